This is an optimization exercise on Yosys and OpenROAD, whose aim is small area, not a production implementation. In this exercise RTL edits were held to simulation tests only and were not proved equivalent to the original. Order is by start time. A run may have started before the one above it ended, and the first run may already hold edits. Some runs may be left out. An edit can pass the tests and still lose a function that they never use.

<file path="design/flow/design.v">
module uart_rx #(
  parameter NUM_SYNC_STAGE = 5,     
  parameter BAUDGEN_PERIOD = 1600   
)(
  input  logic       clk,       
  input  logic       reset_n,   
  input  logic       rx_in,     
  output logic       valid,     
  output logic [7:0] d_out,     
  output logic       f_error    
);
  localparam BAUDGEN_PERIOD_HALF = BAUDGEN_PERIOD / 2;
  logic [NUM_SYNC_STAGE-1:0] rx_buf;
  always_ff @(posedge clk)
    rx_buf <= {rx_buf[NUM_SYNC_STAGE-2:0], rx_in};
  logic rx_sync;
  assign rx_sync = rx_buf[NUM_SYNC_STAGE-1];
  logic baudgen_valid;
  logic [15:0] baudgen_t_count;
  logic [ 4:0] baudgen_b_count;
  logic baudgen_t_match, endofrx;
  assign baudgen_t_match = baudgen_t_count == BAUDGEN_PERIOD_HALF-1;
  assign endofrx = baudgen_valid & baudgen_b_count == 5'd19;
  always_ff @(posedge clk) begin
    if (~reset_n)
      baudgen_valid <= 1'b0;
    else if (endofrx)
      baudgen_valid <= 1'b0;
    else if (~baudgen_valid & ~rx_sync)
      baudgen_valid <= 1'b1;
    else
      baudgen_valid <= baudgen_valid;
  end
  always_ff @(posedge clk) begin
    if (baudgen_valid) begin
      if (baudgen_t_match)
        baudgen_t_count <= 16'd0;
      else
        baudgen_t_count <= baudgen_t_count + 16'd1;
    end
    else
      baudgen_t_count <= 16'd0;
  end
  always_ff @(posedge clk) begin
    if (baudgen_valid) begin
      if (baudgen_t_match)
        baudgen_b_count <= baudgen_b_count + 5'd1;
      else
        baudgen_b_count <= baudgen_b_count;
    end
    else
      baudgen_b_count <= 5'd0;
  end
  logic sample_tmg;
  assign sample_tmg = baudgen_t_match & ~baudgen_b_count[0];
  logic [8:0] d_shiftreg;   
  always_ff @(posedge clk) begin
    if (sample_tmg)
      d_shiftreg <= {rx_sync, d_shiftreg[8:1]};
    else
      d_shiftreg <= d_shiftreg;
  end
  always_ff @(posedge clk) begin
    if (~reset_n)
      d_out <= 8'd0;
    else if (endofrx)
      d_out <= d_shiftreg[7:0];
    else
      d_out <= d_out;
  end
  always_ff @(posedge clk) begin
    if (~reset_n)
      f_error <= 1'd0;
    else if (endofrx)
      f_error <= ~d_shiftreg[8];
    else
      f_error <= f_error;
  end
  always_ff @(posedge clk)
    valid <= endofrx;
endmodule
module midi_perser (
  input  logic        clk,
  input  logic        reset_n,
  input  logic [ 7:0] d_in,
  input  logic        d_valid,
  input  logic        f_error,
  output logic        v_valid,
  output logic [ 3:0] v_channel,
  output logic        v_note_off,
  output logic        v_note_on,
  output logic [ 6:0] v_note_num,
  output logic [ 6:0] v_note_velocity 
);
  typedef enum logic [2:0] {
    V_NOTE_OFF,
    V_NOTE_ON,
    V_KEY_PRESSURE,
    V_PARAMETER,
    V_PROGRAM,
    V_AFTER_TOUCH,
    V_PITCH_WHEEL
  } t_voice;
  t_voice voice_state;
  logic [1:0] voice_len, voice_len_max;
  logic [7:0] d_in_str;
  logic data_valid, is_data_byte, is_status_byte;
  assign data_valid = ~f_error & d_valid;
  assign is_data_byte = ~d_in_str[7];
  assign is_status_byte = d_in_str[7] & ~&d_in_str[6:4];   
  always_ff @(posedge clk) begin
    if (~reset_n)
      d_in_str <= 8'b0;
    else if (data_valid)
      d_in_str <= d_in;
  end
  logic [2:0] data_valid_p;
  always_ff @(posedge clk) begin
    if (~reset_n)
      data_valid_p <= 3'b0;
    else
      data_valid_p <= {data_valid_p[1:0], data_valid};
  end
  always_ff @(posedge clk) begin
    if (~reset_n)
      voice_state <= V_NOTE_OFF;
    else if (data_valid_p[0] & is_status_byte) begin
      voice_state <= t_voice'(d_in_str[6:4]);
    end
  end
  always_ff @(posedge clk) begin
    case (voice_state)
      V_NOTE_OFF     : voice_len_max <= 2'd2;
      V_NOTE_ON      : voice_len_max <= 2'd2;
      V_KEY_PRESSURE : voice_len_max <= 2'd2;
      V_PARAMETER    : voice_len_max <= 2'd2;
      V_PROGRAM      : voice_len_max <= 2'd1;
      V_AFTER_TOUCH  : voice_len_max <= 2'd1;
      V_PITCH_WHEEL  : voice_len_max <= 2'd2;
      default : voice_len_max <= 2'd1;
    endcase
  end
  always_ff @(posedge clk) begin
    if (~reset_n)
      voice_len <= 2'd0;
    else if (data_valid_p[0]) begin
      if (is_status_byte)
        voice_len <= 2'd0;
      else if (is_data_byte)
        voice_len <= (voice_len == voice_len_max) ? 2'd1 : voice_len + 2'd1;
    end
  end
  always_ff @(posedge clk) begin
    if (~reset_n)
      v_valid <= 1'b0;
    else if (data_valid_p[2]) begin
      if (voice_len == voice_len_max)
        v_valid <= 1'b1;
    end
    else
      v_valid <= 1'b0;
  end
  always_ff @(posedge clk) begin
    if (~reset_n)
      v_channel <= 4'd0;
    else if (data_valid_p[2] & is_status_byte)
      v_channel <= d_in_str[3:0];
  end
  always_ff @(posedge clk) begin
    if (~reset_n)
      v_note_off <= 1'b0;
    else if (data_valid_p[2] & is_status_byte)
      v_note_off <= voice_state == V_NOTE_OFF;
  end
  always_ff @(posedge clk) begin
    if (~reset_n)
      v_note_on <= 1'b0;
    else if (data_valid_p[2] & is_status_byte)
      v_note_on <= voice_state == V_NOTE_ON;
  end
  always_ff @(posedge clk) begin
    if (~reset_n)
      v_note_num <= 7'd0;
    else if (data_valid_p[2] & voice_len == 2'd1) begin
      if (voice_state == V_NOTE_OFF | voice_state == V_NOTE_ON)
        v_note_num <= d_in_str[6:0];
    end
  end
  always_ff @(posedge clk) begin
    if (~reset_n)
      v_note_velocity <= 7'd0;
    else if (data_valid_p[2] & voice_len == 2'd2) begin
      if (voice_state == V_NOTE_OFF | voice_state == V_NOTE_ON)
        v_note_velocity <= d_in_str[6:0];
    end
  end
endmodule
module ptcam #(
  parameter DWIDTH = 19,
  parameter MEMSIZE = 16
)(
  input  logic              clk,
  input  logic              reset_n,
  input  logic [AWIDTH-1:0] w_addr,
  input  logic [DWIDTH-1:0] w_din,
  input  logic [DWIDTH-1:0] w_mask,
  input  logic              w_en,
  input  logic [AWIDTH-1:0] r_addr,
  output logic [DWIDTH-1:0] r_dout,
  input  logic [DWIDTH-1:0] search_din,
  input  logic [DWIDTH-1:0] search_mask,
  input  logic              search_en,
  output logic              search_valid,
  output logic [DWIDTH-1:0] search_dout,
  output logic [AWIDTH-1:0] search_addr_out,
  output logic              search_notfound
);
  localparam AWIDTH = $clog2(MEMSIZE);
  integer i;
  logic [MEMSIZE-1:0][DWIDTH-1:0] mem;
  always_ff @(posedge clk) begin
    if (~reset_n) begin
      for (i=0; i<MEMSIZE; i=i+1)
        mem[i] <= 0;
    end
    else if (w_en)
      mem[w_addr] <= (w_din & w_mask) | (mem[w_addr] & ~w_mask);
  end
  always_ff @(posedge clk)
    r_dout <= mem[r_addr];
  logic [DWIDTH-1:0] search_din_str;
  logic [DWIDTH-1:0] search_mask_str;
  logic [AWIDTH-1:0] search_addr;
  logic search_busy;
  logic search_match, end_of_search;
  assign search_match = (mem[search_addr] & search_mask_str) == (search_din_str & search_mask_str);
  assign end_of_search = search_addr == MEMSIZE-1;
  always_ff @(posedge clk) begin
    if (~search_busy & search_en) begin
      search_din_str <= search_din;
      search_mask_str <= search_mask;
    end
  end
  always_ff @(posedge clk) begin
    if (~reset_n)
      search_busy <= 1'b0;
    else if (search_busy & (search_match | end_of_search))
      search_busy <= 1'b0;
    else if (~search_busy & search_en)
      search_busy <= 1'b1;
  end
  always_ff @(posedge clk) begin
    if (~reset_n)
      search_addr <= 0;
    else if (search_busy) begin
      if (search_match | end_of_search)
        search_addr <= 0;
      else
        search_addr <= search_addr + 1;
    end
  end
  always_ff @(posedge clk) begin
    if (~reset_n)
      search_dout <= 0;
    else if (search_match)
      search_dout <= mem[search_addr];
  end
  always_ff @(posedge clk) begin
    if (~reset_n)
      search_addr_out <= 0;
    else if (search_match)
      search_addr_out <= search_addr;
  end
  always_ff @(posedge clk) begin
    if (~reset_n)
      search_notfound <= 1'b0;
    else if (search_match)
      search_notfound <= 1'b0;
    else if (end_of_search)
      search_notfound <= 1'b1;
  end
  always_ff @(posedge clk)
    search_valid <= search_busy & (end_of_search | search_match);
endmodule
module poly2mono #(
  parameter MAX_VOICE = 16
)(
  input  logic       clk,
  input  logic       reset_n,
  output logic       ready,
  input  logic       valid_in,
  input  logic       note_on_in,
  input  logic [6:0] note_num_in,
  input  logic [6:0] velocity_in,
  output logic       note_on_out,
  output logic [6:0] note_num_out,
  output logic [6:0] velocity_out
);
  typedef enum logic [3:0] {
    S_IDLE,
    S_STORE_INPUT,
    S_SEARCH_SAME_NOTE,
    S_SEARCH_SAME_NOTE_WAIT,
    S_UPDATE_VELOCITY,
    S_SEARCH_NONACTIVE,
    S_SEARCH_NONACTIVE_WAIT,
    S_UPDATE_LIST,
    S_CLEAR_ACTIVE,
    S_CHECK_VOICES,
    S_SEARCH_LAST_VOICED,
    S_SEARCH_LAST_VOICED_WAIT,
    S_UPDATE_TO_LAST_VOICED,
    S_SEARCH_PRIORITY,
    S_SEARCH_PRIORITY_WAIT,
    S_UPDATE_PRIORITY
  } t_state;
  typedef enum logic [18:0] {
    M_ACTIVE = {1'b1, 18'b0},
    M_PRIORITY = {1'b0, ~4'b0, 14'b0},
    M_NOTENUM = {5'b0, ~7'b0, 7'b0},
    M_VELOCITY = {12'b0, ~7'b0}
  } t_mask;
  t_state state;
  logic note_on_str;
  logic [6:0] note_num_str, velocity_str;
  logic [3:0] w_addr, search_addr_out;
  logic [18:0] w_din, search_din, search_dout;
  logic [18:0] w_mask, search_mask;   
  logic w_en, search_en, search_valid, search_notfound;
  logic [3:0] search_addr_out_str;
  logic [18:0] search_dout_str;
  logic [4:0] voices;
  logic [3:0] pcount;
  ptcam ptcam_i (
    .r_addr (4'd0),
    .r_dout (),
    .*
  );
  always_ff @(posedge clk) begin
    if (~reset_n)
      state <= S_IDLE;
    else if (state == S_UPDATE_VELOCITY)
      state <= S_IDLE;
    else if (state == S_UPDATE_LIST)
      state <= S_IDLE;
    else if (state == S_UPDATE_TO_LAST_VOICED)
      state <= S_IDLE;
    else if (state == S_IDLE & valid_in)
      state <= S_STORE_INPUT;
    else if (state == S_STORE_INPUT)
      state <= S_SEARCH_SAME_NOTE;
    else if (state == S_SEARCH_SAME_NOTE)
      state <= S_SEARCH_SAME_NOTE_WAIT;
    else if (state == S_SEARCH_SAME_NOTE_WAIT & search_valid) begin
      if (note_on_str & |velocity_str)
        state <= search_notfound ? S_SEARCH_NONACTIVE : S_UPDATE_VELOCITY;
      else
        state <= search_notfound ? S_IDLE : S_CLEAR_ACTIVE;
    end
    else if (state == S_SEARCH_NONACTIVE)
      state <= S_SEARCH_NONACTIVE_WAIT;
    else if (state == S_SEARCH_NONACTIVE_WAIT & search_valid)
      state <= search_notfound ? S_IDLE : S_UPDATE_LIST;
    else if (state == S_CLEAR_ACTIVE)
      state <= S_CHECK_VOICES;
    else if (state == S_CHECK_VOICES) begin
      if (voices[3:0] == pcount)
        state <= S_SEARCH_LAST_VOICED;
      else if (|voices)
        state <= S_SEARCH_PRIORITY;
      else
        state <= S_IDLE;
    end
    else if (state == S_SEARCH_LAST_VOICED)
      state <= S_SEARCH_LAST_VOICED_WAIT;
    else if (state == S_SEARCH_LAST_VOICED_WAIT & search_valid)
      state <= S_UPDATE_TO_LAST_VOICED;
    else if (state == S_SEARCH_PRIORITY)
      state <= S_SEARCH_PRIORITY_WAIT;
    else if (state == S_SEARCH_PRIORITY_WAIT & search_valid)
      state <= S_UPDATE_PRIORITY;
    else if (state == S_UPDATE_PRIORITY)
      state <= (pcount == voices[3:0]) ? S_IDLE : S_SEARCH_PRIORITY;
  end
  always_ff @(posedge clk) begin
    if (state == S_IDLE & valid_in) begin
      note_on_str <= note_on_in;
      note_num_str <= note_num_in;
      velocity_str <= velocity_in;
    end
  end
  always_ff @(posedge clk) begin
    if (state == S_SEARCH_SAME_NOTE)
      search_din <= {1'b1, 4'b0, note_num_str, 7'b0};
    else if (state == S_SEARCH_NONACTIVE)
      search_din <= {1'b0, 4'b0, 7'b0, 7'b0};
    else if (state == S_SEARCH_LAST_VOICED)
      search_din <= {1'b1, pcount - 4'd1, 7'b0, 7'b0};
    else if (state == S_SEARCH_PRIORITY)
      search_din <= {1'b1, pcount, 7'b0, 7'b0};
  end
  always_ff @(posedge clk) begin
    if (state == S_SEARCH_SAME_NOTE)
      search_mask <= M_ACTIVE | M_NOTENUM;
    else if (state == S_SEARCH_NONACTIVE)
      search_mask <= M_ACTIVE;
    else if (state == S_SEARCH_LAST_VOICED)
      search_mask <= M_ACTIVE | M_PRIORITY;
    else if (state == S_SEARCH_PRIORITY)
      search_mask <= M_ACTIVE | M_PRIORITY;
  end
  always_ff @(posedge clk) begin
    if (state == S_SEARCH_SAME_NOTE)
      search_en <= 1'b1;
    else if (state == S_SEARCH_NONACTIVE)
      search_en <= 1'b1;
    else if (state == S_SEARCH_LAST_VOICED)
      search_en <= 1'b1;
    else if (state == S_SEARCH_PRIORITY)
      search_en <= 1'b1;
    else
      search_en <= 1'b0;
  end
  always_ff @(posedge clk) begin
    if (search_valid)
      search_addr_out_str <= search_addr_out;
  end
  always_ff @(posedge clk) begin
    if (search_valid)
      search_dout_str <= search_dout;
  end
  always_ff @(posedge clk) begin
    if (state == S_UPDATE_VELOCITY)
      w_addr <= search_addr_out_str;
    else if (state == S_UPDATE_LIST)
      w_addr <= search_addr_out_str;
    else if (state == S_CLEAR_ACTIVE)
      w_addr <= search_addr_out_str;
    else if (state == S_UPDATE_PRIORITY)
      w_addr <= search_addr_out_str;
  end
  always_ff @(posedge clk) begin
    if (state == S_UPDATE_VELOCITY)
      w_din <= {1'b0, 4'b0, 7'b0, velocity_str};
    else if (state == S_UPDATE_LIST)
      w_din <= {1'b1, voices[3:0], note_num_str, velocity_str};
    else if (state == S_CLEAR_ACTIVE)
      w_din <= {1'b0, 4'b0, 7'b0, 7'b0};
    else if (state == S_UPDATE_PRIORITY)
      w_din <= {1'b0, pcount - 4'd1, 7'b0, 7'b0};
  end
  always_ff @(posedge clk) begin
    if (state == S_UPDATE_VELOCITY)
      w_mask <= M_VELOCITY;
    else if (state == S_UPDATE_LIST)
      w_mask <= M_ACTIVE | M_PRIORITY | M_NOTENUM | M_VELOCITY;
    else if (state == S_CLEAR_ACTIVE)
      w_mask <= M_ACTIVE;
    else if (state == S_UPDATE_PRIORITY)
      w_mask <= M_PRIORITY;
  end
  always_ff @(posedge clk) begin
    if (state == S_UPDATE_VELOCITY)
      w_en <= 1'b1;
    else if (state == S_UPDATE_LIST)
      w_en <= 1'b1;
    else if (state == S_CLEAR_ACTIVE)
      w_en <= 1'b1;
    else if (state == S_UPDATE_PRIORITY)
      w_en <= 1'b1;
    else
      w_en <= 1'b0;
  end
  always @(posedge clk) begin
    if (~reset_n)
      voices <= 5'd0;
    else if (state == S_UPDATE_LIST)
      voices <= voices + 5'd1;
    else if (state == S_CLEAR_ACTIVE)
      voices <= voices - 5'd1;
  end
  always @(posedge clk) begin
    if (state == S_CLEAR_ACTIVE)
      pcount <= search_dout_str[17:14];
    else if (state == S_UPDATE_PRIORITY & pcount != voices[3:0])
      pcount <= pcount + 4'd1;
  end
  always @(posedge clk) begin
    if (~reset_n)
      note_on_out <= 1'b0;
    else if (state == S_STORE_INPUT & ~voices[4] & note_on_str & |velocity_str)
      note_on_out <= 1'b1;
    else if (state == S_CHECK_VOICES & ~|voices)
      note_on_out <= 1'b0;
  end
  always @(posedge clk) begin
    if (~reset_n)
      note_num_out <= 7'd0;
    else if (state == S_STORE_INPUT & ~voices[4] & note_on_str & |velocity_str)
      note_num_out <= note_num_str;
    else if (state == S_UPDATE_TO_LAST_VOICED)
      note_num_out <= search_dout_str[13:7];
  end
  always @(posedge clk) begin
    if (~reset_n)
      velocity_out <= 7'd0;
    else if (state == S_STORE_INPUT & ~voices[4] & note_on_str & |velocity_str)
      velocity_out <= velocity_str;
    else if (state == S_UPDATE_TO_LAST_VOICED)
      velocity_out <= search_dout_str[6:0];
  end
  assign ready = state == S_IDLE;
endmodule
module dsm #(
  parameter DEPTH = 8
)(
  input  logic             clk,
  input  logic             reset_n,
  input  logic             enable,
  input  logic [DEPTH-1:0] data_in,
  output logic             dsm_out_p,
  output logic             dsm_out_n
);
  logic [DEPTH-1:0] dse;
  logic [DEPTH  :0] add;
  assign add = data_in + dse;
  always_ff @(posedge clk) begin
    if (~reset_n)
      dse <= 0;
    else if (enable)
      dse <= add[DEPTH-1:0];
  end
  always_ff @(posedge clk) begin
    dsm_out_p <=  add[DEPTH];
    dsm_out_n <= ~add[DEPTH];
  end
endmodule
module top (
  input  logic clk,   
  input  logic reset_n_in,
  input  logic midi_in,
  output logic note_cv_p,
  output logic note_cv_n
);
  logic [9:0] reset_n_buf;
  always_ff @(posedge clk)
    reset_n_buf <= {reset_n_buf[8:0], reset_n_in};
  logic reset_n;
  always_ff @(posedge clk)
    reset_n <= &reset_n_buf;
  logic [5:0] dsm_enable_count;
  logic dsm_enable_count_match;
  assign dsm_enable_count_match = dsm_enable_count == 6'd49;   
  always_ff @(posedge clk) begin
    if (~reset_n)
      dsm_enable_count <= 6'd0;
    else if (dsm_enable_count_match)
      dsm_enable_count <= 6'd0;
    else
      dsm_enable_count <= dsm_enable_count + 6'd1;
  end
  logic dsm_enable;
  always_ff @(posedge clk)
    dsm_enable <= dsm_enable_count_match;
  logic rx_valid, rx_f_error;
  logic [7:0] rx_data;
  uart_rx uart_rx_i (
    .rx_in   (midi_in   ),
    .valid   (rx_valid  ),
    .d_out   (rx_data   ),
    .f_error (rx_f_error),
    .*
  );
  logic v_valid, v_note_off, v_note_on;
  logic [3:0] v_channel;
  logic [6:0] v_note_num;
  logic [6:0] v_note_velocity;
  midi_perser midi_perser_i (
    .d_in    (rx_data   ),
    .d_valid (rx_valid  ),
    .f_error (rx_f_error),
    .*
  );
  logic [6:0] note_num_out_mono;
  poly2mono poly2mono_i (
    .ready (),
    .valid_in (v_valid & (v_note_off | v_note_on)),
    .note_on_in (v_note_on),
    .note_num_in (v_note_num),
    .velocity_in (v_note_velocity),
    .note_on_out (),
    .note_num_out (note_num_out_mono),
    .velocity_out (),
    .*
  );
  logic [6:0] note_num_wrap;
  always_ff @(posedge clk) begin
    if (note_num_out_mono >= 7'd60)
      note_num_wrap <= 7'd59;
    else
      note_num_wrap <= note_num_out_mono;
  end
  dsm #(
    .DEPTH   (6)
  ) dsm_i (
    .enable   (dsm_enable          ),
    .data_in  (note_num_wrap[5:0]),
    .dsm_out_p(note_cv_p           ),
    .dsm_out_n(note_cv_n           ),
    .*
  );
endmodule
</file>
<file path="design/flow/run.sh">
#!/bin/bash
# synth_recipe.tcl (not shown) runs the flow's synth.tcl, then flattens the netlist and writes it again
# the make line also repeats each setting of config.mk as NAME=value (left out here)
make -C /OpenROAD-flow-scripts/flow DESIGN_CONFIG=/design/flow/config.mk WORK_HOME=/design/flow/orfs CLKGATE_MAP_FILE= SYNTH_SCRIPT=/design/flow/synth_recipe.tcl finish
</file>
<file path="design/flow/config.mk">
export PLATFORM = sky130hd
export DESIGN_NAME = top
export DESIGN_NICKNAME = top
export VERILOG_FILES = /design/flow/design.v
export SDC_FILE = /design/flow/constraint.sdc
export NUM_CORES = 4
export LEC_CHECK = 0
export CAP_MARGIN = 20
export CORE_MARGIN = 2
export CORE_UTILIZATION = 40
export SLEW_MARGIN = 20
</file>
<file path="design/flow/constraint.sdc">
create_clock -name core_clock -period 20.0 [get_ports {clk}]
set_input_delay 4.0000 -clock core_clock [delete_from_list [all_inputs] [get_ports {clk}]]
set_output_delay 4.0000 -clock core_clock [all_outputs]
set_load 0.01 [all_outputs]
</file>
==> results of run 1 <==
==> worst paths after layout <==
check | end | slack (ps) | depth (start not counted)
worst min-delay path | uart_rx_i.rx_buf[4]$_DFF_P_ | 320 | 0
worst min register to register | uart_rx_i.rx_buf[4]$_DFF_P_ | 320 | 0
worst max-delay path | note_cv_p | 14600 | 1
worst max register to register | poly2mono_i.ptcam_i.mem[242]$_SDFFE_PN0P_ | 15620 | 8
==> routing by layer <==
| metal | vias up | track usage | routed length (µm) |
|---|---|---|---|
| li1 | 6730 | - | - |
| met1 | 7053 | 0.269 | 21400 |
| met2 | 534 | 0.321 | 23100 |
| met3 | 129 | 0.0465 | 4230 |
| met4 | 0 | 0.0946 | 2130 |
| met5 | - | 0 | 0 |
==> Yosys cell counts (12+ instances only) <==
cell type and count:
dfxtp_1 357, ha_1 22, a2bb2oi_1 36, and3_1 23, buf_4 14, a21oi_1 179, nor2b_1 15, nand2_1 114
nand2b_1 26, buf_1 15, mux2_2 12, o21ai_0 50, xnor2_1 20, nor3_1 20, edfxtp_1 68, buf_2 18
clkbuf_1 98, a211oi_1 59, nor2_1 363, mux4_2 103, nand3_1 38, mux2i_1 54, and2_1 13, nor4_1 16
xor2_1 32, a21o_1 12, inv_1 23
==> state kept, by name, summed over array words and instances, names as in the netlist, 5 cells and up <==
signal / count
dsm_enable_count: 6
dsm_i.dse: 6
midi_perser_i.d_in_str: 8
midi_perser_i.v_note_num: 7
midi_perser_i.v_note_velocity: 7
note_num_wrap: 6
poly2mono_i.note_num_out: 7
poly2mono_i.note_num_str: 7
poly2mono_i.ptcam_i.mem: 192
poly2mono_i.ptcam_i.search_din_str: 12
poly2mono_i.ptcam_i.search_dout: 11
poly2mono_i.search_din: 12
poly2mono_i.search_dout_str: 11
poly2mono_i.velocity_str: 7
poly2mono_i.voices: 5
poly2mono_i.w_din: 11
reset_n_buf: 10
uart_rx_i.baudgen_b_count: 5
uart_rx_i.baudgen_t_count: 16
uart_rx_i.d_out: 8
uart_rx_i.d_shiftreg: 9
uart_rx_i.rx_buf: 5
==> per-stage QoR <==
stage,worst slack [ps],hold slack (ps)
2_1_floorplan,15670,310
3_3_place_gp,15160,315
3_5_place_dp,15170,321
4_1_cts,14560,329
5_1_grt,14550,336
6_report,14600,322
==> cell families after synthesis <==
| group | Yosys count | share of synthesized area |
|---|---|---|
| simple gates | 664 | 0.153 |
| flops | 425 | 0.478 |
| compound gates | 402 | 0.131 |
| mux | 169 | 0.156 |
| buf+inv | 180 | 0.0426 |
| xor+xnor | 53 | 0.0245 |
| fa+ha+maj | 24 | 0.0164 |
==> cell usage in the layout (no fill, tap or decap), types with 9 or more instances in the layout <==
cell type / n
o21ai_0: 50
inv_1: 23
dfxtp_1: 354
nor2b_1: 15
and2_1: 13
clkbuf_8: 9
a22o_1: 9
nand2b_1: 26
nand2_1: 114
xor2_1: 32
edfxtp_1: 68
a21o_1: 12
nand3_1: 38
nor3_1: 19
nand4_1: 10
clkbuf_16: 50
xnor2_1: 20
clkinv_2: 9
mux2_2: 12
o22ai_1: 11
ha_1: 22
mux2i_1: 50
nor4_1: 15
mux4_2: 103
a21oi_1: 179
nor2_1: 363
a2bb2oi_1: 36
buf_4: 29
a211oi_1: 59
and3_1: 22
==> layout make-up <==
class	count	area [µm²]
sequential	425	9200
tap	615	769
clock buffer	66	1400
timing repair buffer	33	258
inverter	27	109
fill	4463	26400
multi-input combinational	1312	9270
clock inverter	19	204
==> results.cfg, run 1 <==
[finish]
final_area_um2 = 21200
stdcell_count = 2497
syn2layout_area_growth_pct = 10.2
final_layout_size_suffix_gt1_frac = 0.129
num_antenna_cells = 0
final_nets = 1872
fin_util = 0.445

[timing]
timing.fmax_mhz = 185
setup_tns_ps = 0
post-route-period-util = 0.270
hold_violations = 0
setup_violations = 0
tightest_slew_ps = 1200
fin_crit_ps = 5400
drv_slew = 0
rsz0062_at_grt = false
clock_skew_ps = 24.5
slew_headroom = 0.200

[clock_network]
clock_latency_ps = 580
cts_tree = done
cts_buffers = 46
cts_sinks = 425
cts_resized = 0
clockBufferDepth = 3
clk_pin_slew_ps = 60
root_buffer = clkbuf_16
cts_setup_buffers = 0
cts_hold_buf = 0
cts_max_level = 2

[synthesis]
synth_flop_cell = dfxtp_1
syn-num-nets = 1944
synth.area.top_cells = dfxtp_1, mux4_2, edfxtp_1
synth_largest_area_cell = dfxtp_1
async_flop_share = 0
yosysSeqAreaShare = 0.478
syn_avg_cell_area_um2 = 10.0
netlist_instances = 1917
yosysUniqueCellTypes = 70
synth_seq_cells = 425
synth.cell_area_um2 = 19200
synth_edf_count = 68
synth_warnings = 6
synth_top_cell_area_share = 0.371

[global_routing]
overflow = 0
grt_pass1_vias = 13806
grt_first_pass_wirelength_mm = 79.5
antenna_found_initial = 1
grt_max_degree = 107
track_usage = 0.204

[route]
wl_per_cell_um = 20.3
vias = 14446
viasPerCell = 5.79
drc = 0
finalWirelength_mm = 50.8
postRouteAntennaNets = 0
firstDrtPassIters = 7
drt_iter0_drc = 1234

[place]
port_buffers = 4
dp.cells = 2412
dpl-instance-area_um2 = 19600
gp_congestion = 0.829
hpwlAfterDp_mm = 31.4

[floorplan]
die_area_um2 = 49900
die_w_um = 223
num_rows = 80
start_util = 0.404
die_h_um = 223
ios = 5
core_area_um2 = 47600

[run]
drv_cap = 0

[critical_path]
critPathLaunch = dsm_i.dsm_out_p$_DFF_P_
critPathArrivalTime_ps = 1400
path_cells = clkdlybuf4s50_1
required_ps = 16000
crit_family = buffers and inverters
cp_slowest_cell = clkdlybuf4s50_1
crit_type = register to primary output
reg2reg_from = poly2mono_i.w_addr[0]$_DFFE_PP_
crit_path_end_kind = primary output
cp_max_fo = 1
cpPeakStageDelay_ps = 530
worst-path-buf-inv = 1
start_kind = register

[hold_path]
hold_start = uart_rx_i.rx_buf[3]$_DFF_P_
hold_class = register to register

[outcome]
outcome = finished clean
Power of run 1 is not shown: the default activity estimate is doubtful for this run.
==> run 2: changes to the inputs <==
==> design/flow/design.v (replaced) <==
module top (
  input  logic clk,   
  input  logic reset_n_in,
  input  logic midi_in,
  output logic note_cv_p,
  output logic note_cv_n
);
  logic [3:0] rc;       
  logic       rn;       
  logic       rn_d;     
  wire        rc_full = rc[3] & rc[1];
  always_ff @(posedge clk) begin
    if (~reset_n_in)
      rc <= 4'd0;
    else if (~rc_full)
      rc <= rc + 4'd1;
    rn   <= rc_full;
    rn_d <= rn;
  end
  logic [4:0] rxb;
  always_ff @(posedge clk)
    rxb <= {rxb[3:0], midi_in};
  wire rxs = rxb[4];
  logic [9:0] t;        
  logic [4:0] b;        
  wire idle   = b[4] & b[2];
  wire tmatch = t[9] & t[8] & t[4] & t[3] & t[2] & t[1] & t[0];   
  wire eor    = b[4] & b[1] & b[0];                                
  wire b18    = b[4] & b[1] & ~b[0];                               
  always_ff @(posedge clk) begin
    if (idle | tmatch)
      t <= 10'd0;
    else
      t <= t + 10'd1;
  end
  always_ff @(posedge clk) begin
    if (~rn | eor)
      b <= 5'd20;
    else if (idle)
      b <= rxs ? 5'd20 : 5'd0;
    else if (tmatch)
      b <= b + 5'd1;
  end
  logic [7:0] sr;
  always_ff @(posedge clk)
    if (tmatch & ~b[0])
      sr <= {rxs, sr[7:1]};
  wire ok = rn & tmatch & b18 & rxs;    
  logic [1:0] kind, len;
  logic [6:0] n;
  wire is_data = ~sr[7];
  wire is_stat = sr[7] & ~&sr[6:4];
  wire [1:0] kind_new = {~|sr[6:5], ~|sr[6:5] ? sr[4] : (sr[6] & ~sr[5])};
  wire [1:0] maxl = (kind == 2'b01) ? 2'd1 : 2'd2;
  wire [1:0] nlen = is_stat ? 2'd0 : is_data ? ((len == maxl) ? 2'd1 : len + 2'd1) : len;
  wire ev    = kind[1] & (nlen == maxl);
  wire is_on = kind[0] & (|sr[6:0]);
  always_ff @(posedge clk) begin
    if (~rn) begin
      kind <= 2'b00;
      len  <= 2'd0;
    end
    else if (ok) begin
      if (is_stat)
        kind <= kind_new;
      len <= nlen;
    end
  end
  always_ff @(posedge clk)
    if (ok & kind[1] & (nlen == 2'd1))
      n <= sr[6:0];
  logic [3:0]  ph;                  
  logic [15:0][10:0] ring;          
  logic [4:0]  k;                   
  wire [6:0] hn = ring[15][10:4];
  wire [3:0] hd = ring[15][3:0];
  wire kz   = (k == 5'd0);
  wire k1   = (k == 5'd1);
  wire full = k[4];
  wire act  = (hd != 4'hf) | full;
  wire neq  = (hn == n);
  wire nmatch = act & neq;
  wire newest = act & (hd == 4'd0);
  wire second = act & (hd == 4'd1);
  localparam logic [2:0] S_IDLE = 3'd0, S_ARM = 3'd1, S_F = 3'd2, S_R1 = 3'd3,
                         S_R2 = 3'd4, S_WT = 3'd5, S_P1 = 3'd6, S_P2 = 3'd7;
  logic [2:0] st;
  logic [3:0] tm;
  logic       op;                   
  logic       hit;                  
  logic [3:0] a1, a2;               
  logic [6:0] o2;                   
  logic       held;
  logic [3:0] q;                    
  wire ph15 = &ph;
  wire teq  = (tm == ((st == S_R1) ? a1 : a2));
  wire go   = op ? (~held & ~full) : held;
  always_ff @(posedge clk) begin
    if (~rn)
      st <= S_IDLE;
    else begin
      case (st)
        S_IDLE: if (ok & ev) st <= S_ARM;
        S_ARM:  if (eor) st <= S_F;
        S_F:    if (&tm) st <= (~op & hit & ~kz) ? S_R1 : S_WT;
        S_R1:   if (teq) st <= S_R2;
        S_R2:   if (teq) st <= S_WT;
        S_WT:   if (ph15) st <= S_P1;
        S_P1:   if (ph15) st <= go ? S_P2 : S_IDLE;
        default: if (ph15) st <= S_IDLE;
      endcase
    end
  end
  always_ff @(posedge clk) begin
    if ((st == S_ARM) | ((st == S_R1) & teq))
      tm <= 4'd0;
    else
      tm <= tm + 4'd1;
  end
  always_ff @(posedge clk)
    if (st == S_IDLE)
      op <= is_on;
  always_ff @(posedge clk) begin
    if (newest) begin
      hit <= neq;
      a1  <= ph;
    end
    if (second | (newest & k1)) begin
      a2 <= ph | {4{~second}};
      o2 <= hn;
    end
  end
  wire p2     = (st == S_P2);
  wire ins_w  = p2 & op & ~act & ~held;
  wire del_c  = p2 & ~op & nmatch;
  wire del_d  = p2 & ~op & act & (hd > q);
  wire inc    = p2 & op & act;
  always_ff @(posedge clk) begin
    if (st == S_P1) begin
      if (nmatch)
        q <= hd;
      held <= nmatch | (held & (ph != 4'd0));
    end
    else if (ins_w)
      held <= 1'b1;
  end
  logic [3:0] nd;
  always_comb begin
    if (ins_w)
      nd = 4'd0;
    else if (kz | del_c)
      nd = 4'hf;
    else if (inc)
      nd = hd + 4'd1;
    else if (del_d)
      nd = hd - 4'd1;
    else
      nd = hd;
  end
  always_ff @(posedge clk) begin
    ph <= ph + 4'd1;
    ring <= {ring[14:0], {ins_w ? n : hn, nd}};
  end
  always_ff @(posedge clk) begin
    if (~rn)
      k <= 5'd0;
    else if (ins_w)
      k <= k + 5'd1;
    else if (p2 & ~op & ph15)
      k <= k - 5'd1;
  end
  wire fire = ((st == S_F) & (tm == 4'd6) & op & ~full) | ((st == S_R2) & teq);
  wire [6:0] src = (st == S_F) ? n : o2;
  wire ge60 = src[6] | (&src[5:2]);
  logic [5:0] w;
  always_ff @(posedge clk) begin
    if (~rn_d)
      w <= 6'd0;
    else if (fire)
      w <= {src[5:3] | {3{ge60}}, src[2] & ~ge60, src[1:0] | {2{ge60}}};
  end
  logic [5:0] dc;
  logic       den;
  wire        dm = dc[5] & dc[4] & dc[0];    
  always_ff @(posedge clk) begin
    if (~rn | dm)
      dc <= 6'd0;
    else
      dc <= dc + 6'd1;
    den <= dm;
  end
  logic [5:0] dse;
  wire  [6:0] add = {1'b0, w} + {1'b0, dse};
  always_ff @(posedge clk) begin
    if (~rn)
      dse <= 6'd0;
    else if (den)
      dse <= add[5:0];
    note_cv_p <= add[6];
  end
  assign note_cv_n = ~note_cv_p;
endmodule
==> run 2 against run 1 <==
Synthesized cell count is 65% lower. Via count is 68% lower. Core utilization is 1.9 points higher. Count of clock-buffer cells in the layout is 28 lower. Die area is 55% lower. Register-to-register slack better by 1900 ps. Global-route usage is 8.4 points lower. Final area is 54% lower.
==> results.cfg, run 2 <==
[outcome]
outcome = finished clean

[run]
drv_cap = 0

[floorplan]
core_area_um2 = 20900
die_area_um2 = 22300
start_util = 0.405
num_rows = 53
die_w_um = 149
ios = 5
die_h_um = 149

[clock_network]
clk_pin_slew_ps = 60
cts_hold_buf = 0
cts_setup_buffers = 0
cts_max_level = 1
cts_resized = 0
cts_tree = done
clock_latency_ps = 520
root_buffer = clkbuf_16
cts_sinks = 279
clockBufferDepth = 3
cts_buffers = 27

[hold_path]
hold_class = register to register
hold_start = ring[73]$_DFF_P_
hold_path_depth = 0
hold_end = ring[84]$_DFF_P_

[synthesis]
netlist_instances = 680
synth_flop_cell = dfxtp_1
synth.cell_area_um2 = 8460
yosys.cell_count.top_type = dfxtp_1
async_flop_share = 0
yosysSeqAreaShare = 0.704
synth_edf_count = 37
synth_seq_cells = 279
syn_avg_cell_area_um2 = 12.4
synth_warnings = 1
syn-num-nets = 709
synth_top_cell_area_share = 0.573
synth.area.top_cells = dfxtp_1, edfxtp_1, ha_1
synth_largest_area_cell = dfxtp_1
ys_top_cells_by_count = dfxtp_1, nand2_1, nor2_1, edfxtp_1, ha_1
yosysUniqueCellTypes = 59

[critical_path]
critPathArrivalTime_ps = 1380
worst-path-buf-inv = 2
cpPeakStageDelay_ps = 520
critPathLaunch = note_cv_p$_DFF_P_
start_kind = register
cp_max_fo = 2
crit_type = register to primary output
crit_path_end_kind = primary output
r2r_cells = 5
regToRegEndpoint = w[2]$_SDFFE_PN0P_
crit_family = buffers and inverters
regToRegSetupSlack_ps = 17520
required_ps = 16000
cp_slowest_cell = clkdlybuf4s50_1
path_cells = inv_1 -> clkdlybuf4s50_1
reg2reg_from = st[0]$_SDFFE_PN0P_

[route]
postRouteAntennaNets = 0
finalWirelength_mm = 12.9
viasPerCell = 4.69
firstDrtPassIters = 4
drc = 0
vias = 4651
drt_iter0_drc = 259
wl_per_cell_um = 13.0

[place]
gp_congestion = 0.778
port_buffers = 4
hpwlAfterDp_mm = 8.35

[global_routing]
overflow = 0
grt_max_degree = 23
track_usage = 0.120
antenna_found_initial = 0
grt_first_pass_wirelength_mm = 22.3
grt_pass1_vias = 4800

[finish]
regArea_um2 = 5960
fill_cells = 1887
syn2layout_area_growth_pct = 14.6
top_register = ring
most-common-layout-cells = dfxtp_1, nand2_1, nor2_1
top_regs = ring x176, t x10, sr x8
largest_reg_flops = 176
num_antenna_cells = 0
final_nets = 727
layout_commonest_cell = dfxtp_1
final_layout_size_suffix_gt1_frac = 0.0711
multi_input_area_um2 = 2340

[timing]
fin_crit_ps = 5380
setup_violations = 0
rsz0062_at_grt = false
holdWs_ps = 323
hold_violations = 0
timing.fmax_mhz = 186
post-route-period-util = 0.269
drv_slew = 0
clock_skew_ps = 13.1
setup_tns_ps = 0
tightest_slew_ps = 913
slew_headroom = 0.390
==> run 2: changes by cell type after synthesis, sizes merged, moves of 49 or more <==
cell / before / now
clkbuf: 98 / 10
buf: 55 / 6
dfxtp: 357 / 242
a21oi: 179 / 18
a211oi: 59 / 3
mux4: 103 / 0
nand2: 114 / 58
nor2: 363 / 50
==> run 2: kinds of logic (layout without fill, tap and decap cells) <==
group,count (synthesis),count (layout),share of synthesized area
mux,11,11,0.0132
fa+ha+maj,26,26,0.0393
simple gates,206,206,0.121
buf+inv,40,77,0.0191
xor+xnor,34,34,0.0352
compound gates,84,84,0.0686
flops,279,279,0.704
==> run 2: worst max path at each step <==
stage,end,slack [ps],depth (start not counted)
2_1_floorplan,note_cv_n,15560,1
3_3_place_gp,note_cv_n,15140,2
3_5_place_dp,note_cv_n,15140,2
4_1_cts,note_cv_n,14580,2
5_1_grt,note_cv_n,14560,2
6_report,note_cv_n,14620,2
==> run 2: per-layer routing <==
layer | share of wire | track usage | vias up
met5 | 0 | 0 | -
met4 | 0.023 | 0.0433 | 0
met3 | 0.034 | 0.0262 | 24
met2 | 0.45 | 0.194 | 69
met1 | 0.49 | 0.160 | 2194
li1 | - | - | 2364
==> run 2: final cells by class <==
| type | count | share of cell area |
|---|---|---|
| Sequential cell | 279 | 0.614 |
| Multi-Input combinational cell | 361 | 0.242 |
| Clock buffer | 38 | 0.0836 |
| Tap cell | 275 | 0.0355 |
| Clock inverter | 10 | 0.0111 |
| Inverter | 24 | 0.00929 |
| Timing Repair Buffer | 5 | 0.00490 |
==> run 2: metrics by stage <==
step	instance area (µm²)	setup WS (ps)	instances	util
6_report	9700	14620	992	0.464
5_1_grt	9700	14560	992	0.464
4_1_cts	9700	14580	992	0.464
3_5_place_dp	8780	15140	944	0.420
3_3_place_gp	8780	15140	944	0.420
2_1_floorplan	8460	15560	680	-
==> run 2: worst register-to-register path: stages, from the launching register on <==
cell      delay [ps]
dfxtp_1          770
nand3b_1         310
o31ai_1          460
a41o_1           480
o221ai_1         200
o211a_1          160
Power of run 2 is not shown: the default activity estimate is doubtful for this run.
==> run 3: changes to the inputs <==
--- a/design/flow/design.v
+++ b/design/flow/design.v
@@ -94,7 +94,8 @@
   logic [3:0] q;                    
   wire ph15 = &ph;
   wire teq  = (tm == ((st == S_R1) ? a1 : a2));
-  wire go   = op ? (~held & ~full) : held;
+  wire held_p1 = nmatch | (held & (ph != 4'd0));
+  wire go   = op ? (~held_p1 & ~full) : held_p1;
   always_ff @(posedge clk) begin
     if (~rn)
       st <= S_IDLE;
@@ -139,7 +140,7 @@
     if (st == S_P1) begin
       if (nmatch)
         q <= hd;
-      held <= nmatch | (held & (ph != 4'd0));
+      held <= held_p1;
     end
     else if (ins_w)
       held <= 1'b1;
==> run 3 against run 2 <==
Highest routed layer unchanged. Die area up 0.76%. Still clean on timing, DRC and antenna. Flip-flop and latch count unchanged. Register-to-register slack better by 50 ps. Critical endpoint unchanged. Core utilization up 0.62 points. Clock skew up 8.7 ps.
==> results.cfg, run 3 <==
[outcome]
outcome = finished clean

[hold_path]
hold_class = register to register

[floorplan]
ios = 5
die_area_um2 = 22500
die_w_um = 150
die_h_um = 150
core_area_um2 = 21000
start_util = 0.407
num_rows = 53

[clock_network]
clockBufferDepth = 3
cts_sinks = 279
cts_tree = done
cts_resized = 0
clk_pin_slew_ps = 60
cts_setup_buffers = 0
cts_buffers = 27
root_buffer = clkbuf_16
cts_max_level = 1
cts_hold_buf = 0
clock_latency_ps = 540

[global_routing]
track_usage = 0.122
grt_max_degree = 19
grt_first_pass_wirelength_mm = 22.5
overflow = 0
antenna_found_initial = 0
grt_pass1_vias = 4711

[synthesis]
synth_seq_cells = 279
synth_warnings = 1
yosys.cell_count.top_type = dfxtp_1
synth_largest_area_cell = dfxtp_1
yosysUniqueCellTypes = 60
netlist_instances = 664
syn-num-nets = 693
synth_flop_cell = dfxtp_1
syn_avg_cell_area_um2 = 12.8
synth.area.top_cells = dfxtp_1, edfxtp_1, ha_1
synth.cell_area_um2 = 8530
ys_top_cells_by_count = dfxtp_1, nor2_1, edfxtp_1, xnor2_1, inv_1
yosysSeqAreaShare = 0.699
synth_edf_count = 37
async_flop_share = 0
synth_top_cell_area_share = 0.568

[place]
hpwlAfterDp_mm = 8.65
port_buffers = 4
gp_congestion = 0.786

[finish]
final_layout_size_suffix_gt1_frac = 0.0948
top_register = ring
fill_cells = 1906
top_regs = ring x176, t x10, sr x8
final_nets = 715
largest_reg_flops = 176
most-common-layout-cells = dfxtp_1, nor2_1, edfxtp_1
layout_commonest_cell = dfxtp_1
num_antenna_cells = 0
syn2layout_area_growth_pct = 15.6

[critical_path]
crit_path_end_kind = primary output
crit_type = register to primary output
regToRegSetupSlack_ps = 17570
cp_max_fo = 2
critPathArrivalTime_ps = 1420
start_kind = register
required_ps = 16000

[run]
drv_cap = 0

[timing]
setup_tns_ps = 0
slew_headroom = 0.309
post-route-period-util = 0.271
setup_violations = 0
rsz0062_at_grt = false
clock_skew_ps = 21.8
timing.fmax_mhz = 185
hold_violations = 0
drv_slew = 0
tightest_slew_ps = 1030
fin_crit_ps = 5420

[route]
viasPerCell = 4.76
drc = 0
vias = 4675
drt_iter0_drc = 232
postRouteAntennaNets = 0
firstDrtPassIters = 4
wl_per_cell_um = 13.5
finalWirelength_mm = 13.3
-- run 3: worst max-delay path, stage by stage, from the launching register on --
cell,delay [ps]
dfxtp_1,310
inv_1,50
clkdlybuf4s50_1,520
-- run 3: worst paths after layout --
check	cells after the start	end	start
setup reg to reg	6	w[1]$_SDFFE_PN0P_	st[0]$_SDFFE_PN0P_
hold reg to reg	0	ring[129]$_DFF_P_	ring[118]$_DFF_P_
setup / recovery	2	note_cv_n	note_cv_p$_DFF_P_
hold / removal	0	ring[129]$_DFF_P_	ring[118]$_DFF_P_
-- run 3: layout make-up --
| cell class | count | area (µm²) | share of cell area |
|---|---|---|---|
| sequential | 279 | 5960 | 0.604 |
| tap | 275 | 344 | 0.0349 |
| timing repair buffer | 6 | 55.1 | 0.00558 |
| inverter | 26 | 97.6 | 0.00990 |
| multi-input combinational | 346 | 2430 | 0.246 |
| clock inverter | 15 | 189 | 0.0192 |
| clock buffer | 35 | 790 | 0.0801 |
-- run 3: logic make-up after synthesis --
group           after synthesis  share of synthesized area
flops                       279                      0.699
simple gates                179                      0.113
compound gates               86                     0.0710
buf+inv                      39                     0.0182
xor+xnor                     37                     0.0380
fa+ha+maj                    26                     0.0390
mux                          18                     0.0225
-- run 3: through the flow --
stage | instances | area (µm²) | hold WS, ps | setup slack, ps | util
2_1_floorplan | 664 | 8530 | 310 | 15560 | -
3_3_place_gp | 932 | 8870 | 310 | 15130 | 0.423
3_5_place_dp | 932 | 8870 | 312 | 15150 | 0.423
4_1_cts | 982 | 9850 | 320 | 14550 | 0.470
5_1_grt | 982 | 9860 | 324 | 14540 | 0.470
6_report | 982 | 9860 | 321 | 14580 | 0.470
-- run 3: routing by layer --
metal	vias up	track usage	routed length, µm
met5	-	0	0
met4	0	0.0420	314
met3	22	0.0256	398
met2	45	0.200	6160
met1	2254	0.159	6410
li1	2354	-	-
Power of run 3 is not shown: the default activity estimate is doubtful for this run.
==> run 4: changes to the inputs <==
--- a/design/flow/design.v
+++ b/design/flow/design.v
@@ -7,7 +7,6 @@
 );
   logic [3:0] rc;       
   logic       rn;       
-  logic       rn_d;     
   wire        rc_full = rc[3] & rc[1];
   always_ff @(posedge clk) begin
     if (~reset_n_in)
@@ -15,7 +14,6 @@
     else if (~rc_full)
       rc <= rc + 4'd1;
     rn   <= rc_full;
-    rn_d <= rn;
   end
   logic [4:0] rxb;
   always_ff @(posedge clk)
@@ -24,14 +22,14 @@
   logic [9:0] t;        
   logic [4:0] b;        
   wire idle   = b[4] & b[2];
-  wire tmatch = t[9] & t[8] & t[4] & t[3] & t[2] & t[1] & t[0];   
+  wire tmatch = (t == 10'b0100011001);
   wire eor    = b[4] & b[1] & b[0];                                
   wire b18    = b[4] & b[1] & ~b[0];                               
   always_ff @(posedge clk) begin
     if (idle | tmatch)
       t <= 10'd0;
     else
-      t <= t + 10'd1;
+      t <= {t[8:0], ~(t[9] ^ t[6])};
   end
   always_ff @(posedge clk) begin
     if (~rn | eor)
@@ -43,7 +41,7 @@
   end
   logic [7:0] sr;
   always_ff @(posedge clk)
-    if (tmatch & ~b[0])
+    if (tmatch & ~b[0] & ~b18)
       sr <= {rxs, sr[7:1]};
   wire ok = rn & tmatch & b18 & rxs;    
   logic [1:0] kind, len;
@@ -86,12 +84,12 @@
                          S_R2 = 3'd4, S_WT = 3'd5, S_P1 = 3'd6, S_P2 = 3'd7;
   logic [2:0] st;
   logic [3:0] tm;
-  logic       op;                   
+  wire        op = is_on;           
   logic       hit;                  
   logic [3:0] a1, a2;               
   logic [6:0] o2;                   
-  logic       held;
-  logic [3:0] q;                    
+  wire        held = hit;           
+  wire  [3:0] q = a2;
   wire ph15 = &ph;
   wire teq  = (tm == ((st == S_R1) ? a1 : a2));
   wire held_p1 = nmatch | (held & (ph != 4'd0));
@@ -118,32 +116,31 @@
     else
       tm <= tm + 4'd1;
   end
-  always_ff @(posedge clk)
-    if (st == S_IDLE)
-      op <= is_on;
-  always_ff @(posedge clk) begin
-    if (newest) begin
-      hit <= neq;
-      a1  <= ph;
-    end
-    if (second | (newest & k1)) begin
-      a2 <= ph | {4{~second}};
-      o2 <= hn;
-    end
-  end
   wire p2     = (st == S_P2);
   wire ins_w  = p2 & op & ~act & ~held;
   wire del_c  = p2 & ~op & nmatch;
   wire del_d  = p2 & ~op & act & (hd > q);
   wire inc    = p2 & op & act;
   always_ff @(posedge clk) begin
+    if (newest)
+      a1 <= ph;
+    if (second | (newest & k1))
+      o2 <= hn;
     if (st == S_P1) begin
+      hit <= held_p1;
       if (nmatch)
-        q <= hd;
-      held <= held_p1;
+        a2 <= hd;
     end
-    else if (ins_w)
-      held <= 1'b1;
+    else if (st == S_P2) begin
+      if (ins_w)
+        hit <= 1'b1;
+    end
+    else begin
+      if (newest)
+        hit <= neq;
+      if (second | (newest & k1))
+        a2 <= ph | {4{~second}};
+    end
   end
   logic [3:0] nd;
   always_comb begin
@@ -175,20 +172,19 @@
   wire ge60 = src[6] | (&src[5:2]);
   logic [5:0] w;
   always_ff @(posedge clk) begin
-    if (~rn_d)
+    if (~rn)
       w <= 6'd0;
     else if (fire)
       w <= {src[5:3] | {3{ge60}}, src[2] & ~ge60, src[1:0] | {2{ge60}}};
   end
   logic [5:0] dc;
-  logic       den;
-  wire        dm = dc[5] & dc[4] & dc[0];    
+  wire        dm  = (dc == 6'b001001);
+  wire        den = (dc == 6'd0);
   always_ff @(posedge clk) begin
     if (~rn | dm)
       dc <= 6'd0;
     else
-      dc <= dc + 6'd1;
-    den <= dm;
+      dc <= {dc[4:0], ~(dc[5] ^ dc[4])};
   end
   logic [5:0] dse;
   wire  [6:0] add = {1'b0, w} + {1'b0, dse};
--- a/design/flow/config.mk
+++ b/design/flow/config.mk
@@ -8,4 +8,7 @@
 export CAP_MARGIN = 20
 export CORE_MARGIN = 2
 export CORE_UTILIZATION = 40
+export CTS_BUF_LIST = sky130_fd_sc_hd__clkbuf_8
+export CTS_CLUSTER_DIAMETER = 60
+export CTS_CLUSTER_SIZE = 20
 export SLEW_MARGIN = 20
==> run 4 against run 3 <==
Still clean. Global-route usage is 0.24 points higher. Worst hold slack better by 10 ps. Count of clock-buffer cells in the layout is 16 lower. Maximum frequency hardly changed. Final area is 9.1% lower. First-iteration DRC count is 3.0% higher. Cell count is 1.9% lower. Synthesized cell count is 1.7% higher. Register-to-register slack worse by 400 ps. Wire length is 0.20% higher. Sequential share of layout area is 3.6 points higher. Non-clock buffer count stayed put. Critical path type unchanged. Critical endpoint unchanged.
==> results.cfg, run 4 <==
[synthesis]
yosys.cell_count.top_type = dfxtp_1
synth_edf_count = 31
syn_avg_cell_area_um2 = 12.3
ys_top_cells_by_count = dfxtp_1, nand2_1, nor2_1, edfxtp_1, inv_1
yosysSeqAreaShare = 0.692
synth.cell_area_um2 = 8280
synth_warnings = 1
synth.area.top_cells = dfxtp_1, edfxtp_1, ha_1
synth_seq_cells = 271
synth_top_cell_area_share = 0.580
synth_flop_cell = dfxtp_1
async_flop_share = 0
synth_largest_area_cell = dfxtp_1
syn-num-nets = 703
yosysUniqueCellTypes = 68
netlist_instances = 675

[timing]
setup_tns_ps = 0
hold_violations = 0
slew_headroom = 0.423
rsz0062_at_grt = false
post-route-period-util = 0.271
clock_skew_ps = 14.4
timing.fmax_mhz = 185
fin_crit_ps = 5420
holdWs_ps = 331
tightest_slew_ps = 859
setup_violations = 0
drv_slew = 0

[place]
gp_congestion = 0.882
dp.cells = 935
dpl-instance-area_um2 = 8630
hpwlAfterDp_mm = 9.08
port_buffers = 4

[finish]
stdcell_count = 963
layout_commonest_cell = dfxtp_1
multi_input_area_um2 = 2400
regArea_um2 = 5740
top_register = ring
most-common-layout-cells = dfxtp_1, nand2_1, nor2_1
fill_cells = 1859
num_antenna_cells = 0
syn2layout_area_growth_pct = 8.22
largest_reg_flops = 176
final_nets = 713
final_area_um2 = 8960
top_regs = ring x176, t x10, sr x8
final_layout_size_suffix_gt1_frac = 0.0592

[critical_path]
cp_slowest_cell = clkdlybuf4s50_1
path_cells = inv_1 -> clkdlybuf4s50_1
required_ps = 16000
start_kind = register
crit_path_end_kind = primary output
worst-path-buf-inv = 2
cpPeakStageDelay_ps = 520
critPathArrivalTime_ps = 1420
crit_family = buffers and inverters
cp_max_fo = 2
crit_type = register to primary output

[global_routing]
grtUsageMet2 = 0.207
grt-busiest-layer = met2
overflow = 0
grt_pass1_vias = 4646
grt_first_pass_wirelength_mm = 22.3
grt_max_degree = 38
track_usage = 0.124
use_met1 = 0.162
antenna_found_initial = 0
met3_usage = 0.0272

[floorplan]
num_rows = 52
die_area_um2 = 21900
die_w_um = 148
ios = 5
start_util = 0.408
die_h_um = 148
core_area_um2 = 20300

[clock_network]
cts_buffers = 18
cts_hold_buf = 0
cts_max_level = 1
clockBufferDepth = 3
cts_tree = done
clk_pin_slew_ps = 110
cts_sinks = 271
cts_resized = 0
cts_setup_buffers = 0
clock_latency_ps = 520
root_buffer = clkbuf_8

[outcome]
outcome = finished clean

[route]
firstDrtPassIters = 4
drt_iter0_drc = 239
postRouteAntennaNets = 0
viasPerCell = 4.75
vias = 4574
drc = 0
wl_per_cell_um = 13.8
finalWirelength_mm = 13.3

[hold_path]
hold_class = register to register

[run]
drv_cap = 0
==> run 4: cell types whose count changed after synthesis, sizes merged, moves of 4 or more <==
cell | before | now
o41ai | 1 | 5
edfxtp | 37 | 31
nor2 | 46 | 32
xnor2 | 28 | 17
and2 | 6 | 19
mux2 | 9 | 1
a211oi | 5 | 1
nand2 | 25 | 74
clkbuf | 8 | 15
buf | 5 | 1
and3 | 7 | 12
nand3 | 21 | 16
nand2b | 19 | 9
==> run 4: logic make-up after synthesis <==
| group | after synthesis | share of synthesized area |
|---|---|---|
| buf+inv | 43 | 0.0196 |
| compound gates | 84 | 0.0731 |
| simple gates | 216 | 0.136 |
| flops | 271 | 0.692 |
| xor+xnor | 26 | 0.0275 |
| mux | 10 | 0.0122 |
| fa+ha+maj | 25 | 0.0387 |
==> run 4: cell type report <==
cell class,instances,area share
Sequential cell,271,0.640
Multi-Input combinational cell,361,0.267
Clock buffer,19,0.0292
Inverter,27,0.0113
Tap cell,270,0.0377
Timing Repair Buffer,6,0.00614
Clock inverter,9,0.00851
==> run 4: path summary, 6_finish.rpt <==
| kind | start | end | slack (ps) | cells past startpoint |
|---|---|---|---|---|
| worst max-delay path | note_cv_p$_DFF_P_ | note_cv_n | 14580 | 2 |
| worst min register to register | ring[124]$_DFF_P_ | ring[135]$_DFF_P_ | 330 | 0 |
| worst min-delay path | ring[124]$_DFF_P_ | ring[135]$_DFF_P_ | 330 | 0 |
| worst max register to register | st[0]$_SDFFE_PN0P_ | st[0]$_SDFFE_PN0P_ | 17170 | 7 |
==> run 4: worst reg2reg max path, delay by kind of cell, from the launching register on <==
family,cells,cell delay [ps]
flip-flops,1,630
AND/OR/NAND/NOR,4,1310
AO/OA/AOI/OAI,2,650
multiplexers,1,140
==> run 4: routing by layer <==
layer	wire length [µm]	share of wire
met5	0	0
met4	308	0.023
met3	448	0.034
met2	6170	0.46
met1	6390	0.48
==> run 4: through the flow <==
stage          setup WS, ps  utilization
6_report              14580        0.442
3_3_place_gp          15140        0.425
4_1_cts               14540        0.442
3_5_place_dp          15120        0.425
2_1_floorplan         15560            -
5_1_grt               14500        0.442
Power of run 4 is not shown: the default activity estimate is doubtful for this run.
==> run 5: changes to the inputs <==
--- a/design/flow/config.mk
+++ b/design/flow/config.mk
@@ -7,8 +7,8 @@
 export LEC_CHECK = 0
 export CAP_MARGIN = 20
 export CORE_MARGIN = 2
-export CORE_UTILIZATION = 40
+export CORE_UTILIZATION = 65
 export CTS_BUF_LIST = sky130_fd_sc_hd__clkbuf_8
-export CTS_CLUSTER_DIAMETER = 60
-export CTS_CLUSTER_SIZE = 20
+export CTS_CLUSTER_DIAMETER = 50
+export CTS_CLUSTER_SIZE = 22
 export SLEW_MARGIN = 20
==> run 5 against run 4 <==
Still clean. Final area fell by 0.96%. Worst hold slack better by 4.7 ps. Synthesized area is the same. Clock skew is 2.2 ps higher. First-iteration DRC count grew 0.84%. Count of clock-buffer cells in the layout is the same. Synthesized cell count is the same. Critical path type unchanged.
==> results.cfg, run 5 <==
[outcome]
outcome = finished clean

[finish]
top_register = ring
syn2layout_area_growth_pct = 7.18
top_regs = ring x176, t x10, sr x8
num_antenna_cells = 0
final_nets = 714
multi_input_area_um2 = 2400
most-common-layout-cells = dfxtp_1, nand2_1, nor2_1
fill_cells = 916
regArea_um2 = 5740
final_layout_size_suffix_gt1_frac = 0.0661
layout_commonest_cell = dfxtp_1
largest_reg_flops = 176
final_area_um2 = 8880

[global_routing]
grt_first_pass_wirelength_mm = 20.2
grt_pass1_vias = 4359
grt_max_degree = 38
track_usage = 0.184
overflow = 0
antenna_found_initial = 0

[floorplan]
num_rows = 41
die_h_um = 117
ios = 5
core_area_um2 = 12500
start_util = 0.662
die_w_um = 117
die_area_um2 = 13700

[route]
postRouteAntennaNets = 0
routed-wl-met2_mm = 5.49
drc = 0
route.top_layer_used = met4
wl_met3_um = 462
wl_per_cell_um = 14.0
drt_iter0_drc = 241
firstDrtPassIters = 4
drt-met1-wl_mm = 5.95
finalWirelength_mm = 12.2
viasPerCell = 5.29
vias = 4589

[synthesis]
synth_edf_count = 31
yosys.cell_count.top_type = dfxtp_1
syn_avg_cell_area_um2 = 12.3
synth.cell_area_um2 = 8280
syn-num-nets = 703
synth_largest_area_cell = dfxtp_1
synthSimpleGateAreaFrac = 0.136
synth.area.top_cells = dfxtp_1, edfxtp_1, ha_1
netlist_instances = 675
ys_top_cells_by_count = dfxtp_1, nand2_1, nor2_1, edfxtp_1, inv_1
synth_top_cell_area_share = 0.580
yosys.area_share.xor_xnor = 0.0275
synth_adder_area_share = 0.0387
synth_compound_area_frac = 0.0731
yosysSeqAreaShare = 0.692
synth_warnings = 1
synth_flop_cell = dfxtp_1
synthMuxAreaShare = 0.0122
async_flop_share = 0
synth_seq_cells = 271
yosysUniqueCellTypes = 68
synth_top_family_by_area = simple AND/OR/NAND/NOR gates

[clock_network]
cts_buffers = 19
cts_tree = done
clockBufferDepth = 3
cts_sinks = 271
clock_latency_ps = 510
root_buffer = clkbuf_8
clk_pin_slew_ps = 110
cts_max_level = 1
cts_hold_buf = 0
cts_setup_buffers = 0
cts_resized = 0

[timing]
slew_headroom = 0.520
clock_skew_ps = 16.6
post-route-period-util = 0.270
setup_tns_ps = 0
setup_ws_ps = 14590
timing.fmax_mhz = 185
fin_crit_ps = 5410
tightest_slew_ps = 715
hold_violations = 0
holdWs_ps = 335
drv_slew = 0
rsz0062_at_grt = false
setup_violations = 0

[hold_path]
hold_class = register to register

[place]
port_buffers = 4
pre_cts_slack_ps = 15130
hpwlAfterDp_mm = 8.16
gp_congestion = 0.786
dpl-instance-area_um2 = 8500

[critical_path]
required_ps = 16000
cpPeakStageDelay_ps = 520
path_cells = inv_1 -> clkdlybuf4s50_1
cp_slowest_cell = clkdlybuf4s50_1
crit_path_end_kind = primary output
cp_max_fo = 2
crit_type = register to primary output
start_kind = register
critPathArrivalTime_ps = 1410

[run]
drv_cap = 0
[run 5: cell counts after synthesis]
No cell type changed its count.
[run 5: routing by layer]
| metal | vias up | GRT usage |
|---|---|---|
| met5 | - | 0 |
| met4 | 0 | 0.0510 |
| met3 | 20 | 0.0350 |
| met2 | 96 | 0.292 |
| met1 | 2151 | 0.261 |
| li1 | 2322 | - |
[run 5: critical path, delay by kind of cell, from the launching register on]
kind,cells,cell delay [ps]
flops,1,330
buf+inv,2,570
[run 5: layout make-up]
class | count | area share
Multi-Input combinational cell | 361 | 0.270
Clock inverter | 12 | 0.0127
Inverter | 27 | 0.0114
Sequential cell | 271 | 0.646
Tap cell | 172 | 0.0242
Clock buffer | 19 | 0.0295
Timing Repair Buffer | 6 | 0.00620
[run 5: final timing paths]
path              slack, ps         startpoint                 to  cells past startpoint
setup / recovery      14590  note_cv_p$_DFF_P_          note_cv_n                      2
hold / removal          340   ring[55]$_DFF_P_   ring[66]$_DFF_P_                      0
setup reg to reg      17300    sr[5]$_DFFE_PP_  k[4]$_SDFFE_PN0P_                      7
hold reg to reg         340   ring[55]$_DFF_P_   ring[66]$_DFF_P_                      0
[run 5: cell families (layout without fill, tap and decap cells)]
group           after synthesis  count (layout)
fa+ha+maj                    25              25
mux                          10              10
simple gates                216             216
compound gates               84              84
flops                       271             271
buf+inv                      43              64
xor+xnor                     26              26
[run 5: stage by stage]
stage                util  std cells
finish              0.709        868
global route        0.709        868
CTS                 0.709        868
detailed placement  0.679        837
global placement    0.679        837
floorplan               -        675
Power of run 5 is not shown: the default activity estimate is doubtful for this run.
==> run 6: changes to the inputs <==
--- a/design/flow/design.v
+++ b/design/flow/design.v
@@ -91,7 +91,7 @@
   wire        held = hit;           
   wire  [3:0] q = a2;
   wire ph15 = &ph;
-  wire teq  = (tm == ((st == S_R1) ? a1 : a2));
+  wire tend = &tm;
   wire held_p1 = nmatch | (held & (ph != 4'd0));
   wire go   = op ? (~held_p1 & ~full) : held_p1;
   always_ff @(posedge clk) begin
@@ -101,9 +101,9 @@
       case (st)
         S_IDLE: if (ok & ev) st <= S_ARM;
         S_ARM:  if (eor) st <= S_F;
-        S_F:    if (&tm) st <= (~op & hit & ~kz) ? S_R1 : S_WT;
-        S_R1:   if (teq) st <= S_R2;
-        S_R2:   if (teq) st <= S_WT;
+        S_F:    if (tend) st <= (~op & hit & ~kz) ? S_R1 : S_WT;
+        S_R1:   if (tend) st <= S_R2;
+        S_R2:   if (tend) st <= S_WT;
         S_WT:   if (ph15) st <= S_P1;
         S_P1:   if (ph15) st <= go ? S_P2 : S_IDLE;
         default: if (ph15) st <= S_IDLE;
@@ -111,8 +111,10 @@
     end
   end
   always_ff @(posedge clk) begin
-    if ((st == S_ARM) | ((st == S_R1) & teq))
+    if (st == S_ARM)
       tm <= 4'd0;
+    else if (tend & ((st == S_F) | (st == S_R1)))
+      tm <= ~((st == S_F) ? a1 : a2);
     else
       tm <= tm + 4'd1;
   end
@@ -167,7 +169,7 @@
     else if (p2 & ~op & ph15)
       k <= k - 5'd1;
   end
-  wire fire = ((st == S_F) & (tm == 4'd6) & op & ~full) | ((st == S_R2) & teq);
+  wire fire = ((st == S_F) & (tm == 4'd6) & op & ~full) | ((st == S_R2) & tend);
   wire [6:0] src = (st == S_F) ? n : o2;
   wire ge60 = src[6] | (&src[5:2]);
   logic [5:0] w;
--- a/design/flow/config.mk
+++ b/design/flow/config.mk
@@ -7,8 +7,8 @@
 export LEC_CHECK = 0
 export CAP_MARGIN = 20
 export CORE_MARGIN = 2
-export CORE_UTILIZATION = 65
+export CORE_UTILIZATION = 40
 export CTS_BUF_LIST = sky130_fd_sc_hd__clkbuf_8
-export CTS_CLUSTER_DIAMETER = 50
-export CTS_CLUSTER_SIZE = 22
+export CTS_CLUSTER_DIAMETER = 60
+export CTS_CLUSTER_SIZE = 20
 export SLEW_MARGIN = 20
==> run 6 against run 5 <==
Still clean on timing, DRC and antenna. Setup slack worse by 10 ps. Wire length up 5.3%. Cell count up 9.7%. Critical path type unchanged. Largest cell class unchanged.
==> results.cfg, run 6 <==
[timing]
setup_violations = 0
post-route-period-util = 0.271
fin_crit_ps = 5420
rsz0062_at_grt = false
drv_slew = 0
setup_tns_ps = 0
clock_skew_ps = 37.2
holdWs_ps = 311
hold_violations = 0
timing.fmax_mhz = 185
tightest_slew_ps = 1050
slew_headroom = 0.301
setup_ws_ps = 14580

[synthesis]
yosys.cell_count.top_type = dfxtp_1
syn_avg_cell_area_um2 = 12.4
synth.area.top_cells = dfxtp_1, edfxtp_1, ha_1
synth_flop_cell = dfxtp_1
ys_top_cells_by_count = dfxtp_1, nand2_1, edfxtp_1, nor2_1, ha_1
yosysSeqAreaShare = 0.698
yosysUniqueCellTypes = 62
async_flop_share = 0
synth_warnings = 1
synth.cell_area_um2 = 8220
synth_edf_count = 31
synth_top_cell_area_share = 0.585
synthMuxAreaShare = 0.0101
yosys.area_share.xor_xnor = 0.0256
synth_adder_area_share = 0.0390
syn-num-nets = 688
netlist_instances = 660
synth_top_family_by_area = simple AND/OR/NAND/NOR gates
synth_largest_area_cell = dfxtp_1
synth_seq_cells = 271
synthSimpleGateAreaFrac = 0.124
synth_compound_area_frac = 0.0841

[place]
pre_cts_slack_ps = 15140
hpwlAfterDp_mm = 8.55
port_buffers = 4
gp_congestion = 0.803

[route]
postRouteAntennaNets = 0
vias = 4611
route.top_layer_used = met4
finalWirelength_mm = 12.8
drt-met1-wl_mm = 6.17
drt_iter0_drc = 272
firstDrtPassIters = 4
wl_per_cell_um = 13.4
routed-wl-met2_mm = 5.90
viasPerCell = 4.84
drc = 0
wl_met3_um = 363

[finish]
top_regs = ring x176, t x10, sr x8
most-common-layout-cells = dfxtp_1, nand2_1, nor2_1, edfxtp_1, inv_1
num_antenna_cells = 0
layout_commonest_cell = dfxtp_1
final_layout_size_suffix_gt1_frac = 0.0616
final_nets = 698
fill_cells = 1878
top_register = ring
largest_reg_flops = 176
syn2layout_area_growth_pct = 8.54

[global_routing]
overflow = 0
grt_first_pass_wirelength_mm = 22.0
grt_pass1_vias = 4648
track_usage = 0.123
antenna_found_initial = 0
grt_max_degree = 34

[clock_network]
cts_sinks = 271
cts_max_level = 1
cts_buffers = 20
cts_tree = done
cts_setup_buffers = 0
cts_hold_buf = 0
clockBufferDepth = 3
root_buffer = clkbuf_8
clock_latency_ps = 540
clk_pin_slew_ps = 110
cts_resized = 0

[floorplan]
core_area_um2 = 20200
ios = 5
num_rows = 52
die_h_um = 147
die_area_um2 = 21700
die_w_um = 147
start_util = 0.407

[critical_path]
critPathArrivalTime_ps = 1420
cp_max_fo = 2
worst-path-buf-inv = 2
cp_slowest_cell = clkdlybuf4s50_1
path_cells = inv_1 -> clkdlybuf4s50_1
cpPeakStageDelay_ps = 520
required_ps = 16000
crit_type = register to primary output
crit_path_end_kind = primary output
start_kind = register
crit_family = buffers and inverters

[run]
drv_cap = 0

[outcome]
outcome = finished clean

[hold_path]
hold_class = register to register
## run 6: cell types whose count changed in the layout (fill, tap and decap cells not counted), moves of 4 or more
cell / delta
a21boi_1: +4
o21ai_0: +10
nand2_1: -22
a21oi_1: -4
nand3_1: +4
and3_1: +5
## run 6: logic make-up (layout without fill, tap and decap cells)
kind of cell / after synthesis / count (layout)
XOR/XNOR: 24 / 24
AO/OA/AOI/OAI: 99 / 99
adder cells (fa/ha/maj): 25 / 25
AND/OR/NAND/NOR: 194 / 194
buffers and inverters: 39 / 61
multiplexers: 8 / 8
flip-flops: 271 / 271
## run 6: worst paths after layout
kind / endpoint / slack, ps / cells after the start / from
worst max-delay path: note_cv_n / 14580 / 2 / note_cv_p$_DFF_P_
worst min register to register: ring[59]$_DFF_P_ / 310 / 0 / ring[48]$_DFF_P_
worst max register to register: a2[0]$_DFFE_PP_ / 17370 / 6 / ring[166]$_DFF_P_
worst min-delay path: ring[59]$_DFF_P_ / 310 / 0 / ring[48]$_DFF_P_
## run 6: area by class of cell
class	instances	area [µm²]	area share
sequential	271	5740	0.643
inverter	23	86.3	0.00968
timing repair buffer	4	40.0	0.00449
multi-input combinational	350	2320	0.261
clock buffer	21	289	0.0324
tap	270	338	0.0379
clock inverter	13	104	0.0116
## run 6: through the flow
| stage | utilization | cell area, µm² | std cells |
|---|---|---|---|
| floorplan | - | 8220 | 660 |
| global placement | 0.422 | 8520 | 918 |
| detailed placement | 0.422 | 8520 | 918 |
| CTS | 0.442 | 8910 | 952 |
| global route | 0.442 | 8920 | 952 |
| finish | 0.442 | 8920 | 952 |
## run 6: metal layers
metal  global-route usage  vias to the layer above
li1                     -                     2306
met1                0.162                     2234
met2                0.200                       50
met3               0.0261                       21
met4               0.0438                        0
met5                    0                        -
Power of run 6 is not shown: the default activity estimate is doubtful for this run.
==> run 7: changes to the inputs <==
==> design/flow/flow/run.sh (new file) <==
#!/bin/bash
set -euo pipefail
export CTS_ARGS="-sink_clustering_enable -repair_clock_nets -dont_use_dummy_load -buf_list sky130_fd_sc_hd__clkbuf_8 -sink_clustering_size 20 -sink_clustering_max_diameter 60"
bash standard.sh > standard.log 2>&1
==> design/flow/standard.sh (new file) <==
#!/bin/bash
# synth_recipe.tcl (not shown) runs the flow's synth.tcl, then flattens the netlist and writes it again
# the make line also repeats each setting of config.mk as NAME=value (left out here)
make -C /OpenROAD-flow-scripts/flow DESIGN_CONFIG=/design/flow/config.mk WORK_HOME=/design/flow/orfs CLKGATE_MAP_FILE= SYNTH_SCRIPT=/design/flow/synth_recipe.tcl "${@:-finish}"
removed: design/flow/run.sh
==> run 7 against run 6 <==
Cell count shrank 1.5%. Setup slack gained 1.4 ps. Global-route usage shrank 0.080 points. Register-to-register slack is essentially flat. Maximum frequency is essentially flat. Critical endpoint unchanged. First-iteration DRC count shrank 12%. Count of clock-buffer cells in the layout shrank 1. Still clean on timing, DRC and antenna. Worst hold slack lost 20 ps. Largest cell class unchanged. Via count shrank 0.93%. Highest routed layer unchanged. Clock skew grew 32 ps.
==> results.cfg, run 7 <==
[timing]
post-route-period-util = 0.271
setup_violations = 0
slew_headroom = 0.320
drv_slew = 0
hold_violations = 0
timing.fmax_mhz = 185
rsz0062_at_grt = false
fin_crit_ps = 5420
clock_skew_ps = 69.3
tightest_slew_ps = 1020
setup_tns_ps = 0

[clock_network]
clk_pin_slew_ps = 110
root_buffer = clkbuf_8
cts_hold_buf = 0
clock_latency_ps = 530
cts_sinks = 271
cts_buffers = 20
cts_tree = done
clockBufferDepth = 3
cts_max_level = 1
cts_setup_buffers = 0
cts_resized = 0

[route]
firstDrtPassIters = 4
wl_per_cell_um = 13.6
postRouteAntennaNets = 0
vias = 4568
finalWirelength_mm = 12.7
drt_iter0_drc = 239
drc = 0
viasPerCell = 4.87

[finish]
top_regs = ring x176, t x10, sr x8
num_antenna_cells = 0
largest_reg_flops = 176
final_layout_size_suffix_gt1_frac = 0.0479
syn2layout_area_growth_pct = 7.11
top_register = ring
final_nets = 698
most-common-layout-cells = dfxtp_1, nand2_1, nor2_1, edfxtp_1, ha_1
layout_commonest_cell = dfxtp_1

[critical_path]
cp_max_fo = 2
regToRegSetupSlack_ps = 17370
critPathArrivalTime_ps = 1420
regToRegEndpoint = ring[3]$_SDFF_PP0_
crit_path_end_kind = primary output
crit_type = register to primary output
required_ps = 16000
r2r_cells = 6
start_kind = register
critPathLaunch = note_cv_p$_DFF_P_
reg2reg_from = sr[4]$_DFFE_PP_

[synthesis]
synth_edf_count = 31
synth_seq_cells = 271
netlist_instances = 660
synth_largest_area_cell = dfxtp_1
syn_avg_cell_area_um2 = 12.4
yosys.cell_count.top_type = dfxtp_1
syn-num-nets = 688
synth.cell_area_um2 = 8220
synth_warnings = 1
yosysUniqueCellTypes = 62
yosysSeqAreaShare = 0.698
synth.area.top_cells = dfxtp_1, edfxtp_1, ha_1
synth_flop_cell = dfxtp_1
ys_top_cells_by_count = dfxtp_1, nand2_1, edfxtp_1, nor2_1, ha_1
synth_top_cell_area_share = 0.585
async_flop_share = 0

[floorplan]
num_rows = 52
die_w_um = 147
die_area_um2 = 21700
die_h_um = 147
ios = 5
start_util = 0.407
core_area_um2 = 20200

[global_routing]
antenna_found_initial = 0
grt_first_pass_wirelength_mm = 21.9
overflow = 0
grt_pass1_vias = 4624
grt_max_degree = 34
track_usage = 0.122

[hold_path]
hold_start = ring[156]$_DFF_P_
hold_class = register to register
hold_path_depth = 0
hold_end = ring[167]$_DFF_P_

[outcome]
outcome = finished clean

[place]
hpwlAfterDp_mm = 8.55
gp_congestion = 0.803
port_buffers = 4

[run]
drv_cap = 0
run 7: how the worst max path moves through the flow:
stage / to / slack [ps] / cells past startpoint
final: note_cv_n / 14580 / 2
after global routing: note_cv_n / 14530 / 2
after CTS: note_cv_n / 14550 / 2
after detailed placement: note_cv_n / 15140 / 2
after global placement: note_cv_n / 15130 / 2
after floorplan: note_cv_n / 15560 / 1
run 7: cell families (layout without fill, tap and decap cells):
kind of cell,count (synthesis),count (layout),synth area share
fa+ha+maj,25,25,0.0390
compound gates,99,99,0.0841
xor+xnor,24,24,0.0256
flops,271,271,0.698
mux,8,8,0.0101
buf+inv,39,47,0.0196
simple gates,194,194,0.124
run 7: worst max-delay path: stages (launching register included):
cell and delay, ps:
dfxtp_1 320, inv_1 40, clkdlybuf4s50_1 520
run 7: stage by stage:
| step | worst slack [ps] | area, µm² | hold slack (ps) | std cells | util |
|---|---|---|---|---|---|
| final | 14580 | 8800 | 291 | 938 | 0.436 |
| after global placement | 15130 | 8520 | 310 | 918 | 0.422 |
| after floorplan | 15560 | 8220 | 310 | 660 | - |
| after detailed placement | 15140 | 8520 | 312 | 918 | 0.422 |
| after CTS | 14550 | 8790 | 292 | 938 | 0.436 |
| after global routing | 14530 | 8800 | 289 | 938 | 0.436 |
run 7: layout make-up:
type / instances / area, µm²
Timing Repair Buffer: 4 / 40.0
Clock buffer: 20 / 275
Sequential cell: 271 / 5740
Inverter: 23 / 86.3
Multi-Input combinational cell: 350 / 2320
Fill cell: 1882 / 11400
Tap cell: 270 / 338
run 7: layer usage:
metal	part of all wire	global-route usage	wire length, µm	up-vias
met5	0	0	0	-
met4	0.026	0.0442	326	0
met3	0.030	0.0261	386	21
met2	0.47	0.199	5920	53
met1	0.48	0.160	6080	2204
li1	-	-	-	2290
Power of run 7 is not shown: the default activity estimate is doubtful for this run.
==> run 8: changes to the inputs <==
--- a/design/flow/design.v
+++ b/design/flow/design.v
@@ -40,9 +40,7 @@
       b <= b + 5'd1;
   end
   logic [7:0] sr;
-  always_ff @(posedge clk)
-    if (tmatch & ~b[0] & ~b18)
-      sr <= {rxs, sr[7:1]};
+  wire shift = tmatch & ~b[0] & ~b18;
   wire ok = rn & tmatch & b18 & rxs;    
   logic [1:0] kind, len;
   logic [6:0] n;
@@ -84,9 +82,10 @@
                          S_R2 = 3'd4, S_WT = 3'd5, S_P1 = 3'd6, S_P2 = 3'd7;
   logic [2:0] st;
   logic [3:0] tm;
-  wire        op = is_on;           
+  logic       op;                   
   logic       hit;                  
-  logic [3:0] a1, a2;               
+  wire  [3:0] a1 = sr[3:0];         
+  wire  [3:0] a2 = sr[7:4];
   logic [6:0] o2;                   
   wire        held = hit;           
   wire  [3:0] q = a2;
@@ -94,21 +93,14 @@
   wire tend = &tm;
   wire held_p1 = nmatch | (held & (ph != 4'd0));
   wire go   = op ? (~held_p1 & ~full) : held_p1;
-  always_ff @(posedge clk) begin
-    if (~rn)
+  wire adv = (st == S_IDLE) ? (ok & ev) :
+             (st == S_ARM)  ? eor :
+             ((st == S_F) | (st == S_R1) | (st == S_R2)) ? tend : ph15;
+  always_ff @(posedge clk) begin
+    if (~rn | (adv & (st == S_P1) & ~go))
       st <= S_IDLE;
-    else begin
-      case (st)
-        S_IDLE: if (ok & ev) st <= S_ARM;
-        S_ARM:  if (eor) st <= S_F;
-        S_F:    if (tend) st <= (~op & hit & ~kz) ? S_R1 : S_WT;
-        S_R1:   if (tend) st <= S_R2;
-        S_R2:   if (tend) st <= S_WT;
-        S_WT:   if (ph15) st <= S_P1;
-        S_P1:   if (ph15) st <= go ? S_P2 : S_IDLE;
-        default: if (ph15) st <= S_IDLE;
-      endcase
-    end
+    else if (adv)
+      st <= st + 3'd1;
   end
   always_ff @(posedge clk) begin
     if (st == S_ARM)
@@ -124,24 +116,35 @@
   wire del_d  = p2 & ~op & act & (hd > q);
   wire inc    = p2 & op & act;
   always_ff @(posedge clk) begin
-    if (newest)
-      a1 <= ph;
+    if (ok)
+      op <= is_on;
     if (second | (newest & k1))
       o2 <= hn;
-    if (st == S_P1) begin
+    if (st == S_P1)
       hit <= held_p1;
-      if (nmatch)
-        a2 <= hd;
-    end
     else if (st == S_P2) begin
       if (ins_w)
         hit <= 1'b1;
     end
+    else if (newest)
+      hit <= neq;
+  end
+  always_ff @(posedge clk) begin
+    if (st == S_IDLE) begin
+      if (shift)
+        sr <= {rxs, sr[7:1]};
+    end
     else begin
       if (newest)
-        hit <= neq;
-      if (second | (newest & k1))
-        a2 <= ph | {4{~second}};
+        sr[3:0] <= ph;
+      if (st == S_P1) begin
+        if (nmatch)
+          sr[7:4] <= hd;
+      end
+      else if (st != S_P2) begin
+        if (second | (newest & k1))
+          sr[7:4] <= ph | {4{~second}};
+      end
     end
   end
   logic [3:0] nd;
@@ -169,7 +172,7 @@
     else if (p2 & ~op & ph15)
       k <= k - 5'd1;
   end
-  wire fire = ((st == S_F) & (tm == 4'd6) & op & ~full) | ((st == S_R2) & tend);
+  wire fire = ((st == S_F) & (tm == 4'd6) & op & ~full) | ((st == S_R2) & tend & ~op & hit & ~kz);
   wire [6:0] src = (st == S_F) ? n : o2;
   wire ge60 = src[6] | (&src[5:2]);
   logic [5:0] w;
==> run 8 against run 7 <==
Still clean. First-iteration DRC count shrank 31%. Count of clock-buffer cells in the layout down 2. Maximum frequency rose by 0.34%. Die area shrank 2.1%. Final area shrank 2.2%. Synthesized cell count rose by 0.76%. Wire length is 2.5% higher. Via count is 0.70% higher. Critical path depth unchanged. Cell count unchanged.
==> results.cfg, run 8 <==
[outcome]
outcome = finished clean

[clock_network]
clock_latency_ps = 520
cts_tree = done
root_buffer = clkbuf_8
cts_setup_buffers = 0
clockBufferDepth = 3
cts_sinks = 264
clk_pin_slew_ps = 110
cts_hold_buf = 0
cts_resized = 0
cts_max_level = 1
cts_buffers = 18

[route]
viasPerCell = 4.90
wl_per_cell_um = 13.9
postRouteAntennaNets = 0
drc = 0
firstDrtPassIters = 5
drt_iter0_drc = 166
vias = 4600
finalWirelength_mm = 13.0

[critical_path]
required_ps = 16000
start_kind = register
cp_slowest_cell = clkdlybuf4s50_1
path_cells = inv_1 -> clkdlybuf4s50_1
critPathLaunch = note_cv_p$_DFF_P_
critPathArrivalTime_ps = 1400
cpPeakStageDelay_ps = 520
regToRegSetupSlack_ps = 17340
crit_type = register to primary output
crit_path_end_kind = primary output
worst-path-buf-inv = 2
cp_max_fo = 2
crit_family = buffers and inverters
reg2reg_from = rn$_DFF_P_

[global_routing]
track_usage = 0.125
overflow = 0
grt_first_pass_wirelength_mm = 22.1
antenna_found_initial = 0
grt_pass1_vias = 4493
grt_max_degree = 21

[finish]
final_nets = 709
layout_commonest_cell = dfxtp_1
final_layout_size_suffix_gt1_frac = 0.0401
num_antenna_cells = 0
syn2layout_area_growth_pct = 7.05
top_regs = ring x176, t x10, sr x8
largest_reg_flops = 176
top_register = ring
most-common-layout-cells = dfxtp_1, nand2_1, nor2_1

[floorplan]
die_area_um2 = 21200
die_h_um = 146
ios = 5
die_w_um = 146
core_area_um2 = 19600
num_rows = 51
start_util = 0.410

[place]
hpwlAfterDp_mm = 8.94
gp_congestion = 0.825
port_buffers = 4

[synthesis]
synth_top_cell_area_share = 0.598
yosysSeqAreaShare = 0.687
yosysUniqueCellTypes = 60
syn_avg_cell_area_um2 = 12.1
synth.area.top_cells = dfxtp_1, edfxtp_1, ha_1
synth_seq_cells = 264
yosys.cell_count.top_type = dfxtp_1
synth.cell_area_um2 = 8040
synth_flop_cell = dfxtp_1
synth_largest_area_cell = dfxtp_1
synth_warnings = 1
netlist_instances = 665
syn-num-nets = 699
synth_edf_count = 24
async_flop_share = 0
ys_top_cells_by_count = dfxtp_1, nand2_1, nor2_1, ha_1, inv_1

[timing]
post-route-period-util = 0.270
fin_crit_ps = 5400
setup_tns_ps = 0
hold_violations = 0
setup_violations = 0
timing.fmax_mhz = 185
drv_slew = 0
slew_headroom = 0.394
tightest_slew_ps = 905
clock_skew_ps = 36.4
rsz0062_at_grt = false

[run]
drv_cap = 0

[hold_path]
hold_start = ring[146]$_DFF_P_
hold_class = register to register
-- run 8: final cells by class --
type	instances	area [µm²]
Fill cell	1835	11000
Clock buffer	18	248
Timing Repair Buffer	4	40.0
Inverter	27	101
Tap cell	265	332
Sequential cell	264	5530
Multi-Input combinational cell	360	2360
-- run 8: cells by family after synthesis --
| group | count (synthesis) | share of synthesized area |
|---|---|---|
| fa+ha+maj | 31 | 0.0492 |
| xor+xnor | 24 | 0.0262 |
| compound gates | 100 | 0.0847 |
| buf+inv | 41 | 0.0191 |
| mux | 3 | 0.00374 |
| flops | 264 | 0.687 |
| simple gates | 202 | 0.130 |
-- run 8: worst register-to-register path: cells and delay by family, from the launching register on --
| kind | cells | cell delay (ps) |
|---|---|---|
| AO/OA/AOI/OAI | 1 | 580 |
| flip-flops | 1 | 750 |
| AND/OR/NAND/NOR | 3 | 950 |
-- run 8: path summary, 6_finish.rpt --
check / depth (start not counted) / end
worst max-delay path: 2 / note_cv_n
worst min-delay path: 0 / ring[157]$_DFF_P_
worst max register to register: 4 / n[0]$_DFFE_PP_
worst min register to register: 0 / ring[157]$_DFF_P_
-- run 8: metrics by stage --
step | instance area (µm²) | cells | setup WS [ps] | util | hold slack [ps]
2_1_floorplan | 8040 | 665 | 15560 | - | 310
3_3_place_gp | 8360 | 920 | 15140 | 0.427 | 310
3_5_place_dp | 8360 | 920 | 15150 | 0.427 | 312
4_1_cts | 8600 | 938 | 14570 | 0.439 | 295
5_1_grt | 8600 | 938 | 14540 | 0.439 | 300
6_report | 8600 | 938 | 14600 | 0.439 | 291
-- run 8: metal layers --
layer | part of all wire | GRT usage
met5 | 0 | 0
met2 | 0.45 | 0.202
met4 | 0.028 | 0.0392
met3 | 0.037 | 0.0241
met1 | 0.48 | 0.170
Power of run 8 is not shown: the default activity estimate is doubtful for this run.
==> run 9: changes to the inputs <==
==> design/flow/flow/run.sh (replaced) <==
#!/bin/bash
set -euo pipefail
export CTS_ARGS="-sink_clustering_enable -repair_clock_nets -dont_use_dummy_load -buf_list {sky130_fd_sc_hd__clkbuf_4 sky130_fd_sc_hd__clkbuf_8} -sink_clustering_size 20 -sink_clustering_max_diameter 60"
bash standard.sh > standard.log 2>&1
==> run 9 against run 8 <==
Still clean on timing, DRC and antenna. Core utilization is the same. Critical path depth unchanged. Worst hold slack is the same. Flip-flop and latch count is the same. Die area is the same. Final area unchanged. Highest routed layer unchanged.
==> results.cfg, run 9 <==
[outcome]
outcome = finished clean

[synthesis]
synth.cell_area_um2 = 8040
synth_edf_count = 24
yosys.cell_count.top_type = dfxtp_1
async_flop_share = 0
synth_top_cell_area_share = 0.598
netlist_instances = 665
synth_largest_area_cell = dfxtp_1
synth_warnings = 1
synth.area.top_cells = dfxtp_1, edfxtp_1, ha_1
syn-num-nets = 699
ys_top_cells_by_count = dfxtp_1, nand2_1, nor2_1, ha_1, inv_1
yosysUniqueCellTypes = 60
synth_seq_cells = 264
syn_avg_cell_area_um2 = 12.1
synth_flop_cell = dfxtp_1
yosysSeqAreaShare = 0.687

[timing]
timing.fmax_mhz = 185
setup_ws_ps = 14600
hold_violations = 0
setup_tns_ps = 0
fin_crit_ps = 5400
slew_headroom = 0.394
tightest_slew_ps = 905
setup_violations = 0
clock_skew_ps = 36.4
rsz0062_at_grt = false
drv_slew = 0
post-route-period-util = 0.270

[route]
postRouteAntennaNets = 0
drc = 0
vias = 4600
drt_iter0_drc = 166
finalWirelength_mm = 13.0
firstDrtPassIters = 5
wl_per_cell_um = 13.9
viasPerCell = 4.90

[critical_path]
reg2reg_from = rn$_DFF_P_
required_ps = 16000
crit_family = buffers and inverters
crit_type = register to primary output
r2r_cells = 4
cp_slowest_cell = clkdlybuf4s50_1
worst-path-buf-inv = 2
cpPeakStageDelay_ps = 520
regToRegEndpoint = n[0]$_DFFE_PP_
regToRegSetupSlack_ps = 17340
path_cells = inv_1 -> clkdlybuf4s50_1
start_kind = register
critPathArrivalTime_ps = 1400
cp_max_fo = 2
crit_path_end_kind = primary output

[finish]
final_nets = 709
top_regs = ring x176, t x10, sr x8
largest_reg_flops = 176
syn2layout_area_growth_pct = 7.05
most-common-layout-cells = dfxtp_1, nand2_1, nor2_1
num_antenna_cells = 0
fill_cells = 1835
top_register = ring
final_layout_size_suffix_gt1_frac = 0.0401
layout_commonest_cell = dfxtp_1

[clock_network]
clock_latency_ps = 520
cts_hold_buf = 0
clk_pin_slew_ps = 110
root_buffer = clkbuf_8
cts_buffers = 18
clockBufferDepth = 3
cts_max_level = 1
cts_tree = done
cts_sinks = 264
cts_resized = 0
cts_setup_buffers = 0

[floorplan]
start_util = 0.410
die_w_um = 146
core_area_um2 = 19600
ios = 5
die_h_um = 146
die_area_um2 = 21200
num_rows = 51

[global_routing]
grt_max_degree = 21
antenna_found_initial = 0
overflow = 0
track_usage = 0.125
grt_pass1_vias = 4493
grt_first_pass_wirelength_mm = 22.1

[hold_path]
hold_end = ring[157]$_DFF_P_
hold_path_depth = 0
hold_start = ring[146]$_DFF_P_
hold_class = register to register

[place]
hpwlAfterDp_mm = 8.94
pre_cts_slack_ps = 15150
gp_congestion = 0.825
port_buffers = 4

[run]
drv_cap = 0
[run 9: logic make-up (layout without fill, tap and decap cells)]
logic type / count (synthesis) / after routing / share of synthesized area
simple gates: 202 / 202 / 0.130
mux: 3 / 3 / 0.00374
compound gates: 100 / 100 / 0.0847
fa+ha+maj: 31 / 31 / 0.0492
buf+inv: 41 / 49 / 0.0191
xor+xnor: 24 / 24 / 0.0262
flops: 264 / 264 / 0.687
[run 9: layout make-up]
| cell class | count | area (µm²) | share of cell area |
|---|---|---|---|
| Multi-Input combinational cell | 360 | 2360 | 0.274 |
| Sequential cell | 264 | 5530 | 0.642 |
| Clock buffer | 18 | 248 | 0.0288 |
| Inverter | 27 | 101 | 0.0118 |
| Tap cell | 265 | 332 | 0.0385 |
| Timing Repair Buffer | 4 | 40.0 | 0.00465 |
[run 9: worst max path at each step]
stage | from | to | depth (start not counted)
finish | note_cv_p$_DFF_P_ | note_cv_n | 2
global route | note_cv_p$_DFF_P_ | note_cv_n | 2
CTS | note_cv_p$_DFF_P_ | note_cv_n | 2
detailed placement | note_cv_p$_DFF_P_ | note_cv_n | 2
global placement | note_cv_p$_DFF_P_ | note_cv_n | 2
floorplan | note_cv_p$_DFF_P_ | note_cv_n | 1
[run 9: routing by layer]
metal | global-route usage | part of all wire | vias up
li1 | - | - | 2284
met1 | 0.170 | 0.48 | 2220
met2 | 0.202 | 0.45 | 67
met3 | 0.0241 | 0.037 | 29
met4 | 0.0392 | 0.028 | 0
met5 | 0 | 0 | -
[run 9: stage by stage]
| stage | cells | instance area [µm²] | util | hold WS (ps) |
|---|---|---|---|---|
| final | 938 | 8600 | 0.439 | 291 |
| after global routing | 938 | 8600 | 0.439 | 300 |
| after CTS | 938 | 8600 | 0.439 | 295 |
| after detailed placement | 920 | 8360 | 0.427 | 312 |
| after global placement | 920 | 8360 | 0.427 | 310 |
| after floorplan | 665 | 8040 | - | 310 |
Power of run 9 is not shown: the default activity estimate is doubtful for this run.
==> run 10: changes to the inputs <==
==> design/flow/flow/run.sh (replaced) <==
#!/bin/bash
set -euo pipefail
export CTS_ARGS="-sink_clustering_enable -repair_clock_nets -dont_use_dummy_load -buf_list sky130_fd_sc_hd__clkbuf_16 -sink_clustering_size 40 -sink_clustering_max_diameter 60"
bash standard.sh > standard.log 2>&1
==> run 10 against run 9 <==
Setup slack better by 58 ps. Synthesized area did not move. Core utilization grew 0.65 points. Flip-flop and latch count unchanged. Critical path depth did not move. Cell count down 0.32%.
==> results.cfg, run 10 <==
[outcome]
outcome = finished clean

[global_routing]
grt_first_pass_wirelength_mm = 22.0
grt_max_degree = 39
overflow = 0
track_usage = 0.124
antenna_found_initial = 0
grt_pass1_vias = 4446

[run]
drv_cap = 0

[floorplan]
start_util = 0.410
ios = 5
die_area_um2 = 21200
die_h_um = 146
core_area_um2 = 19600
die_w_um = 146
num_rows = 51

[timing]
setup_violations = 0
post-route-period-util = 0.267
tightest_slew_ps = 870
setup_tns_ps = 0
hold_violations = 0
fin_crit_ps = 5340
clock_skew_ps = 53.1
timing.fmax_mhz = 187
slew_headroom = 0.418
drv_slew = 0
rsz0062_at_grt = false

[finish]
largest_reg_flops = 176
final_layout_size_suffix_gt1_frac = 0.0358
top_register = ring
layout_commonest_cell = dfxtp_1
top_regs = ring x176, t x10, sr x8
most-common-layout-cells = dfxtp_1, nand2_1, nor2_1
num_antenna_cells = 0
syn2layout_area_growth_pct = 8.64
stdcell_count = 935
final_nets = 706

[synthesis]
synth_warnings = 1
yosys.area_share.xor_xnor = 0.0262
synthMuxAreaShare = 0.00374
netlist_instances = 665
synth_compound_area_frac = 0.0847
async_flop_share = 0
synth_top_cell_area_share = 0.598
synth_edf_count = 24
syn_avg_cell_area_um2 = 12.1
yosysSeqAreaShare = 0.687
synth.cell_area_um2 = 8040
synth_top_family_by_area = simple AND/OR/NAND/NOR gates
ys_top_cells_by_count = dfxtp_1, nand2_1, nor2_1, ha_1, inv_1
synth_seq_cells = 264
synth_largest_area_cell = dfxtp_1
syn-num-nets = 699
yosys.cell_count.top_type = dfxtp_1
synth_flop_cell = dfxtp_1
synthSimpleGateAreaFrac = 0.130
synth.area.top_cells = dfxtp_1, edfxtp_1, ha_1
yosysUniqueCellTypes = 60
synth_adder_area_share = 0.0492

[critical_path]
crit_path_end_kind = primary output
start_kind = register
critPathArrivalTime_ps = 1340
cp_max_fo = 2
crit_type = register to primary output
required_ps = 16000

[clock_network]
cts_resized = 0
clockBufferDepth = 3
cts_buffers = 15
cts_hold_buf = 0
root_buffer = clkbuf_16
cts_sinks = 264
cts_tree = done
cts_setup_buffers = 0
clk_pin_slew_ps = 120
clock_latency_ps = 500
cts_max_level = 1

[hold_path]
hold_class = register to register

[route]
postRouteAntennaNets = 0
drc = 0
vias = 4567
finalWirelength_mm = 13.0
viasPerCell = 4.88
drt_iter0_drc = 167
firstDrtPassIters = 4
wl_per_cell_um = 13.9

[place]
dp.cells = 920
hpwlAfterDp_mm = 8.94
port_buffers = 4
gp_congestion = 0.825
[run 10: final timing paths]
kind	from	end	slack [ps]	cells past startpoint
setup / recovery	note_cv_p$_DFF_P_	note_cv_n	14660	2
hold / removal	ring[9]$_DFF_P_	ring[20]$_DFF_P_	270	0
setup reg to reg	rn$_DFF_P_	n[2]$_DFFE_PP_	17380	4
hold reg to reg	ring[9]$_DFF_P_	ring[20]$_DFF_P_	270	0
[run 10: kinds of logic (layout without fill, tap and decap cells)]
| logic type | count (synthesis) | after routing |
|---|---|---|
| mux | 3 | 3 |
| xor+xnor | 24 | 24 |
| flops | 264 | 264 |
| fa+ha+maj | 31 | 31 |
| compound gates | 100 | 100 |
| buf+inv | 41 | 46 |
| simple gates | 202 | 202 |
[run 10: area by class of cell]
type / instances / area (µm²)
Timing Repair Buffer: 4 / 40.0
Tap cell: 265 / 332
Clock buffer: 15 / 375
Sequential cell: 264 / 5530
Fill cell: 1816 / 10900
Inverter: 27 / 101
Multi-Input combinational cell: 360 / 2360
[run 10: worst max-delay path, cell delays in order (launching register included)]
cell	delay [ps]
dfxtp_1	310
inv_1	40
clkdlybuf4s50_1	520
[run 10: metal layers]
layer / global-route usage / vias up / wire [µm]
li1: - / 2282 / -
met1: 0.168 / 2206 / 6340
met2: 0.201 / 55 / 5890
met3: 0.0232 / 24 / 438
met4: 0.0392 / 0 / 296
met5: 0 / - / 0
[run 10: metrics by stage]
| stage | area, µm² | util | setup slack (ps) | hold WS [ps] |
|---|---|---|---|---|
| 2_1_floorplan | 8040 | - | 15560 | 310 |
| 3_3_place_gp | 8360 | 0.427 | 15140 | 310 |
| 3_5_place_dp | 8360 | 0.427 | 15150 | 312 |
| 4_1_cts | 8730 | 0.446 | 14640 | 272 |
| 5_1_grt | 8730 | 0.446 | 14610 | 271 |
| 6_report | 8730 | 0.446 | 14660 | 268 |
Power of run 10 is not shown: the default activity estimate is doubtful for this run.
==> run 11: changes to the inputs <==
==> design/flow/flow/run.sh (replaced) <==
#!/bin/bash
set -euo pipefail
export CTS_ARGS="-sink_clustering_enable -repair_clock_nets -dont_use_dummy_load -buf_list sky130_fd_sc_hd__clkbuf_8 -sink_clustering_size 22 -sink_clustering_max_diameter 50"
bash standard.sh > standard.log 2>&1
==> run 11 against run 10 <==
Worst hold slack better by 33 ps. Wire length grew 0.25%. Non-clock buffer count unchanged. Still clean. Highest routed layer unchanged. Final area fell by 0.83%. Register-to-register slack got worse by 20 ps. Cell count increased by 0.75%. Largest cell class unchanged. Die area is the same.
==> results.cfg, run 11 <==
[critical_path]
regToRegSetupSlack_ps = 17360
critPathArrivalTime_ps = 1440
crit_path_end_kind = primary output
cpPeakStageDelay_ps = 520
cp_slowest_cell = clkdlybuf4s50_1
reg2reg_from = rn$_DFF_P_
crit_type = register to primary output
r2r_cells = 4
start_kind = register
path_cells = inv_1 -> clkdlybuf4s50_1
regToRegEndpoint = n[5]$_DFFE_PP_
cp_max_fo = 2
required_ps = 16000

[clock_network]
cts_hold_buf = 0
cts_sinks = 264
cts_resized = 0
cts_tree = done
cts_max_level = 1
cts_buffers = 22
cts_setup_buffers = 0
clockBufferDepth = 3
clk_pin_slew_ps = 110
root_buffer = clkbuf_8
clock_latency_ps = 550

[finish]
layout_commonest_cell = dfxtp_1
num_antenna_cells = 0
top_register = ring
syn2layout_area_growth_pct = 7.74
largest_reg_flops = 176
top_regs = ring x176, t x10, sr x8
final_area_um2 = 8660
final_layout_size_suffix_gt1_frac = 0.0458
final_nets = 713
most-common-layout-cells = dfxtp_1, nand2_1, nor2_1

[synthesis]
synth_seq_cells = 264
yosysUniqueCellTypes = 60
syn-num-nets = 699
syn_avg_cell_area_um2 = 12.1
yosys.cell_count.top_type = dfxtp_1
synth_warnings = 1
synth_edf_count = 24
synth.cell_area_um2 = 8040
yosysSeqAreaShare = 0.687
netlist_instances = 665
synth.area.top_cells = dfxtp_1, edfxtp_1, ha_1
async_flop_share = 0
synth_largest_area_cell = dfxtp_1
synth_top_cell_area_share = 0.598
synth_flop_cell = dfxtp_1
ys_top_cells_by_count = dfxtp_1, nand2_1, nor2_1, ha_1, inv_1

[global_routing]
grt_max_degree = 23
overflow = 0
grt_pass1_vias = 4500
grt_first_pass_wirelength_mm = 22.1
track_usage = 0.124
antenna_found_initial = 0

[place]
port_buffers = 4
hpwlAfterDp_mm = 8.94
dpl-instance-area_um2 = 8360
gp_congestion = 0.825
pre_cts_slack_ps = 15150

[run]
drv_cap = 0

[floorplan]
num_rows = 51
die_area_um2 = 21200
die_h_um = 146
start_util = 0.410
core_area_um2 = 19600
ios = 5
die_w_um = 146

[hold_path]
hold_end = ring[112]$_DFF_P_
hold_start = ring[101]$_DFF_P_
hold_class = register to register
hold_path_depth = 0

[timing]
setup_ws_ps = 14560
hold_violations = 0
fin_crit_ps = 5440
clock_skew_ps = 56.3
holdWs_ps = 302
setup_tns_ps = 0
setup_violations = 0
post-route-period-util = 0.272
tightest_slew_ps = 907
slew_headroom = 0.393
timing.fmax_mhz = 184
drv_slew = 0
rsz0062_at_grt = false

[route]
firstDrtPassIters = 5
drt_iter0_drc = 186
drc = 0
viasPerCell = 4.89
finalWirelength_mm = 13.0
vias = 4611
postRouteAntennaNets = 0
wl_per_cell_um = 13.8

[outcome]
outcome = finished clean
## run 11: cell counts after synthesis
Identical to the previous run, type by type.
## run 11: through the flow
stage	std cells	util
floorplan	665	-
global placement	920	0.427
detailed placement	920	0.427
CTS	942	0.442
global route	942	0.442
finish	942	0.442
## run 11: critical path, delay by kind of cell (launching register included)
kind / cells / cell delay, ps
flops: 1 / 320
buf+inv: 2 / 560
## run 11: final cells by class
type / count / area (µm²)
fillers: 1828 / 10900
flip-flops and latches: 264 / 5530
multi-input cells: 360 / 2360
well taps: 265 / 332
clock buffers: 22 / 303
inverters: 27 / 101
repair buffers: 4 / 40.0
## run 11: worst max-delay path by stage
stage / to / from
detailed placement: note_cv_n / note_cv_p$_DFF_P_
global route: note_cv_n / note_cv_p$_DFF_P_
finish: note_cv_n / note_cv_p$_DFF_P_
CTS: note_cv_n / note_cv_p$_DFF_P_
global placement: note_cv_n / note_cv_p$_DFF_P_
floorplan: note_cv_n / note_cv_p$_DFF_P_
## run 11: cell families after synthesis
group,after synthesis,share of synthesized area
AND/OR/NAND/NOR,202,0.130
buffers and inverters,41,0.0191
flip-flops,264,0.687
XOR/XNOR,24,0.0262
adder cells (fa/ha/maj),31,0.0492
AO/OA/AOI/OAI,100,0.0847
multiplexers,3,0.00374
## run 11: per-layer routing
layer / track usage / wire length (µm) / vias up
met3: 0.0263 / 550 / 25
met1: 0.168 / 6240 / 2218
li1: - / - / 2293
met2: 0.200 / 5910 / 75
met4: 0.0397 / 313 / 0
met5: 0 / 0 / -
Power of run 11 is not shown: the default activity estimate is doubtful for this run.
==> run 12: changes to the inputs <==
==> design/flow/flow/run.sh (replaced) <==
#!/bin/bash
set -euo pipefail
export CTS_ARGS="-sink_clustering_enable -repair_clock_nets -dont_use_dummy_load -buf_list sky130_fd_sc_hd__clkbuf_8 -sink_clustering_size 21 -sink_clustering_max_diameter 70"
bash standard.sh > standard.log 2>&1
==> run 12 against run 11 <==
Cell count decreased by 0.53%. Synthesized cell count is the same. Final area is 0.79% lower. Setup slack gained 67 ps. Flip-flop and latch count is the same. Core utilization shrank 0.35 points. Maximum frequency up 1.3%. Still clean. Sequential share of layout area increased by 0.51 points. Synthesized area did not move. Clock skew is 29 ps lower.
==> results.cfg, run 12 <==
[clock_network]
cts_hold_buf = 0
cts_tree = done
cts_buffers = 17
root_buffer = clkbuf_8
clockBufferDepth = 3
cts_setup_buffers = 0
clock_latency_ps = 510
cts_resized = 0
clk_pin_slew_ps = 120
cts_max_level = 1
cts_sinks = 264

[critical_path]
cp_max_fo = 2
crit_type = register to primary output
path_cells = inv_1 -> clkdlybuf4s50_1
crit_path_end_kind = primary output
cpPeakStageDelay_ps = 520
crit_family = buffers and inverters
required_ps = 16000
worst-path-buf-inv = 2
critPathArrivalTime_ps = 1370
start_kind = register
cp_slowest_cell = clkdlybuf4s50_1

[synthesis]
synth_seq_cells = 264
yosysUniqueCellTypes = 60
yosysSeqAreaShare = 0.687
async_flop_share = 0
ys_top_cells_by_count = dfxtp_1, nand2_1, nor2_1, ha_1, inv_1
yosys.cell_count.top_type = dfxtp_1
synth_top_cell_area_share = 0.598
netlist_instances = 665
synth_edf_count = 24
synth.cell_area_um2 = 8040
synth.area.top_cells = dfxtp_1, edfxtp_1, ha_1
synth_warnings = 1
syn_avg_cell_area_um2 = 12.1
synth_largest_area_cell = dfxtp_1
synth_flop_cell = dfxtp_1
syn-num-nets = 699

[timing]
rsz0062_at_grt = false
setup_violations = 0
tightest_slew_ps = 890
slew_headroom = 0.404
post-route-period-util = 0.268
hold_violations = 0
clock_skew_ps = 27.4
setup_tns_ps = 0
drv_slew = 0
fin_crit_ps = 5370
timing.fmax_mhz = 186

[global_routing]
grt_pass1_vias = 4465
antenna_found_initial = 0
met3_usage = 0.0241
grt_max_degree = 22
grt_first_pass_wirelength_mm = 22.0
use_met1 = 0.168
grtUsageMet2 = 0.201
overflow = 0
grt-busiest-layer = met2
track_usage = 0.124

[finish]
top_register = ring
num_antenna_cells = 0
final_layout_size_suffix_gt1_frac = 0.0387
top_regs = ring x176, t x10, sr x8
most-common-layout-cells = dfxtp_1, nand2_1, nor2_1
layout_commonest_cell = dfxtp_1
final_area_um2 = 8590
syn2layout_area_growth_pct = 6.88
largest_reg_flops = 176
final_nets = 708

[route]
firstDrtPassIters = 5
vias = 4565
drt_iter0_drc = 206
viasPerCell = 4.87
postRouteAntennaNets = 0
finalWirelength_mm = 12.9
drc = 0
wl_per_cell_um = 13.8

[floorplan]
ios = 5
num_rows = 51
die_h_um = 146
die_w_um = 146
die_area_um2 = 21200
start_util = 0.410
core_area_um2 = 19600

[run]
drv_cap = 0

[place]
gp_congestion = 0.825
dpl-instance-area_um2 = 8360
hpwlAfterDp_mm = 8.94
port_buffers = 4

[hold_path]
hold_class = register to register

[outcome]
outcome = finished clean
[run 12: cell counts after synthesis]
No cell type changed its count.
[run 12: final timing paths]
kind,from,end,slack [ps],cells past startpoint
worst max-delay path,note_cv_p$_DFF_P_,note_cv_n,14630,2
worst min-delay path,rxb[1]$_DFF_P_,rxb[2]$_DFF_P_,310,0
worst max register to register,rn$_DFF_P_,n[2]$_DFFE_PP_,17340,4
worst min register to register,rxb[1]$_DFF_P_,rxb[2]$_DFF_P_,310,0
[run 12: final cells by class]
| type | instances | area [µm²] |
|---|---|---|
| well taps | 265 | 332 |
| inverters | 27 | 101 |
| repair buffers | 4 | 40.0 |
| clock buffers | 17 | 234 |
| multi-input cells | 360 | 2360 |
| flip-flops and latches | 264 | 5530 |
| fillers | 1830 | 11000 |
[run 12: cells by family after synthesis]
group / after synthesis / share of synthesized area
flops: 264 / 0.687
buf+inv: 41 / 0.0191
mux: 3 / 0.00374
simple gates: 202 / 0.130
fa+ha+maj: 31 / 0.0492
xor+xnor: 24 / 0.0262
compound gates: 100 / 0.0847
[run 12: layer usage]
metal	vias up	routed length, µm
li1	2283	-
met1	2196	6230
met2	62	5940
met3	24	458
met4	0	283
met5	-	0
[run 12: metrics by stage]
stage,std cells,hold slack [ps],utilization,worst slack [ps]
3_5_place_dp,920,312,0.427,15150
6_report,937,305,0.439,14630
5_1_grt,937,306,0.439,14580
4_1_cts,937,301,0.439,14600
3_3_place_gp,920,310,0.427,15140
2_1_floorplan,665,310,-,15560
Power of run 12 is not shown: the default activity estimate is doubtful for this run.
==> run 13: changes to the inputs <==
==> design/flow/flow/run.sh (replaced) <==
#!/bin/bash
set -euo pipefail
export CTS_ARGS="-sink_clustering_enable -repair_clock_nets -dont_use_dummy_load -buf_list sky130_fd_sc_hd__clkbuf_8 -sink_clustering_size 20 -sink_clustering_max_diameter 80"
bash standard.sh > standard.log 2>&1
==> run 13 against run 12 <==
Setup slack lost 44 ps. Wire length rose by 0.56%. Final area did not move.
==> results.cfg, run 13 <==
[outcome]
outcome = finished clean

[synthesis]
synth_top_cell_area_share = 0.598
netlist_instances = 665
syn-num-nets = 699
yosysSeqAreaShare = 0.687
synth_seq_cells = 264
syn_avg_cell_area_um2 = 12.1
synth.cell_area_um2 = 8040
synth_edf_count = 24
synth_flop_cell = dfxtp_1
yosysUniqueCellTypes = 60
async_flop_share = 0
ys_top_cells_by_count = dfxtp_1, nand2_1, nor2_1, ha_1, inv_1
synth_largest_area_cell = dfxtp_1
synth.area.top_cells = dfxtp_1, edfxtp_1, ha_1
synth_warnings = 1
yosys.cell_count.top_type = dfxtp_1

[timing]
setup_violations = 0
timing.fmax_mhz = 185
setup_tns_ps = 0
hold_violations = 0
fin_crit_ps = 5410
rsz0062_at_grt = false
post-route-period-util = 0.271
slew_headroom = 0.392
clock_skew_ps = 60.2
tightest_slew_ps = 899
setup_ws_ps = 14590
drv_slew = 0

[place]
pre_cts_slack_ps = 15150
dp.cells = 920
gp_congestion = 0.825
port_buffers = 4
hpwlAfterDp_mm = 8.94

[clock_network]
clk_pin_slew_ps = 120
cts_max_level = 1
clock_latency_ps = 510
cts_setup_buffers = 0
cts_resized = 0
root_buffer = clkbuf_8
cts_buffers = 17
cts_hold_buf = 0
cts_tree = done
cts_sinks = 264
clockBufferDepth = 3

[route]
drc = 0
drt_iter0_drc = 176
viasPerCell = 4.88
postRouteAntennaNets = 0
wl_per_cell_um = 13.9
firstDrtPassIters = 5
vias = 4573
finalWirelength_mm = 13.0

[finish]
layout_commonest_cell = dfxtp_1
num_antenna_cells = 0
top_register = ring
final_layout_size_suffix_gt1_frac = 0.0387
final_nets = 708
fin_util = 0.439
stdcell_count = 937
top_regs = ring x176, t x10, sr x8
largest_reg_flops = 176
most-common-layout-cells = dfxtp_1, nand2_1, nor2_1
syn2layout_area_growth_pct = 6.88

[global_routing]
overflow = 0
grt_pass1_vias = 4473
grtUsageMet2 = 0.203
grt_max_degree = 21
use_met1 = 0.166
track_usage = 0.124
antenna_found_initial = 0
grt_first_pass_wirelength_mm = 22.0
grt-busiest-layer = met2
met3_usage = 0.0248

[floorplan]
num_rows = 51
core_area_um2 = 19600
die_area_um2 = 21200
die_h_um = 146
start_util = 0.410
die_w_um = 146
ios = 5

[critical_path]
start_kind = register
critPathArrivalTime_ps = 1410
path_cells = inv_1 -> clkdlybuf4s50_1
crit_family = buffers and inverters
crit_path_end_kind = primary output
cpPeakStageDelay_ps = 520
crit_type = register to primary output
cp_slowest_cell = clkdlybuf4s50_1
cp_max_fo = 2
worst-path-buf-inv = 2
required_ps = 16000

[hold_path]
hold_class = register to register

[run]
drv_cap = 0
-- run 13: cell families after synthesis --
| group | count (synthesis) | synth area share |
|---|---|---|
| multiplexers | 3 | 0.00374 |
| adder cells (fa/ha/maj) | 31 | 0.0492 |
| AND/OR/NAND/NOR | 202 | 0.130 |
| buffers and inverters | 41 | 0.0191 |
| flip-flops | 264 | 0.687 |
| XOR/XNOR | 24 | 0.0262 |
| AO/OA/AOI/OAI | 100 | 0.0847 |
-- run 13: final timing paths --
path	end	from	cells past startpoint	slack, ps
setup reg to reg	n[3]$_DFFE_PP_	rn$_DFF_P_	4	17390
hold reg to reg	ring[113]$_DFF_P_	ring[102]$_DFF_P_	0	280
setup / recovery	note_cv_n	note_cv_p$_DFF_P_	2	14590
hold / removal	ring[113]$_DFF_P_	ring[102]$_DFF_P_	0	280
-- run 13: layout make-up --
cell class / count / area, µm²
fill: 1834 / 11000
sequential: 264 / 5530
multi-input combinational: 360 / 2360
tap: 265 / 332
clock buffer: 17 / 234
inverter: 27 / 101
timing repair buffer: 4 / 40.0
-- run 13: per-stage QoR --
step	hold slack (ps)	cell area, µm²
after floorplan	310	8040
after global placement	310	8360
after detailed placement	312	8360
after CTS	283	8590
after global routing	285	8590
final	275	8590
-- run 13: per-layer routing --
layer / vias up / share of wire
li1: 2280 / -
met1: 2220 / 0.48
met2: 58 / 0.46
met3: 15 / 0.036
met4: 0 / 0.018
met5: - / 0
Power of run 13 is not shown: the default activity estimate is doubtful for this run.
==> run 14: changes to the inputs <==
--- a/design/flow/design.v
+++ b/design/flow/design.v
@@ -65,39 +65,40 @@
   always_ff @(posedge clk)
     if (ok & kind[1] & (nlen == 2'd1))
       n <= sr[6:0];
-  logic [3:0]  ph;                  
+  logic [3:0]  ph;
   logic [15:0][10:0] ring;          
-  logic [4:0]  k;                   
+  logic        full;                
+  logic        empty;               
   wire [6:0] hn = ring[15][10:4];
   wire [3:0] hd = ring[15][3:0];
-  wire kz   = (k == 5'd0);
-  wire k1   = (k == 5'd1);
-  wire full = k[4];
-  wire act  = (hd != 4'hf) | full;
-  wire neq  = (hn == n);
+  wire act    = (hd != 4'hf) | full;
+  wire neq    = (hn == n);
   wire nmatch = act & neq;
-  wire newest = act & (hd == 4'd0);
   wire second = act & (hd == 4'd1);
+  wire age14  = act & (hd == 4'd14);
   localparam logic [2:0] S_IDLE = 3'd0, S_ARM = 3'd1, S_F = 3'd2, S_R1 = 3'd3,
-                         S_R2 = 3'd4, S_WT = 3'd5, S_P1 = 3'd6, S_P2 = 3'd7;
+                         S_R2 = 3'd4, S_WT = 3'd5, S_P2 = 3'd6;
   logic [2:0] st;
   logic [3:0] tm;
   logic       op;                   
-  logic       hit;                  
-  wire  [3:0] a1 = sr[3:0];         
+  logic       held;                 
+  logic       nw;                   
+  logic       s2;                   
+  logic       s14;                  
+  logic [6:0] o2;                   
+  wire  [3:0] a1 = sr[3:0];
+  wire  [3:0] q  = sr[3:0];
   wire  [3:0] a2 = sr[7:4];
-  logic [6:0] o2;                   
-  wire        held = hit;           
-  wire  [3:0] q = a2;
-  wire ph15 = &ph;
-  wire tend = &tm;
-  wire held_p1 = nmatch | (held & (ph != 4'd0));
-  wire go   = op ? (~held_p1 & ~full) : held_p1;
+  wire ph15  = &ph;
+  wire tend  = &tm;
+  wire first = (st == S_ARM);
+  wire scan  = first | ((st == S_F) & ~tend);
+  wire go    = op ? (~held & ~full) : held;
   wire adv = (st == S_IDLE) ? (ok & ev) :
              (st == S_ARM)  ? eor :
              ((st == S_F) | (st == S_R1) | (st == S_R2)) ? tend : ph15;
   always_ff @(posedge clk) begin
-    if (~rn | (adv & (st == S_P1) & ~go))
+    if (~rn | (adv & ((st == S_P2) | ((st == S_WT) & ~go))))
       st <= S_IDLE;
     else if (adv)
       st <= st + 3'd1;
@@ -106,52 +107,56 @@
     if (st == S_ARM)
       tm <= 4'd0;
     else if (tend & ((st == S_F) | (st == S_R1)))
-      tm <= ~((st == S_F) ? a1 : a2);
+      tm <= (st == S_F) ? ~a1 : (~a2 & {4{s2}});    
     else
       tm <= tm + 4'd1;
   end
   wire p2     = (st == S_P2);
   wire ins_w  = p2 & op & ~act & ~held;
   wire del_c  = p2 & ~op & nmatch;
-  wire del_d  = p2 & ~op & act & (hd > q);
+  wire del_d  = p2 & ~op & act & (nw ? (hd != 4'd0) : (hd > q));
   wire inc    = p2 & op & act;
   always_ff @(posedge clk) begin
     if (ok)
       op <= is_on;
-    if (second | (newest & k1))
-      o2 <= hn;
-    if (st == S_P1)
-      hit <= held_p1;
-    else if (st == S_P2) begin
-      if (ins_w)
-        hit <= 1'b1;
-    end
-    else if (newest)
-      hit <= neq;
+    if (scan) begin
+      held <= nmatch | (held & ~first);
+      nw   <= (nmatch & (hd == 4'd0)) | (nw & ~first);
+      s2   <= second | (s2 & ~first);
+      s14  <= age14 | (s14 & ~first);
+      if (second)
+        o2 <= hn;
+    end
+    else if (ins_w)
+      held <= 1'b1;
   end
   always_ff @(posedge clk) begin
     if (st == S_IDLE) begin
       if (shift)
         sr <= {rxs, sr[7:1]};
     end
-    else begin
-      if (newest)
-        sr[3:0] <= ph;
-      if (st == S_P1) begin
-        if (nmatch)
-          sr[7:4] <= hd;
-      end
-      else if (st != S_P2) begin
-        if (second | (newest & k1))
-          sr[7:4] <= ph | {4{~second}};
-      end
+    else if (scan) begin
+      if (nmatch)
+        sr[3:0] <= (hd == 4'd0) ? ph : hd;
+      if (second)
+        sr[7:4] <= ph;
+    end
+  end
+  always_ff @(posedge clk) begin
+    if (~rn) begin
+      full  <= 1'b0;
+      empty <= 1'b1;
+    end
+    else if (p2 & ph15) begin
+      full  <= op & s14;
+      empty <= ~op & ~s2;
     end
   end
   logic [3:0] nd;
   always_comb begin
     if (ins_w)
       nd = 4'd0;
-    else if (kz | del_c)
+    else if (empty | del_c)
       nd = 4'hf;
     else if (inc)
       nd = hd + 4'd1;
@@ -164,16 +169,8 @@
     ph <= ph + 4'd1;
     ring <= {ring[14:0], {ins_w ? n : hn, nd}};
   end
-  always_ff @(posedge clk) begin
-    if (~rn)
-      k <= 5'd0;
-    else if (ins_w)
-      k <= k + 5'd1;
-    else if (p2 & ~op & ph15)
-      k <= k - 5'd1;
-  end
-  wire fire = ((st == S_F) & (tm == 4'd6) & op & ~full) | ((st == S_R2) & tend & ~op & hit & ~kz);
-  wire [6:0] src = (st == S_F) ? n : o2;
+  wire fire = ((st == S_F) & (tm == 4'd6) & op & ~full) | ((st == S_R2) & tend & ~op & nw);
+  wire [6:0] src = ((st == S_F) | ~s2) ? n : o2;    
   wire ge60 = src[6] | (&src[5:2]);
   logic [5:0] w;
   always_ff @(posedge clk) begin
==> design/flow/flow/run.sh (replaced) <==
#!/bin/bash
set -euo pipefail
export CTS_ARGS="-sink_clustering_enable -repair_clock_nets -dont_use_dummy_load -buf_list sky130_fd_sc_hd__clkbuf_8 -sink_clustering_size 20 -sink_clustering_max_diameter 60"
bash standard.sh > standard.log 2>&1
==> run 14 against run 13 <==
Still clean on timing, DRC and antenna. Core utilization decreased by 0.20 points. Flip-flop and latch count unchanged. Register-to-register slack got worse by 360 ps. Wire length decreased by 6.3%. Final area decreased by 1.4%. Sequential share of layout area increased by 1.3 points. Global-route usage decreased by 0.12 points. Critical path type unchanged. Largest cell class unchanged.
==> results.cfg, run 14 <==
[global_routing]
track_usage = 0.123
grt_max_degree = 32
grt_first_pass_wirelength_mm = 20.5
grt_pass1_vias = 4217
overflow = 0
antenna_found_initial = 0

[synthesis]
yosysSeqAreaShare = 0.704
synth_top_cell_area_share = 0.601
synth_seq_cells = 264
synth_warnings = 1
synth.cell_area_um2 = 7900
async_flop_share = 0
syn_avg_cell_area_um2 = 12.6
syn-num-nets = 654
synth_edf_count = 27
synth.area.top_cells = dfxtp_1, edfxtp_1, ha_1
netlist_instances = 625
yosysUniqueCellTypes = 55
synth_flop_cell = dfxtp_1
yosys.cell_count.top_type = dfxtp_1
ys_top_cells_by_count = dfxtp_1, nand2_1, edfxtp_1, inv_1, o21ai_0
synth_largest_area_cell = dfxtp_1

[clock_network]
clockBufferDepth = 3
root_buffer = clkbuf_8
cts_buffers = 19
cts_resized = 0
cts_tree = done
cts_sinks = 264
cts_setup_buffers = 0
clock_latency_ps = 500
cts_hold_buf = 0
cts_max_level = 1
clk_pin_slew_ps = 110

[critical_path]
cp_max_fo = 2
crit_type = register to primary output
critPathArrivalTime_ps = 1410
path_depth = 2
worst-path-buf-inv = 2
r2r_cells = 5
path_cells = inv_1 -> clkdlybuf4s50_1
crit_family = buffers and inverters
cp_slowest_cell = clkdlybuf4s50_1
required_ps = 16000
crit_path_end_kind = primary output
cpPeakStageDelay_ps = 520
start_kind = register

[timing]
slew_headroom = 0.290
timing.fmax_mhz = 185
hold_violations = 0
tightest_slew_ps = 1060
setup_violations = 0
drv_slew = 0
rsz0062_at_grt = false
setup_tns_ps = 0
post-route-period-util = 0.270
fin_crit_ps = 5410
clock_skew_ps = 46.3

[floorplan]
ios = 5
num_rows = 51
die_h_um = 144
die_area_um2 = 20900
start_util = 0.407
die_w_um = 144
core_area_um2 = 19400

[route]
vias = 4191
firstDrtPassIters = 4
postRouteAntennaNets = 0
wl_per_cell_um = 13.5
viasPerCell = 4.66
drt_iter0_drc = 278
finalWirelength_mm = 12.2
drc = 0

[finish]
syn2layout_area_growth_pct = 7.26
fill_cells = 1811
most-common-layout-cells = dfxtp_1, nand2_1, inv_1, o21ai_0, edfxtp_1
final_nets = 665
multi_input_area_um2 = 2170
top_register = ring
regArea_um2 = 5560
num_antenna_cells = 0
largest_reg_flops = 176
top_regs = ring x176, t x10, sr x8
final_layout_size_suffix_gt1_frac = 0.0505
layout_commonest_cell = dfxtp_1

[place]
gp_congestion = 0.832
port_buffers = 4
hpwlAfterDp_mm = 8.06

[hold_path]
hold_path_depth = 0
hold_class = register to register

[run]
drv_cap = 0

[outcome]
outcome = finished clean
run 14: changes by cell type after synthesis, sizes merged, moves of 6 or more:
cell	previous run	this run
nor2	33	21
nand4	12	6
xor2	9	15
nand2	72	47
o31ai	6	0
mux2	0	7
and3	3	9
mux2i	3	14
o21ai	17	30
xnor2	15	8
nor2b	8	16
run 14: worst register-to-register path: cells and delay by family, from the launching register on:
| kind | cells | cell delay (ps) |
|---|---|---|
| flops | 1 | 330 |
| simple gates | 5 | 2270 |
run 14: path summary, 6_finish.rpt:
kind,startpoint,end,slack [ps]
setup / recovery,note_cv_p$_DFF_P_,note_cv_n,14590
hold / removal,ring[90]$_DFF_P_,ring[101]$_DFF_P_,280
setup reg to reg,t[5]$_SDFF_PP0_,n[2]$_DFFE_PP_,17030
hold reg to reg,ring[90]$_DFF_P_,ring[101]$_DFF_P_,280
run 14: per-stage QoR:
step	std cells	util	setup WS [ps]	hold slack [ps]	cell area, µm²
final	899	0.437	14590	277	8470
after floorplan	625	-	15560	310	7900
after global placement	880	0.423	15140	312	8210
after detailed placement	880	0.423	15150	312	8210
after CTS	899	0.437	14550	275	8470
after global routing	899	0.437	14490	266	8470
run 14: logic make-up (layout without fill, tap and decap cells):
group,after synthesis,in the layout,share of synthesized area
adder cells (fa/ha/maj),26,26,0.0422
XOR/XNOR,23,23,0.0255
AND/OR/NAND/NOR,160,160,0.107
multiplexers,21,21,0.0277
flip-flops,264,264,0.704
AO/OA/AOI/OAI,89,89,0.0727
buffers and inverters,42,51,0.0214
run 14: layout make-up:
cell class | instances | share of cell area
Clock buffer | 19 | 0.0309
Multi-Input combinational cell | 319 | 0.256
Tap cell | 265 | 0.0392
Sequential cell | 264 | 0.656
Timing Repair Buffer | 5 | 0.00561
Inverter | 27 | 0.0120
run 14: per-layer routing:
layer	routed length [µm]	vias to the layer above	track usage
met4	352	0	0.0480
met3	452	27	0.0265
met5	0	-	0
met1	6000	1976	0.166
li1	-	2128	-
met2	5360	60	0.194
Power of run 14 is not shown: the default activity estimate is doubtful for this run.
==> run 15: changes to the inputs <==
--- a/design/flow/design.v
+++ b/design/flow/design.v
@@ -15,10 +15,11 @@
       rc <= rc + 4'd1;
     rn   <= rc_full;
   end
-  logic [4:0] rxb;
+  wire rn_u = reset_n_in & rc[3] & (rc[1] | rc[0]);    
+  logic [2:0] rxb;
   always_ff @(posedge clk)
-    rxb <= {rxb[3:0], midi_in};
-  wire rxs = rxb[4];
+    rxb <= {rxb[1:0], midi_in};
+  wire rxs = rxb[2];
   logic [9:0] t;        
   logic [4:0] b;        
   wire idle   = b[4] & b[2];
@@ -32,7 +33,7 @@
       t <= {t[8:0], ~(t[9] ^ t[6])};
   end
   always_ff @(posedge clk) begin
-    if (~rn | eor)
+    if (~rn_u | eor)
       b <= 5'd20;
     else if (idle)
       b <= rxs ? 5'd20 : 5'd0;
@@ -41,7 +42,7 @@
   end
   logic [7:0] sr;
   wire shift = tmatch & ~b[0] & ~b18;
-  wire ok = rn & tmatch & b18 & rxs;    
+  wire ok = rn_u & tmatch & b18 & rxs;    
   logic [1:0] kind, len;
   logic [6:0] n;
   wire is_data = ~sr[7];
@@ -91,12 +92,10 @@
   wire  [3:0] a2 = sr[7:4];
   wire ph15  = &ph;
   wire tend  = &tm;
-  wire first = (st == S_ARM);
-  wire scan  = first | ((st == S_F) & ~tend);
+  wire scan  = (st == S_ARM) | ((st == S_F) & ~tend);
   wire go    = op ? (~held & ~full) : held;
   wire adv = (st == S_IDLE) ? (ok & ev) :
-             (st == S_ARM)  ? eor :
-             ((st == S_F) | (st == S_R1) | (st == S_R2)) ? tend : ph15;
+             ((st == S_ARM) | (st == S_F) | (st == S_R1) | (st == S_R2)) ? tend : ph15;
   always_ff @(posedge clk) begin
     if (~rn | (adv & ((st == S_P2) | ((st == S_WT) & ~go))))
       st <= S_IDLE;
@@ -104,8 +103,8 @@
       st <= st + 3'd1;
   end
   always_ff @(posedge clk) begin
-    if (st == S_ARM)
-      tm <= 4'd0;
+    if (st == S_IDLE)
+      tm <= 4'd13;
     else if (tend & ((st == S_F) | (st == S_R1)))
       tm <= (st == S_F) ? ~a1 : (~a2 & {4{s2}});    
     else
@@ -119,11 +118,17 @@
   always_ff @(posedge clk) begin
     if (ok)
       op <= is_on;
-    if (scan) begin
-      held <= nmatch | (held & ~first);
-      nw   <= (nmatch & (hd == 4'd0)) | (nw & ~first);
-      s2   <= second | (s2 & ~first);
-      s14  <= age14 | (s14 & ~first);
+    if (st == S_IDLE) begin
+      held <= 1'b0;
+      nw   <= 1'b0;
+      s2   <= 1'b0;
+      s14  <= 1'b0;
+    end
+    else if (scan) begin
+      held <= held | nmatch;
+      nw   <= nw | (nmatch & (hd == 4'd0));
+      s2   <= s2 | second;
+      s14  <= s14 | age14;
       if (second)
         o2 <= hn;
     end
@@ -149,7 +154,7 @@
     end
     else if (p2 & ph15) begin
       full  <= op & s14;
-      empty <= ~op & ~s2;
+      empty <= 1'b0;      
     end
   end
   logic [3:0] nd;
==> run 15 against run 14 <==
Core utilization fell by 0.17 points. Cell count fell by 0.67%. Wire length fell by 1.7%. Register-to-register slack improved by 430 ps. Via count fell by 0.76%. Setup slack got worse by 360 ps. Highest routed layer unchanged.
==> results.cfg, run 15 <==
[outcome]
outcome = finished clean

[timing]
fin_crit_ps = 5770
hold_violations = 0
drv_slew = 0
setup_tns_ps = 0
rsz0062_at_grt = false
post-route-period-util = 0.289
tightest_slew_ps = 937
clock_skew_ps = 36.1
setup_violations = 0
timing.fmax_mhz = 173
slew_headroom = 0.370

[global_routing]
grt_first_pass_wirelength_mm = 20.1
grt_pass1_vias = 4143
antenna_found_initial = 0
grt_max_degree = 25
track_usage = 0.121
overflow = 0

[synthesis]
netlist_instances = 619
syn-num-nets = 649
syn_avg_cell_area_um2 = 12.7
synth_top_cell_area_share = 0.611
yosysSeqAreaShare = 0.699
synth_flop_cell = dfxtp_1
synth_warnings = 1
async_flop_share = 0
yosys.cell_count.top_type = dfxtp_1
synth_edf_count = 23
synth.cell_area_um2 = 7830
yosysUniqueCellTypes = 58
synth.area.top_cells = dfxtp_1, edfxtp_1, ha_1
synth_seq_cells = 262
ys_top_cells_by_count = dfxtp_1, nand2_1, nor2_1, inv_1, ha_1
synth_largest_area_cell = dfxtp_1

[floorplan]
start_util = 0.405
die_h_um = 144
die_w_um = 144
core_area_um2 = 19300
ios = 5
num_rows = 51
die_area_um2 = 20700

[critical_path]
crit_path_end_kind = register
path_cells = clkdlybuf4s50_1 -> nand3b_1 -> nor3_4 -> nand2_1 -> nor3_1
cp_max_fo = 7
reg2reg_from = ring[166]$_DFF_P_
critPathLaunch = reset_n_in
crit_type = primary input to register
cpPeakStageDelay_ps = 730
endpoint = n[5]$_DFFE_PP_
cp_slowest_cell = nor3_1
regToRegEndpoint = ring[7]$_DFF_P_
critPathArrivalTime_ps = 5900
required_ps = 20130
r2r_cells = 5
start_kind = primary input
regToRegSetupSlack_ps = 17460

[route]
finalWirelength_mm = 12.0
wl_per_cell_um = 13.4
drc = 0
firstDrtPassIters = 4
vias = 4159
viasPerCell = 4.66
postRouteAntennaNets = 0
drt_iter0_drc = 224

[clock_network]
cts_tree = done
cts_max_level = 1
clk_pin_slew_ps = 110
cts_sinks = 262
clockBufferDepth = 3
cts_buffers = 18
clock_latency_ps = 520
root_buffer = clkbuf_8
cts_hold_buf = 0
cts_setup_buffers = 0
cts_resized = 0

[hold_path]
hold_class = register to register

[finish]
final_layout_size_suffix_gt1_frac = 0.0701
fill_cells = 1790
syn2layout_area_growth_pct = 7.35
top_regs = ring x176, t x10, sr x8
largest_reg_flops = 176
final_nets = 660
top_register = ring
num_antenna_cells = 0
most-common-layout-cells = dfxtp_1, nand2_1, nor2_1
layout_commonest_cell = dfxtp_1

[place]
port_buffers = 4
hpwlAfterDp_mm = 8.05
gp_congestion = 0.897

[run]
drv_cap = 0
run 15: cell types whose count changed in the layout (fill, tap and decap cells not counted), moves of 4 or more:
| cell | before | now |
|---|---|---|
| nor2_1 | 21 | 30 |
| and3_2 | 0 | 8 |
| nand2_1 | 47 | 39 |
| nand3_1 | 15 | 7 |
| and3_1 | 9 | 2 |
| a21oi_1 | 23 | 18 |
| nor2b_1 | 16 | 11 |
| edfxtp_1 | 27 | 23 |
run 15: critical path, delay by kind of cell:
kind,cells,cell delay (ps)
and+or+nand+nor,4,1380
buffers and inverters,1,520
run 15: area by class of cell:
| cell class | instances | area (µm²) | area share |
|---|---|---|---|
| well taps | 265 | 332 | 0.0394 |
| inverters | 27 | 101 | 0.0121 |
| clock buffers | 18 | 248 | 0.0295 |
| multi-input cells | 316 | 2200 | 0.262 |
| flip-flops and latches | 262 | 5480 | 0.651 |
| repair buffers | 5 | 47.5 | 0.00565 |
run 15: cell families (layout without fill, tap and decap cells):
logic type,after synthesis,in the layout,synth area share
flip-flops,262,262,0.699
AND/OR/NAND/NOR,166,166,0.119
AO/OA/AOI/OAI,80,80,0.0653
buffers and inverters,41,50,0.0198
adder cells (fa/ha/maj),27,27,0.0441
XOR/XNOR,23,23,0.0257
multiplexers,20,20,0.0268
run 15: metal layers:
layer / GRT usage / wire, µm
met1: 0.160 / 5800
met2: 0.195 / 5360
met3: 0.0267 / 475
met4: 0.0464 / 323
met5: 0 / 0
run 15: worst min path at each step:
| stage | start | depth (start not counted) | endpoint | slack, ps |
|---|---|---|---|---|
| after floorplan | ring[89]$_DFF_P_ | 0 | ring[100]$_DFF_P_ | 310 |
| after global placement | ring[148]$_DFF_P_ | 0 | ring[159]$_DFF_P_ | 310 |
| after detailed placement | ring[163]$_DFF_P_ | 0 | ring[174]$_DFF_P_ | 310 |
| after CTS | ring[142]$_DFF_P_ | 0 | ring[153]$_DFF_P_ | 300 |
| after global routing | ring[144]$_DFF_P_ | 0 | ring[155]$_DFF_P_ | 320 |
| final | ring[63]$_DFF_P_ | 0 | ring[74]$_DFF_P_ | 310 |
run 15: metrics by stage:
| stage | util | hold slack (ps) | instances | instance area, µm² | worst slack [ps] |
|---|---|---|---|---|---|
| CTS | 0.435 | 299 | 893 | 8410 | 14230 |
| finish | 0.435 | 310 | 893 | 8410 | 14230 |
| global placement | 0.422 | 310 | 875 | 8160 | 13840 |
| global route | 0.435 | 320 | 893 | 8410 | 14040 |
| floorplan | - | 310 | 619 | 7830 | 14550 |
| detailed placement | 0.422 | 312 | 875 | 8160 | 13670 |
Power of run 15 is not shown: the default activity estimate is doubtful for this run.
==> run 16: changes to the inputs <==
--- a/design/flow/design.v
+++ b/design/flow/design.v
@@ -43,28 +43,28 @@
   logic [7:0] sr;
   wire shift = tmatch & ~b[0] & ~b18;
   wire ok = rn_u & tmatch & b18 & rxs;    
-  logic [1:0] kind, len;
+  logic       on;
+  logic [1:0] len;
   logic [6:0] n;
   wire is_data = ~sr[7];
   wire is_stat = sr[7] & ~&sr[6:4];
-  wire [1:0] kind_new = {~|sr[6:5], ~|sr[6:5] ? sr[4] : (sr[6] & ~sr[5])};
-  wire [1:0] maxl = (kind == 2'b01) ? 2'd1 : 2'd2;
-  wire [1:0] nlen = is_stat ? 2'd0 : is_data ? ((len == maxl) ? 2'd1 : len + 2'd1) : len;
-  wire ev    = kind[1] & (nlen == maxl);
-  wire is_on = kind[0] & (|sr[6:0]);
-  always_ff @(posedge clk) begin
-    if (~rn) begin
-      kind <= 2'b00;
-      len  <= 2'd0;
-    end
+  wire is_note = ~sr[6] & ~sr[5];
+  wire other   = &len;
+  wire [1:0] nlen = is_stat ? {~is_note, ~is_note} :
+                    (is_data & ~other) ? ((len == 2'd2) ? 2'd1 : len + 2'd1) : len;
+  wire ev    = (nlen == 2'd2);
+  wire is_on = on & (|sr[6:0]);
+  always_ff @(posedge clk) begin
+    if (~rn)
+      len <= 2'd3;
     else if (ok) begin
       if (is_stat)
-        kind <= kind_new;
+        on <= sr[4];
       len <= nlen;
     end
   end
   always_ff @(posedge clk)
-    if (ok & kind[1] & (nlen == 2'd1))
+    if (ok & (nlen == 2'd1))
       n <= sr[6:0];
   logic [3:0]  ph;
   logic [15:0][10:0] ring;          
@@ -171,7 +171,7 @@
       nd = hd;
   end
   always_ff @(posedge clk) begin
-    ph <= ph + 4'd1;
+    ph <= rn ? ph + 4'd1 : 4'd0;
     ring <= {ring[14:0], {ins_w ? n : hn, nd}};
   end
   wire fire = ((st == S_F) & (tm == 4'd6) & op & ~full) | ((st == S_R2) & tend & ~op & nw);
==> design/flow/flow/run.sh (replaced) <==
#!/bin/bash
set -euo pipefail
export CTS_ARGS="-sink_clustering_enable -repair_clock_nets -dont_use_dummy_load -buf_list sky130_fd_sc_hd__clkbuf_8 -sink_clustering_size 16 -sink_clustering_max_diameter 60"
bash standard.sh > standard.log 2>&1
==> run 16 against run 15 <==
Worst hold slack got worse by 5.6 ps. Wire length increased by 2.1%. Flip-flop and latch count is 1 lower. Final area fell by 0.16%. Synthesized area is 0.61% lower. Critical path depth is the same. First-iteration DRC count is 2.7% lower. Synthesized cell count rose by 0.16%. Global-route usage fell by 0.063 points. Critical path type unchanged.
==> results.cfg, run 16 <==
[synthesis]
synth_largest_area_cell = dfxtp_1
async_flop_share = 0
syn_avg_cell_area_um2 = 12.6
syn-num-nets = 650
synth_seq_cells = 261
yosysSeqAreaShare = 0.702
synth_top_cell_area_share = 0.609
yosys.cell_count.top_type = dfxtp_1
netlist_instances = 620
synth_edf_count = 24
yosysUniqueCellTypes = 57
synth_warnings = 1
ys_top_cells_by_count = dfxtp_1, nand2_1, nor2_1, inv_1, ha_1
synth_flop_cell = dfxtp_1
synth.cell_area_um2 = 7780
synth.area.top_cells = dfxtp_1, edfxtp_1, ha_1

[timing]
hold_violations = 0
clock_skew_ps = 37.4
post-route-period-util = 0.283
timing.fmax_mhz = 177
slew_headroom = 0.328
setup_tns_ps = 0
tightest_slew_ps = 1000
drv_slew = 0
fin_crit_ps = 5660
rsz0062_at_grt = false
setup_ws_ps = 14340
setup_violations = 0

[floorplan]
die_h_um = 144
ios = 5
die_w_um = 144
start_util = 0.404
num_rows = 51
die_area_um2 = 20600
core_area_um2 = 19300

[hold_path]
hold_end = ring[167]$_DFF_P_
hold_class = register to register
hold_start = ring[156]$_DFF_P_
hold_path_depth = 0

[finish]
syn2layout_area_growth_pct = 7.83
top_regs = ring x176, t x10, sr x8
num_antenna_cells = 0
layout_commonest_cell = dfxtp_1
final_layout_size_suffix_gt1_frac = 0.0824
fill_cells = 1788
largest_reg_flops = 176
most-common-layout-cells = dfxtp_1, nand2_1, nor2_1
top_register = ring
final_nets = 663

[route]
drt_iter0_drc = 218
firstDrtPassIters = 4
finalWirelength_mm = 12.2
drc = 0
postRouteAntennaNets = 0
vias = 4219
wl_per_cell_um = 13.6
viasPerCell = 4.71

[critical_path]
regToRegEndpoint = w[2]$_SDFFE_PN0P_
r2r_cells = 8
start_kind = primary input
critPathArrivalTime_ps = 5820
regToRegSetupSlack_ps = 17610
crit_type = primary input to register
path_cells = clkdlybuf4s50_1 -> nand3b_1 -> nor4_4 -> nand3_1 -> nor2_1
cpPeakStageDelay_ps = 530
crit_path_end_kind = register
cp_max_fo = 7
required_ps = 20160
reg2reg_from = st[0]$_SDFFE_PP0P_
cp_slowest_cell = clkdlybuf4s50_1

[clock_network]
cts_buffers = 20
cts_resized = 0
clockBufferDepth = 3
clk_pin_slew_ps = 90
cts_tree = done
clock_latency_ps = 510
root_buffer = clkbuf_8
cts_setup_buffers = 0
cts_hold_buf = 0
cts_max_level = 1
cts_sinks = 261

[place]
hpwlAfterDp_mm = 8.40
port_buffers = 4
gp_congestion = 0.880
pre_cts_slack_ps = 13800

[global_routing]
grt_first_pass_wirelength_mm = 20.0
antenna_found_initial = 0
overflow = 0
grt_max_degree = 19
track_usage = 0.121
grt_pass1_vias = 4145

[run]
drv_cap = 0

[outcome]
outcome = finished clean
==> run 16: cell types whose count changed after synthesis, moves of 5 or more <==
cell | before | now
inv_1 | 27 | 32
nor2_1 | 30 | 36
xor2_1 | 12 | 6
a21oi_1 | 18 | 24
and2_1 | 14 | 9
nor2b_1 | 12 | 6
nand3_1 | 7 | 15
==> run 16: worst max-delay path by stage <==
stage	start	endpoint	slack, ps	cells past startpoint
final	reset_n_in	n[1]$_DFFE_PP_	14340	5
after global routing	reset_n_in	n[1]$_DFFE_PP_	14180	5
after CTS	reset_n_in	n[1]$_DFFE_PP_	14370	5
after detailed placement	reset_n_in	n[2]$_DFFE_PP_	13800	5
after global placement	reset_n_in	n[0]$_DFFE_PP_	13860	5
after floorplan	reset_n_in	n[0]$_DFFE_PP_	14630	4
==> run 16: final cells by class <==
type                    count  area, µm²  area share
clock buffers              20        275      0.0328
inverters                  32        120      0.0143
multi-input cells         312       2150       0.256
flip-flops and latches    261       5470       0.651
well taps                 265        332      0.0395
repair buffers              6       55.1     0.00656
==> run 16: worst max-delay path, delay by kind of cell <==
kind | cells | cell delay, ps
buffers and inverters | 1 | 530
and+or+nand+nor | 4 | 1280
==> run 16: cell families after synthesis <==
group,Yosys count,share of synthesized area
flops,261,0.702
simple gates,156,0.108
compound gates,85,0.0672
buf+inv,47,0.0230
fa+ha+maj,27,0.0444
mux,23,0.0313
xor+xnor,21,0.0236
==> run 16: metrics by stage <==
stage	hold slack (ps)	instance area, µm²	std cells	utilization
after global placement	310	8120	876	0.421
after CTS	310	8390	896	0.436
after detailed placement	312	8120	876	0.421
after global routing	305	8390	896	0.436
after floorplan	310	7780	620	-
final	304	8390	896	0.436
==> run 16: per-layer routing <==
metal | vias to the layer above | wire length [µm] | global-route usage
li1 | 2113 | - | -
met1 | 2000 | 5760 | 0.155
met2 | 81 | 5560 | 0.196
met3 | 25 | 508 | 0.0270
met4 | 0 | 383 | 0.0506
met5 | - | 0 | 0
Power of run 16 is not shown: the default activity estimate is doubtful for this run.
==> run 17: changes to the inputs <==
==> design/flow/flow/run.sh (replaced) <==
#!/bin/bash
set -euo pipefail
export CTS_ARGS="-sink_clustering_enable -repair_clock_nets -dont_use_dummy_load -buf_list sky130_fd_sc_hd__clkbuf_8 -sink_clustering_size 18 -sink_clustering_max_diameter 60"
bash standard.sh > standard.log 2>&1
==> run 17 against run 16 <==
Still clean. Cell count decreased by 0.11%. Die area unchanged. Final area decreased by 0.16%. Via count increased by 0.38%. Wire length increased by 1.1%. Count of clock-buffer cells in the layout decreased by 1. Non-clock buffer count unchanged. Core utilization decreased by 0.071 points. Critical endpoint is now n[2]$_DFFE_PP_. Highest routed layer unchanged.
==> results.cfg, run 17 <==
[outcome]
outcome = finished clean

[clock_network]
cts_buffers = 19
cts_sinks = 261
clockBufferDepth = 3
cts_max_level = 1
cts_hold_buf = 0
cts_tree = done
root_buffer = clkbuf_8
cts_setup_buffers = 0
clock_latency_ps = 500
clk_pin_slew_ps = 100
cts_resized = 0

[global_routing]
grt_max_degree = 19
grt_pass1_vias = 4190
antenna_found_initial = 0
grt_first_pass_wirelength_mm = 20.1
track_usage = 0.121
overflow = 0

[timing]
post-route-period-util = 0.284
timing.fmax_mhz = 176
hold_violations = 0
clock_skew_ps = 38.1
tightest_slew_ps = 1040
holdWs_ps = 321
setup_violations = 0
fin_crit_ps = 5680
drv_slew = 0
setup_tns_ps = 0
slew_headroom = 0.304
rsz0062_at_grt = false

[synthesis]
synth_largest_area_cell = dfxtp_1
synth.area.top_cells = dfxtp_1, edfxtp_1, ha_1
synth.cell_area_um2 = 7780
synth_seq_cells = 261
async_flop_share = 0
yosysSeqAreaShare = 0.702
yosys.cell_count.top_type = dfxtp_1
netlist_instances = 620
synth_warnings = 1
synth_edf_count = 24
syn_avg_cell_area_um2 = 12.6
ys_top_cells_by_count = dfxtp_1, nand2_1, nor2_1, inv_1, ha_1
syn-num-nets = 650
synth_top_cell_area_share = 0.609
synth_flop_cell = dfxtp_1
yosysUniqueCellTypes = 57

[hold_path]
hold_class = register to register

[finish]
layout_commonest_cell = dfxtp_1
top_register = ring
num_antenna_cells = 0
final_layout_size_suffix_gt1_frac = 0.0810
largest_reg_flops = 176
syn2layout_area_growth_pct = 7.65
top_regs = ring x176, t x10, sr x8
fill_cells = 1779
final_nets = 662
most-common-layout-cells = dfxtp_1, nand2_1, nor2_1

[run]
drv_cap = 0

[floorplan]
core_area_um2 = 19300
die_h_um = 144
die_w_um = 144
ios = 5
start_util = 0.404
num_rows = 51
die_area_um2 = 20600

[route]
viasPerCell = 4.73
drc = 0
drt_iter0_drc = 225
firstDrtPassIters = 5
postRouteAntennaNets = 0
vias = 4235
finalWirelength_mm = 12.3
wl_per_cell_um = 13.8

[critical_path]
crit_path_end_kind = register
critPathArrivalTime_ps = 5830
crit_type = primary input to register
start_kind = primary input
cp_max_fo = 7
required_ps = 20150

[place]
port_buffers = 4
gp_congestion = 0.880
hpwlAfterDp_mm = 8.40
[run 17: area by class of cell]
class                           count  area, µm²  share of cell area
Clock buffer                       19        262              0.0312
Sequential cell                   261       5470               0.652
Multi-Input combinational cell    312       2150               0.256
Timing Repair Buffer                6       55.1             0.00657
Tap cell                          265        332              0.0396
Inverter                           32        120              0.0143
[run 17: worst paths after layout]
kind	from	endpoint	slack, ps	cells after the start
min	ring[112]$_DFF_P_	ring[123]$_DFF_P_	320	0
max	reset_n_in	n[2]$_DFFE_PP_	14320	5
max reg2reg	rc[0]$_SDFFE_PN0N_	n[2]$_DFFE_PP_	17620	6
min reg2reg	ring[112]$_DFF_P_	ring[123]$_DFF_P_	320	0
[run 17: logic make-up (layout without fill, tap and decap cells)]
family,count (synthesis),in the layout,share of synthesized area
AOI/OAI and AO/OA,85,85,0.0672
xor gates and xnor gates,21,21,0.0236
adders and majority gates,27,27,0.0444
buffers and inverters,47,57,0.0230
DFF,261,261,0.702
muxes,23,23,0.0313
and+or+nand+nor,156,156,0.108
[run 17: critical path, stage by stage]
cell             delay [ps]
clkdlybuf4s50_1         530
nand3b_1                170
nor4_4                  450
nand3_1                 160
nor2_1                  510
[run 17: metrics by stage]
step,setup WS [ps],util,cells,instance area (µm²)
floorplan,14630,-,620,7780
global placement,13860,0.421,876,8120
detailed placement,13800,0.421,876,8120
CTS,14360,0.435,895,8380
global route,14180,0.435,895,8380
finish,14320,0.435,895,8380
[run 17: per-layer routing]
metal	GRT usage	wire length (µm)	share of wire
met3	0.0260	494	0.040
met1	0.155	5820	0.47
met2	0.199	5620	0.46
met5	0	0	0
met4	0.0470	412	0.033
Power of run 17 is not shown: the default activity estimate is doubtful for this run.
==> run 18: changes to the inputs <==
==> design/flow/flow/run.sh (replaced) <==
#!/bin/bash
set -euo pipefail
export CTS_ARGS="-sink_clustering_enable -repair_clock_nets -dont_use_dummy_load -buf_list sky130_fd_sc_hd__clkbuf_8 -root_buf sky130_fd_sc_hd__clkbuf_4 -tree_buf sky130_fd_sc_hd__clkbuf_4 -sink_clustering_buffer sky130_fd_sc_hd__clkbuf_8 -sink_clustering_size 18 -sink_clustering_max_diameter 60"
bash standard.sh > standard.log 2>&1
==> run 18 against run 17 <==
Wire length down 0.27%. Synthesized area unchanged. Clock skew up 6.6 ps. Final area down 0.16%. Maximum frequency up 1.9%.
==> results.cfg, run 18 <==
[timing]
timing.fmax_mhz = 179
slew_headroom = 0.308
post-route-period-util = 0.279
tightest_slew_ps = 1030
drv_slew = 0
holdWs_ps = 321
fin_crit_ps = 5580
setup_violations = 0
clock_skew_ps = 44.7
hold_violations = 0
rsz0062_at_grt = false
setup_tns_ps = 0

[route]
firstDrtPassIters = 6
drc = 0
postRouteAntennaNets = 0
viasPerCell = 4.72
finalWirelength_mm = 12.3
wl_per_cell_um = 13.7
vias = 4237
drt_iter0_drc = 220

[critical_path]
crit_type = primary input to register
cp_max_fo = 7
cpPeakStageDelay_ps = 530
crit_path_end_kind = register
path_cells = clkdlybuf4s50_1 -> nand3b_1 -> nor4_4 -> nand3_1 -> nor2_1
cp_slowest_cell = clkdlybuf4s50_1
crit_family = simple AND/OR/NAND/NOR gates
critPathArrivalTime_ps = 5830
worst-path-buf-inv = 1
start_kind = primary input
required_ps = 20250

[floorplan]
die_w_um = 144
ios = 5
die_area_um2 = 20600
die_h_um = 144
num_rows = 51
core_area_um2 = 19300
start_util = 0.404

[clock_network]
clock_latency_ps = 610
cts_buffers = 19
cts_resized = 0
cts_sinks = 261
cts_setup_buffers = 0
root_buffer = clkbuf_4
cts_tree = done
clk_pin_slew_ps = 100
clockBufferDepth = 3
cts_max_level = 1
cts_hold_buf = 0

[synthesis]
syn-num-nets = 650
synth_largest_area_cell = dfxtp_1
synth_flop_cell = dfxtp_1
synth.cell_area_um2 = 7780
yosysSeqAreaShare = 0.702
synth_top_cell_area_share = 0.609
synth.area.top_cells = dfxtp_1, edfxtp_1, ha_1
async_flop_share = 0
synth_warnings = 1
ys_top_cells_by_count = dfxtp_1, nand2_1, nor2_1, inv_1, ha_1
yosys.cell_count.top_type = dfxtp_1
netlist_instances = 620
yosysUniqueCellTypes = 57
syn_avg_cell_area_um2 = 12.6
synth_edf_count = 24
synth_seq_cells = 261

[finish]
final_layout_size_suffix_gt1_frac = 0.0810
final_nets = 662
top_regs = ring x176, t x10, sr x8
stdcell_count = 897
layout_commonest_cell = dfxtp_1
fill_cells = 1775
most-common-layout-cells = dfxtp_1, nand2_1, nor2_1
largest_reg_flops = 176
syn2layout_area_growth_pct = 7.47
top_register = ring
final_area_um2 = 8370

[hold_path]
hold_class = register to register

[global_routing]
track_usage = 0.121
grt_pass1_vias = 4171
grt_max_degree = 19
overflow = 0
use_met1 = 0.155
grtUsageMet2 = 0.199
grt-busiest-layer = met2
met3_usage = 0.0247
grt_first_pass_wirelength_mm = 20.1
antenna_found_initial = 1

[outcome]
outcome = finished clean

[place]
hpwlAfterDp_mm = 8.40
dp.cells = 876
gp_congestion = 0.880
dpl-instance-area_um2 = 8120
port_buffers = 4

[run]
drv_cap = 0
-- run 18: changes by cell type in the layout (fill, tap and decap cells not counted), sizes merged --
cell,change
diode,+2
-- run 18: metrics by stage --
step | util | setup WS [ps]
5_1_grt | 0.434 | 14300
3_3_place_gp | 0.421 | 13860
6_report | 0.434 | 14420
2_1_floorplan | - | 14630
3_5_place_dp | 0.421 | 13800
4_1_cts | 0.434 | 14450
-- run 18: final timing paths --
| path | startpoint | to | slack [ps] | cells past startpoint |
|---|---|---|---|---|
| worst max-delay path | reset_n_in | n[1]$_DFFE_PP_ | 14420 | 5 |
| worst min register to register | ring[112]$_DFF_P_ | ring[123]$_DFF_P_ | 320 | 0 |
| worst min-delay path | ring[112]$_DFF_P_ | ring[123]$_DFF_P_ | 320 | 0 |
| worst max register to register | rc[0]$_SDFFE_PN0N_ | n[1]$_DFFE_PP_ | 17620 | 6 |
-- run 18: area by class of cell --
type                            count  area [µm²]  area share
Sequential cell                   261        5470       0.653
Timing Repair Buffer                6        55.1     0.00658
Multi-Input combinational cell    312        2150       0.257
Tap cell                          265         332      0.0396
Inverter                           32         120      0.0144
Clock buffer                       19         243      0.0290
Antenna cell                        2        5.00    0.000598
-- run 18: routing by layer --
metal / vias up / part of all wire
met5: - / 0
met2: 86 / 0.45
met1: 2011 / 0.48
li1: 2111 / -
met3: 29 / 0.035
met4: 0 / 0.034
-- run 18: logic make-up (layout without fill, tap and decap cells) --
| family | Yosys count | count (layout) | share of synthesized area |
|---|---|---|---|
| flops | 261 | 261 | 0.702 |
| simple gates | 156 | 156 | 0.108 |
| mux | 23 | 23 | 0.0313 |
| other cells | 0 | 2 | 0 |
| compound gates | 85 | 85 | 0.0672 |
| xor+xnor | 21 | 21 | 0.0236 |
| buf+inv | 47 | 57 | 0.0230 |
| fa+ha+maj | 27 | 27 | 0.0444 |
Power of run 18 is not shown: the default activity estimate is doubtful for this run.
==> run 19: changes to the inputs <==
==> design/flow/flow/run.sh (replaced) <==
#!/bin/bash
set -euo pipefail
export CTS_ARGS="-sink_clustering_enable -repair_clock_nets -dont_use_dummy_load -buf_list sky130_fd_sc_hd__clkbuf_8 -root_buf sky130_fd_sc_hd__clkbuf_4 -tree_buf sky130_fd_sc_hd__clkbuf_4 -sink_clustering_buffer sky130_fd_sc_hd__clkbuf_8 -sink_clustering_size 18 -sink_clustering_max_diameter 60"
export BUFFER_PORTS_ARGS="-buffer_cell sky130_fd_sc_hd__buf_1"
bash standard.sh > standard.log 2>&1
==> run 19 against run 18 <==
Via count grew 0.54%. Sequential share of layout area increased by 0.14 points. Critical path depth did not move. First-iteration DRC count down 4.5%. Core utilization is 0.091 points lower. Die area stayed put. Non-clock buffer count up 1. Synthesized cell count did not move. Synthesized area unchanged. Global-route usage increased by 0.24 points.
==> results.cfg, run 19 <==
[critical_path]
cp_slowest_cell = nor4_4
worst-path-buf-inv = 1
required_ps = 20250
start_kind = primary input
critPathArrivalTime_ps = 5470
crit_type = primary input to register
path_cells = buf_1 -> nand3b_1 -> nor4_4 -> nand3_1 -> nor2_1
crit_path_end_kind = register
crit_family = simple AND/OR/NAND/NOR gates
cpPeakStageDelay_ps = 500
cp_max_fo = 7

[route]
finalWirelength_mm = 12.3
viasPerCell = 4.74
wl_per_cell_um = 13.7
postRouteAntennaNets = 0
drt_iter0_drc = 210
drc = 0
vias = 4260
firstDrtPassIters = 5

[synthesis]
synth_seq_cells = 261
syn_avg_cell_area_um2 = 12.6
syn-num-nets = 650
synth_largest_area_cell = dfxtp_1
synth_warnings = 1
netlist_instances = 620
synth_top_cell_area_share = 0.609
synth_edf_count = 24
synth.area.top_cells = dfxtp_1, edfxtp_1, ha_1
yosys.cell_count.top_type = dfxtp_1
async_flop_share = 0
yosysUniqueCellTypes = 57
synth_flop_cell = dfxtp_1
ys_top_cells_by_count = dfxtp_1, nand2_1, nor2_1, inv_1, ha_1
yosysSeqAreaShare = 0.702
synth.cell_area_um2 = 7780

[timing]
setup_violations = 0
hold_violations = 0
fin_crit_ps = 5220
post-route-period-util = 0.261
timing.fmax_mhz = 192
rsz0062_at_grt = false
tightest_slew_ps = 654
drv_slew = 0
clock_skew_ps = 29.6
setup_tns_ps = 0
slew_headroom = 0.564

[clock_network]
root_buffer = clkbuf_4
cts_setup_buffers = 0
cts_hold_buf = 0
cts_max_level = 1
cts_resized = 0
clock_latency_ps = 610
clk_pin_slew_ps = 100
clockBufferDepth = 3
cts_buffers = 19
cts_sinks = 261
cts_tree = done

[floorplan]
ios = 5
core_area_um2 = 19300
start_util = 0.404
num_rows = 51
die_h_um = 144
die_area_um2 = 20600
die_w_um = 144

[finish]
final_area_um2 = 8350
regArea_um2 = 5470
top_register = ring
stdcell_count = 898
final_layout_size_suffix_gt1_frac = 0.0824
final_nets = 663
largest_reg_flops = 176
syn2layout_area_growth_pct = 7.25
top_regs = ring x176, t x10, sr x8
most-common-layout-cells = dfxtp_1, nand2_1, nor2_1
multi_input_area_um2 = 2150
fill_cells = 1801
layout_commonest_cell = dfxtp_1

[global_routing]
antenna_found_initial = 1
track_usage = 0.124
grt_max_degree = 19
overflow = 0
grt_pass1_vias = 4198
grt_first_pass_wirelength_mm = 20.5

[place]
hpwlAfterDp_mm = 8.33
port_buffers = 4
gp_congestion = 0.831
dpl-instance-area_um2 = 8100
dp.cells = 877

[hold_path]
hold_class = register to register

[outcome]
outcome = finished clean

[run]
drv_cap = 0
## run 19: changes by cell type in the layout (fill, tap and decap cells not counted)
cell	before	now
clkdlybuf4s50_1	4	0
buf_1	0	4
buf_4	2	3
## run 19: worst paths after layout
check	startpoint	endpoint	slack (ps)	cells past startpoint
worst min register to register	ring[123]$_DFF_P_	ring[134]$_DFF_P_	320	0
worst max-delay path	reset_n_in	n[6]$_DFFE_PP_	14780	5
worst min-delay path	ring[123]$_DFF_P_	ring[134]$_DFF_P_	320	0
worst max register to register	rc[0]$_SDFFE_PN0N_	n[6]$_DFFE_PP_	17610	6
## run 19: logic make-up after synthesis
group / share of synthesized area
simple gates: 0.108
fa+ha+maj: 0.0444
buf+inv: 0.0230
flops: 0.702
mux: 0.0313
xor+xnor: 0.0236
compound gates: 0.0672
## run 19: area by class of cell
type / count / share of cell area
flip-flops and latches: 261 / 0.655
multi-input cells: 312 / 0.257
well taps: 265 / 0.0397
inverters: 32 / 0.0144
clock buffers: 19 / 0.0291
diodes: 2 / 0.000599
repair buffers: 7 / 0.00450
## run 19: metal layers
layer / GRT usage / part of all wire
met3: 0.0223 / 0.045
met4: 0.0485 / 0.032
met1: 0.170 / 0.49
met5: 0 / 0
met2: 0.193 / 0.43
## run 19: through the flow
step,util,setup slack (ps),hold slack [ps]
floorplan,-,14630,310
finish,0.433,14780,318
CTS,0.433,14810,323
global route,0.433,14680,321
global placement,0.420,14270,310
detailed placement,0.420,14150,312
Power of run 19 is not shown: the default activity estimate is doubtful for this run.
==> run 20: changes to the inputs <==
==> design/flow/config.mk (replaced) <==
export PLATFORM = sky130hd
export DESIGN_NAME = top
export DESIGN_NICKNAME = top
export VERILOG_FILES = /design/flow/design.v
export SDC_FILE = /design/flow/constraint.sdc
export NUM_CORES = 4
export LEC_CHECK = 0
export CAP_MARGIN = 0
export CORE_MARGIN = 2
export CORE_UTILIZATION = 40
export GPL_TIMING_DRIVEN = 0
export SLEW_MARGIN = 0
==> run 20 against run 19 <==
Register-to-register slack got worse by 110 ps. Synthesized cell count did not move. Flip-flop and latch count did not move. Maximum frequency fell by 1.8%. Setup slack got worse by 94 ps. Via count rose by 1.8%. Global-route usage barely moved. Still clean. Critical path type unchanged. Count of clock-buffer cells in the layout did not move. Cell count rose by 1.2%. Critical path depth did not move. Critical endpoint is now n[3]$_DFFE_PP_.
==> results.cfg, run 20 <==
[synthesis]
synth_compound_area_frac = 0.0672
yosys.cell_count.top_type = dfxtp_1
yosysSeqAreaShare = 0.702
synth_edf_count = 24
yosysUniqueCellTypes = 57
async_flop_share = 0
synth_flop_cell = dfxtp_1
synthMuxAreaShare = 0.0313
synth_adder_area_share = 0.0444
synth_warnings = 1
synth_largest_area_cell = dfxtp_1
synth_top_family_by_area = simple AND/OR/NAND/NOR gates
synth_seq_cells = 261
yosys.area_share.xor_xnor = 0.0236
synthSimpleGateAreaFrac = 0.108
netlist_instances = 620
syn-num-nets = 650
synth.cell_area_um2 = 7780
synth_top_cell_area_share = 0.609
synth.area.top_cells = dfxtp_1, edfxtp_1, ha_1
ys_top_cells_by_count = dfxtp_1, nand2_1, nor2_1, inv_1, ha_1
syn_avg_cell_area_um2 = 12.6

[critical_path]
cp_max_fo = 7
required_ps = 20250
start_kind = primary input
critPathArrivalTime_ps = 5560
crit_type = primary input to register
crit_path_end_kind = register

[route]
vias = 4338
routed-wl-met2_mm = 5.86
drt-met1-wl_mm = 5.75
drt_iter0_drc = 206
wl_per_cell_um = 13.7
finalWirelength_mm = 12.5
viasPerCell = 4.77
firstDrtPassIters = 7
postRouteAntennaNets = 0
route.top_layer_used = met4
drc = 0
wl_met3_um = 527

[clock_network]
clockBufferDepth = 3
cts_hold_buf = 0
clock_latency_ps = 630
cts_setup_buffers = 0
root_buffer = clkbuf_4
cts_resized = 0
clk_pin_slew_ps = 110
cts_max_level = 1
cts_tree = done
cts_sinks = 261
cts_buffers = 19

[place]
port_buffers = 4
dpl-instance-area_um2 = 8130
dp.cells = 889
hpwlAfterDp_mm = 8.57
gp_congestion = 0.850

[global_routing]
antenna_found_initial = 1
grt_pass1_vias = 4311
grt_first_pass_wirelength_mm = 20.6
grt_max_degree = 19
track_usage = 0.124
overflow = 0

[finish]
largest_reg_flops = 176
final_layout_size_suffix_gt1_frac = 0.0778
syn2layout_area_growth_pct = 7.60
top_register = ring
final_nets = 675
final_area_um2 = 8380
fill_cells = 1834
layout_commonest_cell = dfxtp_1
most-common-layout-cells = dfxtp_1, nand2_1, nor2_1
top_regs = ring x176, t x10, sr x8
stdcell_count = 909

[timing]
holdWs_ps = 322
setup_violations = 0
post-route-period-util = 0.266
fin_crit_ps = 5310
timing.fmax_mhz = 188
rsz0062_at_grt = false
clock_skew_ps = 39.9
hold_violations = 0
drv_slew = 0
tightest_slew_ps = 703
slew_headroom = 0.525
setup_tns_ps = 0

[floorplan]
die_h_um = 144
die_area_um2 = 20600
num_rows = 51
ios = 5
start_util = 0.404
core_area_um2 = 19300
die_w_um = 144

[hold_path]
hold_class = register to register

[outcome]
outcome = finished clean

[run]
drv_cap = 0
==> run 20: worst paths after layout <==
path / startpoint / to / slack [ps] / cells past startpoint
max reg2reg: rc[0]$_SDFFE_PN0N_ / n[3]$_DFFE_PP_ / 17500 / 6
min reg2reg: ring[132]$_DFF_P_ / ring[143]$_DFF_P_ / 320 / 0
max: reset_n_in / n[3]$_DFFE_PP_ / 14690 / 5
min: ring[132]$_DFF_P_ / ring[143]$_DFF_P_ / 320 / 0
==> run 20: routing by layer <==
layer / track usage / up-vias
met5: 0 / -
met4: 0.0423 / 0
met3: 0.0270 / 23
met2: 0.211 / 66
met1: 0.157 / 2100
li1: - / 2149
==> run 20: logic make-up after synthesis <==
family / count (synthesis)
AND/OR/NAND/NOR: 156
flip-flops: 261
XOR/XNOR: 21
AO/OA/AOI/OAI: 85
multiplexers: 23
buffers and inverters: 47
adder cells (fa/ha/maj): 27
==> run 20: cell type report <==
class | instances | area [µm²] | share of cell area
flip-flops and latches | 261 | 5470 | 0.652
multi-input cells | 312 | 2140 | 0.256
well taps | 265 | 332 | 0.0396
clock buffers | 19 | 243 | 0.0290
inverters | 32 | 120 | 0.0143
plain buffers | 15 | 58.8 | 0.00702
repair buffers | 4 | 15.0 | 0.00179
diodes | 1 | 2.50 | 0.000299
==> run 20: worst max-delay path: stages <==
cell and delay (ps):
buf_1 160, nand3b_1 190, nor4_4 470, nand3_1 170, nor2_1 570
==> run 20: metrics by stage <==
step,setup slack (ps),util
2_1_floorplan,14630,-
3_3_place_gp,14090,0.422
3_5_place_dp,14040,0.422
4_1_cts,14720,0.435
5_1_grt,14590,0.435
6_report,14690,0.435
Power of run 20 is not shown: the default activity estimate is doubtful for this run.
==> run 21: changes to the inputs <==
==> design/flow/flow/run.sh (replaced) <==
#!/bin/bash
# The standard layout (standard.sh, synth_recipe.tcl, ORFS) with three changes:
#  * synthesis maps the logic with an area-oriented ABC script
#    (flow/abc_area_map.script: strash; dch -f; amap) in place of ORFS's
#    speed script; everything else in the synthesis, and so every register,
#    is as in the standard synthesis;
#  * clock tree synthesis without dummy loads, with clkbuf_8 leaf clusters of
#    at most 18 sinks and clkbuf_4 root and tree buffers;
#  * ports are buffered with buf_1.
# The whole make output goes to standard.log; ORFS keeps each step's log
# under orfs/logs.
set -euo pipefail
here=$(pwd)
rm -rf "$here/scripts_area"
cp -r "$FLOW_HOME/scripts" "$here/scripts_area"
cp "$here/flow/abc_area_map.script" "$here/scripts_area/abc_speed.script"
export SCRIPTS_DIR="$here/scripts_area"
export CTS_ARGS="-sink_clustering_enable -repair_clock_nets -dont_use_dummy_load -buf_list sky130_fd_sc_hd__clkbuf_8 -root_buf sky130_fd_sc_hd__clkbuf_4 -tree_buf sky130_fd_sc_hd__clkbuf_4 -sink_clustering_buffer sky130_fd_sc_hd__clkbuf_8 -sink_clustering_size 18 -sink_clustering_max_diameter 60"
export BUFFER_PORTS_ARGS="-buffer_cell sky130_fd_sc_hd__buf_1"
bash standard.sh > standard.log 2>&1
==> design/flow/flow/abc_area_map.script (new file) <==
strash
dch -f
amap
==> design/flow/config.mk (replaced) <==
export PLATFORM = sky130hd
export DESIGN_NAME = top
export DESIGN_NICKNAME = top
export VERILOG_FILES = /design/flow/design.v
export SDC_FILE = /design/flow/constraint.sdc
export NUM_CORES = 4
export LEC_CHECK = 0
export CAP_MARGIN = 20
export CORE_MARGIN = 2
export CORE_UTILIZATION = 40
export SLEW_MARGIN = 20
==> run 21 against run 20 <==
Still clean. Setup slack got worse by 5.6 ps. Flip-flop and latch count did not move. Synthesized cell count rose by 0.48%. First-iteration DRC count rose by 17%. Synthesized area fell by 3.6%. Sequential share of layout area rose by 2.4 points. Count of clock-buffer cells in the layout did not move. Via count fell by 1.4%. Worst hold slack got worse by 33 ps. Cell count fell by 2.9%. Maximum frequency fell by 0.10%. Critical endpoint is now n[0]$_DFFE_PP_.
==> results.cfg, run 21 <==
[floorplan]
start_util = 0.404
die_h_um = 141
ios = 5
die_area_um2 = 19900
num_rows = 50
die_w_um = 141
core_area_um2 = 18600

[timing]
rsz0062_at_grt = false
setup_tns_ps = 0
hold_violations = 0
post-route-period-util = 0.266
setup_violations = 0
drv_slew = 0
clock_skew_ps = 77.6
tightest_slew_ps = 975
fin_crit_ps = 5320
slew_headroom = 0.344
timing.fmax_mhz = 188

[critical_path]
cp_max_fo = 7
r2r_cells = 11
regToRegSetupSlack_ps = 16340
regToRegEndpoint = w[1]$_SDFFE_PN0P_
reg2reg_from = st[0]$_SDFFE_PP0P_
crit_type = primary input to register
critPathArrivalTime_ps = 5610
required_ps = 20290
crit_path_end_kind = register
start_kind = primary input

[finish]
layout_commonest_cell = dfxtp_1
top_register = ring
syn2layout_area_growth_pct = 7.72
num_antenna_cells = 0
final_layout_size_suffix_gt1_frac = 0.0354
final_nets = 681
most-common-layout-cells = dfxtp_1, clkinv_1, nor2_1
top_regs = ring x176, t x10, sr x8
fin_util = 0.435
largest_reg_flops = 176

[clock_network]
root_buffer = clkbuf_4
clockBufferDepth = 3
cts_resized = 0
cts_buffers = 19
cts_sinks = 261
cts_tree = done
cts_setup_buffers = 0
clk_pin_slew_ps = 110
cts_hold_buf = 0
cts_max_level = 1
clock_latency_ps = 640

[synthesis]
synth_seq_cells = 261
synth_edf_count = 24
synth_flop_cell = dfxtp_1
synth_warnings = 1
synth_top_cell_area_share = 0.632
syn_avg_cell_area_um2 = 12.0
syn-num-nets = 653
synth.cell_area_um2 = 7500
yosysUniqueCellTypes = 38
ys_top_cells_by_count = dfxtp_1, clkinv_1, nor2_1, a21oi_1, ha_1
yosys.cell_count.top_type = dfxtp_1
synth.area.top_cells = dfxtp_1, edfxtp_1, ha_1
netlist_instances = 623
yosysSeqAreaShare = 0.728
async_flop_share = 0
synth_largest_area_cell = dfxtp_1

[global_routing]
grt_pass1_vias = 4184
grt_first_pass_wirelength_mm = 20.1
overflow = 0
grt_max_degree = 19
track_usage = 0.124
antenna_found_initial = 0

[route]
postRouteAntennaNets = 0
vias = 4278
firstDrtPassIters = 4
drc = 0
viasPerCell = 4.84
finalWirelength_mm = 11.9
wl_per_cell_um = 13.4
drt_iter0_drc = 240

[place]
gp_congestion = 0.873
port_buffers = 4
hpwlAfterDp_mm = 8.09

[hold_path]
hold_path_depth = 0
hold_class = register to register
hold_end = ring[117]$_DFF_P_
hold_start = ring[106]$_DFF_P_

[run]
drv_cap = 0

[outcome]
outcome = finished clean
## run 21: cell count changes in the layout (fill, tap and decap cells not counted), sizes merged, moves of 12 or more
cell    change
xnor2      -15
inv        -32
nor2       +33
o22ai      +21
clkbuf     -14
clkinv     +82
mux2i      -12
a22oi      +13
nand2      -24
## run 21: area by class of cell
type,count,area [µm²]
fillers,1670,10500
multi-input cells,280,1740
flip-flops and latches,261,5470
inverters,82,308
clock buffers,19,243
repair buffers,7,37.5
well taps,234,293
## run 21: worst max-delay path by stage
stage	start	endpoint	slack (ps)	cells after the start
after detailed placement	reset_n_in	n[0]$_DFFE_PP_	14030	7
after global placement	reset_n_in	n[0]$_DFFE_PP_	14100	7
after floorplan	reset_n_in	st[0]$_SDFFE_PP0P_	14470	9
after CTS	reset_n_in	n[0]$_DFFE_PP_	14730	7
final	reset_n_in	n[0]$_DFFE_PP_	14680	7
after global routing	reset_n_in	st[1]$_SDFFE_PP0P_	14390	10
## run 21: through the flow
stage	worst slack [ps]	cell area (µm²)	instances	hold slack [ps]
floorplan	14470	7500	623	310
global placement	14100	7830	864	311
detailed placement	14030	7830	864	312
CTS	14730	8080	883	296
global route	14390	8080	883	288
finish	14680	8080	883	289
## run 21: logic make-up (layout without fill, tap and decap cells)
group / Yosys count / count (layout) / share of synthesized area
buf+inv: 82 / 108 / 0.0410
fa+ha+maj: 27 / 27 / 0.0460
flops: 261 / 261 / 0.728
compound gates: 123 / 123 / 0.108
simple gates: 130 / 130 / 0.0769
## run 21: critical path: stages
cell and delay [ps]:
buf_1 70, clkinv_1 120, nor3_1 370, nand3_1 120, nor2_1 330, nand2_1 120
nor2_1 470
## run 21: routing by layer
layer  GRT usage  part of all wire
met1       0.166              0.49
met2       0.201              0.45
met3      0.0268             0.030
met4      0.0395             0.023
met5           0                 0
Power of run 21 is not shown: the default activity estimate is doubtful for this run.
==> run 22: changes to the inputs <==
--- a/design/flow/flow/run.sh
+++ b/design/flow/flow/run.sh
@@ -15,6 +15,6 @@
 cp -r "$FLOW_HOME/scripts" "$here/scripts_area"
 cp "$here/flow/abc_area_map.script" "$here/scripts_area/abc_speed.script"
 export SCRIPTS_DIR="$here/scripts_area"
-export CTS_ARGS="-sink_clustering_enable -repair_clock_nets -dont_use_dummy_load -buf_list sky130_fd_sc_hd__clkbuf_8 -root_buf sky130_fd_sc_hd__clkbuf_4 -tree_buf sky130_fd_sc_hd__clkbuf_4 -sink_clustering_buffer sky130_fd_sc_hd__clkbuf_8 -sink_clustering_size 18 -sink_clustering_max_diameter 60"
+export CTS_ARGS="-sink_clustering_enable -repair_clock_nets -dont_use_dummy_load -buf_list sky130_fd_sc_hd__clkbuf_16 -root_buf sky130_fd_sc_hd__clkbuf_4 -tree_buf sky130_fd_sc_hd__clkbuf_4 -sink_clustering_buffer sky130_fd_sc_hd__clkbuf_16 -sink_clustering_size 32 -sink_clustering_max_diameter 60"
 export BUFFER_PORTS_ARGS="-buffer_cell sky130_fd_sc_hd__buf_1"
 bash standard.sh > standard.log 2>&1
==> run 22 against run 21 <==
Worst hold slack lost 9.9 ps. Clock skew shrank 13 ps. Still clean on timing, DRC and antenna. Via count fell by 1.1%. Die area unchanged. Flip-flop and latch count did not move. First-iteration DRC count down 8.8%. Global-route usage shrank 0.18 points. Non-clock buffer count stayed put. Critical endpoint unchanged. Core utilization is 0.43 points higher.
==> results.cfg, run 22 <==
[finish]
final_layout_size_suffix_gt1_frac = 0.0295
largest_reg_flops = 176
layout_commonest_cell = dfxtp_1
top_register = ring
most-common-layout-cells = dfxtp_1, clkinv_1, nor2_1
fill_cells = 1662
num_antenna_cells = 0
top_regs = ring x176, t x10, sr x8
final_nets = 677
syn2layout_area_growth_pct = 8.79

[route]
finalWirelength_mm = 11.7
drt_iter0_drc = 219
postRouteAntennaNets = 0
drc = 0
viasPerCell = 4.81
wl_per_cell_um = 13.3
firstDrtPassIters = 4
vias = 4232

[floorplan]
start_util = 0.404
die_h_um = 141
die_area_um2 = 19900
ios = 5
die_w_um = 141
core_area_um2 = 18600
num_rows = 50

[timing]
hold_violations = 0
fin_crit_ps = 5310
clock_skew_ps = 64.5
setup_ws_ps = 14690
slew_headroom = 0.349
rsz0062_at_grt = false
tightest_slew_ps = 968
drv_slew = 0
post-route-period-util = 0.266
timing.fmax_mhz = 188
setup_violations = 0
setup_tns_ps = 0

[critical_path]
crit_top_cell = nor2_1
required_ps = 20290
cpPeakStageDelay_ps = 480
critPathArrivalTime_ps = 5600
worst-path-buf-inv = 2
crit_path_end_kind = register
cp_max_fo = 7
start_kind = primary input
path_cells = buf_1 -> clkinv_1 -> nor3_1 -> nand3_1 -> nor2_1 -> nand2_1 -> nor2_1
cp_slowest_cell = nor2_1
crit_family = simple AND/OR/NAND/NOR gates
crit_type = primary input to register

[outcome]
outcome = finished clean

[synthesis]
syn-num-nets = 653
synth_warnings = 1
synth_largest_area_cell = dfxtp_1
synth_flop_cell = dfxtp_1
yosysUniqueCellTypes = 38
synth_top_cell_area_share = 0.632
ys_top_cells_by_count = dfxtp_1, clkinv_1, nor2_1, a21oi_1, ha_1
async_flop_share = 0
synth_seq_cells = 261
yosysSeqAreaShare = 0.728
yosys.cell_count.top_type = dfxtp_1
netlist_instances = 623
syn_avg_cell_area_um2 = 12.0
synth.area.top_cells = dfxtp_1, edfxtp_1, ha_1
synth.cell_area_um2 = 7500
synth_edf_count = 24

[global_routing]
antenna_found_initial = 0
grt_max_degree = 33
grt_pass1_vias = 4118
track_usage = 0.122
grt_first_pass_wirelength_mm = 19.9
overflow = 0

[run]
drv_cap = 0

[place]
pre_cts_slack_ps = 14030
hpwlAfterDp_mm = 8.09
port_buffers = 4
gp_congestion = 0.873

[clock_network]
clockBufferDepth = 3
cts_tree = done
cts_setup_buffers = 0
cts_hold_buf = 0
cts_sinks = 261
cts_resized = 0
cts_buffers = 15
clock_latency_ps = 640
root_buffer = clkbuf_4
cts_max_level = 1
clk_pin_slew_ps = 100

[hold_path]
hold_class = register to register
==> run 22: final cells by class <==
type / count / area (µm²) / share of cell area
Inverter: 82 / 308 / 0.0377
Tap cell: 234 / 293 / 0.0359
Timing Repair Buffer: 7 / 37.5 / 0.00460
Sequential cell: 261 / 5470 / 0.670
Multi-Input combinational cell: 280 / 1740 / 0.213
Clock buffer: 15 / 323 / 0.0396
==> run 22: logic make-up (layout without fill, tap and decap cells) <==
| family | after synthesis | count (layout) | synth area share |
|---|---|---|---|
| flops | 261 | 261 | 0.728 |
| simple gates | 130 | 130 | 0.0769 |
| compound gates | 123 | 123 | 0.108 |
| buf+inv | 82 | 104 | 0.0410 |
| fa+ha+maj | 27 | 27 | 0.0460 |
==> run 22: worst paths after layout <==
path | startpoint | end | slack (ps) | cells after the start
max | reset_n_in | n[0]$_DFFE_PP_ | 14690 | 7
max reg2reg | st[0]$_SDFFE_PP0P_ | w[1]$_SDFFE_PN0P_ | 16330 | 11
min reg2reg | ring[15]$_DFF_P_ | ring[26]$_DFF_P_ | 280 | 0
min | ring[15]$_DFF_P_ | ring[26]$_DFF_P_ | 280 | 0
==> run 22: stage by stage <==
step | util | instance area, µm² | hold WS (ps) | instances
4_1_cts | 0.439 | 8160 | 280 | 879
6_report | 0.439 | 8160 | 280 | 879
3_5_place_dp | 0.422 | 7830 | 312 | 864
2_1_floorplan | - | 7500 | 310 | 623
5_1_grt | 0.439 | 8160 | 277 | 879
3_3_place_gp | 0.422 | 7830 | 311 | 864
==> run 22: layer usage <==
| layer | vias up | global-route usage | share of wire |
|---|---|---|---|
| met5 | - | 0 | 0 |
| met3 | 20 | 0.0248 | 0.036 |
| met2 | 56 | 0.198 | 0.45 |
| met4 | 0 | 0.0332 | 0.022 |
| li1 | 2175 | - | - |
| met1 | 1981 | 0.167 | 0.49 |
Power of run 22 is not shown: the default activity estimate is doubtful for this run.
==> run 23: changes to the inputs <==
--- a/design/flow/flow/run.sh
+++ b/design/flow/flow/run.sh
@@ -15,6 +15,6 @@
 cp -r "$FLOW_HOME/scripts" "$here/scripts_area"
 cp "$here/flow/abc_area_map.script" "$here/scripts_area/abc_speed.script"
 export SCRIPTS_DIR="$here/scripts_area"
-export CTS_ARGS="-sink_clustering_enable -repair_clock_nets -dont_use_dummy_load -buf_list sky130_fd_sc_hd__clkbuf_16 -root_buf sky130_fd_sc_hd__clkbuf_4 -tree_buf sky130_fd_sc_hd__clkbuf_4 -sink_clustering_buffer sky130_fd_sc_hd__clkbuf_16 -sink_clustering_size 32 -sink_clustering_max_diameter 60"
+export CTS_ARGS="-sink_clustering_enable -repair_clock_nets -dont_use_dummy_load -buf_list sky130_fd_sc_hd__clkbuf_16 -root_buf sky130_fd_sc_hd__clkbuf_4 -tree_buf sky130_fd_sc_hd__clkbuf_4 -sink_clustering_buffer sky130_fd_sc_hd__clkbuf_16 -sink_clustering_size 36 -sink_clustering_max_diameter 60"
 export BUFFER_PORTS_ARGS="-buffer_cell sky130_fd_sc_hd__buf_1"
 bash standard.sh > standard.log 2>&1
==> run 23 against run 22 <==
Count of clock-buffer cells in the layout fell by 1. Synthesized cell count did not move. Clock skew rose by 36 ps. Core utilization fell by 0.13 points. Die area did not move. Flip-flop and latch count did not move. Setup slack got worse by 37 ps. First-iteration DRC count rose by 8.2%. Non-clock buffer count did not move. Maximum frequency fell by 0.68%. Global-route usage fell by 0.051 points. Register-to-register slack improved by 50 ps. Critical path type unchanged. Largest cell class unchanged. Highest routed layer unchanged.
==> results.cfg, run 23 <==
[timing]
timing.fmax_mhz = 187
setup_violations = 0
clock_skew_ps = 101
drv_slew = 0
setup_ws_ps = 14650
rsz0062_at_grt = false
tightest_slew_ps = 987
holdWs_ps = 295
fin_crit_ps = 5350
hold_violations = 0
post-route-period-util = 0.268
setup_tns_ps = 0
slew_headroom = 0.336

[critical_path]
regToRegSetupSlack_ps = 16380
crit_path_end_kind = register
required_ps = 20240
r2r_cells = 11
cp_max_fo = 7
cpPeakStageDelay_ps = 470
start_kind = primary input
regToRegEndpoint = w[1]$_SDFFE_PN0P_
critPathArrivalTime_ps = 5590
crit_type = primary input to register
cp_slowest_cell = nor2_1
reg2reg_from = st[0]$_SDFFE_PP0P_
path_cells = buf_1 -> clkinv_1 -> nor3_1 -> nand3_1 -> nor2_1 -> nand2_1 -> nor2_1
critPathLaunch = reset_n_in
crit_top_cell = nor2_1

[clock_network]
cts_buffers = 14
clk_pin_slew_ps = 110
cts_resized = 0
root_buffer = clkbuf_4
cts_max_level = 1
cts_tree = done
cts_hold_buf = 0
clockBufferDepth = 3
cts_setup_buffers = 0
cts_sinks = 261
clock_latency_ps = 640

[global_routing]
grt_max_degree = 37
track_usage = 0.121
overflow = 0
grt_first_pass_wirelength_mm = 19.7
grt_pass1_vias = 4104
antenna_found_initial = 0

[floorplan]
start_util = 0.404
ios = 5
die_area_um2 = 19900
core_area_um2 = 18600
die_h_um = 141
die_w_um = 141
num_rows = 50

[synthesis]
netlist_instances = 623
synth_flop_cell = dfxtp_1
yosys.cell_count.top_type = dfxtp_1
yosysSeqAreaShare = 0.728
syn-num-nets = 653
yosysUniqueCellTypes = 38
synth_largest_area_cell = dfxtp_1
synth.cell_area_um2 = 7500
synth_seq_cells = 261
synth_warnings = 1
synth_top_cell_area_share = 0.632
async_flop_share = 0
synth.area.top_cells = dfxtp_1, edfxtp_1, ha_1
synth_edf_count = 24
ys_top_cells_by_count = dfxtp_1, clkinv_1, nor2_1, a21oi_1, ha_1
syn_avg_cell_area_um2 = 12.0

[finish]
fill_cells = 1664
final_layout_size_suffix_gt1_frac = 0.0280
most-common-layout-cells = dfxtp_1, clkinv_1, nor2_1
layout_commonest_cell = dfxtp_1
top_register = ring
final_nets = 676
top_regs = ring x176, t x10, sr x8
largest_reg_flops = 176
num_antenna_cells = 0
syn2layout_area_growth_pct = 8.46

[hold_path]
hold_path_depth = 0
hold_end = ring[111]$_DFF_P_
hold_start = ring[100]$_DFF_P_
hold_class = register to register

[route]
postRouteAntennaNets = 0
wl_per_cell_um = 13.3
finalWirelength_mm = 11.7
viasPerCell = 4.86
vias = 4264
drt_iter0_drc = 237
drc = 0
firstDrtPassIters = 4

[place]
gp_congestion = 0.873
pre_cts_slack_ps = 14030
hpwlAfterDp_mm = 8.09
port_buffers = 4

[run]
drv_cap = 0

[outcome]
outcome = finished clean
-- run 23: worst max-delay path by stage --
stage / end / slack (ps) / cells after the start
after floorplan: st[0]$_SDFFE_PP0P_ / 14470 / 9
after global placement: n[0]$_DFFE_PP_ / 14100 / 7
after detailed placement: n[0]$_DFFE_PP_ / 14030 / 7
after CTS: n[0]$_DFFE_PP_ / 14690 / 7
after global routing: st[1]$_SDFFE_PP0P_ / 14310 / 10
final: n[0]$_DFFE_PP_ / 14650 / 7
-- run 23: critical path, delay by kind of cell --
kind | cells | cell delay [ps]
AND/OR/NAND/NOR | 5 | 1400
buffers and inverters | 2 | 190
-- run 23: final cells by class --
| cell class | count | area [µm²] | share of cell area |
|---|---|---|---|
| flip-flops and latches | 261 | 5470 | 0.672 |
| multi-input cells | 280 | 1740 | 0.213 |
| inverters | 82 | 308 | 0.0378 |
| clock buffers | 14 | 298 | 0.0366 |
| well taps | 234 | 293 | 0.0360 |
| repair buffers | 7 | 37.5 | 0.00461 |
-- run 23: metrics by stage --
stage / area (µm²) / util / std cells
6_report: 8140 / 0.438 / 878
5_1_grt: 8140 / 0.438 / 878
4_1_cts: 8130 / 0.438 / 878
3_5_place_dp: 7830 / 0.422 / 864
3_3_place_gp: 7830 / 0.422 / 864
2_1_floorplan: 7500 / - / 623
-- run 23: kinds of logic after synthesis --
| logic type | synth area share |
|---|---|
| AOI/OAI and AO/OA | 0.108 |
| and+or+nand+nor | 0.0769 |
| DFF | 0.728 |
| adders and majority gates | 0.0460 |
| buffers and inverters | 0.0410 |
-- run 23: routing by layer --
layer  vias up  GRT usage  routed length [µm]
li1       2178          -                   -
met1      2009      0.165                5700
met2        63      0.197                5390
met3        14     0.0245                 429
met4         0     0.0363                 168
met5         -          0                   0
Power of run 23 is not shown: the default activity estimate is doubtful for this run.
==> run 24: changes to the inputs <==
--- a/design/flow/flow/run.sh
+++ b/design/flow/flow/run.sh
@@ -15,6 +15,6 @@
 cp -r "$FLOW_HOME/scripts" "$here/scripts_area"
 cp "$here/flow/abc_area_map.script" "$here/scripts_area/abc_speed.script"
 export SCRIPTS_DIR="$here/scripts_area"
-export CTS_ARGS="-sink_clustering_enable -repair_clock_nets -dont_use_dummy_load -buf_list sky130_fd_sc_hd__clkbuf_16 -root_buf sky130_fd_sc_hd__clkbuf_4 -tree_buf sky130_fd_sc_hd__clkbuf_4 -sink_clustering_buffer sky130_fd_sc_hd__clkbuf_16 -sink_clustering_size 36 -sink_clustering_max_diameter 60"
+export CTS_ARGS="-sink_clustering_enable -repair_clock_nets -dont_use_dummy_load -buf_list sky130_fd_sc_hd__clkbuf_8 -root_buf sky130_fd_sc_hd__clkbuf_4 -tree_buf sky130_fd_sc_hd__clkbuf_4 -sink_clustering_buffer sky130_fd_sc_hd__clkbuf_8 -sink_clustering_size 18 -sink_clustering_max_diameter 60"
 export BUFFER_PORTS_ARGS="-buffer_cell sky130_fd_sc_hd__buf_1"
 bash standard.sh > standard.log 2>&1
--- a/design/flow/config.mk
+++ b/design/flow/config.mk
@@ -8,4 +8,5 @@
 export CAP_MARGIN = 20
 export CORE_MARGIN = 2
 export CORE_UTILIZATION = 40
+export GPL_TIMING_DRIVEN = 0
 export SLEW_MARGIN = 20
==> run 24 against run 23 <==
Still clean on timing, DRC and antenna. Setup slack worse by 230 ps. Core utilization is 0.35 points lower. Sequential share of layout area is 0.54 points higher. Register-to-register slack worse by 30 ps. Global-route usage is 0.64 points higher. Highest routed layer unchanged.
==> results.cfg, run 24 <==
[place]
dp.cells = 861
gp_congestion = 0.815
hpwlAfterDp_mm = 8.27
port_buffers = 4

[critical_path]
start_kind = primary input
reg2reg_from = st[0]$_SDFFE_PP0P_
regToRegEndpoint = w[1]$_SDFFE_PN0P_
r2r_cells = 11
cp_max_fo = 6
crit_path_end_kind = register
critPathArrivalTime_ps = 6030
regToRegSetupSlack_ps = 16350
required_ps = 20460
crit_type = primary input to register

[finish]
final_layout_size_suffix_gt1_frac = 0.0356
layout_commonest_cell = dfxtp_1
syn2layout_area_growth_pct = 7.59
top_regs = ring x176, t x10, sr x8
stdcell_count = 880
final_nets = 678
largest_reg_flops = 176
num_antenna_cells = 0
fill_cells = 1696
most-common-layout-cells = dfxtp_1, clkinv_1, nor2_1
top_register = ring

[synthesis]
syn-num-nets = 653
synth_top_cell_area_share = 0.632
netlist_instances = 623
synthSimpleGateAreaFrac = 0.0769
synth_adder_area_share = 0.0460
synth_flop_cell = dfxtp_1
yosys.cell_count.top_type = dfxtp_1
synth_top_family_by_area = compound AO/OA/AOI/OAI gates
synth_largest_area_cell = dfxtp_1
synth_warnings = 1
synth_compound_area_frac = 0.108
synth.area.top_cells = dfxtp_1, edfxtp_1, ha_1
yosys.area_share.xor_xnor = 0
synth_seq_cells = 261
syn_avg_cell_area_um2 = 12.0
synth_edf_count = 24
synth.cell_area_um2 = 7500
async_flop_share = 0
yosysSeqAreaShare = 0.728
yosysUniqueCellTypes = 38
ys_top_cells_by_count = dfxtp_1, clkinv_1, nor2_1, a21oi_1, ha_1
synthMuxAreaShare = 0

[timing]
fin_crit_ps = 5580
post-route-period-util = 0.279
clock_skew_ps = 67.9
rsz0062_at_grt = false
slew_headroom = 0.315
timing.fmax_mhz = 179
tightest_slew_ps = 1010
setup_violations = 0
setup_tns_ps = 0
hold_violations = 0
drv_slew = 0

[clock_network]
root_buffer = clkbuf_4
clock_latency_ps = 640
cts_tree = done
cts_buffers = 19
cts_hold_buf = 0
clk_pin_slew_ps = 110
cts_max_level = 1
clockBufferDepth = 3
cts_setup_buffers = 0
cts_resized = 0
cts_sinks = 261

[route]
firstDrtPassIters = 4
wl_per_cell_um = 13.6
drc = 0
viasPerCell = 4.86
vias = 4281
postRouteAntennaNets = 0
drt_iter0_drc = 207
finalWirelength_mm = 12.0

[floorplan]
core_area_um2 = 18600
die_h_um = 141
start_util = 0.404
die_area_um2 = 19900
die_w_um = 141
ios = 5
num_rows = 50

[global_routing]
track_usage = 0.128
antenna_found_initial = 0
grt_max_degree = 19
grt_first_pass_wirelength_mm = 20.9
overflow = 0
grt_pass1_vias = 4483

[hold_path]
hold_path_depth = 0
hold_class = register to register
hold_end = ring[169]$_DFF_P_
hold_start = ring[158]$_DFF_P_

[run]
drv_cap = 0

[outcome]
outcome = finished clean
[run 24: layer usage]
metal / GRT usage / share of wire / vias up / wire length, µm
met5: 0 / 0 / - / 0
met2: 0.217 / 0.47 / 62 / 5680
met1: 0.163 / 0.47 / 2014 / 5610
met3: 0.0272 / 0.033 / 30 / 391
li1: - / - / 2175 / -
met4: 0.0437 / 0.027 / 0 / 325
[run 24: critical path, cell delays in order]
cell and delay (ps):
buf_1 70, clkinv_1 130, nor3_1 410, nand3_1 130
nor2_1 400, nand2_1 140, nor3_1 180, a21oi_1 140
o21ai_0 350, nor2_1 80
[run 24: final cells by class]
class / instances / area, µm² / share of cell area
flip-flops and latches: 261 / 5470 / 0.677
clock buffers: 19 / 243 / 0.0301
repair buffers: 4 / 15.0 / 0.00186
well taps: 234 / 293 / 0.0363
multi-input cells: 280 / 1750 / 0.217
inverters: 82 / 308 / 0.0381
[run 24: cell families after synthesis]
kind of cell    count (synthesis)
flops                         261
simple gates                  130
compound gates                123
buf+inv                        82
fa+ha+maj                      27
[run 24: per-stage QoR]
stage,cell area [µm²],util,hold WS [ps],setup WS [ps]
2_1_floorplan,7500,-,310,14470
3_3_place_gp,7810,0.420,311,13880
3_5_place_dp,7820,0.421,312,13820
4_1_cts,8070,0.434,300,14460
5_1_grt,8070,0.434,311,14090
6_report,8070,0.434,295,14420
[run 24: worst max-delay path by stage]
stage | startpoint | to
after floorplan | reset_n_in | st[0]$_SDFFE_PP0P_
after detailed placement | reset_n_in | st[1]$_SDFFE_PP0P_
after CTS | reset_n_in | st[2]$_SDFFE_PP0P_
after global placement | reset_n_in | st[2]$_SDFFE_PP0P_
final | reset_n_in | st[2]$_SDFFE_PP0P_
after global routing | reset_n_in | st[2]$_SDFFE_PP0P_
Power of run 24 is not shown: the default activity estimate is doubtful for this run.
==> run 25: changes to the inputs <==
--- a/design/flow/config.mk
+++ b/design/flow/config.mk
@@ -7,6 +7,5 @@
 export LEC_CHECK = 0
 export CAP_MARGIN = 20
 export CORE_MARGIN = 2
-export CORE_UTILIZATION = 40
-export GPL_TIMING_DRIVEN = 0
+export CORE_UTILIZATION = 65
 export SLEW_MARGIN = 20
==> run 25 against run 24 <==
Via count is essentially flat. Setup slack better by 200 ps. Non-clock buffer count increased by 3. Count of clock-buffer cells in the layout decreased by 1. Global-route usage up 6.4 points. Die area fell by 38%. Final area is 1.5% lower. Critical path type unchanged. Critical endpoint is now n[3]$_DFFE_PP_. Highest routed layer unchanged.
==> results.cfg, run 25 <==
[route]
viasPerCell = 5.41
vias = 4280
drc = 0
postRouteAntennaNets = 0
firstDrtPassIters = 5
drt_iter0_drc = 225
finalWirelength_mm = 11.5
wl_per_cell_um = 14.5

[place]
port_buffers = 4
gp_congestion = 0.879
dpl-instance-area_um2 = 7720
hpwlAfterDp_mm = 7.92

[floorplan]
die_w_um = 111
core_area_um2 = 11300
die_area_um2 = 12400
ios = 5
die_h_um = 111
num_rows = 39
start_util = 0.663

[critical_path]
required_ps = 20230
crit_type = primary input to register
cp_slowest_cell = nor2_1
crit_top_cell = nor2_1
cp_max_fo = 7
critPathArrivalTime_ps = 5600
crit_path_end_kind = register
path_cells = buf_1 -> clkinv_1 -> nor3_1 -> nand3_1 -> nor2_1 -> nand2_1 -> nor2_1
cpPeakStageDelay_ps = 450
start_kind = primary input

[global_routing]
grt_pass1_vias = 4261
overflow = 0
grt_max_degree = 19
grt_first_pass_wirelength_mm = 19.8
track_usage = 0.192
antenna_found_initial = 0

[timing]
rsz0062_at_grt = false
hold_violations = 0
clock_skew_ps = 45.9
timing.fmax_mhz = 186
slew_headroom = 0.337
setup_violations = 0
fin_crit_ps = 5380
drv_slew = 0
tightest_slew_ps = 986
setup_tns_ps = 0
post-route-period-util = 0.269

[synthesis]
netlist_instances = 623
yosysUniqueCellTypes = 38
syn-num-nets = 653
synth_top_family_by_area = compound AO/OA/AOI/OAI gates
synth.cell_area_um2 = 7500
synth_warnings = 1
synthSimpleGateAreaFrac = 0.0769
synth_compound_area_frac = 0.108
synth_edf_count = 24
synthMuxAreaShare = 0
yosys.cell_count.top_type = dfxtp_1
yosysSeqAreaShare = 0.728
synth.area.top_cells = dfxtp_1, edfxtp_1, ha_1
ys_top_cells_by_count = dfxtp_1, clkinv_1, nor2_1, a21oi_1, ha_1
async_flop_share = 0
synth_flop_cell = dfxtp_1
syn_avg_cell_area_um2 = 12.0
synth_adder_area_share = 0.0460
yosys.area_share.xor_xnor = 0
synth_seq_cells = 261
synth_top_cell_area_share = 0.632
synth_largest_area_cell = dfxtp_1

[finish]
layout_commonest_cell = dfxtp_1
final_nets = 680
top_regs = ring x176, t x10, sr x8
largest_reg_flops = 176
num_antenna_cells = 0
final_layout_size_suffix_gt1_frac = 0.0340
final_area_um2 = 7950
syn2layout_area_growth_pct = 6.02
top_register = ring
most-common-layout-cells = dfxtp_1, clkinv_1, nor2_1

[clock_network]
cts_setup_buffers = 0
cts_buffers = 18
cts_sinks = 261
cts_tree = done
cts_hold_buf = 0
cts_max_level = 1
clk_pin_slew_ps = 100
cts_resized = 0
clock_latency_ps = 600
clockBufferDepth = 3
root_buffer = clkbuf_4

[hold_path]
hold_class = register to register

[run]
drv_cap = 0

[outcome]
outcome = finished clean
==> run 25: cell counts after synthesis <==
Identical to the previous run, type by type.
==> run 25: critical path, delay by kind of cell <==
kind / cells / cell delay, ps
buffers and inverters: 2 / 200
AND/OR/NAND/NOR: 5 / 1390
==> run 25: logic make-up after synthesis <==
group,after synthesis
DFF,261
and+or+nand+nor,130
AOI/OAI and AO/OA,123
buffers and inverters,82
adders and majority gates,27
==> run 25: area by class of cell <==
class	instances	area (µm²)
Clock buffer	18	229
Fill cell	813	3370
Inverter	82	308
Multi-Input combinational cell	280	1740
Sequential cell	261	5470
Tap cell	143	179
Timing Repair Buffer	7	37.5
==> run 25: layer usage <==
metal / track usage / vias to the layer above / wire length, µm
li1: - / 2176 / -
met1: 0.268 / 2007 / 5480
met2: 0.317 / 75 / 5310
met3: 0.0299 / 22 / 408
met4: 0.0535 / 0 / 273
met5: 0 / - / 0
==> run 25: final timing paths <==
kind                                    startpoint           endpoint  slack [ps]  cells past startpoint
worst max-delay path                    reset_n_in     n[3]$_DFFE_PP_       14630                      7
worst min-delay path             ring[128]$_DFF_P_  ring[139]$_DFF_P_         300                      0
worst max register to register  st[1]$_SDFFE_PP0P_  w[1]$_SDFFE_PN0P_       16590                     10
worst min register to register   ring[128]$_DFF_P_  ring[139]$_DFF_P_         300                      0
==> run 25: through the flow <==
stage / utilization / hold WS [ps] / setup WS (ps) / instances
floorplan: - / 310 / 14470 / 623
global placement: 0.682 / 311 / 14100 / 773
CTS: 0.702 / 312 / 14660 / 791
global route: 0.703 / 319 / 14430 / 791
finish: 0.703 / 305 / 14630 / 791
detailed placement: 0.682 / 312 / 14010 / 773
Power of run 25 is not shown: the default activity estimate is doubtful for this run.
==> run 26: changes to the inputs <==
--- a/design/flow/config.mk
+++ b/design/flow/config.mk
@@ -8,4 +8,5 @@
 export CAP_MARGIN = 20
 export CORE_MARGIN = 2
 export CORE_UTILIZATION = 65
+export GPL_TIMING_DRIVEN = 0
 export SLEW_MARGIN = 20
==> run 26 against run 25 <==
Still clean on timing, DRC and antenna. Sequential share of layout area grew 0.097 points. Synthesized area is the same. Worst hold slack got worse by 26 ps. Final area down 0.14%. Non-clock buffer count decreased by 2. Critical path type unchanged. Critical endpoint is now st[1]$_SDFFE_PP0P_. Highest routed layer unchanged.
==> results.cfg, run 26 <==
[outcome]
outcome = finished clean

[clock_network]
cts_sinks = 261
cts_tree = done
cts_buffers = 18
clock_latency_ps = 630
cts_max_level = 1
root_buffer = clkbuf_4
cts_resized = 0
clk_pin_slew_ps = 110
cts_setup_buffers = 0
clockBufferDepth = 3
cts_hold_buf = 0

[global_routing]
overflow = 0
grt-busiest-layer = met2
grt_max_degree = 19
antenna_found_initial = 0
use_met1 = 0.264
met3_usage = 0.0310
grt_first_pass_wirelength_mm = 19.7
grtUsageMet2 = 0.315
grt_pass1_vias = 4218
track_usage = 0.192

[route]
vias = 4245
postRouteAntennaNets = 0
wl_per_cell_um = 14.5
viasPerCell = 5.38
firstDrtPassIters = 4
finalWirelength_mm = 11.4
drc = 0
drt_iter0_drc = 247

[synthesis]
syn_avg_cell_area_um2 = 12.0
synth_top_cell_area_share = 0.632
synth_largest_area_cell = dfxtp_1
netlist_instances = 623
syn-num-nets = 653
synth_warnings = 1
synth_edf_count = 24
yosysSeqAreaShare = 0.728
ys_top_cells_by_count = dfxtp_1, clkinv_1, nor2_1, a21oi_1, ha_1
synth.cell_area_um2 = 7500
yosysUniqueCellTypes = 38
yosys.cell_count.top_type = dfxtp_1
synth_flop_cell = dfxtp_1
async_flop_share = 0
synth.area.top_cells = dfxtp_1, edfxtp_1, ha_1
synth_seq_cells = 261

[timing]
clock_skew_ps = 72.3
holdWs_ps = 279
hold_violations = 0
rsz0062_at_grt = false
timing.fmax_mhz = 185
post-route-period-util = 0.271
slew_headroom = 0.253
drv_slew = 0
fin_crit_ps = 5420
setup_violations = 0
setup_tns_ps = 0
tightest_slew_ps = 1110

[critical_path]
r2r_cells = 11
regToRegSetupSlack_ps = 16340
endpoint = st[1]$_SDFFE_PP0P_
crit_type = primary input to register
start_kind = primary input
crit_path_end_kind = register
reg2reg_from = st[0]$_SDFFE_PP0P_
required_ps = 20460
cp_max_fo = 6
critPathLaunch = reset_n_in
critPathArrivalTime_ps = 5880
regToRegEndpoint = w[1]$_SDFFE_PN0P_

[finish]
final_nets = 678
layout_commonest_cell = dfxtp_1
final_layout_size_suffix_gt1_frac = 0.0325
final_area_um2 = 7940
top_register = ring
syn2layout_area_growth_pct = 5.87
fill_cells = 824
top_regs = ring x176, t x10, sr x8
most-common-layout-cells = dfxtp_1, clkinv_1, nor2_1
regArea_um2 = 5470
multi_input_area_um2 = 1740
largest_reg_flops = 176
num_antenna_cells = 0
stdcell_count = 789

[floorplan]
start_util = 0.663
die_h_um = 111
die_w_um = 111
num_rows = 39
ios = 5
die_area_um2 = 12400
core_area_um2 = 11300

[place]
hpwlAfterDp_mm = 7.80
gp_congestion = 0.854
dpl-instance-area_um2 = 7710
port_buffers = 4
dp.cells = 771

[run]
drv_cap = 0

[hold_path]
hold_class = register to register
## run 26: kinds of logic after synthesis
kind of cell    synth area share
flops                      0.728
simple gates              0.0769
compound gates             0.108
buf+inv                   0.0410
fa+ha+maj                 0.0460
## run 26: how the worst min path moves through the flow
stage | startpoint | slack (ps) | to | cells after the start
3_5_place_dp | ring[47]$_DFF_P_ | 310 | ring[58]$_DFF_P_ | 0
6_report | ring[163]$_DFF_P_ | 280 | ring[174]$_DFF_P_ | 0
4_1_cts | ring[163]$_DFF_P_ | 270 | ring[174]$_DFF_P_ | 0
2_1_floorplan | ring[89]$_DFF_P_ | 310 | ring[100]$_DFF_P_ | 0
5_1_grt | ring[5]$_DFF_P_ | 260 | ring[16]$_DFF_P_ | 0
3_3_place_gp | ring[124]$_DFF_P_ | 310 | ring[135]$_DFF_P_ | 0
## run 26: per-layer routing
layer | wire length, µm | share of wire | vias up
li1 | - | - | 2162
met1 | 5440 | 0.48 | 1974
met2 | 5230 | 0.46 | 88
met3 | 387 | 0.034 | 21
met4 | 379 | 0.033 | 0
met5 | 0 | 0 | -
## run 26: worst max-delay path, cell delays in order
cell and delay (ps):
buf_1 70, clkinv_1 140, nor3_1 350, nand3_1 120
nor2_1 330, nand2_1 120, nor3_1 150, a21oi_1 130
o21ai_0 370, nor2_1 90
## run 26: metrics by stage
step	worst slack (ps)	utilization
after floorplan	14470	-
after global placement	14040	0.680
after detailed placement	13970	0.681
after CTS	14590	0.702
after global routing	14290	0.702
final	14580	0.702
## run 26: cell type report
class	count	area share
Clock buffer	18	0.0288
Inverter	82	0.0388
Multi-Input combinational cell	280	0.219
Sequential cell	261	0.688
Tap cell	143	0.0225
Timing Repair Buffer	5	0.00284
Power of run 26 is not shown: the default activity estimate is doubtful for this run.

-- static timing again, ports no longer ideal --
In the flow no input, the clock included, has a driving cell. The finished layouts below were timed again as built, in two steps. Step 1 sets driving cells, clkbuf_16 on the clock port and buf_2 on the other inputs (assumed; they add their load-dependent delay and slew). Step 2 times the ports against the registers' clock, not the clock port: input delays grow and output delays shrink by t, the midpoint of the rising clock arrivals with the driver on. Three values: ideal ports, drivers, drivers and shift; two values: the first two.
run | t (ns) | setup slack, ns | slew at the worst register clock pin (ns)
run 1 | 0.628 | 14.596 / 14.540 / 15.168 | 0.07 / 0.07
run 2 | 0.560 | 14.616 / 14.571 / 15.132 | 0.06 / 0.06
run 3 | 0.574 | 14.581 / 14.537 / 15.111 | 0.07 / 0.07
run 4 | 0.548 | 14.583 / 14.544 / 15.091 | 0.12 / 0.12
run 5 | 0.542 | 14.591 / 14.555 / 15.096 | 0.11 / 0.11
run 6 | 0.559 | 14.581 / 14.541 / 15.100 | 0.12 / 0.12
run 7 | 0.538 | 14.582 / 14.542 / 15.080 | 0.11 / 0.11
run 8 | 0.538 | 14.600 / 14.563 / 15.101 | 0.12 / 0.12
run 9 | 0.538 | 14.600 / 14.563 / 15.101 | 0.12 / 0.12
run 10 | 0.510 | 14.659 / 14.617 / 15.128 | 0.12 / 0.12
run 11 | 0.559 | 14.564 / 14.527 / 15.087 | 0.11 / 0.11
run 12 | 0.537 | 14.632 / 14.595 / 15.132 | 0.12 / 0.12
run 13 | 0.524 | 14.587 / 14.551 / 15.075 | 0.12 / 0.12
run 14 | 0.534 | 14.590 / 14.552 / 15.086 | 0.11 / 0.11
run 15 | 0.542 | 14.228 / 14.243 / 13.701 | 0.12 / 0.12
run 16 | 0.532 | 14.340 / 14.354 / 13.822 | 0.10 / 0.10
run 17 | 0.524 | 14.316 / 14.329 / 13.805 | 0.10 / 0.10
run 18 | 0.627 | 14.420 / 14.430 / 13.803 | 0.10 / 0.10
run 19 | 0.636 | 14.781 / 14.795 / 14.159 | 0.11 / 0.11
run 20 | 0.653 | 14.686 / 14.701 / 14.048 | 0.11 / 0.11
run 21 | 0.634 | 14.681 / 14.690 / 14.056 | 0.11 / 0.11
run 22 | 0.645 | 14.686 / 14.697 / 14.052 | 0.10 / 0.10
run 23 | 0.624 | 14.650 / 14.661 / 14.037 | 0.11 / 0.11
run 24 | 0.644 | 14.423 / 14.432 / 13.788 | 0.11 / 0.11
run 25 | 0.610 | 14.625 / 14.635 / 14.025 | 0.11 / 0.11
run 26 | 0.625 | 14.582 / 14.590 / 13.965 | 0.11 / 0.11
After both steps setup and hold are still met in every run listed. The setup slack of run 20, which loses most, moves by +0.015 ns with the drivers and by -0.638 ns with both steps.
